Source: an optimization exercise on an open RTL-to-GDS flow (aim: small area and a short achievable clock period). Production flows keep margins and buffers that such runs may drop. Only simulation tests tie the RTL to the original design; equivalence was not proved. Runs are listed by start time; runs that overlapped did not see each other's results, and the first one shown may already differ from the original design. Some runs may be left out. An edit can pass the tests and still lose a function that they never use.

$ cat design/flow/run.sh
#!/bin/bash
# synth_recipe.tcl (not shown) runs the flow's synth.tcl, then flattens the netlist and writes it again
# the make line also repeats each setting of config.mk as NAME=value (left out here)
make -C /OpenROAD-flow-scripts/flow DESIGN_CONFIG=/design/flow/config.mk WORK_HOME=/design/flow/orfs CLKGATE_MAP_FILE= SYNTH_SCRIPT=/design/flow/synth_recipe.tcl finish
$ cat design/flow/config.mk
export PLATFORM = sky130hd
export DESIGN_NAME = ka10_top
export DESIGN_NICKNAME = ka10_top
export VERILOG_FILES = /design/flow/design.v
export SDC_FILE = /design/flow/constraint.sdc
export NUM_CORES = 4
export LEC_CHECK = 0
export CAP_MARGIN = 20
export CORE_MARGIN = 2
export CORE_UTILIZATION = 40
export SLEW_MARGIN = 20
$ cat design/flow/constraint.sdc
create_clock -name core_clock -period 28.0 [get_ports {clk}]
set_input_delay 5.6000 -clock core_clock [delete_from_list [all_inputs] [get_ports {clk}]]
set_output_delay 5.6000 -clock core_clock [all_outputs]
set_load 0.01 [all_outputs]
$ cat design/flow/design.v
module dly45ns(input clk, input reset, input in, output p);
	reg [2-1:0] r;
	always @(posedge clk or posedge reset) begin
		if(reset)
			r <= 0;
		else begin
			if(r)
				r <= r + 2'b1;
			if(in)
				r <= 1;
		end
	end
	assign p = r == 2;
endmodule
module dly65ns(input clk, input reset, input in, output p);
	reg [2-1:0] r;
	always @(posedge clk or posedge reset) begin
		if(reset)
			r <= 0;
		else begin
			if(r)
				r <= r + 2'b1;
			if(in)
				r <= 1;
		end
	end
	assign p = r == 3;
endmodule
module dly90ns(input clk, input reset, input in, output p);
	reg [3-1:0] r;
	always @(posedge clk or posedge reset) begin
		if(reset)
			r <= 0;
		else begin
			if(r)
				r <= r + 3'b1;
			if(in)
				r <= 1;
		end
	end
	assign p = r == 4;
endmodule
module dly100ns(input clk, input reset, input in, output p);
	reg [3-1:0] r;
	always @(posedge clk or posedge reset) begin
		if(reset)
			r <= 0;
		else begin
			if(r)
				r <= r + 3'b1;
			if(in)
				r <= 1;
		end
	end
	assign p = r == 5;
endmodule
module dly115ns(input clk, input reset, input in, output p);
	reg [3-1:0] r;
	always @(posedge clk or posedge reset) begin
		if(reset)
			r <= 0;
		else begin
			if(r)
				r <= r + 3'b1;
			if(in)
				r <= 1;
		end
	end
	assign p = r == 5;
endmodule
module dly140ns(input clk, input reset, input in, output p);
	reg [3-1:0] r;
	always @(posedge clk or posedge reset) begin
		if(reset)
			r <= 0;
		else begin
			if(r)
				r <= r + 3'b1;
			if(in)
				r <= 1;
		end
	end
	assign p = r == 7;
endmodule
module dly150ns(input clk, input reset, input in, output p);
	reg [3-1:0] r;
	always @(posedge clk or posedge reset) begin
		if(reset)
			r <= 0;
		else begin
			if(r)
				r <= r + 3'b1;
			if(in)
				r <= 1;
		end
	end
	assign p = r == 7;
endmodule
module dly165ns(input clk, input reset, input in, output p);
	reg [4-1:0] r;
	always @(posedge clk or posedge reset) begin
		if(reset)
			r <= 0;
		else begin
			if(r)
				r <= r + 4'b1;
			if(in)
				r <= 1;
		end
	end
	assign p = r == 8;
endmodule
module dly170ns(input clk, input reset, input in, output p);
	reg [4-1:0] r;
	always @(posedge clk or posedge reset) begin
		if(reset)
			r <= 0;
		else begin
			if(r)
				r <= r + 4'b1;
			if(in)
				r <= 1;
		end
	end
	assign p = r == 8;
endmodule
module dly190ns(input clk, input reset, input in, output p);
	reg [4-1:0] r;
	always @(posedge clk or posedge reset) begin
		if(reset)
			r <= 0;
		else begin
			if(r)
				r <= r + 4'b1;
			if(in)
				r <= 1;
		end
	end
	assign p = r == 9;
endmodule
module dly215ns(input clk, input reset, input in, output p);
	reg [4-1:0] r;
	always @(posedge clk or posedge reset) begin
		if(reset)
			r <= 0;
		else begin
			if(r)
				r <= r + 4'b1;
			if(in)
				r <= 1;
		end
	end
	assign p = r == 10;
endmodule
module dly240ns(input clk, input reset, input in, output p);
	reg [4-1:0] r;
	always @(posedge clk or posedge reset) begin
		if(reset)
			r <= 0;
		else begin
			if(r)
				r <= r + 4'b1;
			if(in)
				r <= 1;
		end
	end
	assign p = r == 12;
endmodule
module dly265ns(input clk, input reset, input in, output p);
	reg [4-1:0] r;
	always @(posedge clk or posedge reset) begin
		if(reset)
			r <= 0;
		else begin
			if(r)
				r <= r + 4'b1;
			if(in)
				r <= 1;
		end
	end
	assign p = r == 13;
endmodule
module dly280ns(input clk, input reset, input in, output p);
	reg [4-1:0] r;
	always @(posedge clk or posedge reset) begin
		if(reset)
			r <= 0;
		else begin
			if(r)
				r <= r + 4'b1;
			if(in)
				r <= 1;
		end
	end
	assign p = r == 14;
endmodule
module gdly0_2us(input clk, input reset, input p, input l, output q, output ql);
	reg [4-1:0] r;
	wire t;
	dcd dcd(.clk(clk), .reset(reset), .p(p), .l(l), .q(t));
	always @(posedge clk or posedge reset) begin
		if(reset) begin
			r <= 0;
		end else begin
			if(ql)
				r <= r + 1;
			if(t)
				r <= -10;
		end
	end
	assign ql = r != 0 | t;
	assign q = (r != -4'b1) & (r != 0) | t;
endmodule
module gdly1us(input clk, input reset, input p, input l, output q, output ql);
	reg [6-1:0] r;
	wire t;
	dcd dcd(.clk(clk), .reset(reset), .p(p), .l(l), .q(t));
	always @(posedge clk or posedge reset) begin
		if(reset) begin
			r <= 0;
		end else begin
			if(ql)
				r <= r + 1;
			if(t)
				r <= -50;
		end
	end
	assign ql = r != 0 | t;
	assign q = (r != -6'b1) & (r != 0) | t;
endmodule
module gdly1_5us(input clk, input reset, input p, input l, output q, output ql);
	reg [7-1:0] r;
	wire t;
	dcd dcd(.clk(clk), .reset(reset), .p(p), .l(l), .q(t));
	always @(posedge clk or posedge reset) begin
		if(reset) begin
			r <= 0;
		end else begin
			if(ql)
				r <= r + 1;
			if(t)
				r <= -75;
		end
	end
	assign ql = r != 0 | t;
	assign q = (r != -7'b1) & (r != 0) | t;
endmodule
module gdly2us(input clk, input reset, input p, input l, output q, output ql);
	reg [7-1:0] r;
	wire t;
	dcd dcd(.clk(clk), .reset(reset), .p(p), .l(l), .q(t));
	always @(posedge clk or posedge reset) begin
		if(reset) begin
			r <= 0;
		end else begin
			if(ql)
				r <= r + 1;
			if(t)
				r <= -100;
		end
	end
	assign ql = r != 0 | t;
	assign q = (r != -7'b1) & (r != 0) | t;
endmodule
module gdly2_5us(input clk, input reset, input p, input l, output q, output ql);
	reg [7-1:0] r;
	wire t;
	dcd dcd(.clk(clk), .reset(reset), .p(p), .l(l), .q(t));
	always @(posedge clk or posedge reset) begin
		if(reset) begin
			r <= 0;
		end else begin
			if(ql)
				r <= r + 1;
			if(t)
				r <= -125;
		end
	end
	assign ql = r != 0 | t;
	assign q = (r != -7'b1) & (r != 0) | t;
endmodule
module gdly100us(input clk, input reset, input p, input l, output q, output ql);
	reg [13-1:0] r;
	wire t;
	dcd dcd(.clk(clk), .reset(reset), .p(p), .l(l), .q(t));
	always @(posedge clk or posedge reset) begin
		if(reset) begin
			r <= 0;
		end else begin
			if(ql)
				r <= r + 1;
			if(t)
				r <= -5000;
		end
	end
	assign ql = r != 0 | t;
	assign q = (r != -13'b1) & (r != 0) | t;
endmodule
module clk60hz(
	input wire clk,
	input wire reset,
	output wire outclk
);
	reg [19:0] cnt;
	assign outclk = cnt == 833333;
	always @(posedge clk or posedge reset)
		if(reset)
			cnt <= 0;
		else if(outclk)
			cnt <= 0;
		else
			cnt <= cnt + 20'b1;
endmodule
module adr(input a, input b, input cin, input cins, input ckill, output s, output cout);
	wire c = cin | cins;
	assign s = a ^ b ^ c;
	assign cout = (a & b | (a^b)&c) & ~ckill;
endmodule
module pg(
	input clk,
	input reset,
	input in,
	output p
);
	reg [1:0] x;
	always @(posedge clk or posedge reset)
		if(reset)
			x <= 0;
		else
			x <= { x[0], in };
	assign p = x[0] & !x[1];
endmodule
module pa(input wire clk, input wire reset, input wire in, output wire p);
	reg [1:0] x;
	reg [1:0] init;
	always @(posedge clk or posedge reset)
		if(reset)
			init <= 0;
		else begin
			x <= { x[0], in };
			init <= { init[0], 1'b1 };
		end
	assign p = (&init) & x[0] & !x[1];
endmodule
module dcd(input clk, input reset, input p, input l, output q);
	reg [1:0] x;
	reg [1:0] init;
	reg [1:0] ll;
	always @(posedge clk or posedge reset)
		if(reset)
			init <= 0;
		else begin
			x <= { x[0], p };
			ll <= { ll[0], l };
			init <= { init[0], 1'b1 };
		end
	assign q = ll[1] & (&init) & x[0] & !x[1];
endmodule
module pa_dcd(input clk, input reset, input p, input l, output q);
	dcd dcd(clk, reset, p, l, q);
endmodule
module pa_dcd2(input clk, input reset,
		input p1, input l1,
		input p2, input l2,
		output q);
	wire q1, q2;
	dcd dcd1(clk, reset, p1, l1, q1);
	dcd dcd2(clk, reset, p2, l2, q2);
	assign q = q1 | q2;
endmodule
module pa_dcd4(input clk, input reset,
		input p1, input l1,
		input p2, input l2,
		input p3, input l3,
		input p4, input l4,
		output q);
	wire q1, q2, q3, q4;
	dcd dcd1(clk, reset, p1, l1, q1);
	dcd dcd2(clk, reset, p2, l2, q2);
	dcd dcd3(clk, reset, p3, l3, q3);
	dcd dcd4(clk, reset, p4, l4, q4);
	assign q = q1 | q2 | q3 | q4;
endmodule
module ka10(
	input wire clk,
	input wire reset,
	input wire key_stop_sw,
	input wire key_exa_sw,
	input wire key_ex_nxt_sw,
	input wire key_dep_sw,
	input wire key_dep_nxt_sw,
	input wire key_reset_sw,
	input wire key_exe_sw,
	input wire key_sta_sw,
	input wire key_rdi_sw,
	input wire key_cont_sw,
	input wire key_sing_inst,
	input wire key_sing_cycle,
	input wire key_adr_inst,
	input wire key_adr_rd,
	input wire key_adr_wr,
	input wire key_adr_stop,
	input wire key_adr_brk,
	input wire key_par_stop,
	input wire key_nxm_stop,
	input wire key_repeat_sw,
	input wire [0:35] ds,
	input wire [18:35] as,
	output wire membus_rd_rq,
	output wire membus_wr_rq,
	output wire membus_rq_cyc,
	output wire membus_wr_rs,	 
	output wire [21:35] membus_ma,
	output wire [18:21] membus_sel,
	output wire membus_fmc_select,
	output wire [0:35] membus_mb_out,
	input  wire membus_addr_ack,	 
	input  wire membus_rd_rs,	 
	input  wire [0:35] membus_mb_in,
	output wire iobus_iob_poweron,	 
	output wire iobus_iob_reset,	 
	output wire iobus_datao_clear,	 
	output wire iobus_datao_set,	 
	output wire iobus_cono_clear,	 
	output wire iobus_cono_set,	 
	output wire iobus_iob_fm_datai,
	output wire iobus_iob_fm_status,
	output wire iobus_rdi_pulse,	 
	output wire [3:9]  iobus_ios,
	output wire [0:35] iobus_iob_out,
	input  wire [1:7]  iobus_pi_req,
	input  wire [0:35] iobus_iob_in,
	input  wire iobus_iob_dr_split,
	input  wire iobus_rdi_data,	 
	output wire ind_run,
	output wire ind_pi_on,
	output wire pwr_on_ind,
	output wire ind_prog_stop,
	output wire ind_user,
	output wire ind_mem_stop,
	output wire [1:7] ind_pih,
	output wire [1:7] ind_pir,
	output wire [1:7] ind_pio,
	output wire [1:7] ind_iob_req,
	output wire [18:35] ind_pc_reg,
	output wire [0:17] ind_ir_reg,
	output wire [18:35] ind_ma_reg,
	output wire [0:35] ind_mi_reg,
	output wire ind_mi_prog,
	output wire [6:0] ind_ar,
	output wire [0:35] ind_ar_reg,
	output wire [0:35] ind_br_reg,
	output wire [0:35] ind_mq_reg,
	output wire [10:0] ind_ad,
	output wire [0:35] ind_ad_reg,
	output wire ind_sc,
	output wire [0:8] ind_sc_reg,
	output wire [0:8] ind_fe_reg,
	output wire [7:0] ind_scad,
	output wire [0:8] ind_scad_reg,
	output wire [2:0] ind_ir,
	output wire [11:0] ind_key,
	output wire [11:0] ind_opr,
	output wire [5:0] ind_fetch,
	output wire [4:0] ind_store,
	output wire [32:35] ind_fma,
	output wire [15:0] ind_pr_reg,
	output wire [15:0] ind_rl_reg,
	output wire [15:0] ind_rla_reg,
	output wire [9:0] ind_mem,
	output wire [4:0] ind_ex,
	output wire [1:0] ind_pi,
	output wire [1:0] ind_byte,
	output wire [13:0] ind_cpa,
	output wire [15:0] ind_misc,
	output wire [2:0] ind_nr,
	output wire [1:0] ind_as,
	input wire sw_power,
	input wire sc_stop_sw,
	input wire fm_enable_sw,
	input wire key_repeat_bypass_sw,
	input wire mi_prog_dis_sw,
	input wire [3:9] rdi_sel,
	input wire [17:0] s_address,
	input wire s_write,
	input wire s_read,
	input wire [35:0] s_writedata,
	output wire [35:0] s_readdata,
	output wire s_waitrequest
);
	assign ind_run = run;
	assign ind_pi_on = pi_act;
	assign ind_prog_stop = key_prog_stop;
	assign ind_user = ex_user;
	assign ind_mem_stop = mc_stop;
	assign ind_pih = pih;
	assign ind_pir = pir;
	assign ind_pio = pio;
	assign ind_iob_req = iobus_pi_req;
	assign ind_pc_reg = pc;
	assign ind_ir_reg = ir;
	assign ind_ma_reg = ma;
	assign ind_mi_reg = mi;
	assign ind_mi_prog = mi_prog;
	assign ind_ar = {
		ar_ov_flag,
		ar_cry0_flag, ar_cry1_flag, ar_fov,
		ar_fxu, ar_dck, ar_ov_cond };
	assign ind_ar_reg = ar;
	assign ind_br_reg = br;
	assign ind_mq_reg = mq;
	assign ind_ad = {
		ad_ar_p_en, ad_ar_m_en,
		ad_br_p_en, ad_br_m_en, ad_cry_36,
		ad_cry_ins, ad_p1_lh, ad_m1_lh,
		ad_md_p, ad_md_m, ad_cond };
	assign ind_ad_reg = ad;
	assign ind_sc = sc_stop;
	assign ind_sc_reg = sc;
	assign ind_fe_reg = fe;
	assign ind_scad = {
		scad_data0, scad_data1,
		scad_sc_comp, scad_inc_en, scad_br_en,
		scad_ar6_11_en, scad_200_en, scad_33_en };
	assign ind_scad_reg = scad;
	assign ind_ir = { ir_uuo, ir_lt_en, ir_rt_en };
	assign ind_key = {
		key_f1, key_sync_rq, key_sync,
		key_reset, key_examine, key_ex_nxt,
		key_deposit, key_dep_nxt, key_rdi,
		key_start, key_execute, key_cont };
	assign ind_opr = {
		if0, af2, ff1,
		ff2, ff4, e_uuof,
		e_xctf, e_long, ef0_long,
		sf1, sf6, sf8 };
	assign ind_fetch = {
		fce, fce_pse, fac_inh,
		fac2, fcc_aclt, fcc_acrt };
	assign ind_store = {
		sce, st_inh,
		sac2, sac_inh, sac_eq_0 };	 
	assign ind_fma = fma;
	assign ind_pr_reg = { prb, pr };
	assign ind_rl_reg = { rlb, rl };
	assign ind_rla_reg = { rlc, rla };
	assign ind_mem = {
		mc_rq,
		mc_rd, mc_wr, mc_req_cyc,
		mc_split_cyc_sync, mc_fm_en, mai_fma_sel,
		fma_ac, fma_ac2, fma_xr };
	assign ind_ex = {
		ex_ill_op, ex_pi_sync,
		ex_mode_sync, ex_iot_user, ex_rel };
	assign ind_pi = { pi_ov, pi_cyc };
	assign ind_byte = { lb_byte_load, db_byte_dep };
	assign ind_cpa = {
		cpa_pwr_fail, cpa_adr_break,
		cpa_par_err, cpa_par_enb, cpa_pdl_ov,
		cpa_mem_prot_flag, cpa_non_ex_mem, cpa_clk_en,
		cpa_clk_flag, cpa_fov_en, cpa_ar_ov_en,
		cpa_pia };
	assign ind_misc = {
		bltf1, mpf1, mpf2,
		msf1, byf4, byf5,
		byf6, dsf1, dsf7,
		faf1, fdf1, fdf3,
		key_rim, iot_f1, iot_go };
	assign ind_nr = { nr_sh_rt_cond, nr_normal, nr_round };
	assign ind_as = { as_eq_rla, as_eq_fma };
	wire ma_trap_offset = 0;
	wire ir_fp_trap_sw = 0;
	wire pn_par_even = 0;
	assign membus_rd_rq = mc_rd;
	assign membus_wr_rq = mc_wr;
	assign membus_rq_cyc = mc_req_cyc;
	assign membus_wr_rs = mc_wr_rs;
	assign membus_sel = mai[18:21];
	assign membus_ma = mai[21:35];
	assign membus_fmc_select = 0;
	assign membus_mb_out =
		mc_membus_fm_ar1 ? ar :
		0;
	assign iobus_iob_poweron = sw_power;	 
	assign iobus_iob_reset = iot_reset;	 
	wire iob_dr_split = iobus_iob_dr_split;
	assign iobus_ios = ir[3:9];
	assign iobus_datao_clear = iot_datao_clr;	 
	assign iobus_datao_set = iot_datao_set;	 
	assign iobus_cono_clear = iot_cono_clr;	 
	assign iobus_cono_set = iot_cono_set;	 
	assign iobus_iob_fm_datai = iob_datai;
	assign iobus_iob_fm_status = iob_status;
	assign iobus_rdi_pulse = iot_rdi_pulse;	 
	assign iobus_iob_out = iob_fm_ar ? ar :
		cpa_status ? cpa_iob :
		pi_status ? pi_iob :
		0;
	wire [1:7] iob_pi = iobus_pi_req | {7{ cpa_req_enable}}&cpa_req;
	wire [0:35] iob = iobus_iob_in | iobus_iob_out;
	wire iob_status = iot_data_xfer & (iot_consx | iot_coni);
	wire iob_datai = iot_datai & iot_data_xfer;
	wire iob_fm_ar = iot_out_going & iot_data_xfer;
	wire iob_rdi_data_posedge;
	wire iob_rdi_data_negedge;
	wire iob_rdi_data;
	gdly1us iob_dly0(.clk(clk), .reset(reset),
		.p(iobus_rdi_data), .l(1'b1),
		.q(iob_rdi_data));
	pa iob_pa0(clk, reset, iob_rdi_data, iob_rdi_data_posedge);
	pa iob_pa1(clk, reset, ~iob_rdi_data, iob_rdi_data_negedge);
	wire bio_cpa_sel = ir[3:9] == 0;
	wire bio_pi_sel = ir[3:9] == 1;
	wire mr_pwr_clr_enb = 0;
	wire mr_pwr_clr;
	pg mr_pg1(.clk(clk), .reset(reset), .in(sw_power), .p(mr_pwr_clr));
	assign pwr_on_ind = sw_power;
	wire mr_start;
	wire mr_clr;
	pa mr_pa1(.clk(clk), .reset(reset),
		.in(mr_pwr_clr |
		    kt0a & key_rdi & ~run |
		    kst2),
		.p(mr_start));
	pa mr_pa2(.clk(clk), .reset(reset),
		.in(mr_start |
		    kt1 & ~key_cont |
		    it0),
		.p(mr_clr));
	reg key_examine, key_ex_nxt;
	reg key_deposit, key_dep_nxt;
	reg key_reset;
	reg key_execute;
	reg key_start;
	reg key_rdi;
	reg key_cont;
	reg key_rept_sync;
	reg key_pi_inh;
	reg key_sync;
	reg key_sync_rq;
	reg run;
	reg key_rim;
	reg key_f1;
	reg key_rdi_part2;
	wire key_manual = key_rdi_sw | key_sta_sw |
		key_cont_sw | key_reset_sw |
		key_exe_sw | key_exa_sw |
		key_dep_sw | key_ex_nxt_sw |
		key_dep_nxt_sw;
	wire key_next = key_dep_nxt | key_ex_nxt;
	wire key_mem_ref = key_dep_nxt | key_ex_nxt | key_examine | key_deposit;
	wire key_ex_OR_ex_nxt = key_examine | key_ex_nxt;
	wire key_dep_OR_dep_nxt = key_deposit | key_dep_nxt;
	wire key_dep_OR_dep_nxt_OR_exe = key_deposit | key_dep_nxt | key_execute;
	wire key_as_strobe_en = key_examine | key_deposit | key_start;
	wire kt1_en = ~run &
		(key_start | key_rdi | key_examine | key_deposit | key_execute);
	wire key_sync_ops = key_examine | key_deposit | key_execute;
	wire key_mid_inst_stop = mc_stop | sc_stop;
	wire key_prog_stop = ir_jrst & ir[10];
	wire key_fcn_strobe;
	wire key_fcn_clr;
	wire key_rept_dly;
	wire key_clr = mr_clr;
	wire key_run_clr = kst1 |
		et0 & (key_prog_stop | key_sing_inst);
	wire key_it0_en = run & ~pi_ov & (e_xctf | ~key_sync);
	wire key_at_inh;
	wire kt0;
	wire kt0a;
	wire kt1;
	wire kt2;
	wire kt3;
	wire kt3a;
	wire kt4;
	wire knt1;
	wire knt2;
	wire knt3;
	wire kct0;
	wire kst1;
	wire kst2;
	wire key_rdi_dly;
	wire key_rdi_done = st1 & key_rim & pi_ov;
	wire key_done;
	wire key_rept_in, key_at_inh_in;
	pa_dcd4 key_pa1(.clk(clk), .reset(reset),
		.p1(mr_pwr_clr), .l1(1'b1),
		.p2(kt0), .l2(run & (key_ex_nxt | key_dep_nxt | key_start | key_rdi)),
		.p3(key_done), .l3(~key_rept_sync),
		.p4(~key_rept_dly), .l4(~key_rept_sync),
		.q(key_fcn_clr));
	pa_dcd key_pa2(.clk(clk), .reset(reset),
		.p(~key_manual_D),
		.l(~key_rept_sync),
		.q(key_fcn_strobe));
	pa_dcd2 key_pa3(.clk(clk), .reset(reset),
		.p1(~key_fcn_strobe_D), .l1(1'b1),
		.p2(~key_rept_dly), .l2(key_rept_sync),
		.q(kt0));
	pa key_pa4(.clk(clk), .reset(reset), .in(kt0), .p(kt0a));
	pa key_pa5(.clk(clk), .reset(reset),
		.in(kt0a_D & kt1_en |
		    knt3_D |
		    st9 & key_sync & ~e_xctf |
		    iob_rdi_data_posedge & key_rim),
		.p(kt1));
	pa key_pa6(.clk(clk), .reset(reset), .in(kt1_D), .p(kt2));
	pa key_pa7(.clk(clk), .reset(reset), .in(kt2_D), .p(kt3));
	pa key_pa8(.clk(clk), .reset(reset), .in(kt3_D), .p(kt3a));
	pa key_pa9(.clk(clk), .reset(reset),
		.in(kt3_D & key_start |
		    mc_rst1 & key_f1 |
		    kct0_D),
		.p(kt4));
	pa key_pa10(.clk(clk), .reset(reset),
		.in(kt0a & (key_cont & key_mid_inst_stop |
		            run & key_cont & ~key_mid_inst_stop) |
		    kt3a & key_execute |
		    kt4 |
		    kst2 |
		    key_run_clr & key_cont |
		    key_rdi_done),
		.p(key_done));
	pa key_pa11(.clk(clk), .reset(reset),
		.in(kt0a & key_next & ~run),
		.p(knt1));
	pa key_pa12(.clk(clk), .reset(reset),
		.in(knt1_D),
		.p(knt2));
	pa key_pa13(.clk(clk), .reset(reset),
		.in(knt2_D),
		.p(knt3));
	pa_dcd2 key_pa14(.clk(clk), .reset(reset),
		.p1(key_done), .l1(key_rept_sync),
		.p2(kt0), .l2(key_repeat_bypass_sw),
		.q(key_rept_in));
	pa key_pa15(.clk(clk), .reset(reset),
		.in(kt0a & ~run & key_cont & ~key_mid_inst_stop),
		.p(kct0));
	pa_dcd2 key_pa16(.clk(clk), .reset(reset),
		.p1(key_stop_sw), .l1(1'b1),
		.p2(kt0), .l2(key_reset & run),
		.q(kst1));
	pa_dcd key_pa17(.clk(clk), .reset(reset),
		.p(~key_at_inh), .l(key_reset),
		.q(kst2));
	wire key_manual_D;
	wire key_fcn_strobe_D;
	wire kt0a_D, kt1_D, kt2_D, kt3_D;
	wire knt1_D, knt2_D, knt3_D;
	wire kct0_D;
	wire kst1_D;
	gdly0_2us key_dly1(.clk(clk), .reset(reset),
		.p(key_manual), .l(~mr_pwr_clr_enb),
		.q(key_manual_D));
	gdly1us key_dly2(.clk(clk), .reset(reset),
		.p(key_fcn_strobe), .l(1'b1),
		.q(key_fcn_strobe_D));
	dly165ns key_dly3(.clk(clk), .reset(reset), .in(kt0a), .p(kt0a_D));
	dly90ns key_dly4(.clk(clk), .reset(reset), .in(kt1), .p(kt1_D));
	dly90ns key_dly5(.clk(clk), .reset(reset), .in(kt2), .p(kt2_D));
	dly265ns key_dly6(.clk(clk), .reset(reset), .in(kt3), .p(kt3_D));
	dly90ns key_dly7(.clk(clk), .reset(reset), .in(knt1), .p(knt1_D));
	dly90ns key_dly8(.clk(clk), .reset(reset), .in(knt2), .p(knt2_D));
	dly90ns key_dly9(.clk(clk), .reset(reset), .in(knt3), .p(knt3_D));
	dly165ns key_dly10(.clk(clk), .reset(reset), .in(kct0), .p(kct0_D));
	gdly1us key_dly11(.clk(clk), .reset(reset),
		.p(key_rept_in), .l(1'b1),
		.q(key_rept_dly));
	gdly100us key_dly12(.clk(clk), .reset(reset),
		.p(kst1), .l(1'b1),
		.q(kst1_D));
	gdly100us key_dly13(.clk(clk), .reset(reset),
		.p(key_at_inh_in), .l(1'b1),
		.q(key_at_inh));
	gdly1_5us key_dly14(.clk(clk), .reset(reset),
		.p(kt0), .l(key_rdi & ~run),
		.q(key_rdi_dly));
	wire key_rept_sync_clr;
	wire key_rept_sync_set = 1'b0;
	pa_dcd2 key_dcd1(.clk(clk), .reset(reset),
		.p1(key_done), .l1(~key_repeat_sw),
		.p2(key_reset_sw), .l2(1'b1),
		.q(key_rept_sync_clr));
	pa_dcd2 key_dcd2(.clk(clk), .reset(reset),
		.p1(kt0), .l1(key_reset & ~run),
		.p2(~kst1_D), .l2(1'b1),
		.q(key_at_inh_in));
	always @(posedge clk) begin
		if(mr_pwr_clr)
			key_rept_sync <= 0;
		if(key_fcn_clr) begin
			key_examine <= 0;
			key_ex_nxt <= 0;
			key_deposit <= 0;
			key_dep_nxt <= 0;
			key_reset <= 0;
			key_execute <= 0;
			key_start <= 0;
			key_rdi <= 0;
			key_cont <= 0;
		end
		if(mr_start) begin
			key_sync <= 0;
			key_sync_rq <= 0;
			run <= 0;
			key_rim <= 0;
		end
		if(key_clr) begin
			key_f1 <= 0;
			key_pi_inh <= 0;
		end
		if(ex_clr)
			key_rdi_part2 <= 0;
		if(iob_rdi_data_negedge)
			key_rdi_part2 <= 1;
		if(key_run_clr)
			run <= 0;
		if(key_fcn_strobe) begin
			key_examine <= key_exa_sw;
			key_ex_nxt <= key_ex_nxt_sw;
			key_deposit <= key_dep_sw;
			key_dep_nxt <= key_dep_nxt_sw;
			key_reset <= key_reset_sw;
			key_execute <= key_exe_sw;
			key_start <= key_sta_sw;
			key_rdi <= key_rdi_sw;
			key_cont <= key_cont_sw;
		end
		if((key_fcn_strobe | kt0) & key_repeat_sw)
			key_rept_sync <= 1;
		if(key_rept_sync_clr)
			key_rept_sync <= 0;
		if(key_rept_sync_set)
			key_rept_sync <= 1;
		if(key_rdi_done) begin
			key_rim <= 0;
			if(~key_sing_inst)
				run <= 1;
		end
		if(kt0a & key_cont & ~key_mid_inst_stop)
			run <= 1;
		if(kt0a & run & key_sync_ops)
			key_sync_rq <= 1;
		if(kt2 & key_execute)
			key_pi_inh <= 1;
		if(kt3) begin
			if(key_start)
				run <= 1;
			if(key_mem_ref)
				key_f1 <= 1;
			key_sync <= 0;
			key_sync_rq <= 0;
		end
		if(kt3a & key_rdi)
			key_rim <= 1;
		if(kt4)
			key_f1 <= 0;
		if(ft9 & key_sync_rq)
			key_sync <= 1;
		if(reset) begin
			key_rept_sync <= 0;
			key_examine <= 0;
			key_ex_nxt <= 0;
			key_deposit <= 0;
			key_dep_nxt <= 0;
			key_reset <= 0;
			key_execute <= 0;
			key_start <= 0;
			key_rdi <= 0;
			key_cont <= 0;
			key_sync <= 0;
			key_sync_rq <= 0;
			run <= 0;
			key_rim <= 0;
			key_f1 <= 0;
			key_pi_inh <= 0;
			key_rdi_part2 <= 0;
		end
	end
	reg if0;
	wire it0;
	wire it1;
	pa i_pa1(.clk(clk), .reset(reset),
		.in(kt4 & run |
		    pi_t0_D |
		    st9 & key_it0_en),
		.p(it0));
	pa i_pa2(.clk(clk), .reset(reset),
		.in(kt3a & (key_execute | key_rim) |
		    mc_rst1 & if0 |
		    mc_illeg_adr_del & if0 |
		    byt7a_D),
		.p(it1));
	always @(posedge clk) begin
		if(mr_start | it1 | key_at_inh)
			if0 <= 0;
		if(it0 | at4)
			if0 <= 1;
		if(reset) begin
			if0 <= 0;
		end
	end
	reg af2;
	wire at1;
	wire at2;
	wire at3;
	wire at4;
	wire at6;
	pa a_pa1(.clk(clk), .reset(reset),
		.in(it1 & ~pi_rq & ir[14:17] != 0),
		.p(at1));
	pa a_pa2(.clk(clk), .reset(reset),
		.in(at1_D & mc_fm_en |
		    mc_rst1 & af2),
		.p(at2));
	pa a_pa3(.clk(clk), .reset(reset),
		.in(at2_D |
		    it1 & ~pi_rq & ir[14:17] == 0 |
		    iot_t1),
		.p(at3));
	pa a_pa4(.clk(clk), .reset(reset),
		.in(at3_D & ir[13]),
		.p(at4));
	pa a_pa6(.clk(clk), .reset(reset),
		.in(at3_D & ~ir[13]),
		.p(at6));
	wire at1_D, at2_D, at3_D, at6_D;
	dly90ns a_dly1(.clk(clk), .reset(reset),
		.in(at1), .p(at1_D));
	dly90ns a_dly2(.clk(clk), .reset(reset),
		.in(at2), .p(at2_D));
	dly90ns a_dly3(.clk(clk), .reset(reset),
		.in(at3), .p(at3_D));
	dly90ns a_dly4(.clk(clk), .reset(reset),
		.in(at6), .p(at6_D));
	always @(posedge clk) begin
		if(mr_clr | at3)
			af2 <= 0;
		if(at1)
			af2 <= 1;
		if(reset) begin
			af2 <= 0;
		end
	end
	reg ff1;
	reg ff2;
	reg ff4;
	wire ft0;
	wire ft1;
	wire ft1a;
	wire ft2;
	wire ft3;
	wire ft4;
	wire ft4a;
	wire ft5;
	wire ft6;
	wire ft7;
	wire ft8;
	wire ft9;
	wire fce = ir_as_dir | ir_fwt_dir | hwt_dir |
		ir_skipx | ir_camx | ir_test_fce |
		ir_push | ir_fp_NOT_imm | ir_md_fce |
		byte_ptr_not_inc | lb_byte_load | iot_datao |
		ir_boole_dir & ~ir_boole_0 & ~ir_boole_5 & ~ir_boole_12 & ~ir_boole_17 |
		ir_ufa | db_byte_dep;
	wire fce_pse = ir_as_mem | ir_as_both | ir_fwt_self | hwt_self |
		ir_dfn | ir_exch | ir_xosx |
		byte_ptr_inc | iot_blk |
		ir_boole & ir[7] & ~ir_boole_0 & ~ir_boole_5 & ~ir_boole_12 & ~ir_boole_17 |
		hwt_3_let & hwt_mem;
	wire fac_inh = ir_fwt_dir | ir_fwt_imm | ir_fwt_self | hwt_self |
		ir_boole_0 | ir_boole_3 | ir_boole_14 | ir_boole_17 |
		ir_skips | byte_ptr_inc | byte_ptr_not_inc | lb_byte_load |
		ir_xct | ir_uuo | ir_iot | ir_254_7 | ir_jsr | ir_jsp |
		ir_hwt & ~hwt_3_let & ~hwt_mem;
	wire fac2 = ir_ashc | ir_rotc | ir_lshc | ir_div | ir_fdvl;
	wire fcc_aclt = ir_jra | ir_blt;
	wire fcc_acrt = ir_pop | ir_popj;
	pa f_pa1(.clk(clk), .reset(reset),
		.in(at6 & fce),
		.p(ft0));
	pa f_pa2(.clk(clk), .reset(reset),
		.in(at6_D & fce_pse),
		.p(ft1));
	pa f_pa3(.clk(clk), .reset(reset),
		.in(at6 & ~ir_fp_imm & ~fce_pse & ~fce |
		    mc_rst1 & ff1 |
		    ft8_D),
		.p(ft1a));
	pa f_pa4(.clk(clk), .reset(reset),
		.in(ft1a & ~fac_inh),
		.p(ft2));
	pa f_pa5(.clk(clk), .reset(reset),
		.in(ft2_D & mc_fm_en |
		    mc_rst1 & ff2),
		.p(ft3));
	pa f_pa6(.clk(clk), .reset(reset),
		.in(ft3_D & fac2),
		.p(ft4));
	pa f_pa7(.clk(clk), .reset(reset),
		.in(ft4_D & mc_fm_en),
		.p(ft5));
	pa f_pa8(.clk(clk), .reset(reset),
		.in(ft5_D |
		    mc_rst1 & ff4),
		.p(ft4a));
	pa f_pa9(.clk(clk), .reset(reset),
		.in(ft3_D & fcc_aclt |
		    blt_t3_D & ~pi_rq),
		.p(ft6));
	pa f_pa10(.clk(clk), .reset(reset),
		.in(ft3_D & fcc_acrt |
		    ft6_D),
		.p(ft7));
	pa f_pa11(.clk(clk), .reset(reset),
		.in(at6 & ir_fp_imm),
		.p(ft8));
	pa f_pa12(.clk(clk), .reset(reset),
		.in(ft1a & fac_inh |
		    ft3 & ~fac2 & ~fcc_aclt & ~fcc_acrt |
		    ft4a),
		.p(ft9));
	wire ft2_D, ft3_D, ft4_D, ft5_D, ft6_D, ft8_D;
	wire ft9_D1, ft9_D2;
	dly100ns f_dly1(.clk(clk), .reset(reset), .in(ft2), .p(ft2_D));
	dly90ns f_dly2(.clk(clk), .reset(reset), .in(ft3), .p(ft3_D));
	dly90ns f_dly3(.clk(clk), .reset(reset), .in(ft4), .p(ft4_D));
	dly90ns f_dly4(.clk(clk), .reset(reset), .in(ft5), .p(ft5_D));
	dly115ns f_dly5(.clk(clk), .reset(reset), .in(ft6), .p(ft6_D));
	dly65ns f_dly6(.clk(clk), .reset(reset), .in(ft8), .p(ft8_D));
	dly90ns f_dly7(.clk(clk), .reset(reset), .in(ft9), .p(ft9_D1));
	dly265ns f_dly8(.clk(clk), .reset(reset), .in(ft9), .p(ft9_D2));
	always @(posedge clk) begin
		if(mr_clr) begin
			ff1 <= 0;
			ff2 <= 0;
			ff4 <= 0;
		end
		if(ft0 | ft1)
			ff1 <= 1;
		if(ft1a)
			ff1 <= 0;
		if(ft2)
			ff2 <= 1;
		if(ft3)
			ff2 <= 0;
		if(ft4 | ft7)
			ff4 <= 1;
		if(ft4a)
			ff4 <= 0;
		if(reset) begin
			ff1 <= 0;
			ff2 <= 0;
			ff4 <= 0;
		end
	end
	reg e_uuof;
	reg e_xctf;
	wire e_long = ir_boole_2 | ir_boole_10 | ir_boole_13 | ir_boole_16 |
		hwt_e_long | ir_test |
		ir_26x_e_long | key_prog_stop | ir_dfn | ir_idiv | ir_fsc | ir_blt |
		ir_div_OR_fdvl | ir_jffo;
	wire ef0_long = ir_as | ir_21x | ir_3xx |
		ir_aobjp | ir_aobjn | ir_260_3 |
		ir_idiv | ir_fsb | iot_blk |
		ir_dfn | ir_fdv_NOT_l | ir_jffo;
	wire e_long_OR_st_inh = e_long | st_inh;
	wire et0;
	wire et0_del, et0_dela;
	wire et1;
	wire et2;
	wire et2b_del;
	pa e_pa1(.clk(clk), .reset(reset),
		.in(ft9_D1 & ~ef0_long |
		    ft9_D2 & ef0_long),
		.p(et0));
	pa e_pa2(.clk(clk), .reset(reset),
		.in(et0_del & e_long),
		.p(et1));
	pa e_pa3(.clk(clk), .reset(reset),
		.in(et1_D),
		.p(et2));
	wire et1_D;
	dly140ns e_dly1(.clk(clk), .reset(reset), .in(et0), .p(et0_del));
	dly165ns e_dly2(.clk(clk), .reset(reset), .in(et0), .p(et0_dela));
	dly215ns e_dly3(.clk(clk), .reset(reset), .in(et1), .p(et1_D));
	dly90ns e_dly4(.clk(clk), .reset(reset), .in(et2), .p(et2b_del));
	always @(posedge clk) begin
		if(mr_start | it1) begin
			e_uuof <= 0;
			e_xctf <= 0;
		end
		if(et0 & ir_uuo)
			e_uuof <= 1;
		if(et0 & (ir_uuo | ir_xct) | key_rdi_done)
			e_xctf <= 1;
		if(reset) begin
			e_uuof <= 0;
			e_xctf <= 0;
		end
	end
	reg sf1;
	reg sf6;
	reg sf8;
	wire sce = ir_jsr | ir_uuo | ir_fwt_mem |
		ir_fp_mem | ir_fp_both | ir_md_sce |
		iot_datai | iot_coni | hwt_sce |
		ir_boole & ir[7] & ~fce_pse |
		db_byte_dep;
	wire sar_ne_br = ir_push | ir_pushj | ir_pop |
		ir_jsa | ir_exch | ir_dfn;
	wire sac2 = ir_ashc | ir_fp_long | ir_md_sac2 |
		ir_lshc | ir_rotc;
	wire sac_eq_0 = ir[9:12] == 0;
	wire sac_inh = ir_md_sac_inh | db_byte_dep |
		ir_fp_mem | ir_boole_mem | ir_fwt_mem | hwt_mem |
		ir_cax | ir_jumpx | ir_txnx | ir_jsr | ir_254_7 | ir_uuo |
		ir_iot | ir_as_mem | ir_ibp |
		(ir_fwt_self | hwt_self | ir_skips) & sac_eq_0;
	wire st_inh =
		sr_op | ir_md | ir_fp | ir_blt | ir_iot | ir_fsc |
		ir_ufa | byte_ptr_inc | byte_ptr_not_inc |
		lb_byte_load | db_byte_dep | ir_jffo;
	wire sar_ne_br_OR_sac2 = sar_ne_br | sac2;
	wire sac_inh_OR_fm_en = sac_inh | mc_fm_en;
	wire sce_OR_fce_pse = sce | fce_pse;
	wire st0;
	wire st1;
	wire st1a;
	wire st2;
	wire st5;
	wire st6;
	wire st6a;
	wire st7;
	wire st8;
	wire st9;
	pa s_pa1(.clk(clk), .reset(reset),
		.in(iot_t4 & ~iot_consx |
		    iot_t5 |
		    blt_t3 & pi_rq |
		    et2 & ir_jffo & ~jffo_cycle |
		    jffo_t1_del & ~jffo_cycle |
		    sct4 & sr_op |
		    lbt1 | dbt5 |
		    mpt2 & ir[6] | mpt4 |
		    div_t5 |
		    nrt99 |
		    fdt8_del & ir_fdv_NOT_l |
		    fdt14),
		.p(st0));
	pa s_pa2(.clk(clk), .reset(reset),
		.in(et2b_del & ~st_inh |
		    et0_del & ~e_long_OR_st_inh |
		    st0_D),
		.p(st1));
	pa s_pa3(.clk(clk), .reset(reset),
		.in(st1 & ex_pi_sync & sac_inh_OR_fm_en &
		          ~sce_OR_fce_pse & ~sar_ne_br_OR_sac2 |
		    blt_t2 |
		    mc_rst1 & byf4 & ir_ibp),
		.p(st1a));
	pa s_pa4(.clk(clk), .reset(reset),
		.in(mc_rst1 & sf1 |
		    st1 & sac_inh_OR_fm_en & sar_ne_br_OR_sac2),
		.p(st2));
	pa s_pa5(.clk(clk), .reset(reset),
		.in(st1 & sac_inh_OR_fm_en & fce_pse & ~sar_ne_br_OR_sac2 |
		    st2 & fce_pse),
		.p(st5));
	pa s_pa6(.clk(clk), .reset(reset),
		.in(st1 & sac_inh_OR_fm_en & sce & ~sar_ne_br_OR_sac2 |
		    st2 & ~fce_pse & sar_ne_br |
		    st2 & sce & ~sar_ne_br),	 
		.p(st6));
	pa s_pa7(.clk(clk), .reset(reset),
		.in(mc_rst1 & sf6),
		.p(st6a));
	pa s_pa8(.clk(clk), .reset(reset),
		.in(st6a & sac2 |
		    st2 & ~sce_OR_fce_pse & ~sar_ne_br & sac2),
		.p(st7));
	pa s_pa9(.clk(clk), .reset(reset), .in(st7_D), .p(st8));
	pa s_pa10(.clk(clk), .reset(reset),
		.in(st1 & ~ex_pi_sync & sac_inh_OR_fm_en &
		          ~sce_OR_fce_pse & ~sar_ne_br_OR_sac2 |
		    st1a |
		    st2 & ~sce_OR_fce_pse & ~sar_ne_br_OR_sac2 |
		    st6a & ~sac2 |
		    st8 & mc_fm_en |
		    mc_rst1 & sf8 |
		    mc_illeg_adr_del & ~if0 |
		    dst7),
		.p(st9));
	wire st0_D, st1_D, st7_D;
	dly90ns s_dly1(.clk(clk), .reset(reset), .in(st0), .p(st0_D));
	dly90ns s_dly2(.clk(clk), .reset(reset), .in(st1), .p(st1_D));
	dly115ns s_dly3(.clk(clk), .reset(reset), .in(st7), .p(st7_D));
	always @(posedge clk) begin
		if(mr_clr) begin
			sf1 <= 0;
			sf6 <= 0;
			sf8 <= 0;
		end
		if(st1 & ~sac_inh_OR_fm_en)
			sf1 <= 1;
		if(st2)
			sf1 <= 0;
		if(st5 | st6)
			sf6 <= 1;
		if(st6a)
			sf6 <= 0;
		if(st8 & ~mc_fm_en)
			sf8 <= 1;
		if(st9)
			sf8 <= 0;
		if(reset) begin
			sf1 <= 0;
			sf6 <= 0;
			sf8 <= 0;
		end
	end
	reg pi_act;
	reg pi_ov;
	reg pi_cyc;
	reg [1:7] pih;
	reg [1:7] pir;
	reg [1:7] pio;
	wire [1:7] pi_req = pir & ~pih & pi_ok;
	wire [1:7] pi_ok = { pi_act, ~pir[1:6] & ~pih[1:6] & pi_ok[1:6] };
	wire [32:34] pi_enc;
	wire pi_rq = (pi_req != 0) & ~pi_cyc & ~key_pi_inh;
	wire pi_data_io = iot_datao | iot_datai;
	wire pi_sel = bio_pi_sel;
	wire pi_status = pi_sel & iob_status;
	wire pi_hold = pi_cyc & (~ir_iot | ~pi_ov & pi_data_io);
	wire pi_restore = ir_jrst & ir[9] |
		 pi_cyc & ~pi_ov & pi_data_io;
	wire pi_ov_en = pi_cyc | key_rim;
	wire pi_reset =
		mr_start |
		iot_cono_clr & pi_sel & iob[23];
	wire pi_cono_set = iot_cono_set & pi_sel;
	wire pio_set = pi_cono_set & iob[25];
	wire pio_clr = pi_cono_set & iob[26];
	wire pir_fm_iob1 = pi_cono_set & iob[24];
	wire pir_stb = mc_rq_pulse & ~pi_cyc;
	wire pih_fm_pi_chrq = ft9 & pi_hold;
	wire pi_ok_clrs_pih = et0 & pi_restore;
	wire pi_t0;
	assign pi_enc[32] = pi_req[4] | pi_req[5] | pi_req[6] | pi_req[7];
	assign pi_enc[33] = pi_req[2] | pi_req[3] | pi_req[6] | pi_req[7];
	assign pi_enc[34] = pi_req[1] | pi_req[3] | pi_req[5] | pi_req[7];
	wire [18:35] pi_iob = {
		cpa_pwr_fail, cpa_par_err, cpa_par_enb,
		pih, pi_act, pio };
	pa pi_pa0(.clk(clk), .reset(reset),
		.in(it1 & pi_rq |
		    st9 & pi_ov),
		.p(pi_t0));
	wire pi_t0_D;
	dly90ns pi_dly0(.clk(clk), .reset(reset), .in(pi_t0), .p(pi_t0_D));
	always @(posedge clk) begin
		if(mr_start) begin
			pi_ov <= 0;
			pi_cyc <= 0;
		end
		if(st1 & pi_hold)
			pi_cyc <= 0;
		if(pi_t0)
			pi_cyc <= 1;
		if(st1 & pi_hold | key_rdi_done)
			pi_ov <= 0;
		if(et0 & iot_blk & pi_ov_en & ad_cry[0])
			pi_ov <= 1;
		if(pi_reset) begin
			pih <= 0;
			pir <= 0;
			pio <= 0;
			pi_act <= 0;
		end else if(pir_stb)
			pir <= pir | iob_pi & pio;
		else if(pir_fm_iob1)
			pir <= pir | iob[29:35];
		else
if(pih)
			pir <= pir & ~pih;
		if(pih_fm_pi_chrq)
			pih <= pih | pi_req;
		if(pi_ok_clrs_pih)
			pih <= pih & ~pi_ok;
		if(pi_cono_set) begin
			if(iob[27] &  pi_act) pi_act <= 0;
			if(iob[28] & ~pi_act) pi_act <= 1;
		end
		if(pio_clr & ~pio_set)
			pio <= pio & ~iob[29:35];
		if(~pio_clr & pio_set)
			pio <= pio | iob[29:35];
		if(pio_clr & pio_set)
			pio <= pio ^ iob[29:35];
		if(reset) begin
			pi_ov <= 0;
			pi_cyc <= 0;
			pih <= 0;
			pir <= 0;
			pio <= 0;
			pi_act <= 0;
		end
	end
	reg ex_user;
	reg ex_ill_op;
	reg ex_pi_sync;
	reg ex_mode_sync;
	reg ex_iot_user;
	wire ex_clr = mr_start | iot_datao_clr & bio_cpa_sel;
	wire ex_set = iot_datao_set & bio_cpa_sel;
	wire ex_allow_iots = ex_iot_user | ~ex_user;
	wire ex_trap_cond = ex_pi_sync | ex_ill_op;
	wire ex_rel = ex_user & ~ex_trap_cond &
		~ma18_31_eq_0 & ~mai_fma_sel &
		~key_f1;
	wire ex_non_rel_uuo = ir_uuo &
		(~ex_user | ir[2] | ir[3] | ir[4:8] == 0);
	always @(posedge clk) begin
		if(mr_start) begin
			ex_user <= 0;
			ex_ill_op <= 0;
			ex_iot_user <= 0;
		end
		if(mr_clr) begin
			if(~pi_cyc)	 
				ex_pi_sync <= 0;
			ex_mode_sync <= 0;
		end else if(pi_cyc)
			ex_pi_sync <= 1;
		if(et0_del & ex_trap_cond & ar_fm_pcJ_et0)
			ex_user <= 0;
		if(mr_clr & ex_mode_sync)
			ex_user <= 1;
		if(et0 & ex_non_rel_uuo)
			ex_ill_op <= 1;
		if(et0_del & ar_fm_pcJ_et0 |
		   et0 & iot_blk)
			ex_ill_op <= 0;
		if(arf_flags_fm_brJ) begin
			if(~br[6])
				ex_iot_user <= 0;
			else if(br[6] & ~ex_user)
				ex_iot_user <= 1;
		end
		if(arf_flags_fm_brJ & br[5] |
		   et0 & ir_jrst & ir[12])
			ex_mode_sync <= 1;
		if(reset) begin
			ex_user <= 0;
			ex_ill_op <= 0;
			ex_iot_user <= 0;
			ex_pi_sync <= 0;
			ex_mode_sync <= 0;
		end
	end
	reg [18:25] pr;
	reg [18:25] prb;
	reg [18:25] rl;
	reg [18:25] rlb;
	reg pr_wr_prot;
	wire [18:25] rla = rl + ma[18:25];
	wire [18:25] rlc = rlb + ma[18:25];
	wire pr1_ill_adr = ma[18:25] > pr;
	wire pr2_ill_adr = ma[18:25] > prb;
	wire pra_ill_adr =
		ex_rel &
		pr1_ill_adr &
		(pr2_ill_adr | ~ma[18] | pr_wr_prot) &
		(pr2_ill_adr | ~ma[18] | mc_wr);
	always @(posedge clk) begin
		if(ex_clr) begin
			pr <= 0;
			prb <= 0;
			pr_wr_prot <= 0;
			rl <= 0;
			rlb <= 0;
		end
		if(ex_set) begin
			pr <= iob[0:7];
			prb <= iob[9:16];
			pr_wr_prot <= iob[17];
			rl <= iob[18:25];
			rlb <= iob[27:34];
		end
		if(reset) begin
			pr <= 0;
			prb <= 0;
			pr_wr_prot <= 0;
			rl <= 0;
			rlb <= 0;
		end
	end
	reg cpa_pwr_fail;
	reg cpa_adr_break;
	reg cpa_par_err;
	reg cpa_par_enb;
	reg cpa_pdl_ov;
	reg cpa_mem_prot_flag;
	reg cpa_non_ex_mem;
	reg cpa_clk_en;
	reg cpa_clk_flag;
	reg cpa_fov_en;
	reg cpa_ar_ov_en;
	reg [33:35] cpa_pia;
	wire cpa_req_enable =	 
		cpa_pwr_fail |
		cpa_adr_break |
		cpa_par_enb & cpa_par_err |
		cpa_pdl_ov |
		cpa_mem_prot_flag |
		cpa_non_ex_mem |
		cpa_clk_en & cpa_clk_flag |
		cpa_fov_en & ar_fov |
		cpa_ar_ov_en & ar_ov_flag;
	wire [1:7] cpa_req = { cpa_req_enable, 7'b0 } >> cpa_pia;
	wire cpa_status = bio_cpa_sel & iob_status;
	wire cpa_pdl_ov_set =
		et0 & (ir_push | ir_pushj) & ad_cry[0] |
		et0 & ir_pops & ~ad_cry[0];
	wire cpa_cono_set = iot_cono_set & bio_cpa_sel;
	wire [18:35] cpa_iob = {
		1'b0, cpa_pdl_ov, ex_iot_user,
		cpa_adr_break, cpa_mem_prot_flag, cpa_non_ex_mem,
		1'b0, cpa_clk_en, cpa_clk_flag,
		1'b0, cpa_fov_en, ar_fov,
		ma_trap_offset, cpa_ar_ov_en, ar_ov_flag,
		cpa_pia };
	wire cpa_adr_break_set;
	dcd cpa_dcd(.clk(clk), .reset(reset),
		.p(mc_adr_break_set), .l(1'b1),
		.q(cpa_adr_break_set));
	wire cpa_pwr_clk;
	clk60hz cpa_clk(.clk(clk), .reset(reset), .outclk(cpa_pwr_clk));
	always @(posedge clk) begin
		if(mr_start) begin
			cpa_pwr_fail <= 0;
			cpa_adr_break <= 0;
			cpa_par_err <= 0;
			cpa_par_enb <= 0;
			cpa_pdl_ov <= 0;
			cpa_mem_prot_flag <= 0;
			cpa_non_ex_mem <= 0;
			cpa_clk_en <= 0;
			cpa_clk_flag <= 0;
			cpa_fov_en <= 0;
			cpa_ar_ov_en <= 0;
			cpa_pia <= 0;
		end
		if(cpa_pdl_ov_set)
			cpa_pdl_ov <= 1;
		if(mc_non_ex_mem)
			cpa_non_ex_mem <= 1;
		if(mc_illeg_adr)
			cpa_mem_prot_flag <= 1;
		if(cpa_adr_break_set)
			cpa_adr_break <= 1;
		if(cpa_cono_set) begin
			if(iob[18]) cpa_pdl_ov <= 0;
			if(iob[21]) cpa_adr_break <= 0;
			if(iob[22]) cpa_mem_prot_flag <= 0;
			if(iob[23]) cpa_non_ex_mem <= 0;
			if(iob[24] &  cpa_clk_en) cpa_clk_en <= 0;
			if(iob[25] & ~cpa_clk_en) cpa_clk_en <= 1;
			if(iob[26]) cpa_clk_flag <= 0;
			if(iob[27] &  cpa_fov_en) cpa_fov_en <= 0;
			if(iob[28] & ~cpa_fov_en) cpa_fov_en <= 1;
			if(iob[30] &  cpa_ar_ov_en) cpa_ar_ov_en <= 0;
			if(iob[31] & ~cpa_ar_ov_en) cpa_ar_ov_en <= 1;
			cpa_pia <= iob[33:35];
		end
		if(pi_cono_set) begin
			if(iob[18]) cpa_pwr_fail <= 0;
			if(iob[19]) cpa_par_err <= 0;
			if(iob[20] &  cpa_par_enb) cpa_par_enb <= 0;
			if(iob[21] & ~cpa_par_enb) cpa_par_enb <= 1;
		end
		if(~key_sing_inst & cpa_pwr_clk)
			cpa_clk_flag <= 1;
		if(reset) begin
			cpa_pwr_fail <= 0;
			cpa_adr_break <= 0;
			cpa_par_err <= 0;
			cpa_par_enb <= 0;
			cpa_pdl_ov <= 0;
			cpa_mem_prot_flag <= 0;
			cpa_non_ex_mem <= 0;
			cpa_clk_en <= 0;
			cpa_clk_flag <= 0;
			cpa_fov_en <= 0;
			cpa_ar_ov_en <= 0;
			cpa_pia <= 0;
		end
	end
	reg [0:35] mq;
	wire mq_clr = mr_clr | ft6 | nrt7;
	wire mq_fm_adJ =
		et0 & mq_fm_adJ_et0 |
		et1 & (ir_idiv | jffo_f1) |
		et2 & ir_blt |
		ft4 | ft7 | ft4a |
		dbt2 |
		mst0 |
		div_t0 & ar[0] |
		div_t1 |
		dst5 |
		nlt1 | nlt4 |
		fdt13;
	wire mq_sh_lt =
		et2 & ir_idiv |
		jffo_t1 |
		sct3 & (sr_go_left | db_byte_dep | dsf1 | byf4) |
		div_t4 |
		dst3 |
		nrt2 & ~ir_fdvx;
	wire mq_sh_rt =
		sct3 & (sr_go_right | msf1 | faf1) |
		mpt2 |
		nrt10 & ~ir_fdvx |
		fdt3;
	wire mq_fm_adJ_et0 = ir_pops | ir_pushj;
	always @(posedge clk) begin
		if(mq_clr)
			mq <= 0;
		if(mq_fm_adJ)
			mq <= ad;
		if(et0 & jffo_swap) begin
			mq[31] <= 1;
			mq[34] <= 1;
		end
		if(mq_sh_lt)
			mq <= { mq0_sh_lt_inp, mq[2:7],
				mq7_sh_lt_inp, mq[9:35],
				mq35_sh_lt_inp };
		if(mq_sh_rt)
			mq <= { mq0_sh_rt_inp,
				mq1_sh_rt_inp, mq[1:6],
				mq8_sh_rt_inp, mq[8:34] };
		if(fmt3)
			mq[35] <= 0;
		if(reset) begin
			mq <= 0;
		end
	end
	wire armq_fp_sh_en = ir_fp | ir_ufa | ir_fsc;
	wire armq_byte_mask = byte_ptr_inc | byte_ptr_not_inc;
	wire armq_preserve_sign = (ir_ash | ir_ashc | armq_fp_sh_en) & ~dsf1;
	wire armq_mul_OR_ashx_OR_fp = armq_preserve_sign | msf1;
	wire armq_ar35_fm_mq0_en = ir_lshc | ir_rotc | ir_xdiv;
	wire armq_fdv_norm = ir_fdvx & ~dsf1;
	wire armq_lrc_OR_mul = ir_lshc | ir_rotc | msf1;
	wire armq_ashc_OR_mul_last = ir_ashc | ir_xmul & ~msf1;
	wire ar0_sh_lt_inp = armq_preserve_sign & ad[0] | ~armq_preserve_sign & ad[1];
	wire ar35_sh_lt_inp =
		ir_rot & ad[0] |
		armq_ar35_fm_mq0_en & mq[0] |
		ir_ashc & mq[1] |
		armq_fp_sh_en & ~armq_fdv_norm & mq[8];
	wire ar0_sh_rt_inp =
		armq_mul_OR_ashx_OR_fp & ad[0] |
		ir_rot & ad[35] |
		ir_rotc & mq[35];
	wire mq0_sh_lt_inp = mq[1] & ~ir_ashc | ad[0] & ir_ashc;
	wire mq7_sh_lt_inp = mq[8] & ~armq_fp_sh_en;
	wire mq35_sh_lt_inp = armq_byte_mask | ad[0] & ir_rotc | ~ad[0] & dsf1;
	wire mq0_sh_rt_inp =
		armq_lrc_OR_mul & ~armq_fp_sh_en & ad[35] |
		armq_ashc_OR_mul_last & ~armq_fp_sh_en & ad[0];
	wire mq1_sh_rt_inp = ir_ashc & ad[35] | ~ir_ashc & mq[0];
	wire mq8_sh_rt_inp = armq_fp_sh_en & ad[35] | ~armq_fp_sh_en & mq[7];
	reg [0:35] ar;
	wire ar_clr =	 
		et0 & (iot_datai | iot_coni | iot_consx) |
		mc_rd_rq_pulse |
		mc_rdwr_rq_pulse |
		kt1 | at1 |
		ft2 | ft4 |
		mst1 |
		nlt1 & scad[0] |
		fat4 |
		fdt9 |
		fdt12 & ~ar0_eq_scad0;
	wire arlt_clr =
		ar_clr |
		et0 & hwt_arlt_clr_et0 |
		et1 & ir_idiv |
		at3 |
		blt_t1;
	wire arrt_clr =
		ar_clr |
		et1 & ir_idiv |
		et0 & hwt_arrt_clr_et0;
	wire ar_sh_lt =
		sct3 & (db_byte_dep | sr_go_left | dsf1) |
		nrt2 |
		et2 & ir_idiv;	 
	wire ar_sh_rt =
		sct3 & (lb_byte_load | sr_go_right | msf1 | faf1) |
		nrt10 | nlt2 |
		fdt3 |
		fdt6 & ir[6];
	wire ar_fm_ds1 =
		kt2 & key_dep_OR_dep_nxt_OR_exe |
		iot_t3 & bio_cpa_sel & iob_datai;
	wire ar_fm_pcJ =
		et0 & ar_fm_pcJ_et0 |
		et1 & ir_jsa |
		knt1 |
		knt3;
	wire arrt_fm_pcJ = ar_fm_pcJ;
	wire arlt_fm_ir1 = et0 & ir_uuo;
	wire arlt_fm_flagsJ = et0 & ar_fm_flags_et0;
	wire ar_fm_fm1 =
		at2 & mc_fm_en |
		ft3 & mc_fm_en |
		ft5 |
		fmat1 & mc_rd |
		fdt10;
	wire ar_fm_iob1 = iot_t3;
	wire ar_swap = ft6 | ft8;
	wire arlt_fm_arrtJ =
		ar_swap |
		et0 & arlt_fm_arrt_et0 |
		et1 & arlt_fm_arrt_et1 |
		et2 & ar_swap_et2;
	wire arrt_fm_arltJ =
		ar_swap |
		et0 & arrt_fm_arlt_et0 |
		et1 & arrt_fm_arlt_et1 |
		et2 & ar_swap_et2;
	wire ar_fm_adJ =
		st2 & sar_ne_br |
		byt2 |
		dbt3 |
		mpt2 |
		div_t3 |
		dst3 |
		dst4 & ~mq[35] |
		div_t5 & dsf7_XOR_br0 |
		nrt7 |
		fmt3 |
		fat3a | fat8 |
		fdt8 & (dsf7 ^ br[0]) |
		fdt14;
	wire arlt_fm_adJ =
		ar_fm_adJ |
		et0 & arlt_fm_adJ_et0 |
		et1 & arlt_fm_adJ_et1;
	wire arrt_fm_adJ =
		ar_fm_adJ |
		et0 & arrt_fm_adJ_et0 |
		et1 & arrt_fm_adJ_et1 |
		at3 & af2 |
		jffo_t1;
	wire ar_fm_ad0 =
		et0 & ar_fm_ad0_et0 |
		et1 & ar_fm_ad0_et1 |
		et2 & ar_fm_adJ_et2;
	wire ar_fm_ad1 =
		et0 & ar_fm_ad1_et0 |
		et1 & ar_fm_ad1_et1 |
		et2 & ar_fm_adJ_et2 |
		dbt5;
	wire arlt_fm_ad0 = arlt_fm_adJ | ar_fm_ad0;
	wire arlt_fm_ad1 = arlt_fm_adJ | ar_fm_ad1;
	wire arrt_fm_ad0 = arrt_fm_adJ | ar_fm_ad0;
	wire arrt_fm_ad1 = arrt_fm_adJ | ar_fm_ad1;
	wire ar_fm_mqJ =
		st7 |
		blt_t3 |
		ft4a |
		dbt2 |
		mpt4 |
		div_t0 & ar[0] |
		div_t1 |
		dst5 |
		nlt1 & ~scad[0] |
		nlt4 |
		fdt11;
	wire ar_fm_mq0 =
		ar_fm_mqJ |
		et0 & ir_pops |
		et1 & ar_fm_mqJ_et1 |
		et2 & ar_fm_mqJ_et2 |
		lbt1 |
		dbt4;
	wire ar_fm_mq1 =
		ar_fm_mqJ |
		et0 & ir_pops |
		et1 & ar_fm_mqJ_et1 |
		et2 & ar_fm_mqJ_et2;
	wire arlt_fm_mq0 = ar_fm_mq0;
	wire arlt_fm_mq1 = ar_fm_mq1;
	wire arrt_fm_mq0 = ar_fm_mq0 | blt_t1;
	wire arrt_fm_mq1 = ar_fm_mq1 | blt_t1;
	wire ar0_5_fm_scad3_8J = byt4;
	wire ar1_8_fm_scad1_8J =
		et1 & ir_dfn |
		nrt5 |
		nlt3 & ad[9:35] != 0 |
		fdt12 & ar0_eq_scad0 & ~ad_eq_0;
	wire ar1_8_fm_ar0J =
		et1 & ir_fsc |
		fpt3 |
		fat5;
	wire ari_dfn_clr = ir_dfn & ~scad[0];
	wire ari_dfn_set = ir_dfn & scad[0];
	wire ar_fm_adJ_et0 =
		ir_as | ir_exch | ir_3xx | ir_aobjp | ir_aobjn | ir_push |
		iot_blk | ir_jra | ir_movnx |
		ar[0] & (ir_movmx | ir_idiv | ir_fdv_NOT_l) |
		ir_dfn | ir_boole_0 | ir_boole_6 |
		ir_boole_11 | ir_boole_12 | ir_boole_14;
	wire ar_fm_ad0_et0 =
		ar_fm_adJ_et0 |
		ir_boole_1 | ir_boole_4 | ir_boole_13 | ir_boole_16;
	wire ar_fm_ad1_et0 =
		ar_fm_adJ_et0 |
		ir_boole_2 | ir_boole_7 | ir_boole_10 | ir_boole_15 | ir_boole_17;
	wire arlt_fm_arrt_et0 =
		ir_movsx | ir_test_swap |
		hwt_lt_fm_rt_et0 | iot_cono |
		ir_blt | jffo_swap;
	wire arrt_fm_arlt_et0 =
		ir_movsx | ir_test_swap |
		hwt_rt_fm_lt_et0 |
		ir_blt | jffo_swap;
	wire arlt_fm_adJ_et0 = hwt_arlt_fm_adJ_et0 | ir_fsb;
	wire arrt_fm_adJ_et0 = hwt_arrt_fm_adJ_et0 | ir_fsb;
	wire ar_fm_pcJ_et0 = ir_pushj | ir_jsa | ir_jsp | ir_jsr | ir_jrst;
	wire ar_fm_flags_et0 = ir_jsr | ir_jsp | ir_pushj;
	wire arlt_fm_arrt_et1 = hwt_lt_fm_rt_et1 | ir_jsa;
	wire arrt_fm_arlt_et1 = hwt_rt_fm_lt_et1;
	wire arlt_fm_adJ_et1 = hwt_e_long & ir[3];
	wire arrt_fm_adJ_et1 = hwt_e_long & ~ir[3];
	wire ar_fm_ad0_et1 = ir_pop | ir_txzx | ir_txcx;
	wire ar_fm_ad1_et1 = ir_pop | ir_txcx | ir_txox;
	wire ar_fm_mqJ_et1 = ir_popj | ir_jra | ir_pushj | jffo_f1;
	wire ar_fm_adJ_et2 = ir_boole | ir_dfn;
	wire ar_swap_et2 = ir_test_swap | ir_jsa;
	wire ar_fm_mqJ_et2 = ir_pop | ir_blt;
	wire ar0_eq_br0 = ar[0] == br[0];
	wire ar0_eq_scad0 = ar[0] == scad[0];
	always @(posedge clk) begin: arctl
		integer i;
		if(arlt_fm_ir1)
			ar[0:12] <= ar[0:12] | ir[0:12];
		if(ar_fm_iob1)
			ar <= ar | iob;
		if(ar_fm_ds1)
			ar <= ar | ds;
		if(arlt_clr)
			ar[0:17] <= 0;
		if(arrt_clr)
			ar[18:35] <= 0;
		if(arlt_fm_arrtJ)
			ar[0:17] <= ar[18:35];
		if(arrt_fm_arltJ)
			ar[18:35] <= ar[0:17];
		if(ar_sh_lt)
			ar <= { ar0_sh_lt_inp, ad[2:35], ar35_sh_lt_inp };
		if(ar_sh_rt)
			ar <= { ar0_sh_rt_inp, ad[0:34] };
		if(arlt_fm_flagsJ) begin
			ar[0:6] <= { ar_ov_flag, ar_cry0_flag, ar_cry1_flag, ar_fov,
				byf6, ex_user, ex_iot_user };
			ar[11:12] <= { ar_fxu, ar_dck };
		end
		if(arrt_fm_pcJ)
			ar[18:35] <= pc;
		for(i = 0; i < 18; i = i+1) begin
			if(arlt_fm_ad0 & ~ad[i])
				ar[i] <= 0;
			if(arlt_fm_ad1 & ad[i])
				ar[i] <= 1;
			if(arrt_fm_ad0 & ~ad[i+18])
				ar[i+18] <= 0;
			if(arrt_fm_ad1 & ad[i+18])
				ar[i+18] <= 1;
			if(arlt_fm_mq0 & ~mq[i])
				ar[i] <= 0;
			if(arlt_fm_mq1 & mq[i])
				ar[i] <= 1;
			if(arrt_fm_mq0 & ~mq[i+18])
				ar[i+18] <= 0;
			if(arrt_fm_mq1 & mq[i+18])
				ar[i+18] <= 1;
		end
		if(ar0_5_fm_scad3_8J)
			ar[0:5] <= scad[3:8];
		if(ar1_8_fm_scad1_8J) begin
			ar[1:8] <= scad[1:8];
			if(ari_dfn_clr)
				ar[0] <= 0;
			if(ari_dfn_set)
				ar[0] <= 1;
		end
		if(ar1_8_fm_ar0J)
			ar[1:8] <= {8{ar[0]}};
		if(mc_rd)
			ar <= ar | membus_mb_in;
		if(ar_fm_fm1)
			ar <= ar | fm;
		if(reset) begin
			ar <= 0;
		end
	end
	reg ar_ov_flag;
	reg ar_cry0_flag;
	reg ar_cry1_flag;
	reg ar_fov;
	reg ar_fxu;
	reg ar_dck;
	reg ar_fxu_hold;	 
	wire ar_ov_cond = ad_cry[0] ^ ad_cry[1];
	wire ar0_XOR_ar1 = ar[0] ^ ar[1];
	wire arf_flags_fm_brJ = et0 & ir_jrst & ir[11];
	wire ar_jfcl_clr = et0 & ir_jfcl;
	wire arf_cry_stb =
		et0 & (ir_as | ir_3xx & ir[3] | ar_fm_adJ_et0 & ir_21x);
	wire ar_ov_set =
		mpt2 & ad[0] & mpf2 |
		mpt4 & ~ad_eq_0 |
		sct3 & ar0_XOR_ar1 & sr_go_left & ir_24x & ir[7:8] == 0 |
		dst7 |
		nrt4 & ~sc[0];
	always @(posedge clk) begin
		if(mr_start) begin
			ar_ov_flag = 0;
			ar_cry0_flag = 0;
			ar_cry1_flag = 0;
			ar_fov = 0;
			ar_fxu = 0;
			ar_dck = 0;
		end
		if(arf_cry_stb & ar_ov_cond | ar_ov_set)
			ar_ov_flag <= 1;
		if(arf_cry_stb & ad_cry[0])
			ar_cry0_flag <= 1;
		if(arf_cry_stb & ad_cry[1])
			ar_cry1_flag <= 1;
		if(ar_jfcl_clr & ir[9])
			ar_ov_flag <= 0;
		if(ar_jfcl_clr & ir[10])
			ar_cry0_flag <= 0;
		if(ar_jfcl_clr & ir[11])
			ar_cry1_flag <= 0;
		if(ar_jfcl_clr & ir[12])
			ar_fov <= 0;
		if(ar_ov_set & (ir_fp | ir_13x))
			ar_fov <= 1;
		if(dst7)
			ar_dck <= 1;
		if(mr_clr)
			ar_fxu_hold <= 0;
		if(nrt1 & ~nrf1 & sc_sc0_XOR_sc1 |
		   fdt4 & sc_sc0_XOR_sc1)
			ar_fxu_hold <= 1;
		if(nrt4 & ~sc[0] & ~ar_fxu_hold)
			ar_fxu <= 1;
		if(arf_flags_fm_brJ) begin
			ar_ov_flag <= br[0];
			ar_cry0_flag <= br[1];
			ar_cry1_flag <= br[2];
			ar_fov <= br[3];
			ar_fxu <= br[11];
			ar_dck <= br[12];
		end
		if(cpa_cono_set) begin
			if(iob[29]) ar_fov <= 0;
			if(iob[32]) ar_ov_flag <= 0;
		end
		if(reset) begin
			ar_ov_flag <= 0;
			ar_cry0_flag <= 0;
			ar_cry1_flag <= 0;
			ar_fov <= 0;
			ar_dck <= 0;
			ar_fxu_hold <= 0;
			ar_fxu <= 0;
		end
	end
	reg [0:35] br;
	wire br_fm_ar0 =
		br_fm_arJ |
		et1 & ir_test |
		iot_t4 & iot_consx |
		dbt3;
	wire br_fm_ar1 = br_fm_arJ;
	wire br_fm_arJ =
		et0 & br_fm_arJ_et0 |
		et1 & br_fm_arJ_et1 |
		et2 & ir_dfn |
		at1 | at3 |
		ft1a & ~ir_jrst |
		dbt2 |
		mst0 |
		fat3a |
		fdt9;
	wire br1_8_clr = (fpt3 | fat7) & ~br[0];
	wire br1_8_set = (fpt3 | fat7) & br[0];
	wire br_fm_arJ_et0 = ir_jsa | ir_exch | ir_fsb |
		hwt_e_long | ir_dfn | ir_fsc;
	wire br_fm_arJ_et1 = ir_pushj | ir_pop;
	always @(posedge clk) begin: brctl
		integer i;
		for(i = 0; i < 36; i = i+1) begin
			if(br_fm_ar0 & ~ar[i])
				br[i] <= 0;
			if(br_fm_ar1 & ar[i])
				br[i] <= 1;
		end
		if(br1_8_clr)
			br[1:8] <= 0;
		if(br1_8_set)
			br[1:8] <= 8'o377;
		if(reset) begin
			br <= 0;
		end
	end
	reg ad_ar_p_en;
	reg ad_ar_m_en;
	reg ad_br_p_en;
	reg ad_br_m_en;
	reg ad_cry_ins;
	reg ad_p1_lh;
	reg ad_m1_lh;
	reg ad_cry_36;
	wire ad_cry_allow =
		ad_ar_p_en & ad_br_p_en |
		ad_ar_p_en & ad_br_m_en |
		ad_ar_m_en & ad_br_p_en |
		ad_ar_m_en & ad_br_m_en |
		ad_cry_36;
	wire ad_cond = ad[0] ^ (ad_cry[0] ^ ad_cry[1]);
	wire ad_md_p =
		msf1 & mq[35] & ~mq[34] |
		dsf1 & (ad[0] ^ br[0]);
	wire ad_md_m =
		msf1 & ~mq[35] & mq[34] |
		dsf1 & (ad[0] == br[0]);
	wire ad_ar_p_en_clr =
		ft9 & ~ad_ar_p_en_ft9 |
		et0 & ad_br_p_only_en_et0 |
		et1 & ir_test |
		et2 & ~st_inh |
		st0 |
		dbt1 |
		dst4 & dsf7 |
		dst5 & ir[1] |
		fdt7 | fdt13;
	wire ad_ar_p_en_set =
		mr_clr |
		et0 & ir_idiv |
		sct0 |
		div_t1 |
		dst1 |
		dst5 & ~ir[1] |
		nrt0 |
		fat4 |
		fdt1 | fdt8;
	wire ad_ar_m_en_clr =
		et0 & ad_br_p_only_en_et0 |
		et0 & ir_idiv |
		et2 & ~st_inh |
		st0 |
		sct0 |
		dbt3 |
		div_t1 |
		dst5 & ~ir[1] |
		fpt3 |
		fdt8;
	wire ad_ar_m_en_set =
		ft9 & ad_ar_m_en_ft9 |
		et1 & ir_boole |
		dbt2 |
		dst4 & dsf7 |
		dst5 & ir[1] |
		fdt7;
	wire ad_br_p_en_clr =
		at3 |
		et1 & ir_boole |
		sct3 & ~ad_md_p |
		dbt2 |
		mst1 |
		mpt3 |
		dst3 & ~ad_md_p |
		dst4 |
		nrt0 |
		fat5 |
		fdt2;
	wire ad_br_p_en_set =
		mr_clr | at4 |
		ft9 & ad_br_p_en_ft9 |
		et0 & ad_br_p_only_en_et0 |
		et1 & ir_test |
		et2 & ~st_inh |
		st0 |
		iot_t3 |
		sct3 & ad_md_p |
		byt7a |
		dbt1 | dbt3 |
		dst1 & br[0] |
		dst3 & ad_md_p |
		fmt1 |
		fat1 | fat6 |
		fdt1 & br[0] |
		fdt13;
	wire ad_br_m_en_clr =
		mr_clr |
		et0 & ad_br_p_only_en_et0 |
		et1 & (ir_boole | ir_test) |
		et2 & ~st_inh |
		st0 |
		blt_t3 |
		sct3 & ~ad_md_m |
		mst1 & ~mq[35] |
		mpt3 |
		dst3 & ~ad_md_m |
		dst4 |
		nrt0 |
		fat1 |
		fdt2;
	wire ad_br_m_en_set =
		ft9 & ad_br_m_en_ft9 |
		blt_t1 |
		sct3 & ad_md_m |
		mst1 & mq[35] |
		dst1 & ~br[0] |
		dst3 & ad_md_m |
		fdt1 & ~br[0];
	wire ad_clr = mr_clr | dst1;
	wire ad_cry_ins_clr = et1 | st0;
	wire ad_cry_ins_set =
		ft9 & ad_cry_ins_ft9 |
		mpt3 & ar[0];
	wire ad_cry36_clr =
		et0 & (ir_idiv | ad_br_p_only_en_et0) |
		et0 & ir_dfn & ad[9:35] != 0 |
		et2 & ~st_inh |
		st0 |
		blt_t1 |
		sct3 & ~ad_md_m |
		byt7a |
		mst1 & ~mq[35] |
		mpt3 |
		div_t1 & ~div_low_zero_cond |
		dst3 & ~ad_md_m |
		dst4 & ~dsf7 |
		nrt0 |
		fpt3 |
		fat1 |
		fdt2 | fdt8;
	wire ad_cry36_set =
		ft9 & ad_cry36_ft9 |
		et1 & jffo_f1 |
		sct3 & ad_md_m |
		mst1 & mq[35] |
		div_t0 & ar[0] |
		dst1 & ~br[0] |
		dst3 & ad_md_m |
		dst4 & dsf7 |
		dst5 |
		nrt6 |
		fdt1 & ~br[0] |
		fdt7;
	wire [0:35] ad_cry_kill = {
		5'b0, ~ad_cry_allow,
		8'b0, ~ad_cry_allow,
		8'b0, ~ad_cry_allow,
		8'b0, ~ad_cry_allow,
		3'b0 };
	wire [0:35] ad_ar_inp = {36{ad_ar_p_en}} & ar | {36{ad_ar_m_en}} & ~ar;
	wire [0:35] ad_br_inp =
		({36{ad_br_p_en}} & br | {36{ad_br_m_en}} & ~br) &
		 ~{ 17'b0, ad_m1_lh, 18'b0 } |
		{ 17'b0, ad_p1_lh, 18'b0 };
	wire [0:35] ad;
	wire [0:36] ad_cry;
	assign ad_cry[36] = ad_cry_36;
	wire [35:0] ad_p, ad_g;
	genvar i;
	generate
		for(i = 0; i < 36; i = i + 1) begin : adgen
			wire a = ad_ar_inp[35-i];
			wire b = ad_br_inp[35-i];
			wire k = ad_cry_kill[35-i];
			if(i == 0) begin : b0
				assign ad_p[0] = 1'b0;
				assign ad_g[0] = ((a & b) | ((a ^ b) & (ad_cry_ins | ad_cry_36))) & ~k;
			end else begin : bn
				assign ad_p[i] = (a ^ b) & ~k;
				assign ad_g[i] = ((a & b) | ((a ^ b) & ad_cry_ins)) & ~k;
			end
		end
	endgenerate
	wire [35:0] ad_gl [0:6];
	wire [35:0] ad_pl [0:6];
	assign ad_gl[0] = ad_g;
	assign ad_pl[0] = ad_p;
	genvar l, j;
	generate
		for(l = 0; l < 6; l = l + 1) begin : adlvl
			for(j = 0; j < 36; j = j + 1) begin : adbit
				if(((j >> l) & 1) == 1) begin : comb
					localparam integer s = ((j >> l) << l) - 1;
					assign ad_gl[l+1][j] = ad_gl[l][j] | ad_pl[l][j] & ad_gl[l][s];
					assign ad_pl[l+1][j] = ad_pl[l][j] & ad_pl[l][s];
				end else begin : pass
					assign ad_gl[l+1][j] = ad_gl[l][j];
					assign ad_pl[l+1][j] = ad_pl[l][j];
				end
			end
		end
		for(j = 0; j < 36; j = j + 1) begin : adsum
			assign ad_cry[35-j] = ad_gl[6][j];
			wire c = (j == 0) ? ad_cry_36 : ad_gl[6][j > 0 ? j-1 : 0];
			assign ad[35-j] = ad_ar_inp[35-j] ^ ad_br_inp[35-j] ^ (c | ad_cry_ins);
		end
	endgenerate
	wire ad_eq_0 = ad == 0;
	wire ad_inc_both_ft9 = ir_aobjp | ir_aobjn |
		ir_push | ir_pushj |
		iot_blk | ir_blt;
	wire ad_ar_negate_ft9 = ir_21x | ir_idiv | ir_fdv_NOT_l;
	wire ad_minus_br_ft9 = ir_sub | ir_fsb | ir_cax | ir_dfn;
	wire ad_br_pm_ft9 = ir_soxx | ir_pops | hwt_br_pm_en_ft9;
	wire ad_ar_p_en_ft9 = ad_inc_both_ft9 |
		ir_as | ir_3xx | ir_pops | ir_txcx |
		byte_ptr_inc | ir_jffo;
	wire ad_ar_m_en_ft9 = ad_ar_negate_ft9 |
		ir_boole_6 | ir_boole_11 | ir_boole_12 | ir_boole_17 |
		ir_div_OR_fdvl;
	wire ad_br_p_en_ft9 = ad_br_pm_ft9 |
		ir_add | ir_exch | ir_jsa | ir_jra | ir_txox | ir_hwt |
		ir_xmul | ir_boole_1 | ir_boole_6 | ir_boole_7 | ir_boole_10 | ir_boole_16;
	wire ad_br_m_en_ft9 = ad_br_pm_ft9 | ad_minus_br_ft9 |
		ir_txcx | ir_txzx | ir_boole_2 | ir_boole_4 |
		ir_boole_11 | ir_boole_13 | ir_boole_14 | ir_boole_15;
	wire ad_cry_ins_ft9 = ir_boole_6 | ir_boole_11 | ir_txcx;
	wire ad_cry36_ft9 = ad_inc_both_ft9 | ad_minus_br_ft9 |
		ad_ar_negate_ft9 | ir_aoxx | byte_ptr_inc;
	wire ad_br_p_only_en_et0 = hwt_e_long | ir_pops |
		~e_long_OR_st_inh;
	always @(posedge clk) begin
		if(ad_clr) begin
			ad_cry_ins <= 0;
			ad_p1_lh <= 0;
			ad_m1_lh <= 0;
			if(~ad_cry36_set)	 
				ad_cry_36 <= 0;
		end
		if(ad_cry_ins_clr)
			ad_cry_ins <= 0;
		if(ad_cry_ins_set)
			ad_cry_ins <= 1;
		if(ad_cry36_clr)
			ad_cry_36 <= 0;
		if(ad_cry36_set)
			ad_cry_36 <= 1;
		if(et0 & ~ir_blt | et2)
			ad_p1_lh <= 0;
		if(ft9 & ad_inc_both_ft9)
			ad_p1_lh <= 1;
		if(et0)
			ad_m1_lh <= 0;
		if(ft9 & ir_pops)
			ad_m1_lh <= 1;
		if(ad_ar_p_en_clr) ad_ar_p_en <= 0;
		if(ad_ar_m_en_clr | ad_clr) ad_ar_m_en <= 0;
		if(ad_ar_p_en_set) ad_ar_p_en <= 1;
		if(ad_ar_m_en_set) ad_ar_m_en <= 1;
		if(ad_br_p_en_clr) ad_br_p_en <= 0;
		if(ad_br_m_en_clr) ad_br_m_en <= 0;
		if(ad_br_p_en_set) ad_br_p_en <= 1;
		if(ad_br_m_en_set) ad_br_m_en <= 1;
		if(reset) begin
			ad_cry_ins <= 0;
			ad_p1_lh <= 0;
			ad_m1_lh <= 0;
			ad_cry_36 <= 0;
			ad_ar_p_en <= 0;
			ad_ar_m_en <= 0;
			ad_br_p_en <= 0;
			ad_br_m_en <= 0;
		end
	end
	reg [18:35] pc;
	wire pc_inc_inh =
		ir_xct | ir_uuo | iot_blk |
		ir_blt | pi_cyc | key_pi_inh |
		ir_134_7 & ~byf5;
	wire pc_cond_p =
		ir[6:8] == 4 |			 
		~ir[6] & ir[7] & ad_eq_0 |	 
		ir[6] & ~ir[8] & ~ad_eq_0;	 
	wire pc_cond_r =
		~ir[6] & ir[8] & ad[0] |	 
		ir[6] & ~ir[7] & ~ad[0] |	 
		ir[6] & ~ad_eq_0 & ~ad[0];	 
	wire pc_cond_q =
		~ir[6] & ir[8] & ad_cond |	 
		ir[6] & ~ir[7] & ~ad_cond |	 
		ir[6] & ~ad_eq_0 & ~ad_cond;	 
	wire pc_fm_ma =
		et0 & (pc_set_et0 | ir_jumps & (pc_cond_r | pc_cond_p)) |
		et2 & (ir_popj | ir_jra) |
		knt1 |
		knt3 |
		kt3 & key_start;
	wire pc_inc =
		et0 & ir_skips & (pc_cond_p | pc_cond_r) |
		et0 & ir_cax & (pc_cond_p | pc_cond_q) |
		et0 & iot_blk & ~pi_cyc & ~ad_cry[0] |
		et2 & pc_inc_et2 |
		ft9 & ~pc_inc_inh |
		knt2 |
		iot_t5 & (iot_conso & ~ad_eq_0 |
		          iot_consz & ad_eq_0) |
		blt_t2;
	wire pc_set_et0 =
		ir_aobjp & ~ad[0] |
		ir_aobjn & ad[0] |
		ir_jffo & ~ad_eq_0 |
		ar_fm_pcJ_et0 |
		ir_jfcl &
			(ir[9] & ar_ov_flag |
			 ir[10] & ar_cry0_flag |
			 ir[11] & ar_cry1_flag |
			 ir[12] & ar_fov);
	wire pc_inc_et2 =
		ir_test & (ir[6:7] == 1 & ad_eq_0 |
		           ir[6:7] == 2 |
		           ir[6:7] == 3 & ~ad_eq_0) |
		ir_jsr | ir_jsa;
	always @(posedge clk) begin
		if(pc_fm_ma)
			pc <= ma;
		if(pc_inc)
			pc <= pc + 1;
		if(reset) begin
			pc <= 0;
		end
	end
	reg [0:17] ir;
	reg ir_lt_en;
	reg ir_rt_en;
	wire ir_rdi_setup = kt3 & key_rdi;
	wire ir_lt_clr = mr_clr;
	wire ir_rt_clr = mr_clr | at4 | at6 & ir_134_7;
	wire ir_uuo = ir[0:1] == 0 &
			(ir_fp_trap_sw |
			 ir[2] == 0 |
			 ir[3] == 0 & (ir[4] == 0 | ir[5] == 0)) |
		ir_jrsta & ~ex_allow_iots & (ir[9] | ir[10]) |
		ir_iota & ~ex_allow_iots & ~ex_pi_sync;
	wire ir_0xx = ir[0:2] == 0;
	wire ir_1xx = ir[0:2] == 1;
	wire ir_2xx = ir[0:2] == 2;
	wire ir_3xx = ir[0:2] == 3;
	wire ir_boole = ir[0:2] == 4;
	wire ir_hwt = ir[0:2] == 5;
	wire ir_test = ir[0:2] == 6;
	wire ir_iota = ir[0:2] == 7;
	wire ir_iot = ir_iota & ~ir_uuo;
	wire ir_20x = ir_2xx & ir[3:5] == 0;
	wire ir_21x = ir_2xx & ir[3:5] == 1;
	wire ir_xmul = ir_2xx & ir[3:5] == 2;
	wire ir_xdiv = ir_2xx & ir[3:5] == 3;
	wire ir_24x = ir_2xx & ir[3:5] == 4;
	wire ir_25x = ir_2xx & ir[3:5] == 5;
	wire ir_26x = ir_2xx & ir[3:5] == 6;
	wire ir_as = ir_2xx & ir[3:5] == 7;
	wire ir_13x = ir[0:5] == 6'o13 & ~ir_uuo;
	wire ir_134_7 = ir_13x & ir[6];
	wire ir_ufa = ir_13x & ir[6:8] == 0;
	wire ir_dfn = ir_13x & ir[6:8] == 1;
	wire ir_fsc = ir_13x & ir[6:8] == 2;
	wire ir_ibp = ir_13x & ir[6:8] == 3;
	wire ir_ildb = ir_13x & ir[6:8] == 4;
	wire ir_ldb = ir_13x & ir[6:8] == 5;
	wire ir_idpb = ir_13x & ir[6:8] == 6;
	wire ir_dpb = ir_13x & ir[6:8] == 7;
	wire ir_fp = ir_1xx & ir[3] & ~ir_uuo;
	wire ir_fad = ir_fp & ir[4:5] == 0;
	wire ir_fsb = ir_fp & ir[4:5] == 1;
	wire ir_fmp = ir_fp & ir[4:5] == 2;
	wire ir_fdvx = ir_fp & ir[4:5] == 3;
	wire ir_fp_dir = ir_fp & ir[7:8] == 0;
	wire ir_fp_l_i = ir_fp & ir[7:8] == 1;
	wire ir_fp_mem = ir_fp & ir[7:8] == 2;
	wire ir_fp_both = ir_fp & ir[7:8] == 3;
	wire ir_fp_long = ir_fp_l_i & ~ir[6];
	wire ir_fp_imm = ir_fp_l_i & ir[6];
	wire ir_fp_NOT_imm = ir_fp & (~ir[6] | ir[7] | ~ir[8]);
	wire ir_fdvl = ir_fdvx & ir_fp_long;
	wire ir_fdv_NOT_l = ir_fdvx & ~ir_fp_long;
	wire ir_fwt = ir_20x | ir_21x;
	wire ir_movex = ir_fwt & ir[5:6] == 0;
	wire ir_movsx = ir_fwt & ir[5:6] == 1;
	wire ir_movnx = ir_fwt & ir[5:6] == 2;
	wire ir_movmx = ir_fwt & ir[5:6] == 3;
	wire ir_fwt_dir = ir_fwt & ir[7:8] == 0;
	wire ir_fwt_imm = ir_fwt & ir[7:8] == 1;
	wire ir_fwt_mem = ir_fwt & ir[7:8] == 2;
	wire ir_fwt_self = ir_fwt & ir[7:8] == 3;
	wire ir_idiv = ir_xdiv & ~ir[6];
	wire ir_div = ir_xdiv & ir[6];
	wire ir_md = ir_2xx & ~ir[3] & ir[4];
	wire ir_md_sce = ir_md & ir[7];
	wire ir_md_fce = ir_md & (ir[7] | ~ir[8]);
	wire ir_md_sac_inh = ir_md & ir[7] & ~ir[8];
	wire ir_md_sac2 = ~ir_md_sac_inh & (ir_xdiv | ir_xmul & ir[6]);
	wire ir_ash = ir_24x & ir[6:8] == 0;
	wire ir_rot = ir_24x & ir[6:8] == 1;
	wire ir_lsh = ir_24x & ir[6:8] == 2;
	wire ir_jffo = ir_24x & ir[6:8] == 3;
	wire ir_ashc = ir_24x & ir[6:8] == 4;
	wire ir_rotc = ir_24x & ir[6:8] == 5;
	wire ir_lshc = ir_24x & ir[6:8] == 6;
	wire ir_247 = ir_24x & ir[6:8] == 7;
	wire ir_254_7 = ir_25x & ir[6];
	wire ir_exch = ir_25x & ir[6:8] == 0;
	wire ir_blt = ir_25x & ir[6:8] == 1;
	wire ir_aobjp = ir_25x & ir[6:8] == 2;
	wire ir_aobjn = ir_25x & ir[6:8] == 3;
	wire ir_jrsta = ir_25x & ir[6:8] == 4;
	wire ir_jfcl = ir_25x & ir[6:8] == 5;
	wire ir_xct = ir_25x & ir[6:8] == 6;
	wire ir_257 = ir_25x & ir[6:8] == 7;
	wire ir_jrst = ir_jrsta & ~ir_uuo;
	wire ir_26x_e_long = ir_26x & ~ir_jsp;
	wire ir_260_3 = ir_26x & ~ir[6];
	wire ir_pushj = ir_26x & ir[6:8] == 0;
	wire ir_push = ir_26x & ir[6:8] == 1;
	wire ir_pop = ir_26x & ir[6:8] == 2;
	wire ir_popj = ir_26x & ir[6:8] == 3;
	wire ir_jsr = ir_26x & ir[6:8] == 4;
	wire ir_jsp = ir_26x & ir[6:8] == 5;
	wire ir_jsa = ir_26x & ir[6:8] == 6;
	wire ir_jra = ir_26x & ir[6:8] == 7;
	wire ir_pops = ir_pop | ir_popj;
	wire ir_add = ir_as & ~ir[6];
	wire ir_sub = ir_as & ir[6];
	wire ir_as_dir = ir_as & ir[7:8] == 0;
	wire ir_as_imm = ir_as & ir[7:8] == 1;
	wire ir_as_mem = ir_as & ir[7:8] == 2;
	wire ir_as_both = ir_as & ir[7:8] == 3;
	wire ir_caix = ir_3xx & ir[3:5] == 0;
	wire ir_camx = ir_3xx & ir[3:5] == 1;
	wire ir_jumpx = ir_3xx & ir[3:5] == 2;
	wire ir_skipx = ir_3xx & ir[3:5] == 3;
	wire ir_aojx = ir_3xx & ir[3:5] == 4;
	wire ir_aosx = ir_3xx & ir[3:5] == 5;
	wire ir_sojx = ir_3xx & ir[3:5] == 6;
	wire ir_sosx = ir_3xx & ir[3:5] == 7;
	wire ir_cax = ir_caix | ir_camx;
	wire ir_jumps = ir_jumpx | ir_aojx | ir_sojx;
	wire ir_aoxx = ir_aojx | ir_aosx;
	wire ir_soxx = ir_sojx | ir_sosx;
	wire ir_xosx = ir_3xx & ir[3] & ir[5];
	wire ir_skips = ir_3xx & ir[5] & ~ir_camx;
	wire ir_boole_0 = ir_boole & ir[3:6] == 0;
	wire ir_boole_1 = ir_boole & ir[3:6] == 1;
	wire ir_boole_2 = ir_boole & ir[3:6] == 2;
	wire ir_boole_3 = ir_boole & ir[3:6] == 3;
	wire ir_boole_4 = ir_boole & ir[3:6] == 4;
	wire ir_boole_5 = ir_boole & ir[3:6] == 5;
	wire ir_boole_6 = ir_boole & ir[3:6] == 6;
	wire ir_boole_7 = ir_boole & ir[3:6] == 7;
	wire ir_boole_10 = ir_boole & ir[3:6] == 8;
	wire ir_boole_11 = ir_boole & ir[3:6] == 9;
	wire ir_boole_12 = ir_boole & ir[3:6] == 10;
	wire ir_boole_13 = ir_boole & ir[3:6] == 11;
	wire ir_boole_14 = ir_boole & ir[3:6] == 12;
	wire ir_boole_15 = ir_boole & ir[3:6] == 13;
	wire ir_boole_16 = ir_boole & ir[3:6] == 14;
	wire ir_boole_17 = ir_boole & ir[3:6] == 15;
	wire ir_boole_dir = ir_boole & ir[7:8] == 0;
	wire ir_boole_mem = ir_boole & ir[7:8] == 2;
	wire ir_txnx = ir_test & ir[3:4] == 0;
	wire ir_txzx = ir_test & ir[3:4] == 1;
	wire ir_txcx = ir_test & ir[3:4] == 2;
	wire ir_txox = ir_test & ir[3:4] == 3;
	wire ir_test_fce = ir_test & ir[5];
	wire ir_test_swap = ir_test & ir[8];
	wire ir_div_OR_fdvl = ir_div | ir_fdvl;
	always @(posedge clk) begin
		if(ir_lt_en)
			ir[0:12] <= ir[0:12] | membus_mb_in[0:12];
		if(ir_rt_en)
			ir[13:17] <= ir[13:17] | membus_mb_in[13:17];
		if(ir_lt_clr)
			ir[0:12] <= 0;
		if(ir_rt_clr)
			ir[13:17] <= 0;
		if(it1) begin
			ir_lt_en <= 0;
			ir_rt_en <= 0;
		end
		if(ft1a)
			ir_rt_en <= 0;
		if(at4 | at6 & ir_134_7)
			ir_rt_en <= 1;
		if(kt2 & key_execute | it0) begin
			ir_lt_en <= 1;
			ir_rt_en <= 1;
		end
		if(st1 & key_rim)
			ir[12] <= 0;
		if(et0 & iot_blk)
			ir[12] <= 1;
		if(ir_rdi_setup) begin
			ir[0:2] <= 3'o7;
			ir[3:9] <= rdi_sel;
			ir[12] <= ~key_rdi_part2;
		end
		if(reset) begin
			ir <= 0;
			ir_lt_en <= 0;
			ir_rt_en <= 0;
		end
	end
	wire hwt_3_let = ir_hwt & ir[4:5] == 0;
	wire hwt_z = ir_hwt & ir[4:5] == 1;
	wire hwt_o = ir_hwt & ir[4:5] == 2;
	wire hwt_e = ir_hwt & ir[4:5] == 3;
	wire hwt_dir = ir_hwt & ir[7:8] == 0;
	wire hwt_imm = ir_hwt & ir[7:8] == 1;
	wire hwt_mem = ir_hwt & ir[7:8] == 2;
	wire hwt_self = ir_hwt & ir[7:8] == 3;
	wire hwt_e_long = hwt_3_let & ir[6] & ~ir[7];
	wire hwt_sce = hwt_mem & ~hwt_3_let;
	wire hwt_e_test =
		(ir[3]^ir[6]) & ar[18] |
		~(ir[3]^ir[6]) & ar[0];
	wire hwt_br_pm_en_ft9 = ir_hwt & ir[4];
	wire hwt_lt_fm_rt_et0 = ir_hwt & ir[6] & ~hwt_e_long & ~ir[3];
	wire hwt_rt_fm_lt_et0 = ir_hwt & ir[6] & ~hwt_e_long & ir[3];
	wire hwt_lt_fm_rt_et1 = ir_hwt & ir[6] & hwt_e_long & ~ir[3];
	wire hwt_rt_fm_lt_et1 = ir_hwt & ir[6] & hwt_e_long & ir[3];
	wire hwt_arrt_clr_et0 = hwt_e & ~hwt_e_test & ~ir[3] |
		hwt_z & ~ir[3];
	wire hwt_arlt_clr_et0 = hwt_e & ~hwt_e_test & ir[3] |
		hwt_z & ir[3];
	wire hwt_arrt_fm_adJ_et0 = hwt_e & hwt_e_test & ~ir[3] |
		hwt_e_long |
		hwt_3_let & hwt_mem & ~ir[3] |
		hwt_3_let & ~ir[7] & ir[3] |
		hwt_o & ~ir[3];
	wire hwt_arlt_fm_adJ_et0 = hwt_e & hwt_e_test & ir[3] |
		hwt_e_long |
		hwt_3_let & hwt_mem & ir[3] |
		hwt_3_let & ~ir[7] & ~ir[3] |
		hwt_o & ir[3];
	reg jffo_f1;
	wire jffo_swap = ir_jffo & ad[0:17] == 0;
	wire jffo_t1;
	wire jffo_t1_del;
	wire jffo_cycle = jffo_f1 & ~mq[0];
	pa jffo_pa1(.clk(clk), .reset(reset),
		.in((et2b_del | jffo_t1_del) & jffo_cycle),
		.p(jffo_t1));
	dly170ns jffo_dly1(.clk(clk), .reset(reset), .in(jffo_t1), .p(jffo_t1_del));
	always @(posedge clk) begin
		if(mr_clr)
			jffo_f1 <= 0;
		if(et0 & ir_jffo & ~ad_eq_0)
			jffo_f1 <= 1;
		if(reset) begin
			jffo_f1 <= 0;
		end
	end
	reg bltf1;
	wire blt_t1;
	wire blt_t2;
	wire blt_t3;
	pa blt_pa1(.clk(clk), .reset(reset),
		.in(mc_rst1 & bltf1),
		.p(blt_t1));
	pa blt_pa2(.clk(clk), .reset(reset),
		.in(blt_t1_D & ~ad[17]),
		.p(blt_t2));
	pa blt_pa3(.clk(clk), .reset(reset),
		.in(blt_t1_D & ad[17]),
		.p(blt_t3));
	wire blt_t1_D, blt_t3_D;
	dly265ns blt_dly1(.clk(clk), .reset(reset), .in(blt_t1), .p(blt_t1_D));
	dly90ns blt_dly3(.clk(clk), .reset(reset), .in(blt_t3), .p(blt_t3_D));
	always @(posedge clk) begin
		if(mr_clr | blt_t1)
			bltf1 <= 0;
		if(et2 & ir_blt)
			bltf1 <= 1;
		if(reset) begin
			bltf1 <= 0;
		end
	end
	reg byf4;
	reg byf5;
	reg byf6;
	wire byte_ptr_inc = (ir_ildb | ir_idpb | ir_ibp) & ~byf5 & ~byf6;
	wire byte_ptr_not_inc = (ir_ldb | ir_dpb | byf6) & ir_134_7 & ~byf5;
	wire lb_byte_load = (ir_ildb | ir_ldb) & byf5;
	wire db_byte_dep = (ir_idpb | ir_dpb) & byf5;
	wire byt1;
	wire byt2;
	wire byt3;
	wire byt4;
	wire byt6;
	wire byt7;
	wire byt7a;
	wire lbt1;
	wire dbt1;
	wire dbt2;
	wire dbt3;
	wire dbt4;
	wire dbt5;
	pa by_pa1(.clk(clk), .reset(reset),
		.in(et0 & byte_ptr_inc),
		.p(byt1));
	pa by_pa2(.clk(clk), .reset(reset),
		.in(byt1_D & scad[0]),
		.p(byt2));
	pa by_pa3(.clk(clk), .reset(reset), .in(byt2_D), .p(byt3));
	pa by_pa4(.clk(clk), .reset(reset),
		.in(byt1_D & ~scad[0] |
		    byt3_D),
		.p(byt4));
	pa by_pa5(.clk(clk), .reset(reset),
		.in(et0 & byte_ptr_not_inc),
		.p(byt6));
	pa by_pa6(.clk(clk), .reset(reset),
		.in(byt6_D | mc_rst1 & byf4 & ~ir_ibp),
		.p(byt7));
	pa by_pa7(.clk(clk), .reset(reset),
		.in(sct4 & byf4),
		.p(byt7a));
	pa by_pa8(.clk(clk), .reset(reset), .in(sct4 & lb_byte_load), .p(lbt1));
	pa by_pa9(.clk(clk), .reset(reset), .in(sct4 & db_byte_dep), .p(dbt1));
	pa by_pa10(.clk(clk), .reset(reset), .in(dbt1_D), .p(dbt2));
	pa by_pa11(.clk(clk), .reset(reset), .in(dbt2_D), .p(dbt3));
	pa by_pa12(.clk(clk), .reset(reset), .in(dbt3_D), .p(dbt4));
	pa by_pa13(.clk(clk), .reset(reset), .in(dbt4_D), .p(dbt5));
	wire byt1_D, byt2_D, byt3_D, byt6_D, byt7a_D;
	wire dbt1_D, dbt2_D, dbt3_D, dbt4_D;
	dly215ns by_dly1(.clk(clk), .reset(reset), .in(byt1), .p(byt1_D));
	dly90ns by_dly2(.clk(clk), .reset(reset), .in(byt2), .p(byt2_D));
	dly115ns by_dly3(.clk(clk), .reset(reset), .in(byt3), .p(byt3_D));
	dly190ns by_dly4(.clk(clk), .reset(reset), .in(byt6), .p(byt6_D));
	dly65ns by_dly5(.clk(clk), .reset(reset), .in(byt7a), .p(byt7a_D));
	dly115ns by_dly6(.clk(clk), .reset(reset), .in(dbt1), .p(dbt1_D));
	dly115ns by_dly7(.clk(clk), .reset(reset), .in(dbt2), .p(dbt2_D));
	dly90ns by_dly8(.clk(clk), .reset(reset), .in(dbt3), .p(dbt3_D));
	dly90ns by_dly9(.clk(clk), .reset(reset), .in(dbt4), .p(dbt4_D));
	always @(posedge clk) begin
		if(mr_clr | st1a | byt7a)
			byf4 <= 0;
		if(byt4 | byt6)
			byf4 <= 1;
		if(mr_clr)
			byf5 <= 0;
		if(byt7a)
			byf5 <= 1;
		if(mr_start |
		   arlt_fm_flagsJ |
		   arf_flags_fm_brJ & ~br[4] |
		   lbt1 | dbt1)
			byf6 <= 0;
		if(arf_flags_fm_brJ & br[4] | byt7a)
			byf6 <= 1;
		if(reset) begin
			byf4 <= 0;
			byf5 <= 0;
			byf6 <= 0;
		end
	end
	reg iot_f1;
	reg iot_go;
	wire iot_blki = ir_iot & ir[10:12] == 0;
	wire iot_datai = ir_iot & ir[10:12] == 1;
	wire iot_blko = ir_iot & ir[10:12] == 2;
	wire iot_datao = ir_iot & ir[10:12] == 3;
	wire iot_cono = ir_iot & ir[10:12] == 4;
	wire iot_coni = ir_iot & ir[10:12] == 5;
	wire iot_consz = ir_iot & ir[10:12] == 6;
	wire iot_conso = ir_iot & ir[10:12] == 7;
	wire iot_consx = iot_conso | iot_consz;
	wire iot_blk = iot_blki | iot_blko;
	wire iot_out_going = iot_cono | iot_datao;
	wire iot_t0;
	wire iot_t1;
	wire iot_t2;
	wire iot_t3;
	wire iot_t4;
	wire iot_t5;
	wire iot_rdi_pulse;
	wire iot_initial_setup_dly;
	wire iot_restart_dly;
	wire iot_data_dly;
	wire iot_reset_dly;
	wire iot_data_xfer = iot_restart_dly | iot_data_dly;
	wire iob_bus_reset = iot_reset_dly & ~iot_data_dly;
	wire iot_datao_clr;
	wire iot_datao_set;
	wire iot_cono_clr;
	wire iot_cono_set;
	wire iot_reset;
	dcd iot_dcd1(.clk(clk), .reset(reset),
		.p(iot_go & ~iot_reset_dly), .l(1'b1),
		.q(iot_t0));
	dcd iot_dcd2(.clk(clk), .reset(reset),
		.p(~iot_initial_setup_dly), .l(1'b1),
		.q(iot_t2));
	dcd iot_dcd3(.clk(clk), .reset(reset),
		.p(~iot_restart_dly), .l(1'b1),
		.q(iot_t3));
	dcd iot_dcd4(.clk(clk), .reset(reset),
		.p(~iot_data_dly), .l(1'b1),
		.q(iot_t4));
	dcd iot_dcd5(.clk(clk), .reset(reset),
		.p(~key_rdi_dly), .l(1'b1),
		.q(iot_rdi_pulse));
	pa iot_pa1(.clk(clk), .reset(reset),
		.in(iot_t4_D & iot_consx),
		.p(iot_t5));
	pa iot_pa2(.clk(clk), .reset(reset),
		.in(mc_rst1 & iot_f1),
		.p(iot_t1));
	pa iot_pa3(.clk(clk), .reset(reset),
		.in(iot_t2 & iot_datao),
		.p(iot_datao_clr));
	pa iot_pa4(.clk(clk), .reset(reset),
		.in(iot_t2 & iot_cono),
		.p(iot_cono_clr));
	pa iot_pa5(.clk(clk), .reset(reset),
		.in(iot_t3 & iot_datao),
		.p(iot_datao_set));
	pa iot_pa6(.clk(clk), .reset(reset),
		.in(iot_t3 & iot_cono),
		.p(iot_cono_set));
	pa iot_pa7(.clk(clk), .reset(reset),
		.in(mr_start |
		    cpa_cono_set & iob[19]),
		.p(iot_reset));
	wire iot_t4_D;
	gdly1us iot_dly1(.clk(clk), .reset(reset),
		.p(iot_t0), .l(1'b1),
		.q(iot_initial_setup_dly));
	gdly2us iot_dly2(.clk(clk), .reset(reset),
		.p(iot_t0), .l(1'b1),
		.q(iot_restart_dly));
	gdly1_5us iot_dly3(.clk(clk), .reset(reset),
		.p(iot_t2), .l(1'b1),
		.q(iot_data_dly));
	gdly2_5us iot_dly4(.clk(clk), .reset(reset),
		.p(iot_t3), .l(1'b1),
		.q(iot_reset_dly));
	dly190ns iot_dly5(.clk(clk), .reset(reset),
		.in(iot_t4),
		.p(iot_t4_D));
	always @(posedge clk) begin
		if(mr_clr | iot_t1)
			iot_f1 <= 0;
		if(et0 & iot_blk)
			iot_f1 <= 1;
		if(mr_start | iot_t2)
			iot_go <= 0;
		if(et0 & ir_iot & ~iot_blk)
			iot_go <= 1;
		if(reset) begin
			iot_f1 <= 0;
			iot_go <= 0;
		end
	end
	reg [0:8] sc;
	wire [0:8] scad = scad_inp_a + scad_inp_b + scad_inc_en;
	wire [0:8] scad_inp_a = scad_sc_comp ? ~sc : sc;
	wire [0:8] scad_inp_b = {9{scad_data1}} & sc_data | {9{scad_data0}} & ~sc_data;
	wire [0:8] sc_data =
		{9{scad_br_en}} & br[0:8] |
		{6{scad_ar6_11_en}} & ar[6:11] |
		{5{scad_33_en}} & (5'o33 & ~fdf3) |
		(scad_200_en << 7);
	always @(posedge clk) begin
		if(sc_clr)
			sc <= 0;
		if(sc_fm_scadJ)
			sc <= scad;
		if(sc_fm_ar0_5_1)
			sc[3:8] <= sc[3:8] | ar[0:5];
		if(sc_fm_ar0_8_1)
			sc <= sc | ar[0:8];
		if(sc_fm_br1)
			sc <= sc | { br[18], br[28:35] };
		if(sc_inc)
			sc <= sc + 1;
		if(sc_md_setup)
			sc <= sc | 9'o735;
		if(sc_fp_setup) begin
			sc[0:7] <= sc[0:7] | 9'o744>>1;
			if(~ir[5])
				sc[8] <= 1;
		end
		if(sc_fm_fe1)
			sc <= sc | fe;
		if(byt3)
			sc <= sc | 'o44;
		if(fdt5 & ~ir[6])
			sc[8] <= 1;
		if(reset) begin
			sc <= 0;
		end
	end
	reg scad_data0;
	reg scad_data1;
	reg scad_sc_comp;
	reg scad_inc_en;
	reg scad_br_en;
	reg scad_ar6_11_en;
	reg scad_200_en;
	reg scad_33_en;
	wire sc_sc0_XOR_sc1 = sc[0] ^ sc[1];
	wire sc0_eq_ar0 = sc[0] == ar[0];
	wire sc_clr =
		mr_clr |
		byt2 | byt4 |
		fpt3 & ~ir[5] |
		fat4 |
		fdt4 | fdt9;
	wire sc_inc = sct1;
	wire sc_fm_scadJ =
		srt1 |
		byt7 |
		et0 & (byf5 | ir_dfn) |
		et2 & ir_fsc |
		nrt2 | nrt3 | nrt4 | nrt6 | nrt10 | nlt1 |
		fpt1 | fpt2 |
		fpt3 & ir[5] |
		fat2 | fat3 | fat7 |
		fat8 & br[0];
	wire sc_fm_fe1 = fmt3 | fdt6;
	wire sc_fm_ar0_5_1 = byt1 | byt7a;
	wire sc_fm_br1 = et0 & (ir_fsc | sr_op);
	wire sc_fm_ar0_8_1 = fpt0 | fat1 | fdt11;
	wire sc_negate_setup =
		et0 & sr_go_left |
		byt7a |
		fat2 & ~scad[0] & ar0_eq_br0;
	wire scad_sc_inc_setup =
		sct0 |
		nrt0 | nrt2 |
		fpt3 |
		fat2 & scad[0] & ~ar0_eq_br0;
	wire scad_sc_comp_setup =
		nrt1 | nrt3 |
		fpt0 & ar[0] |
		fat2 & ~scad[0] & ~ar0_eq_br0 |
		fat7;
	wire scad_sc_p_br_setup =
		ft9 & ir_dfn |
		et0 & ir_fsc & ~ar[0] |
		fat1 & ~ar0_eq_br0 |
		fat6;
	wire scad_sc_m_br_setup =
		et0 & ir_fsc & ar[0] |
		fat1 & ar0_eq_br0;
	wire sc_md_setup = et0 & ir_md;
	wire sc_fp_setup = fmt1 | fdt5;
	wire scad_all_dis =
		mr_clr |
		et0 & ir_dfn |
		nrt4 & ~ar[0] |
		nlt2 |
		fat2 & scad[0] & ar0_eq_br0;
	wire scad_misc_clr =
		scad_all_dis |
		scad_sc_inc_setup |
		scad_sc_p_br_setup |
		scad_sc_m_br_setup;
	wire sc_p_en =
		scad_sc_p_br_setup |
		fpt2 & ir[5] |
		fdt11 & ar[0];
	wire sc_m_en =
		byt1 | byt6 |
		nlt0 |
		scad_sc_m_br_setup |
		fpt2 & ~ir[5] |
		fdt11 & ~ar[0];
	always @(posedge clk) begin
		if(scad_all_dis) begin
			scad_data0 <= 0;
			scad_data1 <= 0;
			scad_sc_comp <= 0;
			scad_inc_en <= 0;
			scad_br_en <= 0;
			scad_ar6_11_en <= 0;
		end
		if(scad_misc_clr) begin
			scad_200_en <= 0;
			scad_33_en <= 0;
		end
		if(scad_sc_comp_setup) begin
			scad_data0 <= 0;
			scad_data1 <= 0;
			scad_sc_comp <= 1;
			scad_inc_en <= 0;
		end
		if(sc_negate_setup) begin
			scad_data0 <= 0;
			scad_data1 <= 0;
			scad_sc_comp <= 1;
			scad_inc_en <= 1;
		end
		if(scad_sc_inc_setup) begin
			scad_data0 <= 0;
			scad_data1 <= 0;
			scad_sc_comp <= 0;
			scad_inc_en <= 1;
			scad_br_en <= 0;
		end
		if(sc_p_en) begin
			scad_data0 <= 0;
			scad_data1 <= 1;
			scad_sc_comp <= 0;
			scad_inc_en <= 0;
		end
		if(sc_m_en) begin
			scad_data0 <= 1;
			scad_data1 <= 0;
			scad_sc_comp <= 0;
			if(~ir_fsc)
				scad_inc_en <= 1;
		end
		if(fpt1) begin
			if(fp_exp_add)
				scad_data0 <= 1;
			else
				scad_data1 <= 1;
			scad_sc_comp <= 0;
			if(ir[5])
				scad_inc_en <= 1;
		end
		if(fpt2)
			scad_br_en <= 0;
		if(scad_sc_p_br_setup | scad_sc_m_br_setup | fpt1)
			scad_br_en <= 1;
		if(byt1 | byt6)
			scad_ar6_11_en <= 1;
		if(byt7a)
			scad_ar6_11_en <= 0;
		if(nlt0 | fdt11)
			scad_33_en <= 1;
		if(fpt2)
			scad_200_en <= 1;
		if(reset) begin
			scad_data0 <= 0;
			scad_data1 <= 0;
			scad_sc_comp <= 0;
			scad_inc_en <= 0;
			scad_br_en <= 0;
			scad_ar6_11_en <= 0;
			scad_200_en <= 0;
			scad_33_en <= 0;
		end
	end
	reg sc_stop;
	wire sr_op = ~ir_jffo & ~ir_247 & ir_24x;
	wire sr_go_left = sr_op & ~br[18];
	wire sr_go_right = sr_op & br[18];
	wire sc_sbr_et0 = db_byte_dep | lb_byte_load | sr_go_right;
	wire srt1;
	wire sct0;
	wire sct1;
	wire sct2;
	wire sct3;
	wire sct4;
	wire sct4_del;
	pa sr_pa1(.clk(clk), .reset(reset), .in(et0_D & sr_go_left), .p(srt1));
	pa sc_pa2(.clk(clk), .reset(reset),
		.in(et0_D & sc_sbr_et0 |
		    srt1 |
		    byt7 |
		    mst1 |
		    dst2 |
		    fat5),
		.p(sct0));
	pa sc_pa3(.clk(clk), .reset(reset),
		.in((sct0_D | sct3_D) & ~sc_stop & sc[0] |
		    kt0a & sc_stop),
		.p(sct1));
	pa sc_pa4(.clk(clk), .reset(reset),
		.in(sct1 & (ad_br_p_en | ad_br_m_en)),
		.p(sct2));
	pa sc_pa5(.clk(clk), .reset(reset),
		.in(sct1 & ~ad_br_p_en & ~ad_br_m_en |
		    sct2_D),
		.p(sct3));
	pa sc_pa6(.clk(clk), .reset(reset),
		.in((sct0_D | sct3_D) & ~sc[0]),
		.p(sct4));
	wire et0_D;
	wire sct0_D, sct2_D, sct3_D;
	dly140ns sr_dly1(.clk(clk), .reset(reset), .in(et0), .p(et0_D));
	dly165ns sc_dly1(.clk(clk), .reset(reset), .in(sct0), .p(sct0_D));
	dly280ns sc_dly2(.clk(clk), .reset(reset), .in(sct2), .p(sct2_D));
	dly150ns sc_dly3(.clk(clk), .reset(reset), .in(sct3), .p(sct3_D));
	dly165ns sc_dly4(.clk(clk), .reset(reset), .in(sct4), .p(sct4_del));
	always @(posedge clk) begin
		if(mr_clr | sct4)
			sc_stop <= 0;
		if(sct0 & sc_stop_sw)
			sc_stop <= 1;
		if(reset) begin
			sc_stop <= 0;
		end
	end
	reg mpf1;
	reg mpf2;
	reg msf1;
	wire mpt2;
	wire mpt3;
	wire mpt4;
	wire mst0;
	wire mst1;
	pa ms_pa1(.clk(clk), .reset(reset),
		.in(et0 & ir_xmul |
		    fmt1_D),
		.p(mst0));
	pa ms_pa2(.clk(clk), .reset(reset), .in(mst0_D), .p(mst1));
	pa ms_pa3(.clk(clk), .reset(reset),
		.in(sct4_del & mpf1),
		.p(mpt2));
	pa ms_pa4(.clk(clk), .reset(reset), .in(mpt2_D & ~ir[6]), .p(mpt3));
	pa ms_pa5(.clk(clk), .reset(reset), .in(mpt3_D), .p(mpt4));
	wire mst0_D, mpt2_D, mpt3_D;
	dly115ns ms_dly1(.clk(clk), .reset(reset), .in(mst0), .p(mst0_D));
	dly115ns ms_dly2(.clk(clk), .reset(reset), .in(mpt2), .p(mpt2_D));
	dly165ns ms_dly3(.clk(clk), .reset(reset), .in(mpt3), .p(mpt3_D));
	always @(posedge clk) begin
		if(mr_clr) begin
			mpf1 <= 0;
			mpf2 <= 0;
			msf1 <= 0;
		end
		if(mpt2)
			mpf1 <= 0;
		if(et0 & ir_xmul)
			mpf1 <= 1;
		if(mst0 & ar[0] & br[0])
			mpf2 <= 1;
		if(sct4)
			msf1 <= 0;
		if(mst1)
			msf1 <= 1;
		if(reset) begin
			mpf1 <= 0;
			mpf2 <= 0;
			msf1 <= 0;
		end
	end
	reg dsf1;
	reg dsf7;
	wire div_t0;
	wire div_t1;
	wire div_t3;
	wire div_t4;
	wire div_t4_del;
	wire div_t5;
	wire dst1;
	wire dst2;
	wire dst3;
	wire dst4;
	wire dst5;
	wire dst5_del;
	wire dst7;
	wire div_low_zero_cond = ir[1] & ad_cry[1] | ~ir[0] & ad[8:35] == 0;
	wire dsf7_XOR_br0 = dsf7 ^ br[0];
	pa div_pa1(.clk(clk), .reset(reset),
		.in(et0 & ir_div_OR_fdvl),
		.p(div_t0));
	pa div_pa2(.clk(clk), .reset(reset),
		.in(et2 & ir_idiv |
		    div_t4_del & ~ir_fdvl |
		    fdt5),
		.p(dst1));
	pa div_pa3(.clk(clk), .reset(reset),
		.in(et2 & ir_div_OR_fdvl & dsf7),
		.p(div_t1));
	pa div_pa4(.clk(clk), .reset(reset),
		.in(div_t1_D),
		.p(div_t3));
	pa div_pa5(.clk(clk), .reset(reset),
		.in(div_t3 | et2 & ir_div_OR_fdvl & ~dsf7),
		.p(div_t4));
	pa div_pa6(.clk(clk), .reset(reset),
		.in(dst1_D & ad[0]),
		.p(dst2));
	pa div_pa7(.clk(clk), .reset(reset),
		.in(dst1_D & ~ad[0]),
		.p(dst7));
	pa div_pa8(.clk(clk), .reset(reset),
		.in(sct4_del & dsf1),
		.p(dst3));
	pa div_pa9(.clk(clk), .reset(reset),
		.in(dst3_D),
		.p(dst4));
	pa div_pa10(.clk(clk), .reset(reset),
		.in(dst4_D),
		.p(dst5));
	pa div_pa11(.clk(clk), .reset(reset),
		.in(dst5_del & ir[1]),
		.p(div_t5));
	wire div_t1_D, dst1_D, dst3_D, dst4_D;
	dly240ns div_dly1(.clk(clk), .reset(reset), .in(div_t1), .p(div_t1_D));
	dly115ns div_dly2(.clk(clk), .reset(reset), .in(div_t4), .p(div_t4_del));
	dly280ns div_dly3(.clk(clk), .reset(reset), .in(dst1), .p(dst1_D));
	dly240ns div_dly4(.clk(clk), .reset(reset), .in(dst3), .p(dst3_D));
	dly240ns div_dly5(.clk(clk), .reset(reset), .in(dst4), .p(dst4_D));
	dly240ns div_dly6(.clk(clk), .reset(reset), .in(dst5), .p(dst5_del));
	always @(posedge clk) begin
		if(mr_clr) begin
			dsf1 <= 0;
			dsf7 <= 0;
		end
		if(dst4)
			dsf1 <= 0;
		if(dst1)
			dsf1 <= 1;
		if(div_t0 & ar[0] |
		   et0 & ar[0] & (ir_idiv | ir_fdv_NOT_l))
			dsf7 <= 1;
		if(reset) begin
			dsf1 <= 0;
			dsf7 <= 0;
		end
	end
	reg nrf1;
	wire nr_all_zero = ad_eq_0 & (mq[8:35] == 0 | ir_fdvx);
	wire nr_normal = (ar[0] ^ ar[9]) | ad[9] & ad[10:35] == 0 | ir_ufa;
	wire nr_sh_rt_cond = (ar[0] ^ ar[8]) | ad[9:35] == 0;
	wire nr_round = ~nrf1 & ir[6] & mq[8] & (mq[9:35] != 0 & ~ar[0]);
	wire nrt0;
	wire nrt0_del;
	wire nrt10;
	wire nrt1;
	wire nrt2;
	wire nrt3;
	wire nrt4;
	wire nrt5;
	wire nrt6;
	wire nrt7;
	wire nrt99;
	wire nlt0;
	wire nlt1;
	wire nlt2;
	wire nlt3;
	wire nlt4;
	pa pa_nrt1(.clk(clk), .reset(reset),
		.in(et2 & ir_fsc |
		    nrt7 |
		    fmt3 |
		    fat8 |
		    fdt6),
		.p(nrt0));
	pa pa_nrt2(.clk(clk), .reset(reset),
		.in(nrt0_del & nr_sh_rt_cond),
		.p(nrt10));
	pa pa_nrt3(.clk(clk), .reset(reset),
		.in(nrt0_del & ~nr_all_zero),
		.p(nrt1));
	pa pa_nrt4(.clk(clk), .reset(reset),
		.in((nrt1_D | nrt2_D) & ~nr_normal),
		.p(nrt2));
	pa pa_nrt5(.clk(clk), .reset(reset),
		.in((nrt1_D | nrt2_D) & nr_normal),
		.p(nrt3));
	pa pa_nrt6(.clk(clk), .reset(reset),
		.in(nrt3_D & ~nr_round),
		.p(nrt4));
	pa pa_nrt7(.clk(clk), .reset(reset), .in(nrt4_D), .p(nrt5));
	pa pa_nrt8(.clk(clk), .reset(reset),
		.in(nrt3_D & nr_round),
		.p(nrt6));
	pa pa_nrt9(.clk(clk), .reset(reset), .in(nrt6_D), .p(nrt7));
	pa pa_nrt10(.clk(clk), .reset(reset),
		.in(nrt5 & ~ir_fdvx & ir_fp_long),
		.p(nlt0));
	pa pa_nrt11(.clk(clk), .reset(reset), .in(nlt0_D), .p(nlt1));
	pa pa_nrt12(.clk(clk), .reset(reset), .in(nlt1_D), .p(nlt2));
	pa pa_nrt13(.clk(clk), .reset(reset), .in(nlt2_D), .p(nlt3));
	pa pa_nrt14(.clk(clk), .reset(reset), .in(nlt3_D), .p(nlt4));
	pa pa_nrt15(.clk(clk), .reset(reset),
		.in(nlt4 |
		    nrt0_del & nr_all_zero |
		    nrt5 & ~ir_fdvx & ~ir_fp_long),
		.p(nrt99));
	wire nrt1_D, nrt2_D, nrt3_D, nrt4_D, nrt6_D;
	wire nlt0_D, nlt1_D, nlt2_D, nlt3_D;
	dly215ns pa_dly1(.clk(clk), .reset(reset), .in(nrt0), .p(nrt0_del));
	dly215ns pa_dly2(.clk(clk), .reset(reset), .in(nrt1), .p(nrt1_D));
	dly215ns pa_dly3(.clk(clk), .reset(reset), .in(nrt2), .p(nrt2_D));
	dly165ns pa_dly4(.clk(clk), .reset(reset), .in(nrt3), .p(nrt3_D));
	dly140ns pa_dly5(.clk(clk), .reset(reset), .in(nrt4), .p(nrt4_D));
	dly240ns pa_dly6(.clk(clk), .reset(reset), .in(nrt6), .p(nrt6_D));
	dly190ns pa_dly7(.clk(clk), .reset(reset), .in(nlt0), .p(nlt0_D));
	dly115ns pa_dly8(.clk(clk), .reset(reset), .in(nlt1), .p(nlt1_D));
	dly190ns pa_dly9(.clk(clk), .reset(reset), .in(nlt2), .p(nlt2_D));
	dly65ns pa_dly10(.clk(clk), .reset(reset), .in(nlt3), .p(nlt3_D));
	always @(posedge clk) begin
		if(mr_clr)
			nrf1 <= 0;
		if(nrt6 | fdt6)
			nrf1 <= 1;
		if(reset) begin
			nrf1 <= 0;
		end
	end
	reg [0:8] fe;
	wire fe_clr = mr_clr | fdt2;
	wire fe_fm_scad1 = fpt3 | fdt3;
	always @(posedge clk) begin
		if(fe_clr)
			fe <= 0;
		if(fe_fm_scad1)
			fe <= fe | scad;
		if(reset) begin
			fe <= 0;
		end
	end
	wire fp_exp_add = ir[5] ^ br[0];
	wire fpt0;
	wire fpt1;
	wire fpt2;
	wire fpt3;
	wire fpt3_del;
	wire fmt1;
	wire fmt3;
	pa fp_pa1(.clk(clk), .reset(reset),
		.in(et0_del & ir_fdv_NOT_l |
		    et0 & ir_fmp |
		    div_t4_del & ir_fdvl),
		.p(fpt0));
	pa fp_pa2(.clk(clk), .reset(reset), .in(fpt0_D), .p(fpt1));
	pa fp_pa3(.clk(clk), .reset(reset), .in(fpt1_D), .p(fpt2));
	pa fp_pa4(.clk(clk), .reset(reset), .in(fpt2_D), .p(fpt3));
	pa fm_pa1(.clk(clk), .reset(reset), .in(fpt3_del & ~ir[5]), .p(fmt1));
	pa fm_pa2(.clk(clk), .reset(reset), .in(sct4_del & ir_fmp), .p(fmt3));
	wire fpt0_D, fpt1_D, fpt2_D;
	wire fmt1_D;
	dly140ns fp_dly1(.clk(clk), .reset(reset), .in(fpt0), .p(fpt0_D));
	dly140ns fp_dly2(.clk(clk), .reset(reset), .in(fpt1), .p(fpt1_D));
	dly140ns fp_dly3(.clk(clk), .reset(reset), .in(fpt2), .p(fpt2_D));
	dly65ns fp_dly4(.clk(clk), .reset(reset), .in(fpt3), .p(fpt3_del));
	dly90ns fm_dly1(.clk(clk), .reset(reset), .in(fmt1), .p(fmt1_D));
	reg faf1;
	wire fat1;
	wire fat2;
	wire fat3;
	wire fat3a;
	wire fat4;
	wire fat5;
	wire fat6;
	wire fat7;
	wire fat8;
	pa fa_pa1(.clk(clk), .reset(reset),
		.in(et0_del & (ir_fad | ir_fsb | ir_ufa)),
		.p(fat1));
	pa fa_pa2(.clk(clk), .reset(reset), .in(fat1_D), .p(fat2));
	pa fa_pa3(.clk(clk), .reset(reset), .in(fat2_D), .p(fat3));
	pa fa_pa4(.clk(clk), .reset(reset), .in(fat3 & sc0_eq_ar0), .p(fat3a));
	pa fa_pa5(.clk(clk), .reset(reset),
		.in(fat3_D & sc[0] & (~sc[1] | ~sc[2])),	 
		.p(fat4));
	pa fa_pa6(.clk(clk), .reset(reset),
		.in(fat3_D & (~sc[0] | sc[1] & sc[2])),		 
		.p(fat5));
	pa fa_pa7(.clk(clk), .reset(reset),
		.in(sct4 & faf1 | fat4),
		.p(fat6));
	pa fa_pa8(.clk(clk), .reset(reset), .in(fat6_D), .p(fat7));
	pa fa_pa9(.clk(clk), .reset(reset), .in(fat7_D), .p(fat8));
	wire fat1_D, fat2_D, fat3_D, fat6_D, fat7_D;
	dly190ns fa_dly1(.clk(clk), .reset(reset), .in(fat1), .p(fat1_D));
	dly165ns fa_dly2(.clk(clk), .reset(reset), .in(fat2), .p(fat2_D));
	dly140ns fa_dly3(.clk(clk), .reset(reset), .in(fat3), .p(fat3_D));
	dly165ns fa_dly4(.clk(clk), .reset(reset), .in(fat6), .p(fat6_D));
	dly140ns fa_dly5(.clk(clk), .reset(reset), .in(fat7), .p(fat7_D));
	always @(posedge clk) begin
		if(mr_clr | fat6)
			faf1 <= 0;
		if(fat5)
			faf1 <= 1;
		if(reset) begin
			faf1 <= 0;
		end
	end
	reg fdf1;
	reg fdf3;
	wire fdt1;
	wire fdt2;
	wire fdt3;
	wire fdt4;
	wire fdt5;
	wire fdt6;
	wire fdt7;
	wire fdt8;
	wire fdt8_del;
	wire fdt9;
	wire fdt10;
	wire fdt11;
	wire fdt12;
	wire fdt13;
	wire fdt14;
	pa fd_pa1(.clk(clk), .reset(reset),
		.in(fpt3_del & ir[5]),
		.p(fdt1));
	pa fd_pa2(.clk(clk), .reset(reset),
		.in(fdt1_D & ~ar[0]),
		.p(fdt2));
	pa fd_pa3(.clk(clk), .reset(reset), .in(fdt2_D), .p(fdt3));
	pa fd_pa4(.clk(clk), .reset(reset),
		.in(fdt1_D & ar[0] |
		    fdt3),
		.p(fdt4));
	pa fd_pa5(.clk(clk), .reset(reset), .in(fdt4_D), .p(fdt5));
	pa fd_pa6(.clk(clk), .reset(reset), .in(dst5_del & ~ir[1]), .p(fdt6));
	pa fd_pa7(.clk(clk), .reset(reset), .in(nrt5 & ir_fdvx), .p(fdt7));
	pa fd_pa8(.clk(clk), .reset(reset), .in(fdt7_D), .p(fdt8));
	pa fd_pa9(.clk(clk), .reset(reset), .in(fdt8_del & ir_fdvl), .p(fdt9));
	pa fd_pa10(.clk(clk), .reset(reset), .in(fdt9_D & mc_fm_en), .p(fdt10));
	pa fd_pa11(.clk(clk), .reset(reset),
		.in(fdt10_D |
		    mc_rst1 & fdf1),
		.p(fdt11));
	pa fd_pa12(.clk(clk), .reset(reset), .in(fdt11_D), .p(fdt12));
	pa fd_pa13(.clk(clk), .reset(reset), .in(fdt12_D), .p(fdt13));
	pa fd_pa14(.clk(clk), .reset(reset), .in(fdt13_D), .p(fdt14));
	wire fdt1_D, fdt2_D, fdt4_D, fdt7_D, fdt9_D;
	wire fdt10_D, fdt11_D, fdt12_D, fdt13_D;
	dly280ns fd_dly1(.clk(clk), .reset(reset), .in(fdt1), .p(fdt1_D));
	dly115ns fd_dly2(.clk(clk), .reset(reset), .in(fdt2), .p(fdt2_D));
	dly90ns fd_dly3(.clk(clk), .reset(reset), .in(fdt4), .p(fdt4_D));
	dly190ns fd_dly4(.clk(clk), .reset(reset), .in(fdt7), .p(fdt7_D));
	dly90ns fd_dly5(.clk(clk), .reset(reset), .in(fdt8), .p(fdt8_del));
	dly115ns fd_dly6(.clk(clk), .reset(reset), .in(fdt9), .p(fdt9_D));
	dly65ns fd_dly7(.clk(clk), .reset(reset), .in(fdt10), .p(fdt10_D));
	dly215ns fd_dly8(.clk(clk), .reset(reset), .in(fdt11), .p(fdt11_D));
	dly140ns fd_dly9(.clk(clk), .reset(reset), .in(fdt12), .p(fdt12_D));
	dly90ns fd_dly10(.clk(clk), .reset(reset), .in(fdt13), .p(fdt13_D));
	always @(posedge clk) begin
		if(mr_clr | fdt11)
			fdf1 <= 0;
		if(fdt9)
			fdf1 <= 1;
		if(mr_clr)
			fdf3 <= 0;
		if(fdt3)
			fdf3 <= 1;
		if(reset) begin
			fdf1 <= 0;
			fdf3 <= 0;
		end
	end
	reg [0:35] mi;
	reg mi_prog;
	wire mi_prog_en = bio_pi_sel & ~mi_prog_dis_sw;
	wire mi_load;
	wire mit0;
	wire mit1;
	pa mi_pa1(.clk(clk), .reset(reset),
		.in(mc_rst1 & key_f1 |
		    iot_datao_set & mi_prog_en |
		    mit1 & ~mi_prog),
		.p(mi_load));
	pa mi_pa2(.clk(clk), .reset(reset),
		.in(mc_rst0 & as_cond & mc_rd |
		    ar_fm_fm1 & as_eq_fma),
		.p(mit0));
	pa mi_pa3(.clk(clk), .reset(reset),
		.in(mit0_D |
		    st1 & as_eq_fma & ~sac_inh |
		    st8 & as_eq_fma |
		    mc_rst0 & as_cond & ~mc_rd),
		.p(mit1));
	wire mit0_D;
	pa mi_dly1(.clk(clk), .reset(reset), .in(mit0), .p(mit0_D));
	always @(posedge clk) begin
		if(mr_pwr_clr)
			mi <= 0;
		if(mi_load)
			mi <= ar;
		if(mr_start | key_f1 | mi_prog_dis_sw)
			mi_prog <= 0;
		if(iot_datao_set & mi_prog_en)
			mi_prog <= 1;
		if(reset) begin
			mi <= 0;
			mi_prog <= 0;
		end
	end
	wire as_eq_fma = as == { 14'b0, fma };
	wire as_eq_rla = as[18:25] == mai[18:25] & as[26:35] == ma[26:35];
	wire as_cond = as_eq_rla & ~mai_fma_sel | as_eq_fma & mai_fma_sel;
	reg [18:35] ma;
	wire ma18_31_eq_0 = ma[18:31] == 0;
	wire ma_fm_arJ =
		ft7 |
		et1 & (ir_blt | ir_jra | ir_push | ir_popj | ir_jrst) |
		et2 & br_fm_arJ_et1 |
		knt2 |
		kt1 & key_next |
		at4 |
		at6 & ~ir_uuo;
	wire ma_fm_asJ = kt2 & key_as_strobe_en;
	wire ma_fm_pcJ = it0 & ~pi_cyc & ~e_xctf;
	wire ma_fm_pich1 = it0 & pi_cyc;
	wire ma_clr = it1 | pi_t0 & pi_ov;
	always @(posedge clk) begin
		if(ma_clr)
			ma <= 0;
		if(ma_fm_arJ)
			ma <= ar[18:35];
		if(ma_fm_asJ)
			ma <= as;
		if(ma_fm_pcJ)
			ma <= pc;
		if(ma_fm_pich1) begin
			ma[30] <= 1;
			ma[32:34] <= ma[32:34] | pi_enc;
		end
		if(ma_fm_pich1 & ma_trap_offset |
		   et0 & ma_trap_offset & ex_non_rel_uuo)
			ma[29] <= 1;
		if(it0 & (pi_ov | e_uuof))
			ma[35] <= 1;
		if(et0) begin
			if(ir_uuo)
				ma[30] <= 1;
			if(ir_uuo & ir_1xx)
				ma[31] <= 1;
		end
		if(reset) begin
			ma <= 0;
		end
	end
	reg mai_fma_sel;
	wire [18:35] mai;
	assign mai[32:35] = mai_fma_sel ? fma : ma[32:35];
	assign mai[26:31] = mai_fma_sel ? 0 : ma[26:31];
	assign mai[18:25] =
		{8{ex_rel & ~pr1_ill_adr}} & rla |
		{8{ex_rel & pr1_ill_adr}} & rlc |
		{8{~ex_rel & ~mai_fma_sel}} & ma[18:25];
	wire mai_cmc_adr_ack = membus_addr_ack;
	wire mai_cmc_rd_rs = membus_rd_rs;
	always @(posedge clk) begin
		if(mr_start | mc_rst0)
			mai_fma_sel <= 0;
		if(mc_fm_rd_rq | mc_fm_wr_rq)
			mai_fma_sel <= 1;
		if(reset) begin
			mai_fma_sel <= 0;
		end
	end
	reg mc_rd;
	reg mc_wr;
	reg mc_rq;
	reg mc_stop;
	reg mc_split_cyc_sync;
	reg mc_par_stop;
	reg mc_ignore_parity;
	wire mc_req_cyc = (mc_rd | mc_wr) & mc_rq &
		(~ma18_31_eq_0 | ~mc_fm_en);
	wire mc_sw_cond =
		key_adr_inst & if0 |
		key_adr_rd & ~if0 & mc_rd |
		key_adr_wr & ~mc_rd & mc_wr;
	wire mc_stop_en =
		key_sing_cycle |
		as_cond & key_adr_stop & mc_sw_cond;
	wire mc_adr_break_set = mc_rq & mc_sw_cond & as_cond & key_adr_brk;
	wire mc_split_cyc_en =
		key_adr_stop | key_sing_cycle |
		~mc_fm_en | iob_dr_split;
	wire mc_fm_en = fm_enable_sw;
	wire mc_fm_rd_rq;
	wire mc_fm_wr_rq;
	wire mc_rdwr_rs;
	wire mc_rd_rq_pulse;
	wire mc_wr_rq_pulse;
	wire mc_rdwr_rq_pulse;
	wire mc_rq_pulse;
	wire mc_rq_set;
	wire mc_illeg_adr;
	wire mc_illeg_adr_del;
	wire mc_adr_ack;
	wire mc_rd_rs;
	wire mc_wr_rs;
	wire mc_membus_fm_ar1;
	wire mc_bus_wr_rs;
	wire mc_rst0;
	wire mc_rst1;
	wire mc_non_ex_mem;
	wire mc_nxm_rst;
	wire mc_nxm_rd;
	wire mc_stop_set;
	pa mc_pa1(.clk(clk), .reset(reset),
		.in(mc_fm_rd_rq |
		    kt3 & key_ex_OR_ex_nxt |
		    it0 |
		    at4 |
		    ft0 |
		    ft1 & (mc_split_cyc_sync | ma18_31_eq_0) |
		    ft7),
		.p(mc_rd_rq_pulse));
	pa mc_pa2(.clk(clk), .reset(reset),
		.in(mc_fm_wr_rq |
		    mc_rdwr_rs & mc_split_cyc_sync |
		    kt3 & key_dep_OR_dep_nxt |
		    et2 & ir_blt |
		    st6),
		.p(mc_wr_rq_pulse));
	pa mc_pa3(.clk(clk), .reset(reset),
		.in(ft1 & ~mc_split_cyc_sync & ~ma18_31_eq_0),
		.p(mc_rdwr_rq_pulse));
	pa mc_pa4(.clk(clk), .reset(reset),
		.in(et0 & iot_blk |
		    st5 |
		    byt4),
		.p(mc_rdwr_rs));
	pa mc_pa5(.clk(clk), .reset(reset),
		.in((at1 | ft2 | ft4 | fdt9) & ~mc_fm_en),
		.p(mc_fm_rd_rq));
	pa mc_pa6(.clk(clk), .reset(reset),
		.in(st1 & ~sac_inh_OR_fm_en |
		    st8 & ~mc_fm_en),
		.p(mc_fm_wr_rq));
	pa mc_pa7(.clk(clk), .reset(reset),
		.in(mc_rd_rq_pulse | mc_wr_rq_pulse | mc_rdwr_rq_pulse),
		.p(mc_rq_pulse));
	pa mc_pa8(.clk(clk), .reset(reset),
		.in(mc_rq_pulse_D2 & ex_user & pra_ill_adr),
		.p(mc_illeg_adr));
	pa mc_pa9(.clk(clk), .reset(reset),
		.in(mc_rq_pulse_D2 & ex_user & ~pra_ill_adr & ~ma18_31_eq_0 |
		    mc_rq_pulse_D1 & (~ex_user | ma18_31_eq_0)),
		.p(mc_rq_set));
	pa mc_pa10(.clk(clk), .reset(reset),
		.in(fmat2 | mai_cmc_adr_ack | mc_nxm_rst),
		.p(mc_adr_ack));
	pa mc_pa11(.clk(clk), .reset(reset),
		.in(mai_cmc_rd_rs),
		.p(mc_rd_rs));
	pa mc_pa12(.clk(clk), .reset(reset),
		.in(kt3 & key_execute |
		    mc_rdwr_rs_D & ~mc_split_cyc_sync |
		    mc_adr_ack & (fma_ma_en | mc_wr & ~mc_rd)),
		.p(mc_wr_rs));
	pa mc_pa13(.clk(clk), .reset(reset),
		.in(mc_wr_rs),
		.p(mc_membus_fm_ar1));
	pa mc_pa14(.clk(clk), .reset(reset),
		.in(mc_wr_rs_D),
		.p(mc_bus_wr_rs));
	pa mc_pa15(.clk(clk), .reset(reset),
		.in(mc_rd_rs_D & (~pn_par_even | mc_ignore_parity) & ~mc_stop & mc_par_stop |
		    mai_cmc_rd_rs & ~mc_stop & ~mc_par_stop |
		    mc_wr_rs & ~mc_stop |
		    mc_nxm_rd & ~mc_stop |
		    kt0a & mc_stop & key_cont
		),
		.p(mc_rst0));
	pa mc_pa16(.clk(clk), .reset(reset),
		.in(mc_rst0_D),
		.p(mc_rst1));
	pa_dcd mc_pa17(.clk(clk), .reset(reset),
		.p(~mc_rq_pulse_D3), .l(mc_rq & ~mc_stop),
		.q(mc_non_ex_mem));
	pa mc_pa18(.clk(clk), .reset(reset),
		.in(mc_non_ex_mem & ~key_nxm_stop),
		.p(mc_nxm_rst));
	pa mc_pa19(.clk(clk), .reset(reset),
		.in(mc_nxm_rst & mc_rd),
		.p(mc_nxm_rd));
	wire mc_rq_pulse_D1, mc_rq_pulse_D2, mc_rq_pulse_D3;
	wire mc_wr_rs_D, mc_rd_rs_D, mc_rdwr_rs_D;
	wire mc_rst0_D;
	dly45ns mc_dly1(.clk(clk), .reset(reset), .in(mc_rq_pulse), .p(mc_rq_pulse_D1));
	dly140ns mc_dly2(.clk(clk), .reset(reset), .in(mc_rq_pulse), .p(mc_rq_pulse_D2));
	dly215ns mc_dly3(.clk(clk), .reset(reset), .in(mc_rq_pulse), .p(mc_stop_set));
	dly190ns mc_dly4(.clk(clk), .reset(reset), .in(mc_wr_rs), .p(mc_wr_rs_D));
	dly140ns mc_dly5(.clk(clk), .reset(reset), .in(mc_rd_rs), .p(mc_rd_rs_D));
	dly65ns mc_dly6(.clk(clk), .reset(reset), .in(mc_rdwr_rs), .p(mc_rdwr_rs_D));
	dly65ns mc_dly7(.clk(clk), .reset(reset), .in(mc_rst0), .p(mc_rst0_D));
	dly265ns mc_dly8(.clk(clk), .reset(reset), .in(mc_illeg_adr), .p(mc_illeg_adr_del));
	gdly100us mc_dly9(.clk(clk), .reset(reset),
		.p(mc_rq_pulse), .l(1'b1),
		.q(mc_rq_pulse_D3));
	always @(posedge clk) begin
		if(mr_start) begin
			mc_rd <= 0;
			mc_wr <= 0;
			mc_rq <= 0;
			mc_stop <= 0;
			mc_ignore_parity <= 0;
		end
		if(mr_clr) begin
			mc_split_cyc_sync <= 0;
			mc_par_stop <= 0;
		end
		if(mc_stop_set) begin
			if(key_par_stop)
				mc_par_stop <= 1;
			if(mc_stop_en |
			   mc_non_ex_mem & key_nxm_stop)
				mc_stop <= 1;
		end
		if(mc_wr_rq_pulse | mc_rst1)
			mc_rd <= 0;
		if(mc_rd_rq_pulse | mc_rdwr_rq_pulse)
			mc_rd <= 1;
		if(mc_rd_rq_pulse)
			mc_wr <= 0;
		if(mc_wr_rq_pulse | mc_rdwr_rq_pulse)
			mc_wr <= 1;
		if(mc_rq_pulse) begin
			mc_stop <= 0;
			mc_par_stop <= 0;
			mc_ignore_parity <= 0;
		end
		if(mc_rq_set)
			mc_rq <= 1;
		if(mc_adr_ack)
			mc_rq <= 0;
		if(kt0a & ~key_cont | mc_rst1)
			mc_stop <= 0;
		if(it1 & mc_split_cyc_en |
		   ft1 & ma18_31_eq_0)
			mc_split_cyc_sync <= 1;
		if(reset) begin
			mc_rd <= 0;
			mc_wr <= 0;
			mc_rq <= 0;
			mc_stop <= 0;
			mc_ignore_parity <= 0;
			mc_split_cyc_sync <= 0;
			mc_par_stop <= 0;
		end
	end
	reg [0:35] fmem[0:15];
	reg fma_xr;
	reg fma_ac;
	reg fma_ac2;
	wire fma_ma_en = mc_rq & ma18_31_eq_0 & mc_fm_en;
	wire fma_xr_en = fma_xr & ~fma_ma_en;
	wire fma_ac_en = fma_ac & ~fma_ma_en;
	wire fma_ac2_en = fma_ac2 & ~fma_ma_en;
	wire [32:35] fma =
		{4{fma_ma_en}} & ma[32:35] |
		{4{fma_xr_en}} & ir[14:17] |
		{4{fma_ac_en}} & ir[9:12] |
		{4{fma_ac2_en}} & (ir[9:12]+1);
	wire [0:35] fm = fmem[fma];
	wire fmat1;
	wire fmat2;
	wire fma_fm_arJ =
		fmat1 & mc_wr |
		st1 & mc_fm_en & ~sac_inh |
		st8 & mc_fm_en;
	pa fma_pa1(.clk(clk), .reset(reset),
		.in(mc_rq_set_D & fma_ma_en),
		.p(fmat1));
	pa fma_pa2(.clk(clk), .reset(reset),
		.in(fmat1_D),
		.p(fmat2));
	wire mc_rq_set_D, fmat1_D;
	dly115ns fma_dly1(.clk(clk), .reset(reset), .in(mc_rq_set), .p(mc_rq_set_D));
	dly65ns fma_dly2(.clk(clk), .reset(reset), .in(fmat1), .p(fmat1_D));
	always @(posedge clk) begin
		if(mr_clr | at4 | byt7a) begin
			fma_xr <= 1;
			fma_ac <= 0;
			fma_ac2 <= 0;
		end
		if(at3) begin
			fma_xr <= 0;
			fma_ac <= 1;
		end
		if(ft3 & fac2) begin
			fma_ac <= 0;
			fma_ac2 <= 1;
		end
		if(ft4a) begin
			fma_ac <= 1;
			fma_ac2 <= 0;
		end
		if(fma_fm_arJ)
			fmem[fma] <= ar;
		if(et0 & (ir_ufa | ir_jffo) |
		   st2) begin
			fma_ac <= 0;
			fma_ac2 <= 1;
		end
		if(s_write)
			fmem[s_address[3:0]] <= s_writedata;
		if(reset) begin
			fma_xr <= 0;
			fma_ac <= 0;
			fma_ac2 <= 0;
		end
	end
	assign s_readdata = fmem[s_address[3:0]];
	assign s_waitrequest = 0;
endmodule
module ka10_top(
	input wire clk,
	input wire reset,
	input wire sw_power,
	input wire key_stop_sw,
	input wire key_exa_sw,
	input wire key_ex_nxt_sw,
	input wire key_dep_sw,
	input wire key_dep_nxt_sw,
	input wire key_reset_sw,
	input wire key_exe_sw,
	input wire key_sta_sw,
	input wire key_rdi_sw,
	input wire key_cont_sw,
	input wire key_sing_inst,
	input wire key_sing_cycle,
	input wire key_adr_inst,
	input wire key_adr_rd,
	input wire key_adr_wr,
	input wire key_adr_stop,
	input wire key_adr_brk,
	input wire key_par_stop,
	input wire key_nxm_stop,
	input wire key_repeat_sw,
	input wire [0:35] ds,
	input wire [18:35] as,
	input wire sc_stop_sw,
	input wire fm_enable_sw,
	input wire key_repeat_bypass_sw,
	input wire mi_prog_dis_sw,
	input wire [3:9] rdi_sel,
	output wire membus_rd_rq,
	output wire membus_wr_rq,
	output wire membus_rq_cyc,
	output wire membus_wr_rs,
	output wire [21:35] membus_ma,
	output wire [18:21] membus_sel,
	output wire [0:35] membus_mb_out,
	input  wire membus_addr_ack,
	input  wire membus_rd_rs,
	input  wire [0:35] membus_mb_in,
	output wire iobus_iob_reset,
	output wire iobus_datao_clear,
	output wire iobus_datao_set,
	output wire iobus_cono_clear,
	output wire iobus_cono_set,
	output wire iobus_iob_fm_datai,
	output wire iobus_iob_fm_status,
	output wire iobus_rdi_pulse,
	output wire [3:9] iobus_ios,
	output wire [0:35] iobus_iob_out,
	input  wire [1:7] iobus_pi_req,
	input  wire [0:35] iobus_iob_in,
	input  wire iobus_iob_dr_split,
	input  wire iobus_rdi_data,
	output wire ind_run,
	output wire ind_pi_on,
	output wire ind_prog_stop,
	output wire ind_user,
	output wire ind_mem_stop,
	output wire [1:7] ind_pih,
	output wire [1:7] ind_pir,
	output wire [1:7] ind_pio,
	output wire [18:35] ind_pc_reg,
	output wire [0:17] ind_ir_reg,
	output wire [18:35] ind_ma_reg,
	output wire [0:35] ind_mi_reg,
	output wire ind_mi_prog
);
	wire [35:0] s_readdata;
	wire s_waitrequest;
	ka10 ka10(
		.clk(clk),
		.reset(reset),
		.key_stop_sw(key_stop_sw),
		.key_exa_sw(key_exa_sw),
		.key_ex_nxt_sw(key_ex_nxt_sw),
		.key_dep_sw(key_dep_sw),
		.key_dep_nxt_sw(key_dep_nxt_sw),
		.key_reset_sw(key_reset_sw),
		.key_exe_sw(key_exe_sw),
		.key_sta_sw(key_sta_sw),
		.key_rdi_sw(key_rdi_sw),
		.key_cont_sw(key_cont_sw),
		.key_sing_inst(key_sing_inst),
		.key_sing_cycle(key_sing_cycle),
		.key_adr_inst(key_adr_inst),
		.key_adr_rd(key_adr_rd),
		.key_adr_wr(key_adr_wr),
		.key_adr_stop(key_adr_stop),
		.key_adr_brk(key_adr_brk),
		.key_par_stop(key_par_stop),
		.key_nxm_stop(key_nxm_stop),
		.key_repeat_sw(key_repeat_sw),
		.ds(ds),
		.as(as),
		.membus_rd_rq(membus_rd_rq),
		.membus_wr_rq(membus_wr_rq),
		.membus_rq_cyc(membus_rq_cyc),
		.membus_wr_rs(membus_wr_rs),
		.membus_ma(membus_ma),
		.membus_sel(membus_sel),
		.membus_fmc_select(),
		.membus_mb_out(membus_mb_out),
		.membus_addr_ack(membus_addr_ack),
		.membus_rd_rs(membus_rd_rs),
		.membus_mb_in(membus_mb_in),
		.iobus_iob_poweron(),
		.iobus_iob_reset(iobus_iob_reset),
		.iobus_datao_clear(iobus_datao_clear),
		.iobus_datao_set(iobus_datao_set),
		.iobus_cono_clear(iobus_cono_clear),
		.iobus_cono_set(iobus_cono_set),
		.iobus_iob_fm_datai(iobus_iob_fm_datai),
		.iobus_iob_fm_status(iobus_iob_fm_status),
		.iobus_rdi_pulse(iobus_rdi_pulse),
		.iobus_ios(iobus_ios),
		.iobus_iob_out(iobus_iob_out),
		.iobus_pi_req(iobus_pi_req),
		.iobus_iob_in(iobus_iob_in),
		.iobus_iob_dr_split(iobus_iob_dr_split),
		.iobus_rdi_data(iobus_rdi_data),
		.ind_run(ind_run),
		.ind_pi_on(ind_pi_on),
		.pwr_on_ind(),
		.ind_prog_stop(ind_prog_stop),
		.ind_user(ind_user),
		.ind_mem_stop(ind_mem_stop),
		.ind_pih(ind_pih),
		.ind_pir(ind_pir),
		.ind_pio(ind_pio),
		.ind_iob_req(),
		.ind_pc_reg(ind_pc_reg),
		.ind_ir_reg(ind_ir_reg),
		.ind_ma_reg(ind_ma_reg),
		.ind_mi_reg(ind_mi_reg),
		.ind_mi_prog(ind_mi_prog),
		.ind_ar(), .ind_ar_reg(), .ind_br_reg(), .ind_mq_reg(),
		.ind_ad(), .ind_ad_reg(), .ind_sc(), .ind_sc_reg(),
		.ind_fe_reg(), .ind_scad(), .ind_scad_reg(), .ind_ir(),
		.ind_key(), .ind_opr(), .ind_fetch(), .ind_store(),
		.ind_fma(), .ind_pr_reg(), .ind_rl_reg(), .ind_rla_reg(),
		.ind_mem(), .ind_ex(), .ind_pi(), .ind_byte(), .ind_cpa(),
		.ind_misc(), .ind_nr(), .ind_as(),
		.sw_power(sw_power),
		.sc_stop_sw(sc_stop_sw),
		.fm_enable_sw(fm_enable_sw),
		.key_repeat_bypass_sw(key_repeat_bypass_sw),
		.mi_prog_dis_sw(mi_prog_dis_sw),
		.rdi_sel(rdi_sel),
		.s_address(18'd0),
		.s_write(1'b0),
		.s_read(1'b0),
		.s_writedata(36'd0),
		.s_readdata(s_readdata),
		.s_waitrequest(s_waitrequest)
	);
endmodule
==> results.toml, run 1 <==
[detailed_routing]
ant_nets = 0
vias_per_cell = 6.23
wl_per_cell_um = 30.9
drtIter0Drc = 10270
first_pass_iters = 9
vias = 79865
drc_errors = 0
wl_um = 396000

[logic_synthesis]
synth-simple-area-share = 0.203
yosysSeqAreaShare = 0.514
synth.most_common_cell = "nand2_1"
synth_area_um2 = 91700
yosys_register_bits = 1762
synth_commonest_cells = "nand2_1 (1136), edfxtp_1 (970), nor2_1 (871)"
netlist-cell-type-count = 116
syn_inst = 9245
synth_edf_count = 970
ys_warn_count = 25
synth_adder_area_share = 0.0489
synth_top_family_by_area = "simple AND/OR/NAND/NOR gates"
ys_top_cells_by_area = "edfxtp_1 (32%), dfrtp_1 (11%), dfxtp_1 (8.1%), ha_1 (4.8%), nand2_1 (4.7%)"
syn_nets = 9771
synth_top_cell_area_share = 0.318
syn_area_per_cell_um2 = 9.91
yosysTopAreaCell = "edfxtp_1"
ys_async_sr_fraction = 0.238
synth_compound_area_frac = 0.141
synthFlopType = "edfxtp_1"
synthXorXnorAreaFrac = 0.0300
muxShareOfSynthArea = 0.0259

[place]
gp_congestion = 1.02
dpl_cell_area_um2 = 100000
dpl.cell_count = 12426
place_hpwl_um = 282000
portBuffers = 397

[timing]
skew_ns = 0.0534
worstMarginPinSlew_ns = 1.25
rsz0062_at_grt = "false"
max_freq_ghz = 0.0682
relSlewSlack = 0.167
finalSetupTns_ns = 0
finalHoldViolations = 0
fin_crit_sh = 0.524
fin_crit_ns = 14.66
setup_violations = 0
finalMaxSlewViolations = 0

[critical_path]
path_class = "primary input to output port"
end_kind = "output port"
ff2ff_setup_slack_ns = 20.06
crit_fanout = 33
r2r_start = "ka10.ad_br_m_en"
worst_r2r_endpoint = "ka10.pc[33]"
cp.required_ns = 22.40
critPathLaunch = "fm_enable_sw"
reg2reg_depth = 19
arrival_ns = 9.06
crit_end = "membus_ma[32]"
startpoint_type = "primary input"

[clock_tree]
post-cts-setup-buffers = 0
cts_tree = "yes"
htreeDepth = 4
cts_max_path_buffers = 3
clk_pin_slew_ns = 0.06
cts_resized = 0
cts.sink_count = 1762
clk_latency_ns = 0.90
cts-root-buf = "clkbuf_16"
ctsHoldBuffers = 0
numCtsBuffers = 191

[cells_and_area]
finish.instance_area_um2 = 107000
syn2layout_area_growth_pct = 16.4
nNetsFinal = 10139
postLayoutCoreUtil = 0.469
fin_cells = 12816
drive_above_1_share = 0.0898

[die]
start_util = 0.403
rows = 175
die_area_um2 = 233000
die_height_um = 483
io_pins = 398
coreArea_um2 = 227000
die_width_um = 483

[worst_hold_path]
min-delay-path-class = "flip-flop to flip-flop"

[run_status]
status = "timing/DRC/antenna clean"

[global_routing]
grt_start_max_net_pins = 183
overflow = 0
grt_pass1_wl_um = 556000
grt_pass1_vias = 75538
antenna_found_initial = 56
grt_use_total = 0.332

[job]
drv_cap = 0
[placed cells by master, fill, tap and decap left out, drive strengths merged, types with 268 or more instances in the layout]
master,count
o21ai,322
a21oi,536
dfxtp,372
edfxtp,970
dfrtp,420
buf,301
ha,350
nand3,520
inv,371
clkbuf,268
clkdlybuf4s50,396
nor2,872
nand2,1137
[state kept, by name (all words and copies together) (netlist names), 9 cells and up]
register          cells
ka10.ir              18
ka10.mi              36
ka10.cpa_clk.cnt     20
ka10.ma              18
ka10.mq              36
ka10.sc               9
ka10.mc_dly9.r       13
ka10.ar              36
ka10.fe               9
ka10.br              36
ka10.key_dly12.r     13
ka10.fmem           576
ka10.key_dly13.r     13
ka10.pc              18
[worst min path at each step]
| stage | start | end | slack, ns | depth (start not counted) |
|---|---|---|---|---|
| 2_1_floorplan | ka10.mr_pg1.x[0] | ka10.mr_pg1.x[1] | 0.35 | 0 |
| 3_3_place_gp | ka10.mr_pg1.x[0] | ka10.mr_pg1.x[1] | 0.38 | 0 |
| 3_5_place_dp | ka10.mr_pg1.x[0] | ka10.mr_pg1.x[1] | 0.39 | 0 |
| 4_1_cts | ka10.mr_pg1.x[0] | ka10.mr_pg1.x[1] | 0.40 | 0 |
| 5_1_grt | ka10.mr_pg1.x[0] | ka10.mr_pg1.x[1] | 0.42 | 0 |
| 6_report | ka10.mr_pg1.x[0] | ka10.mr_pg1.x[1] | 0.40 | 0 |
[layout make-up]
cell class / instances / area (um^2)
clock buffers: 267 / 5280
repair buffers: 698 / 6290
flip-flops and latches: 1762 / 47100
diodes: 30 / 75.1
well taps: 3009 / 3760
multi-input cells: 6596 / 41700
inverters: 364 / 1370
fillers: 21151 / 121000
clock inverters: 90 / 1110
[per-stage QoR]
stage / worst slack, ns / hold slack (ns)
4_1_cts: 13.39 / 0.404
3_5_place_dp: 13.40 / 0.392
2_1_floorplan: 7.54 / 0.355
3_3_place_gp: 13.45 / 0.384
5_1_grt: 13.27 / 0.421
6_report: 13.34 / 0.401
[layer usage]
layer  wire length (um)  GRT usage
met3              39100     0.0830
met5                457    0.00327
met1             151000      0.415
met2             171000      0.493
met4              34700      0.253
[kinds of logic (layout without fill, tap and decap cells)]
logic type,after synthesis,count (layout)
flops,1762,1762
mux,220,220
simple gates,3817,3817
compound gates,1892,1892
buf+inv,887,1419
other cells,1,31
xor+xnor,311,311
fa+ha+maj,355,355
[worst max-delay path, stage by stage]
cell and delay (ns):
clkdlybuf4s50_1 0.46, buf_4 0.33, nand3_1 0.78, nor2_1 0.55, a31oi_4 0.04, buf_4 0.38, mux2_2 0.39, clkdlybuf4s50_1 0.50
Power of run 1 is not shown: the default activity estimate is doubtful for this run.
==> run 2, diff against run 1 <==
--- a/design/flow/design.v
+++ b/design/flow/design.v
@@ -334,25 +334,38 @@
 	reg [1:0] x;
 	reg [1:0] init;
+	always @(posedge clk)
+		x <= { x[0], in };
 	always @(posedge clk or posedge reset)
 		if(reset)
 			init <= 0;
-		else begin
-			x <= { x[0], in };
+		else
 			init <= { init[0], 1'b1 };
-		end
 	assign p = (&init) & x[0] & !x[1];
 endmodule
+module pa1(input wire clk, input wire reset, input wire in, output wire p);
+	reg x;
+	reg [1:0] init;
+	always @(posedge clk)
+		x <= in;
+	always @(posedge clk or posedge reset)
+		if(reset)
+			init <= 0;
+		else
+			init <= { init[0], 1'b1 };
+	assign p = (&init) & x;
+endmodule
 module dcd(input clk, input reset, input p, input l, output q);
 	reg [1:0] x;
 	reg [1:0] init;
 	reg [1:0] ll;
+	always @(posedge clk) begin
+		x <= { x[0], p };
+		ll <= { ll[0], l };
+	end
 	always @(posedge clk or posedge reset)
 		if(reset)
 			init <= 0;
-		else begin
-			x <= { x[0], p };
-			ll <= { ll[0], l };
+		else
 			init <= { init[0], 1'b1 };
-		end
 	assign q = ll[1] & (&init) & x[0] & !x[1];
 endmodule
@@ -574,8 +587,15 @@
 	assign membus_rd_rq = mc_rd;
 	assign membus_wr_rq = mc_wr;
-	assign membus_rq_cyc = mc_req_cyc;
+	wire mc_req_cyc_v = (mc_rd | mc_wr) & mc_rq;
+	assign membus_rq_cyc = fm_enable_sw ? mc_req_cyc_v & ~ma18_31_eq_0 : mc_req_cyc_v;
 	assign membus_wr_rs = mc_wr_rs;
 	assign membus_sel = mai[18:21];
-	assign membus_ma = mai[21:35];
+	wire [32:35] mai_fma_nomem =
+		{4{fma_xr}} & ir[14:17] |
+		{4{fma_ac}} & ir[9:12] |
+		{4{fma_ac2}} & (ir[9:12]+1);
+	wire [32:35] mai_v0 = mai_fma_sel ? mai_fma_nomem : ma[32:35];
+	wire [32:35] mai_v1 = (~mai_fma_sel | mc_rq & ma18_31_eq_0) ? ma[32:35] : mai_v0;
+	assign membus_ma = { mai[21:31], fm_enable_sw ? mai_v1 : mai_v0 };
 	assign membus_fmc_select = 0;
 	assign membus_mb_out =
@@ -705,7 +725,7 @@
 		    iob_rdi_data_posedge & key_rim),
 		.p(kt1));
-	pa key_pa6(.clk(clk), .reset(reset), .in(kt1_D), .p(kt2));
-	pa key_pa7(.clk(clk), .reset(reset), .in(kt2_D), .p(kt3));
-	pa key_pa8(.clk(clk), .reset(reset), .in(kt3_D), .p(kt3a));
+	pa1 key_pa6(.clk(clk), .reset(reset), .in(kt1_D), .p(kt2));
+	pa1 key_pa7(.clk(clk), .reset(reset), .in(kt2_D), .p(kt3));
+	pa1 key_pa8(.clk(clk), .reset(reset), .in(kt3_D), .p(kt3a));
 	pa key_pa9(.clk(clk), .reset(reset),
 		.in(kt3_D & key_start |
@@ -722,11 +742,11 @@
 		    key_rdi_done),
 		.p(key_done));
-	pa key_pa11(.clk(clk), .reset(reset),
+	pa1 key_pa11(.clk(clk), .reset(reset),
 		.in(kt0a & key_next & ~run),
 		.p(knt1));
-	pa key_pa12(.clk(clk), .reset(reset),
+	pa1 key_pa12(.clk(clk), .reset(reset),
 		.in(knt1_D),
 		.p(knt2));
-	pa key_pa13(.clk(clk), .reset(reset),
+	pa1 key_pa13(.clk(clk), .reset(reset),
 		.in(knt2_D),
 		.p(knt3));
@@ -735,5 +755,5 @@
 		.p2(kt0), .l2(key_repeat_bypass_sw),
 		.q(key_rept_in));
-	pa key_pa15(.clk(clk), .reset(reset),
+	pa1 key_pa15(.clk(clk), .reset(reset),
 		.in(kt0a & ~run & key_cont & ~key_mid_inst_stop),
 		.p(kct0));
@@ -908,5 +928,5 @@
 	wire at4;
 	wire at6;
-	pa a_pa1(.clk(clk), .reset(reset),
+	pa1 a_pa1(.clk(clk), .reset(reset),
 		.in(it1 & ~pi_rq & ir[14:17] != 0),
 		.p(at1));
@@ -920,8 +940,8 @@
 		    iot_t1),
 		.p(at3));
-	pa a_pa4(.clk(clk), .reset(reset),
+	pa1 a_pa4(.clk(clk), .reset(reset),
 		.in(at3_D & ir[13]),
 		.p(at4));
-	pa a_pa6(.clk(clk), .reset(reset),
+	pa1 a_pa6(.clk(clk), .reset(reset),
 		.in(at3_D & ~ir[13]),
 		.p(at6));
@@ -978,8 +998,8 @@
 	wire fcc_aclt = ir_jra | ir_blt;
 	wire fcc_acrt = ir_pop | ir_popj;
-	pa f_pa1(.clk(clk), .reset(reset),
+	pa1 f_pa1(.clk(clk), .reset(reset),
 		.in(at6 & fce),
 		.p(ft0));
-	pa f_pa2(.clk(clk), .reset(reset),
+	pa1 f_pa2(.clk(clk), .reset(reset),
 		.in(at6_D & fce_pse),
 		.p(ft1));
@@ -989,5 +1009,5 @@
 		    ft8_D),
 		.p(ft1a));
-	pa f_pa4(.clk(clk), .reset(reset),
+	pa1 f_pa4(.clk(clk), .reset(reset),
 		.in(ft1a & ~fac_inh),
 		.p(ft2));
@@ -996,8 +1016,8 @@
 		    mc_rst1 & ff2),
 		.p(ft3));
-	pa f_pa6(.clk(clk), .reset(reset),
+	pa1 f_pa6(.clk(clk), .reset(reset),
 		.in(ft3_D & fac2),
 		.p(ft4));
-	pa f_pa7(.clk(clk), .reset(reset),
+	pa1 f_pa7(.clk(clk), .reset(reset),
 		.in(ft4_D & mc_fm_en),
 		.p(ft5));
@@ -1014,5 +1034,5 @@
 		    ft6_D),
 		.p(ft7));
-	pa f_pa11(.clk(clk), .reset(reset),
+	pa1 f_pa11(.clk(clk), .reset(reset),
 		.in(at6 & ir_fp_imm),
 		.p(ft8));
@@ -1076,8 +1096,8 @@
 		    ft9_D2 & ef0_long),
 		.p(et0));
-	pa e_pa2(.clk(clk), .reset(reset),
+	pa1 e_pa2(.clk(clk), .reset(reset),
 		.in(et0_del & e_long),
 		.p(et1));
-	pa e_pa3(.clk(clk), .reset(reset),
+	pa1 e_pa3(.clk(clk), .reset(reset),
 		.in(et1_D),
 		.p(et2));
@@ -1174,5 +1194,5 @@
 		    st2 & sce & ~sar_ne_br),	 
 		.p(st6));
-	pa s_pa7(.clk(clk), .reset(reset),
+	pa1 s_pa7(.clk(clk), .reset(reset),
 		.in(mc_rst1 & sf6),
 		.p(st6a));
@@ -1181,5 +1201,5 @@
 		    st2 & ~sce_OR_fce_pse & ~sar_ne_br & sac2),
 		.p(st7));
-	pa s_pa9(.clk(clk), .reset(reset), .in(st7_D), .p(st8));
+	pa1 s_pa9(.clk(clk), .reset(reset), .in(st7_D), .p(st8));
 	pa s_pa10(.clk(clk), .reset(reset),
 		.in(st1 & ~ex_pi_sync & sac_inh_OR_fm_en &
@@ -2482,11 +2502,11 @@
 	wire blt_t2;
 	wire blt_t3;
-	pa blt_pa1(.clk(clk), .reset(reset),
+	pa1 blt_pa1(.clk(clk), .reset(reset),
 		.in(mc_rst1 & bltf1),
 		.p(blt_t1));
-	pa blt_pa2(.clk(clk), .reset(reset),
+	pa1 blt_pa2(.clk(clk), .reset(reset),
 		.in(blt_t1_D & ~ad[17]),
 		.p(blt_t2));
-	pa blt_pa3(.clk(clk), .reset(reset),
+	pa1 blt_pa3(.clk(clk), .reset(reset),
 		.in(blt_t1_D & ad[17]),
 		.p(blt_t3));
@@ -2523,16 +2543,16 @@
 	wire dbt4;
 	wire dbt5;
-	pa by_pa1(.clk(clk), .reset(reset),
+	pa1 by_pa1(.clk(clk), .reset(reset),
 		.in(et0 & byte_ptr_inc),
 		.p(byt1));
-	pa by_pa2(.clk(clk), .reset(reset),
+	pa1 by_pa2(.clk(clk), .reset(reset),
 		.in(byt1_D & scad[0]),
 		.p(byt2));
-	pa by_pa3(.clk(clk), .reset(reset), .in(byt2_D), .p(byt3));
+	pa1 by_pa3(.clk(clk), .reset(reset), .in(byt2_D), .p(byt3));
 	pa by_pa4(.clk(clk), .reset(reset),
 		.in(byt1_D & ~scad[0] |
 		    byt3_D),
 		.p(byt4));
-	pa by_pa5(.clk(clk), .reset(reset),
+	pa1 by_pa5(.clk(clk), .reset(reset),
 		.in(et0 & byte_ptr_not_inc),
 		.p(byt6));
@@ -2540,13 +2560,13 @@
 		.in(byt6_D | mc_rst1 & byf4 & ~ir_ibp),
 		.p(byt7));
-	pa by_pa7(.clk(clk), .reset(reset),
+	pa1 by_pa7(.clk(clk), .reset(reset),
 		.in(sct4 & byf4),
 		.p(byt7a));
-	pa by_pa8(.clk(clk), .reset(reset), .in(sct4 & lb_byte_load), .p(lbt1));
-	pa by_pa9(.clk(clk), .reset(reset), .in(sct4 & db_byte_dep), .p(dbt1));
-	pa by_pa10(.clk(clk), .reset(reset), .in(dbt1_D), .p(dbt2));
-	pa by_pa11(.clk(clk), .reset(reset), .in(dbt2_D), .p(dbt3));
-	pa by_pa12(.clk(clk), .reset(reset), .in(dbt3_D), .p(dbt4));
-	pa by_pa13(.clk(clk), .reset(reset), .in(dbt4_D), .p(dbt5));
+	pa1 by_pa8(.clk(clk), .reset(reset), .in(sct4 & lb_byte_load), .p(lbt1));
+	pa1 by_pa9(.clk(clk), .reset(reset), .in(sct4 & db_byte_dep), .p(dbt1));
+	pa1 by_pa10(.clk(clk), .reset(reset), .in(dbt1_D), .p(dbt2));
+	pa1 by_pa11(.clk(clk), .reset(reset), .in(dbt2_D), .p(dbt3));
+	pa1 by_pa12(.clk(clk), .reset(reset), .in(dbt3_D), .p(dbt4));
+	pa1 by_pa13(.clk(clk), .reset(reset), .in(dbt4_D), .p(dbt5));
 	wire byt1_D, byt2_D, byt3_D, byt6_D, byt7a_D;
 	wire dbt1_D, dbt2_D, dbt3_D, dbt4_D;
@@ -2628,20 +2648,20 @@
 		.p(~key_rdi_dly), .l(1'b1),
 		.q(iot_rdi_pulse));
-	pa iot_pa1(.clk(clk), .reset(reset),
+	pa1 iot_pa1(.clk(clk), .reset(reset),
 		.in(iot_t4_D & iot_consx),
 		.p(iot_t5));
-	pa iot_pa2(.clk(clk), .reset(reset),
+	pa1 iot_pa2(.clk(clk), .reset(reset),
 		.in(mc_rst1 & iot_f1),
 		.p(iot_t1));
-	pa iot_pa3(.clk(clk), .reset(reset),
+	pa1 iot_pa3(.clk(clk), .reset(reset),
 		.in(iot_t2 & iot_datao),
 		.p(iot_datao_clr));
-	pa iot_pa4(.clk(clk), .reset(reset),
+	pa1 iot_pa4(.clk(clk), .reset(reset),
 		.in(iot_t2 & iot_cono),
 		.p(iot_cono_clr));
-	pa iot_pa5(.clk(clk), .reset(reset),
+	pa1 iot_pa5(.clk(clk), .reset(reset),
 		.in(iot_t3 & iot_datao),
 		.p(iot_datao_set));
-	pa iot_pa6(.clk(clk), .reset(reset),
+	pa1 iot_pa6(.clk(clk), .reset(reset),
 		.in(iot_t3 & iot_cono),
 		.p(iot_cono_set));
@@ -2884,5 +2904,5 @@
 	wire sct4;
 	wire sct4_del;
-	pa sr_pa1(.clk(clk), .reset(reset), .in(et0_D & sr_go_left), .p(srt1));
+	pa1 sr_pa1(.clk(clk), .reset(reset), .in(et0_D & sr_go_left), .p(srt1));
 	pa sc_pa2(.clk(clk), .reset(reset),
 		.in(et0_D & sc_sbr_et0 |
@@ -2897,5 +2917,5 @@
 		    kt0a & sc_stop),
 		.p(sct1));
-	pa sc_pa4(.clk(clk), .reset(reset),
+	pa1 sc_pa4(.clk(clk), .reset(reset),
 		.in(sct1 & (ad_br_p_en | ad_br_m_en)),
 		.p(sct2));
@@ -2935,10 +2955,10 @@
 		    fmt1_D),
 		.p(mst0));
-	pa ms_pa2(.clk(clk), .reset(reset), .in(mst0_D), .p(mst1));
-	pa ms_pa3(.clk(clk), .reset(reset),
+	pa1 ms_pa2(.clk(clk), .reset(reset), .in(mst0_D), .p(mst1));
+	pa1 ms_pa3(.clk(clk), .reset(reset),
 		.in(sct4_del & mpf1),
 		.p(mpt2));
-	pa ms_pa4(.clk(clk), .reset(reset), .in(mpt2_D & ~ir[6]), .p(mpt3));
-	pa ms_pa5(.clk(clk), .reset(reset), .in(mpt3_D), .p(mpt4));
+	pa1 ms_pa4(.clk(clk), .reset(reset), .in(mpt2_D & ~ir[6]), .p(mpt3));
+	pa1 ms_pa5(.clk(clk), .reset(reset), .in(mpt3_D), .p(mpt4));
 	wire mst0_D, mpt2_D, mpt3_D;
 	dly115ns ms_dly1(.clk(clk), .reset(reset), .in(mst0), .p(mst0_D));
@@ -2984,5 +3004,5 @@
 	wire div_low_zero_cond = ir[1] & ad_cry[1] | ~ir[0] & ad[8:35] == 0;
 	wire dsf7_XOR_br0 = dsf7 ^ br[0];
-	pa div_pa1(.clk(clk), .reset(reset),
+	pa1 div_pa1(.clk(clk), .reset(reset),
 		.in(et0 & ir_div_OR_fdvl),
 		.p(div_t0));
@@ -2992,8 +3012,8 @@
 		    fdt5),
 		.p(dst1));
-	pa div_pa3(.clk(clk), .reset(reset),
+	pa1 div_pa3(.clk(clk), .reset(reset),
 		.in(et2 & ir_div_OR_fdvl & dsf7),
 		.p(div_t1));
-	pa div_pa4(.clk(clk), .reset(reset),
+	pa1 div_pa4(.clk(clk), .reset(reset),
 		.in(div_t1_D),
 		.p(div_t3));
@@ -3001,20 +3021,20 @@
 		.in(div_t3 | et2 & ir_div_OR_fdvl & ~dsf7),
 		.p(div_t4));
-	pa div_pa6(.clk(clk), .reset(reset),
+	pa1 div_pa6(.clk(clk), .reset(reset),
 		.in(dst1_D & ad[0]),
 		.p(dst2));
-	pa div_pa7(.clk(clk), .reset(reset),
+	pa1 div_pa7(.clk(clk), .reset(reset),
 		.in(dst1_D & ~ad[0]),
 		.p(dst7));
-	pa div_pa8(.clk(clk), .reset(reset),
+	pa1 div_pa8(.clk(clk), .reset(reset),
 		.in(sct4_del & dsf1),
 		.p(dst3));
-	pa div_pa9(.clk(clk), .reset(reset),
+	pa1 div_pa9(.clk(clk), .reset(reset),
 		.in(dst3_D),
 		.p(dst4));
-	pa div_pa10(.clk(clk), .reset(reset),
+	pa1 div_pa10(.clk(clk), .reset(reset),
 		.in(dst4_D),
 		.p(dst5));
-	pa div_pa11(.clk(clk), .reset(reset),
+	pa1 div_pa11(.clk(clk), .reset(reset),
 		.in(dst5_del & ir[1]),
 		.p(div_t5));
@@ -3071,8 +3091,8 @@
 		    fdt6),
 		.p(nrt0));
-	pa pa_nrt2(.clk(clk), .reset(reset),
+	pa1 pa_nrt2(.clk(clk), .reset(reset),
 		.in(nrt0_del & nr_sh_rt_cond),
 		.p(nrt10));
-	pa pa_nrt3(.clk(clk), .reset(reset),
+	pa1 pa_nrt3(.clk(clk), .reset(reset),
 		.in(nrt0_del & ~nr_all_zero),
 		.p(nrt1));
@@ -3083,19 +3103,19 @@
 		.in((nrt1_D | nrt2_D) & nr_normal),
 		.p(nrt3));
-	pa pa_nrt6(.clk(clk), .reset(reset),
+	pa1 pa_nrt6(.clk(clk), .reset(reset),
 		.in(nrt3_D & ~nr_round),
 		.p(nrt4));
-	pa pa_nrt7(.clk(clk), .reset(reset), .in(nrt4_D), .p(nrt5));
-	pa pa_nrt8(.clk(clk), .reset(reset),
+	pa1 pa_nrt7(.clk(clk), .reset(reset), .in(nrt4_D), .p(nrt5));
+	pa1 pa_nrt8(.clk(clk), .reset(reset),
 		.in(nrt3_D & nr_round),
 		.p(nrt6));
-	pa pa_nrt9(.clk(clk), .reset(reset), .in(nrt6_D), .p(nrt7));
-	pa pa_nrt10(.clk(clk), .reset(reset),
+	pa1 pa_nrt9(.clk(clk), .reset(reset), .in(nrt6_D), .p(nrt7));
+	pa1 pa_nrt10(.clk(clk), .reset(reset),
 		.in(nrt5 & ~ir_fdvx & ir_fp_long),
 		.p(nlt0));
-	pa pa_nrt11(.clk(clk), .reset(reset), .in(nlt0_D), .p(nlt1));
-	pa pa_nrt12(.clk(clk), .reset(reset), .in(nlt1_D), .p(nlt2));
-	pa pa_nrt13(.clk(clk), .reset(reset), .in(nlt2_D), .p(nlt3));
-	pa pa_nrt14(.clk(clk), .reset(reset), .in(nlt3_D), .p(nlt4));
+	pa1 pa_nrt11(.clk(clk), .reset(reset), .in(nlt0_D), .p(nlt1));
+	pa1 pa_nrt12(.clk(clk), .reset(reset), .in(nlt1_D), .p(nlt2));
+	pa1 pa_nrt13(.clk(clk), .reset(reset), .in(nlt2_D), .p(nlt3));
+	pa1 pa_nrt14(.clk(clk), .reset(reset), .in(nlt3_D), .p(nlt4));
 	pa pa_nrt15(.clk(clk), .reset(reset),
 		.in(nlt4 |
@@ -3149,9 +3169,9 @@
 		    div_t4_del & ir_fdvl),
 		.p(fpt0));
-	pa fp_pa2(.clk(clk), .reset(reset), .in(fpt0_D), .p(fpt1));
-	pa fp_pa3(.clk(clk), .reset(reset), .in(fpt1_D), .p(fpt2));
-	pa fp_pa4(.clk(clk), .reset(reset), .in(fpt2_D), .p(fpt3));
-	pa fm_pa1(.clk(clk), .reset(reset), .in(fpt3_del & ~ir[5]), .p(fmt1));
-	pa fm_pa2(.clk(clk), .reset(reset), .in(sct4_del & ir_fmp), .p(fmt3));
+	pa1 fp_pa2(.clk(clk), .reset(reset), .in(fpt0_D), .p(fpt1));
+	pa1 fp_pa3(.clk(clk), .reset(reset), .in(fpt1_D), .p(fpt2));
+	pa1 fp_pa4(.clk(clk), .reset(reset), .in(fpt2_D), .p(fpt3));
+	pa1 fm_pa1(.clk(clk), .reset(reset), .in(fpt3_del & ~ir[5]), .p(fmt1));
+	pa1 fm_pa2(.clk(clk), .reset(reset), .in(sct4_del & ir_fmp), .p(fmt3));
 	wire fpt0_D, fpt1_D, fpt2_D;
 	wire fmt1_D;
@@ -3171,14 +3191,14 @@
 	wire fat7;
 	wire fat8;
-	pa fa_pa1(.clk(clk), .reset(reset),
+	pa1 fa_pa1(.clk(clk), .reset(reset),
 		.in(et0_del & (ir_fad | ir_fsb | ir_ufa)),
 		.p(fat1));
-	pa fa_pa2(.clk(clk), .reset(reset), .in(fat1_D), .p(fat2));
-	pa fa_pa3(.clk(clk), .reset(reset), .in(fat2_D), .p(fat3));
-	pa fa_pa4(.clk(clk), .reset(reset), .in(fat3 & sc0_eq_ar0), .p(fat3a));
-	pa fa_pa5(.clk(clk), .reset(reset),
+	pa1 fa_pa2(.clk(clk), .reset(reset), .in(fat1_D), .p(fat2));
+	pa1 fa_pa3(.clk(clk), .reset(reset), .in(fat2_D), .p(fat3));
+	pa1 fa_pa4(.clk(clk), .reset(reset), .in(fat3 & sc0_eq_ar0), .p(fat3a));
+	pa1 fa_pa5(.clk(clk), .reset(reset),
 		.in(fat3_D & sc[0] & (~sc[1] | ~sc[2])),	 
 		.p(fat4));
-	pa fa_pa6(.clk(clk), .reset(reset),
+	pa1 fa_pa6(.clk(clk), .reset(reset),
 		.in(fat3_D & (~sc[0] | sc[1] & sc[2])),		 
 		.p(fat5));
@@ -3186,6 +3206,6 @@
 		.in(sct4 & faf1 | fat4),
 		.p(fat6));
-	pa fa_pa8(.clk(clk), .reset(reset), .in(fat6_D), .p(fat7));
-	pa fa_pa9(.clk(clk), .reset(reset), .in(fat7_D), .p(fat8));
+	pa1 fa_pa8(.clk(clk), .reset(reset), .in(fat6_D), .p(fat7));
+	pa1 fa_pa9(.clk(clk), .reset(reset), .in(fat7_D), .p(fat8));
 	wire fat1_D, fat2_D, fat3_D, fat6_D, fat7_D;
 	dly190ns fa_dly1(.clk(clk), .reset(reset), .in(fat1), .p(fat1_D));
@@ -3220,28 +3240,28 @@
 	wire fdt13;
 	wire fdt14;
-	pa fd_pa1(.clk(clk), .reset(reset),
+	pa1 fd_pa1(.clk(clk), .reset(reset),
 		.in(fpt3_del & ir[5]),
 		.p(fdt1));
-	pa fd_pa2(.clk(clk), .reset(reset),
+	pa1 fd_pa2(.clk(clk), .reset(reset),
 		.in(fdt1_D & ~ar[0]),
 		.p(fdt2));
-	pa fd_pa3(.clk(clk), .reset(reset), .in(fdt2_D), .p(fdt3));
+	pa1 fd_pa3(.clk(clk), .reset(reset), .in(fdt2_D), .p(fdt3));
 	pa fd_pa4(.clk(clk), .reset(reset),
 		.in(fdt1_D & ar[0] |
 		    fdt3),
 		.p(fdt4));
-	pa fd_pa5(.clk(clk), .reset(reset), .in(fdt4_D), .p(fdt5));
-	pa fd_pa6(.clk(clk), .reset(reset), .in(dst5_del & ~ir[1]), .p(fdt6));
-	pa fd_pa7(.clk(clk), .reset(reset), .in(nrt5 & ir_fdvx), .p(fdt7));
-	pa fd_pa8(.clk(clk), .reset(reset), .in(fdt7_D), .p(fdt8));
-	pa fd_pa9(.clk(clk), .reset(reset), .in(fdt8_del & ir_fdvl), .p(fdt9));
-	pa fd_pa10(.clk(clk), .reset(reset), .in(fdt9_D & mc_fm_en), .p(fdt10));
+	pa1 fd_pa5(.clk(clk), .reset(reset), .in(fdt4_D), .p(fdt5));
+	pa1 fd_pa6(.clk(clk), .reset(reset), .in(dst5_del & ~ir[1]), .p(fdt6));
+	pa1 fd_pa7(.clk(clk), .reset(reset), .in(nrt5 & ir_fdvx), .p(fdt7));
+	pa1 fd_pa8(.clk(clk), .reset(reset), .in(fdt7_D), .p(fdt8));
+	pa1 fd_pa9(.clk(clk), .reset(reset), .in(fdt8_del & ir_fdvl), .p(fdt9));
+	pa1 fd_pa10(.clk(clk), .reset(reset), .in(fdt9_D & mc_fm_en), .p(fdt10));
 	pa fd_pa11(.clk(clk), .reset(reset),
 		.in(fdt10_D |
 		    mc_rst1 & fdf1),
 		.p(fdt11));
-	pa fd_pa12(.clk(clk), .reset(reset), .in(fdt11_D), .p(fdt12));
-	pa fd_pa13(.clk(clk), .reset(reset), .in(fdt12_D), .p(fdt13));
-	pa fd_pa14(.clk(clk), .reset(reset), .in(fdt13_D), .p(fdt14));
+	pa1 fd_pa12(.clk(clk), .reset(reset), .in(fdt11_D), .p(fdt12));
+	pa1 fd_pa13(.clk(clk), .reset(reset), .in(fdt12_D), .p(fdt13));
+	pa1 fd_pa14(.clk(clk), .reset(reset), .in(fdt13_D), .p(fdt14));
 	wire fdt1_D, fdt2_D, fdt4_D, fdt7_D, fdt9_D;
 	wire fdt10_D, fdt11_D, fdt12_D, fdt13_D;
@@ -3292,5 +3312,5 @@
 		.p(mit1));
 	wire mit0_D;
-	pa mi_dly1(.clk(clk), .reset(reset), .in(mit0), .p(mit0_D));
+	pa1 mi_dly1(.clk(clk), .reset(reset), .in(mit0), .p(mit0_D));
 	always @(posedge clk) begin
 		if(mr_pwr_clr)
@@ -3429,5 +3449,5 @@
 		    st6),
 		.p(mc_wr_rq_pulse));
-	pa mc_pa3(.clk(clk), .reset(reset),
+	pa1 mc_pa3(.clk(clk), .reset(reset),
 		.in(ft1 & ~mc_split_cyc_sync & ~ma18_31_eq_0),
 		.p(mc_rdwr_rq_pulse));
@@ -3447,5 +3467,5 @@
 		.in(mc_rd_rq_pulse | mc_wr_rq_pulse | mc_rdwr_rq_pulse),
 		.p(mc_rq_pulse));
-	pa mc_pa8(.clk(clk), .reset(reset),
+	pa1 mc_pa8(.clk(clk), .reset(reset),
 		.in(mc_rq_pulse_D2 & ex_user & pra_ill_adr),
 		.p(mc_illeg_adr));
@@ -3465,8 +3485,8 @@
 		    mc_adr_ack & (fma_ma_en | mc_wr & ~mc_rd)),
 		.p(mc_wr_rs));
-	pa mc_pa13(.clk(clk), .reset(reset),
+	pa1 mc_pa13(.clk(clk), .reset(reset),
 		.in(mc_wr_rs),
 		.p(mc_membus_fm_ar1));
-	pa mc_pa14(.clk(clk), .reset(reset),
+	pa1 mc_pa14(.clk(clk), .reset(reset),
 		.in(mc_wr_rs_D),
 		.p(mc_bus_wr_rs));
@@ -3479,5 +3499,5 @@
 		),
 		.p(mc_rst0));
-	pa mc_pa16(.clk(clk), .reset(reset),
+	pa1 mc_pa16(.clk(clk), .reset(reset),
 		.in(mc_rst0_D),
 		.p(mc_rst1));
@@ -3485,8 +3505,8 @@
 		.p(~mc_rq_pulse_D3), .l(mc_rq & ~mc_stop),
 		.q(mc_non_ex_mem));
-	pa mc_pa18(.clk(clk), .reset(reset),
+	pa1 mc_pa18(.clk(clk), .reset(reset),
 		.in(mc_non_ex_mem & ~key_nxm_stop),
 		.p(mc_nxm_rst));
-	pa mc_pa19(.clk(clk), .reset(reset),
+	pa1 mc_pa19(.clk(clk), .reset(reset),
 		.in(mc_nxm_rst & mc_rd),
 		.p(mc_nxm_rd));
@@ -3576,8 +3596,8 @@
 		st1 & mc_fm_en & ~sac_inh |
 		st8 & mc_fm_en;
-	pa fma_pa1(.clk(clk), .reset(reset),
+	pa1 fma_pa1(.clk(clk), .reset(reset),
 		.in(mc_rq_set_D & fma_ma_en),
 		.p(fmat1));
-	pa fma_pa2(.clk(clk), .reset(reset),
+	pa1 fma_pa2(.clk(clk), .reset(reset),
 		.in(fmat1_D),
 		.p(fmat2));
==> run 2 against run 1 <==
- non-clock buffer count is 39 lower
- via count fell by 3.4%
- cell area is 7.0% lower
- sequential cell count fell by 100
- clock-buffer cell count is the same
- first-iteration DRC count rose by 2.5%
- sequential share of layout area fell by 2.6 points
- global-route usage rose by 0.21 points
- synthesized area fell by 7.4%
- worst hold slack got worse by 0.096 ns
==> results.toml, run 2 <==
[global_routing]
grt_pass1_wl_um = 526000
overflow = 0
grt_use_total = 0.334
grt_pass1_vias = 72423
antenna_found_initial = 53
grt_start_max_net_pins = 144

[clock_tree]
cts_resized = 0
clk_pin_slew_ns = 0.06
numCtsBuffers = 184
ctsHoldBuffers = 0
htreeDepth = 4
cts_max_path_buffers = 3
clk_latency_ns = 0.91
cts-root-buf = "clkbuf_16"
post-cts-setup-buffers = 0
cts.sink_count = 1662
cts_tree = "yes"

[detailed_routing]
wl_per_cell_um = 30.0
first_pass_iters = 9
wl_um = 372000
ant_nets = 0
drtIter0Drc = 10529
vias = 77164
vias_per_cell = 6.21
drc_errors = 0

[timing]
finalMaxSlewViolations = 0
setup_violations = 0
rsz0062_at_grt = "false"
worstMarginPinSlew_ns = 1.25
skew_ns = 0.0988
whs_ns = 0.305
relSlewSlack = 0.162
finalSetupTns_ns = 0
fin_crit_ns = 13.78
max_freq_ghz = 0.0726
fin_crit_sh = 0.492
finalHoldViolations = 0

[logic_synthesis]
synth_compound_area_frac = 0.155
synthXorXnorAreaFrac = 0.0326
synthFlopType = "dfxtp_1"
synth_commonest_cells = "nand2_1 (1280), nor2_1 (829), dfxtp_1 (666)"
ys_warn_count = 26
synth_area_um2 = 84900
ys_async_sr_fraction = 0.253
synth_top_family_by_area = "simple AND/OR/NAND/NOR gates"
syn_inst = 9119
ys_top_cells_by_area = "edfxtp_1 (20%), dfxtp_1 (16%), dfrtp_1 (12%), nand2_1 (5.7%), ha_1 (5.2%)"
netlist-cell-type-count = 118
yosysSeqAreaShare = 0.485
syn_area_per_cell_um2 = 9.31
muxShareOfSynthArea = 0.0307
synth.most_common_cell = "nand2_1"
synth_adder_area_share = 0.0528
synth-simple-area-share = 0.204
yosysTopAreaCell = "edfxtp_1"
yosys_register_bits = 1662
synth_edf_count = 576
synth_top_cell_area_share = 0.204
syn_nets = 9645

[die]
start_util = 0.401
die_area_um2 = 216000
coreArea_um2 = 211000
rows = 169
die_height_um = 465
io_pins = 398
die_width_um = 465

[worst_hold_path]
min-delay-path-class = "flip-flop to flip-flop"
hold_end = "ka10.s_pa3.x[1]"
min_path_cells = 0
hp-start = "ka10.s_pa3.x[0]"

[cells_and_area]
regArea_um2 = 41200
largest_reg_flops = 576
fin_cells = 12422
drive_above_1_share = 0.0871
largest_register = "ka10.fmem"
mostFrequentLayoutCells = "nand2_1 (1279), nor2_1 (827), dfxtp_1 (651), a21oi_1 (625), edfxtp_1 (576)"
multi_input_area_um2 = 40800
nNetsFinal = 9940
nFillCells = 20003
postLayoutCoreUtil = 0.469
syn2layout_area_growth_pct = 16.8
final_common_cell = "nand2_1"

[place]
portBuffers = 397
gp_congestion = 1.01
place_hpwl_um = 264000
dpl.cell_count = 12045

[job]
drv_cap = 0

[critical_path]
r2r_start = "ka10.ar[33]"
cp.required_ns = 22.40
crit_fanout = 13
arrival_ns = 8.18
ff2ff_setup_slack_ns = 19.90
worst_r2r_endpoint = "ka10.pc[20]"
startpoint_type = "primary input"
reg2reg_depth = 17
end_kind = "output port"
path_class = "primary input to output port"

[run_status]
status = "timing/DRC/antenna clean"
==> run 2: how the worst max path moves through the flow <==
stage / slack [ns] / end / startpoint
6_report: 14.22 / membus_ma[35] / fm_enable_sw
5_1_grt: 14.19 / membus_ma[35] / fm_enable_sw
4_1_cts: 14.27 / membus_ma[35] / fm_enable_sw
3_5_place_dp: 14.29 / membus_ma[35] / fm_enable_sw
3_3_place_gp: 14.29 / membus_ma[35] / fm_enable_sw
2_1_floorplan: 4.91 / ka10.a_dly1.r[0] / reset
==> run 2: kinds of logic (layout without fill, tap and decap cells) <==
logic type               after synthesis  in the layout
buffers and inverters                896           1349
multiplexers                         247            247
AND/OR/NAND/NOR                     3684           3684
other                                  1             30
flip-flops                          1662           1662
adder cells (fa/ha/maj)              355            355
AO/OA/AOI/OAI                       1960           1960
XOR/XNOR                             314            314
==> run 2: area by class of cell <==
class	instances	share of cell area
inverters	346	0.0132
diodes	29	0.000732
clock inverters	77	0.0103
clock buffers	267	0.0537
well taps	2821	0.0356
repair buffers	659	0.0605
flip-flops and latches	1662	0.415
multi-input cells	6561	0.411
==> run 2: metrics by stage <==
| stage | cell area [um^2] | setup WS, ns |
|---|---|---|
| 5_1_grt | 99100 | 14.19 |
| 3_3_place_gp | 92700 | 14.29 |
| 4_1_cts | 99000 | 14.27 |
| 2_1_floorplan | 84900 | 4.91 |
| 3_5_place_dp | 92700 | 14.29 |
| 6_report | 99200 | 14.22 |
==> run 2: critical path, cell delays in order <==
cell             delay (ns)
clkdlybuf4s50_1        0.40
buf_4                  0.21
and2_1                 0.17
nand2_1                0.09
buf_4                  0.40
and2_0                 0.41
mux2_2                 0.39
clkdlybuf4s50_1        0.48
==> run 2: routing by layer <==
metal / vias up / global-route usage / wire length, um / part of all wire
met5: - / 0 / 234 / 0.00063
met3: 1149 / 0.0837 / 39800 / 0.11
met2: 4616 / 0.496 / 160000 / 0.43
met4: 28 / 0.213 / 27100 / 0.073
li1: 33406 / - / - / -
met1: 37965 / 0.433 / 145000 / 0.39
Power of run 2 is not shown: the default activity estimate is doubtful for this run.
==> run 3, diff against run 2 <==
--- a/design/flow/design.v
+++ b/design/flow/design.v
@@ -4,12 +4,12 @@
 		if(reset)
 			r <= 0;
-		else begin
-			if(r)
-				r <= r + 2'b1;
-			if(in)
-				r <= 1;
-		end
+		else if(in)
+			r <= 2'd1;
+		else if(p)
+			r <= 0;
+		else
+			r <= { r[0:0], r[1] ^ r[0] };
 	end
-	assign p = r == 2;
+	assign p = r == 2'd3;
 endmodule
 module dly65ns(input clk, input reset, input in, output p);
@@ -18,12 +18,12 @@
 		if(reset)
 			r <= 0;
-		else begin
-			if(r)
-				r <= r + 2'b1;
-			if(in)
-				r <= 1;
-		end
+		else if(in)
+			r <= 2'd1;
+		else if(p)
+			r <= 0;
+		else
+			r <= { r[0:0], r[1] ^ r[0] };
 	end
-	assign p = r == 3;
+	assign p = r == 2'd2;
 endmodule
 module dly90ns(input clk, input reset, input in, output p);
@@ -32,12 +32,12 @@
 		if(reset)
 			r <= 0;
-		else begin
-			if(r)
-				r <= r + 3'b1;
-			if(in)
-				r <= 1;
-		end
+		else if(in)
+			r <= 3'd1;
+		else if(p)
+			r <= 0;
+		else
+			r <= { r[1:0], r[2] ^ r[1] };
 	end
-	assign p = r == 4;
+	assign p = r == 3'd3;
 endmodule
 module dly100ns(input clk, input reset, input in, output p);
@@ -46,12 +46,12 @@
 		if(reset)
 			r <= 0;
-		else begin
-			if(r)
-				r <= r + 3'b1;
-			if(in)
-				r <= 1;
-		end
+		else if(in)
+			r <= 3'd1;
+		else if(p)
+			r <= 0;
+		else
+			r <= { r[1:0], r[2] ^ r[1] };
 	end
-	assign p = r == 5;
+	assign p = r == 3'd7;
 endmodule
 module dly115ns(input clk, input reset, input in, output p);
@@ -60,12 +60,12 @@
 		if(reset)
 			r <= 0;
-		else begin
-			if(r)
-				r <= r + 3'b1;
-			if(in)
-				r <= 1;
-		end
+		else if(in)
+			r <= 3'd1;
+		else if(p)
+			r <= 0;
+		else
+			r <= { r[1:0], r[2] ^ r[1] };
 	end
-	assign p = r == 5;
+	assign p = r == 3'd7;
 endmodule
 module dly140ns(input clk, input reset, input in, output p);
@@ -74,12 +74,12 @@
 		if(reset)
 			r <= 0;
-		else begin
-			if(r)
-				r <= r + 3'b1;
-			if(in)
-				r <= 1;
-		end
+		else if(in)
+			r <= 3'd1;
+		else if(p)
+			r <= 0;
+		else
+			r <= { r[1:0], r[2] ^ r[1] };
 	end
-	assign p = r == 7;
+	assign p = r == 3'd4;
 endmodule
 module dly150ns(input clk, input reset, input in, output p);
@@ -88,12 +88,12 @@
 		if(reset)
 			r <= 0;
-		else begin
-			if(r)
-				r <= r + 3'b1;
-			if(in)
-				r <= 1;
-		end
+		else if(in)
+			r <= 3'd1;
+		else if(p)
+			r <= 0;
+		else
+			r <= { r[1:0], r[2] ^ r[1] };
 	end
-	assign p = r == 7;
+	assign p = r == 3'd4;
 endmodule
 module dly165ns(input clk, input reset, input in, output p);
@@ -102,12 +102,12 @@
 		if(reset)
 			r <= 0;
-		else begin
-			if(r)
-				r <= r + 4'b1;
-			if(in)
-				r <= 1;
-		end
+		else if(in)
+			r <= 4'd1;
+		else if(p)
+			r <= 0;
+		else
+			r <= { r[2:0], r[3] ^ r[2] };
 	end
-	assign p = r == 8;
+	assign p = r == 4'd10;
 endmodule
 module dly170ns(input clk, input reset, input in, output p);
@@ -116,12 +116,12 @@
 		if(reset)
 			r <= 0;
-		else begin
-			if(r)
-				r <= r + 4'b1;
-			if(in)
-				r <= 1;
-		end
+		else if(in)
+			r <= 4'd1;
+		else if(p)
+			r <= 0;
+		else
+			r <= { r[2:0], r[3] ^ r[2] };
 	end
-	assign p = r == 8;
+	assign p = r == 4'd10;
 endmodule
 module dly190ns(input clk, input reset, input in, output p);
@@ -130,12 +130,12 @@
 		if(reset)
 			r <= 0;
-		else begin
-			if(r)
-				r <= r + 4'b1;
-			if(in)
-				r <= 1;
-		end
+		else if(in)
+			r <= 4'd1;
+		else if(p)
+			r <= 0;
+		else
+			r <= { r[2:0], r[3] ^ r[2] };
 	end
-	assign p = r == 9;
+	assign p = r == 4'd5;
 endmodule
 module dly215ns(input clk, input reset, input in, output p);
@@ -144,12 +144,12 @@
 		if(reset)
 			r <= 0;
-		else begin
-			if(r)
-				r <= r + 4'b1;
-			if(in)
-				r <= 1;
-		end
+		else if(in)
+			r <= 4'd1;
+		else if(p)
+			r <= 0;
+		else
+			r <= { r[2:0], r[3] ^ r[2] };
 	end
-	assign p = r == 10;
+	assign p = r == 4'd11;
 endmodule
 module dly240ns(input clk, input reset, input in, output p);
@@ -158,12 +158,12 @@
 		if(reset)
 			r <= 0;
-		else begin
-			if(r)
-				r <= r + 4'b1;
-			if(in)
-				r <= 1;
-		end
+		else if(in)
+			r <= 4'd1;
+		else if(p)
+			r <= 0;
+		else
+			r <= { r[2:0], r[3] ^ r[2] };
 	end
-	assign p = r == 12;
+	assign p = r == 4'd15;
 endmodule
 module dly265ns(input clk, input reset, input in, output p);
@@ -172,12 +172,12 @@
 		if(reset)
 			r <= 0;
-		else begin
-			if(r)
-				r <= r + 4'b1;
-			if(in)
-				r <= 1;
-		end
+		else if(in)
+			r <= 4'd1;
+		else if(p)
+			r <= 0;
+		else
+			r <= { r[2:0], r[3] ^ r[2] };
 	end
-	assign p = r == 13;
+	assign p = r == 4'd14;
 endmodule
 module dly280ns(input clk, input reset, input in, output p);
@@ -186,114 +186,120 @@
 		if(reset)
 			r <= 0;
-		else begin
-			if(r)
-				r <= r + 4'b1;
-			if(in)
-				r <= 1;
-		end
+		else if(in)
+			r <= 4'd1;
+		else if(p)
+			r <= 0;
+		else
+			r <= { r[2:0], r[3] ^ r[2] };
 	end
-	assign p = r == 14;
+	assign p = r == 4'd12;
 endmodule
 module gdly0_2us(input clk, input reset, input p, input l, output q, output ql);
 	reg [4-1:0] r;
 	wire t;
+	wire last = r == 4'd11;
 	dcd dcd(.clk(clk), .reset(reset), .p(p), .l(l), .q(t));
 	always @(posedge clk or posedge reset) begin
-		if(reset) begin
+		if(reset)
 			r <= 0;
-		end else begin
-			if(ql)
-				r <= r + 1;
-			if(t)
-				r <= -10;
-		end
+		else if(t)
+			r <= 4'd1;
+		else if(last)
+			r <= 0;
+		else
+			r <= { r[2:0], r[3] ^ r[2] };
 	end
 	assign ql = r != 0 | t;
-	assign q = (r != -4'b1) & (r != 0) | t;
+	assign q = (r != 0) & ~last | t;
 endmodule
 module gdly1us(input clk, input reset, input p, input l, output q, output ql);
 	reg [6-1:0] r;
 	wire t;
+	wire last = r == 6'd26;
 	dcd dcd(.clk(clk), .reset(reset), .p(p), .l(l), .q(t));
 	always @(posedge clk or posedge reset) begin
-		if(reset) begin
+		if(reset)
 			r <= 0;
-		end else begin
-			if(ql)
-				r <= r + 1;
-			if(t)
-				r <= -50;
-		end
+		else if(t)
+			r <= 6'd1;
+		else if(last)
+			r <= 0;
+		else
+			r <= { r[4:0], r[5] ^ r[4] };
 	end
 	assign ql = r != 0 | t;
-	assign q = (r != -6'b1) & (r != 0) | t;
+	assign q = (r != 0) & ~last | t;
 endmodule
 module gdly1_5us(input clk, input reset, input p, input l, output q, output ql);
 	reg [7-1:0] r;
 	wire t;
+	wire last = r == 7'd53;
 	dcd dcd(.clk(clk), .reset(reset), .p(p), .l(l), .q(t));
 	always @(posedge clk or posedge reset) begin
-		if(reset) begin
+		if(reset)
 			r <= 0;
-		end else begin
-			if(ql)
-				r <= r + 1;
-			if(t)
-				r <= -75;
-		end
+		else if(t)
+			r <= 7'd1;
+		else if(last)
+			r <= 0;
+		else
+			r <= { r[5:0], r[6] ^ r[5] };
 	end
 	assign ql = r != 0 | t;
-	assign q = (r != -7'b1) & (r != 0) | t;
+	assign q = (r != 0) & ~last | t;
 endmodule
 module gdly2us(input clk, input reset, input p, input l, output q, output ql);
 	reg [7-1:0] r;
 	wire t;
+	wire last = r == 7'd93;
 	dcd dcd(.clk(clk), .reset(reset), .p(p), .l(l), .q(t));
 	always @(posedge clk or posedge reset) begin
-		if(reset) begin
+		if(reset)
 			r <= 0;
-		end else begin
-			if(ql)
-				r <= r + 1;
-			if(t)
-				r <= -100;
-		end
+		else if(t)
+			r <= 7'd1;
+		else if(last)
+			r <= 0;
+		else
+			r <= { r[5:0], r[6] ^ r[5] };
 	end
 	assign ql = r != 0 | t;
-	assign q = (r != -7'b1) & (r != 0) | t;
+	assign q = (r != 0) & ~last | t;
 endmodule
 module gdly2_5us(input clk, input reset, input p, input l, output q, output ql);
 	reg [7-1:0] r;
 	wire t;
+	wire last = r == 7'd112;
 	dcd dcd(.clk(clk), .reset(reset), .p(p), .l(l), .q(t));
 	always @(posedge clk or posedge reset) begin
-		if(reset) begin
+		if(reset)
 			r <= 0;
-		end else begin
-			if(ql)
-				r <= r + 1;
-			if(t)
-				r <= -125;
-		end
+		else if(t)
+			r <= 7'd1;
+		else if(last)
+			r <= 0;
+		else
+			r <= { r[5:0], r[6] ^ r[5] };
 	end
 	assign ql = r != 0 | t;
-	assign q = (r != -7'b1) & (r != 0) | t;
+	assign q = (r != 0) & ~last | t;
 endmodule
 module gdly100us(input clk, input reset, input p, input l, output q, output ql);
 	reg [13-1:0] r;
 	wire t;
+	wire last = r == 13'd6578;
 	dcd dcd(.clk(clk), .reset(reset), .p(p), .l(l), .q(t));
 	always @(posedge clk or posedge reset) begin
-		if(reset) begin
+		if(reset)
 			r <= 0;
-		end else begin
-			if(ql)
-				r <= r + 1;
-			if(t)
-				r <= -5000;
-		end
+		else if(t)
+			r <= 13'd1;
+		else if(last)
+			r <= 0;
+		else
+			r <= { r[11:0], r[12] ^ r[11] };
 	end
 	assign ql = r != 0 | t;
-	assign q = (r != -13'b1) & (r != 0) | t;
+	assign q = (r != 0) & ~last | t;
 endmodule
 module clk60hz(
@@ -303,5 +309,6 @@
 );
 	reg [19:0] cnt;
-	assign outclk = cnt == 833333;
+	wire [19:0] r = cnt;
+	assign outclk = cnt == 20'd468554;
 	always @(posedge clk or posedge reset)
 		if(reset)
@@ -310,5 +317,5 @@
 			cnt <= 0;
 		else
-			cnt <= cnt + 20'b1;
+			cnt <= { r[18:0], r[19] ~^ r[16] };
 endmodule
 module adr(input a, input b, input cin, input cins, input ckill, output s, output cout);
==> run 3 against run 2 <==
- first-iteration DRC count shrank 3.3%
- cell area shrank 6.9%
- critical path type unchanged
- cell count shrank 8.2%
- critical endpoint unchanged
==> results.toml, run 3 <==
[detailed_routing]
wl_um = 353000
first_pass_iters = 8
drtIter0Drc = 10178
vias = 71680
vias_per_cell = 6.28
drc_errors = 0
wl_per_cell_um = 30.9
ant_nets = 0

[logic_synthesis]
synth_area_um2 = 78600
synth_edf_count = 576
synth_top_cell_area_share = 0.220
synth_commonest_cells = "nand2_1 (1179), dfxtp_1 (666), nor2_1 (647)"
netlist-cell-type-count = 110
ys_warn_count = 26
ys_top_cells_by_area = "edfxtp_1 (22%), dfxtp_1 (17%), dfrtp_1 (13%), nand2_1 (5.6%), a21oi_1 (3.1%)"
syn_nets = 8582
ys_async_sr_fraction = 0.253
yosysSeqAreaShare = 0.523
syn_inst = 8288
yosys_register_bits = 1662
synth.most_common_cell = "nand2_1"
yosysTopAreaCell = "edfxtp_1"
synthFlopType = "dfxtp_1"
syn_area_per_cell_um2 = 9.49

[clock_tree]
cts_resized = 0
htreeDepth = 4
clk_pin_slew_ns = 0.06
cts.sink_count = 1662
numCtsBuffers = 177
cts_tree = "yes"
clk_latency_ns = 0.88
cts_max_path_buffers = 3
post-cts-setup-buffers = 0
ctsHoldBuffers = 0
cts-root-buf = "clkbuf_16"

[critical_path]
r2r_start = "ka10.ar[34]"
crit_end = "membus_ma[35]"
ff2ff_setup_slack_ns = 19.39
crit_fanout = 14
crit_chain = "clkdlybuf4s50_1 > buf_4 > nand3_1 > buf_4 > and2_0 > mux2_2 > clkdlybuf4s50_1"
path_class = "primary input to output port"
startpoint_type = "primary input"
worst_r2r_endpoint = "ka10.pc[27]"
cp.required_ns = 22.40
critPathLaunch = "fm_enable_sw"
end_kind = "output port"
reg2reg_depth = 18
cp_slowest_cell = "clkdlybuf4s50_1"
arrival_ns = 7.99
slowest_delay_ns = 0.48

[timing]
fin_crit_ns = 13.59
setup_slack_ns = 14.41
finalHoldViolations = 0
finalSetupTns_ns = 0
relSlewSlack = 0.131
worstMarginPinSlew_ns = 1.29
fin_crit_sh = 0.485
skew_ns = 0.0756
rsz0062_at_grt = "false"
finalMaxSlewViolations = 0
max_freq_ghz = 0.0736
setup_violations = 0
whs_ns = 0.326

[global_routing]
grt_pass1_wl_um = 495000
grt_use_total = 0.343
grt_pass1_vias = 67083
overflow = 0
antenna_found_initial = 36
grt_start_max_net_pins = 153

[die]
start_util = 0.403
rows = 162
die_height_um = 447
die_area_um2 = 200000
io_pins = 398
die_width_um = 447
coreArea_um2 = 195000

[job]
drv_cap = 0

[place]
place_ws_ns = 14.43
gp_congestion = 1.02
place_hpwl_um = 247000
portBuffers = 397

[cells_and_area]
mostFrequentLayoutCells = "nand2_1 (1178), dfxtp_1 (659), nor2_1 (645), edfxtp_1 (576), a21oi_1 (490)"
largest_reg_flops = 576
multi_input_area_um2 = 35000
syn2layout_area_growth_pct = 17.4
largest_register = "ka10.fmem"
nFillCells = 18327
regArea_um2 = 41100
drive_above_1_share = 0.0903
final_common_cell = "nand2_1"
nNetsFinal = 8880

[run_status]
status = "timing/DRC/antenna clean"

[worst_hold_path]
hp-start = "ka10.key_dcd2.dcd1.ll[0]"
min-delay-path-class = "flip-flop to flip-flop"
run 3: layout make-up:
type	count	area share
Clock inverter	85	0.00995
Tap cell	2624	0.0356
Multi-Input combinational cell	5880	0.380
Timing Repair Buffer	672	0.0658
Sequential cell	1662	0.446
Clock buffer	249	0.0540
Antenna cell	41	0.00111
Inverter	193	0.00793
run 3: through the flow:
stage,util,cells,cell area (um^2)
after global placement,0.442,11028,86200
final,0.473,11406,92300
after detailed placement,0.442,11029,86200
after CTS,0.472,11363,92100
after floorplan,-,8288,78600
after global routing,0.472,11377,92200
run 3: worst min path at each step:
stage          cells after the start  slack, ns                       end
2_1_floorplan                      0       0.31  ka10.key_dcd1.dcd1.ll[1]
3_3_place_gp                       0       0.31  ka10.key_pa16.dcd2.ll[1]
3_5_place_dp                       0       0.31   ka10.key_pa17.dcd.ll[1]
4_1_cts                            0       0.32  ka10.key_dcd2.dcd1.ll[1]
5_1_grt                            0       0.33   ka10.key_pa17.dcd.ll[1]
6_report                           0       0.33  ka10.key_dcd2.dcd1.ll[1]
run 3: critical path, delay by kind of cell:
family / cells / cell delay, ns
buffers and inverters: 4 / 1.41
muxes: 1 / 0.38
and+or+nand+nor: 2 / 0.53
run 3: cells by family after synthesis:
logic type	share of synthesized area
buffers and inverters	0.0367
xor gates and xnor gates	0.0139
AOI/OAI and AO/OA	0.167
and+or+nand+nor	0.222
muxes	0.0172
adders and majority gates	0.0200
other	0.0000477
DFF	0.523
run 3: metal layers:
metal / part of all wire / vias up / GRT usage
li1: - / 30926 / -
met1: 0.39 / 35231 / 0.443
met2: 0.43 / 4420 / 0.506
met3: 0.11 / 1093 / 0.0898
met4: 0.075 / 10 / 0.224
met5: 0.00020 / - / 0
Power of run 3 is not shown: the default activity estimate is doubtful for this run.
==> run 4, diff against run 3 <==
==> design/flow/flow/run.sh (new file) <==
#!/bin/bash
# The standard layout (standard.sh, the standard flow's own ORFS run with the standard
# synthesis), with two changes to how it is made:
#  - the port buffers that buffer_ports inserts are sky130_fd_sc_hd__buf_2
#    instead of the resizer's default pick (clkdlybuf4s50_1, a delay cell);
#  - repair_timing is asked for 16 ns of setup margin, so it also works on
#    the paths from inputs to outputs, which otherwise never violate.
# The clock period and constraints are the design's (constraint.sdc).
# Each tool's full output stays in orfs/logs/; standard.sh's own output goes
# to standard_sh.log in this folder.
set -euo pipefail
cd "$(dirname "$0")/.."
bash standard.sh \
  "SETUP_SLACK_MARGIN=16" \
  "BUFFER_PORTS_ARGS=-buffer_cell sky130_fd_sc_hd__buf_2" \
  finish > standard_sh.log 2>&1
==> design/flow/standard.sh (new file) <==
#!/bin/bash
# synth_recipe.tcl (not shown) runs the flow's synth.tcl, then flattens the netlist and writes it again
# the make line also repeats each setting of config.mk as NAME=value (left out here)
make -C /OpenROAD-flow-scripts/flow DESIGN_CONFIG=/design/flow/config.mk WORK_HOME=/design/flow/orfs CLKGATE_MAP_FILE= SYNTH_SCRIPT=/design/flow/synth_recipe.tcl "${@:-finish}"
--- a/design/flow/config.mk
+++ b/design/flow/config.mk
@@ -8,4 +8,8 @@
 export CAP_MARGIN = 20
 export CORE_MARGIN = 2
-export CORE_UTILIZATION = 40
+export CORE_UTILIZATION = 55
+export CTS_BUF_LIST = sky130_fd_sc_hd__clkbuf_8
+export CTS_CLUSTER_DIAMETER = 50
+export CTS_CLUSTER_SIZE = 15
+export PLACE_DENSITY = 0.65
 export SLEW_MARGIN = 20
removed: design/flow/run.sh
==> run 4 against run 3 <==
- worst hold slack improved by 0.0090 ns
- largest cell class unchanged
- critical endpoint unchanged
- cell count decreased by 7.0%
- critical path type unchanged
- register-to-register slack improved by 0.20 ns
- sequential share of layout area rose by 2.8 points
- highest routed layer unchanged
- routed wire length shrank 5.4%
==> results.toml, run 4 <==
[global_routing]
grt_use_total = 0.445
grt_start_max_net_pins = 169
grt_pass1_wl_um = 474000
overflow = 0
antenna_found_initial = 49
grt_pass1_vias = 66965

[place]
dpl.cell_count = 10269
place_hpwl_um = 235000
portBuffers = 397
gp_congestion = 1.08

[detailed_routing]
wl_um = 334000
vias = 72547
vias_per_cell = 6.84
first_pass_iters = 7
wl_per_cell_um = 31.5
drtIter0Drc = 10580
dr_wl_met2_um = 138000
m1WireLength_um = 124000
drc_errors = 0
wl_met3_um = 46000
ant_nets = 0
routed.top_layer = "met5"

[logic_synthesis]
synth_area_um2 = 78600
synth_compound_area_frac = 0.167
netlist-cell-type-count = 110
syn_inst = 8288
syn_nets = 8582
synth.most_common_cell = "nand2_1"
synth_commonest_cells = "nand2_1 (1179), dfxtp_1 (666), nor2_1 (647)"
synth_edf_count = 576
synthXorXnorAreaFrac = 0.0139
yosysSeqAreaShare = 0.523
ys_async_sr_fraction = 0.253
muxShareOfSynthArea = 0.0172
synth_adder_area_share = 0.0200
synth_top_cell_area_share = 0.220
synth-simple-area-share = 0.222
syn_area_per_cell_um2 = 9.49
ys_warn_count = 26
yosysTopAreaCell = "edfxtp_1"
ys_top_cells_by_area = "edfxtp_1 (22%), dfxtp_1 (17%), dfrtp_1 (13%), nand2_1 (5.6%), a21oi_1 (3.1%)"
yosys_register_bits = 1662
synth_top_family_by_area = "simple AND/OR/NAND/NOR gates"
synthFlopType = "dfxtp_1"

[timing]
finalMaxSlewViolations = 0
whs_ns = 0.335
max_freq_ghz = 0.0825
setup_violations = 0
rsz0062_at_grt = "true"
fin_crit_ns = 12.12
worstMarginPinSlew_ns = 1.33
skew_ns = 0.105
finalSetupTns_ns = 0
fin_crit_sh = 0.433
relSlewSlack = 0.105
finalHoldViolations = 0

[die]
io_pins = 398
die_width_um = 382
die_height_um = 382
start_util = 0.555
die_area_um2 = 146000
rows = 138
coreArea_um2 = 142000

[clock_tree]
ctsHoldBuffers = 0
cts-root-buf = "clkbuf_8"
clk_latency_ns = 0.96
clk_pin_slew_ns = 0.09
htreeDepth = 4
cts_max_path_buffers = 3
cts_tree = "yes"
cts.sink_count = 1662
numCtsBuffers = 164

[critical_path]
startpoint_type = "primary input"
path_class = "primary input to output port"
crit_fanout = 2
end_kind = "output port"
cp_slowest_cell = "mux2_4"
cp.required_ns = 22.40
arrival_ns = 6.52
slowest_delay_ns = 0.30
crit_chain = "buf_12 > nand3_4 > and2_4 > mux2_4 > buf_6"

[cells_and_area]
drive_above_1_share = 0.132
nNetsFinal = 8846
largest_reg_flops = 576
largest_register = "ka10.fmem"
fin_cells = 10604
mostFrequentLayoutCells = "nand2_1 (1178), dfxtp_1 (660), nor2_1 (642), edfxtp_1 (576), a21oi_1 (490)"
final_common_cell = "nand2_1"
syn2layout_area_growth_pct = 10.4

[worst_hold_path]
min-delay-path-class = "flip-flop to flip-flop"

[run_status]
status = "timing/DRC/antenna clean"

[job]
drv_cap = 0
==> run 4: final timing paths <==
check / from / endpoint / slack (ns) / depth (start not counted)
min reg2reg: ka10.key_dcd2.dcd1.ll[0] / ka10.key_dcd2.dcd1.ll[1] / 0.34 / 0
min: ka10.key_dcd2.dcd1.ll[0] / ka10.key_dcd2.dcd1.ll[1] / 0.34 / 0
max reg2reg: ka10.ar[35] / ka10.ar[18] / 19.59 / 18
max: fm_enable_sw / membus_ma[35] / 15.88 / 5
max in group asynchronous: reset / ka10.f_dly2.r[1] / 20.89 / 4
min in group asynchronous: reset / ka10.mr_pg1.x[0] / 4.95 / 2
==> run 4: worst max-delay path, delay by kind of cell <==
family	cells	cell delay (ns)
buf+inv	2	0.22
mux	1	0.30
simple gates	2	0.39
==> run 4: per-layer routing <==
metal | vias to the layer above | global-route usage
met2 | 5292 | 0.637
met5 | - | 0.00761
met4 | 32 | 0.282
met1 | 35083 | 0.582
li1 | 30804 | -
met3 | 1336 | 0.142
==> run 4: area by class of cell <==
class                      instances  area (um^2)
antenna                           19         47.5
clock buffer                     181         2490
clock inverter                   128         1020
fill                           12049        54900
inverter                         193          732
multi-input combinational       5880        35000
sequential                      1662        41100
tap                             1890         2360
timing repair buffer             651         3980
==> run 4: metrics by stage <==
stage,util,setup slack [ns],instance area (um^2)
floorplan,-,15.83,78700
global placement,0.586,15.37,83100
detailed placement,0.586,15.35,83100
CTS,0.612,15.93,86700
global route,0.612,15.89,86800
finish,0.612,15.88,86800
==> run 4: kinds of logic after synthesis <==
| logic type | count (synthesis) |
|---|---|
| flops | 1662 |
| fa+ha+maj | 123 |
| other cells | 1 |
| buf+inv | 746 |
| xor+xnor | 120 |
| mux | 125 |
| compound gates | 1936 |
| simple gates | 3575 |
==> run 4: what timing repair did <==
action	in CTS	in global routing
setup buffers	4	1
endpoints found under the setup margin	4	4
resized for setup	5	2
pin swaps	1	0
Power of run 4 is not shown: the default activity estimate is doubtful for this run.
==> run 5, diff against run 4 <==
--- a/design/flow/design.v
+++ b/design/flow/design.v
@@ -1,5 +1,5 @@
 module dly45ns(input clk, input reset, input in, output p);
 	reg [2-1:0] r;
-	always @(posedge clk or posedge reset) begin
+	always @(posedge clk) begin
 		if(reset)
 			r <= 0;
@@ -15,5 +15,5 @@
 module dly65ns(input clk, input reset, input in, output p);
 	reg [2-1:0] r;
-	always @(posedge clk or posedge reset) begin
+	always @(posedge clk) begin
 		if(reset)
 			r <= 0;
@@ -29,5 +29,5 @@
 module dly90ns(input clk, input reset, input in, output p);
 	reg [3-1:0] r;
-	always @(posedge clk or posedge reset) begin
+	always @(posedge clk) begin
 		if(reset)
 			r <= 0;
@@ -43,5 +43,5 @@
 module dly100ns(input clk, input reset, input in, output p);
 	reg [3-1:0] r;
-	always @(posedge clk or posedge reset) begin
+	always @(posedge clk) begin
 		if(reset)
 			r <= 0;
@@ -57,5 +57,5 @@
 module dly115ns(input clk, input reset, input in, output p);
 	reg [3-1:0] r;
-	always @(posedge clk or posedge reset) begin
+	always @(posedge clk) begin
 		if(reset)
 			r <= 0;
@@ -71,5 +71,5 @@
 module dly140ns(input clk, input reset, input in, output p);
 	reg [3-1:0] r;
-	always @(posedge clk or posedge reset) begin
+	always @(posedge clk) begin
 		if(reset)
 			r <= 0;
@@ -85,5 +85,5 @@
 module dly150ns(input clk, input reset, input in, output p);
 	reg [3-1:0] r;
-	always @(posedge clk or posedge reset) begin
+	always @(posedge clk) begin
 		if(reset)
 			r <= 0;
@@ -99,5 +99,5 @@
 module dly165ns(input clk, input reset, input in, output p);
 	reg [4-1:0] r;
-	always @(posedge clk or posedge reset) begin
+	always @(posedge clk) begin
 		if(reset)
 			r <= 0;
@@ -113,5 +113,5 @@
 module dly170ns(input clk, input reset, input in, output p);
 	reg [4-1:0] r;
-	always @(posedge clk or posedge reset) begin
+	always @(posedge clk) begin
 		if(reset)
 			r <= 0;
@@ -127,5 +127,5 @@
 module dly190ns(input clk, input reset, input in, output p);
 	reg [4-1:0] r;
-	always @(posedge clk or posedge reset) begin
+	always @(posedge clk) begin
 		if(reset)
 			r <= 0;
@@ -141,5 +141,5 @@
 module dly215ns(input clk, input reset, input in, output p);
 	reg [4-1:0] r;
-	always @(posedge clk or posedge reset) begin
+	always @(posedge clk) begin
 		if(reset)
 			r <= 0;
@@ -155,5 +155,5 @@
 module dly240ns(input clk, input reset, input in, output p);
 	reg [4-1:0] r;
-	always @(posedge clk or posedge reset) begin
+	always @(posedge clk) begin
 		if(reset)
 			r <= 0;
@@ -169,5 +169,5 @@
 module dly265ns(input clk, input reset, input in, output p);
 	reg [4-1:0] r;
-	always @(posedge clk or posedge reset) begin
+	always @(posedge clk) begin
 		if(reset)
 			r <= 0;
@@ -183,5 +183,5 @@
 module dly280ns(input clk, input reset, input in, output p);
 	reg [4-1:0] r;
-	always @(posedge clk or posedge reset) begin
+	always @(posedge clk) begin
 		if(reset)
 			r <= 0;
@@ -200,5 +200,5 @@
 	wire last = r == 4'd11;
 	dcd dcd(.clk(clk), .reset(reset), .p(p), .l(l), .q(t));
-	always @(posedge clk or posedge reset) begin
+	always @(posedge clk) begin
 		if(reset)
 			r <= 0;
@@ -218,5 +218,5 @@
 	wire last = r == 6'd26;
 	dcd dcd(.clk(clk), .reset(reset), .p(p), .l(l), .q(t));
-	always @(posedge clk or posedge reset) begin
+	always @(posedge clk) begin
 		if(reset)
 			r <= 0;
@@ -236,5 +236,5 @@
 	wire last = r == 7'd53;
 	dcd dcd(.clk(clk), .reset(reset), .p(p), .l(l), .q(t));
-	always @(posedge clk or posedge reset) begin
+	always @(posedge clk) begin
 		if(reset)
 			r <= 0;
@@ -254,5 +254,5 @@
 	wire last = r == 7'd93;
 	dcd dcd(.clk(clk), .reset(reset), .p(p), .l(l), .q(t));
-	always @(posedge clk or posedge reset) begin
+	always @(posedge clk) begin
 		if(reset)
 			r <= 0;
@@ -272,5 +272,5 @@
 	wire last = r == 7'd112;
 	dcd dcd(.clk(clk), .reset(reset), .p(p), .l(l), .q(t));
-	always @(posedge clk or posedge reset) begin
+	always @(posedge clk) begin
 		if(reset)
 			r <= 0;
@@ -290,5 +290,5 @@
 	wire last = r == 13'd6578;
 	dcd dcd(.clk(clk), .reset(reset), .p(p), .l(l), .q(t));
-	always @(posedge clk or posedge reset) begin
+	always @(posedge clk) begin
 		if(reset)
 			r <= 0;
@@ -311,5 +311,5 @@
 	wire [19:0] r = cnt;
 	assign outclk = cnt == 20'd468554;
-	always @(posedge clk or posedge reset)
+	always @(posedge clk)
 		if(reset)
 			cnt <= 0;
@@ -3596,5 +3596,11 @@
 		{4{fma_ac_en}} & ir[9:12] |
 		{4{fma_ac2_en}} & (ir[9:12]+1);
-	wire [0:35] fm = fmem[fma];
+	reg [0:35] fm;
+	always @(*) begin: fmrd
+		integer k;
+		fm = 0;
+		for(k = 0; k < 16; k = k + 1)
+			fm = fm | ({36{fma == k}} & fmem[k]);
+	end
 	wire fmat1;
 	wire fmat2;
==> run 5 against run 4 <==
- fmax is 0.33% higher
- critical path depth grew 2
- clock skew down 0.055 ns
- cell area down 3.9%
- worst hold slack lost 0.0018 ns
- via count shrank 2.2%
- die area decreased by 4.0%
- sequential share of layout area shrank 0.58 points
- register-to-register slack improved by 0.28 ns
- highest routed layer unchanged
- synthesized area shrank 4.0%
- clock-buffer cell count fell by 16
- largest cell class unchanged
==> results.toml, run 5 <==
[place]
place_ws_ns = 15.16
dpl_cell_area_um2 = 80000
portBuffers = 397
place_hpwl_um = 240000
gp_congestion = 1.07

[timing]
whs_ns = 0.333
fin_crit_ns = 12.08
fin_crit_sh = 0.431
finalHoldViolations = 0
skew_ns = 0.0499
finalSetupTns_ns = 0
setup_slack_ns = 15.92
finalMaxSlewViolations = 0
rsz0062_at_grt = "true"
relSlewSlack = 0.0822
max_freq_ghz = 0.0828
worstMarginPinSlew_ns = 1.36
setup_violations = 0

[logic_synthesis]
synth.most_common_cell = "dfxtp_1"
netlist-cell-type-count = 114
synthFlopType = "dfxtp_1"
syn_inst = 7827
ys_warn_count = 26
yosysTopAreaCell = "dfxtp_1"
synth_top_cell_area_share = 0.287
syn_area_per_cell_um2 = 9.64
synth_edf_count = 576
synth_commonest_cells = "dfxtp_1 (1082), nor2_1 (801), edfxtp_1 (576)"
ys_async_sr_fraction = 0.00241
yosys_register_bits = 1662
yosysSeqAreaShare = 0.517
syn_nets = 8112
ys_top_cells_by_area = "dfxtp_1 (29%), edfxtp_1 (23%), nor2_1 (4.0%), a21oi_1 (3.8%), nand2_1 (2.7%)"
synth_area_um2 = 75500

[global_routing]
overflow = 0
grt_pass1_vias = 64269
grt_pass1_wl_um = 472000
grt_start_max_net_pins = 135
grt_use_total = 0.467
antenna_found_initial = 37

[job]
drv_cap = 0

[clock_tree]
ctsHoldBuffers = 0
htreeDepth = 4
cts.sink_count = 1662
cts_max_path_buffers = 3
cts_tree = "yes"
cts-root-buf = "clkbuf_8"
clk_pin_slew_ns = 0.09
clk_latency_ns = 0.97
numCtsBuffers = 156

[worst_hold_path]
min-delay-path-class = "flip-flop to flip-flop"

[die]
io_pins = 398
die_area_um2 = 140000
start_util = 0.556
rows = 135
die_height_um = 374
coreArea_um2 = 136000
die_width_um = 374

[detailed_routing]
drc_errors = 0
drtIter0Drc = 11899
wl_um = 339000
vias = 70965
first_pass_iters = 10
ant_nets = 0
wl_per_cell_um = 33.8
vias_per_cell = 7.07

[critical_path]
end_kind = "output port"
startpoint_type = "primary input"
path_class = "primary input to output port"
cp_slowest_cell = "nand2_4"
slowest_delay_ns = 0.17
crit_chain = "buf_16 > nand3_4 > nand2_4 > buf_6 > nand2_2 > o21ai_1 > buf_2"
crit_fanout = 6
cp.required_ns = 22.40
arrival_ns = 6.48

[cells_and_area]
largest_register = "ka10.fmem"
finish.instance_area_um2 = 83500
drive_above_1_share = 0.140
syn2layout_area_growth_pct = 10.6
largest_reg_flops = 576
mostFrequentLayoutCells = "dfxtp_1 (1076), nor2_1 (782), edfxtp_1 (576), a21oi_1 (566), nand2_1 (544)"
nNetsFinal = 8398
final_common_cell = "dfxtp_1"

[run_status]
status = "timing/DRC/antenna clean"
==> run 5: what timing repair did <==
item,CTS,global route
pin swaps,1,1
setup endpoints to repair,4,4
setup buffers,4,1
cloned,1,0
gates resized for setup,8,9
==> run 5: worst paths after layout <==
check                                         start                       end  slack [ns]  cells after the start
min                        ka10.key_dcd1.dcd1.ll[0]  ka10.key_dcd1.dcd1.ll[1]        0.33                      0
max in group asynchronous                     reset        ka10.a_pa1.init[1]       21.82                      3
min reg2reg                ka10.key_dcd1.dcd1.ll[0]  ka10.key_dcd1.dcd1.ll[1]        0.33                      0
max                                    fm_enable_sw             membus_ma[34]       15.92                      7
min in group asynchronous                     reset          ka10.mr_pg1.x[1]        4.97                      2
max reg2reg                             ka10.ar[35]               ka10.pc[32]       19.87                     18
==> run 5: layout make-up <==
type                       instances  area [um^2]
antenna                           32         80.1
multi-input combinational       5493        34400
sequential                      1662        39100
inverter                         164          618
clock buffer                     165         2270
timing repair buffer             636         3840
clock inverter                   101          990
tap                             1781         2230
fill                           11553        52400
==> run 5: worst max-delay path, delay by kind of cell <==
kind | cells | cell delay [ns]
buffers and inverters | 3 | 0.38
AND/OR/NAND/NOR | 3 | 0.38
AO/OA/AOI/OAI | 1 | 0.10
==> run 5: cell families (layout without fill, tap and decap cells) <==
family | after synthesis | after routing | synth area share
flops | 1662 | 1662 | 0.517
mux | 159 | 159 | 0.0227
simple gates | 2972 | 2973 | 0.200
fa+ha+maj | 114 | 114 | 0.0194
xor+xnor | 111 | 111 | 0.0131
compound gates | 2135 | 2135 | 0.193
other cells | 1 | 33 | 0.0000497
buf+inv | 673 | 1066 | 0.0347
==> run 5: metrics by stage <==
step           utilization  cells
2_1_floorplan            -   7827
3_3_place_gp         0.589   9730
3_5_place_dp         0.589   9730
4_1_cts              0.613  10001
5_1_grt              0.614  10007
6_report             0.614  10034
==> run 5: metal layers <==
layer	track usage	vias up	part of all wire	routed length, um
met3	0.170	1367	0.15	51600
met4	0.301	24	0.079	26900
met1	0.604	34110	0.36	123000
met5	0.00412	-	0.00078	264
met2	0.656	5667	0.40	137000
li1	-	29797	-	-
Power of run 5 is not shown: the default activity estimate is doubtful for this run.
==> run 6, diff against run 5 <==
--- a/design/flow/design.v
+++ b/design/flow/design.v
@@ -5,11 +5,9 @@
 			r <= 0;
 		else if(in)
-			r <= 2'd1;
-		else if(p)
-			r <= 0;
+			r <= 2'd3;
 		else
-			r <= { r[0:0], r[1] ^ r[0] };
+			r <= { r[0:0], (r[1] ^ r[0]) & ~p };
 	end
-	assign p = r == 2'd3;
+	assign p = r == 2'd2;
 endmodule
 module dly65ns(input clk, input reset, input in, output p);
@@ -20,8 +18,6 @@
 		else if(in)
 			r <= 2'd1;
-		else if(p)
-			r <= 0;
 		else
-			r <= { r[0:0], r[1] ^ r[0] };
+			r <= { r[0:0], (r[1] ^ r[0]) & ~p };
 	end
 	assign p = r == 2'd2;
@@ -33,11 +29,9 @@
 			r <= 0;
 		else if(in)
-			r <= 3'd1;
-		else if(p)
-			r <= 0;
+			r <= 3'd3;
 		else
-			r <= { r[1:0], r[2] ^ r[1] };
+			r <= { r[1:0], (r[2] ^ r[1]) & ~p };
 	end
-	assign p = r == 3'd3;
+	assign p = r == 3'd4;
 endmodule
 module dly100ns(input clk, input reset, input in, output p);
@@ -47,11 +41,9 @@
 			r <= 0;
 		else if(in)
-			r <= 3'd1;
-		else if(p)
-			r <= 0;
+			r <= 3'd5;
 		else
-			r <= { r[1:0], r[2] ^ r[1] };
+			r <= { r[1:0], (r[2] ^ r[1]) & ~p };
 	end
-	assign p = r == 3'd7;
+	assign p = r == 3'd4;
 endmodule
 module dly115ns(input clk, input reset, input in, output p);
@@ -61,11 +53,9 @@
 			r <= 0;
 		else if(in)
-			r <= 3'd1;
-		else if(p)
-			r <= 0;
+			r <= 3'd5;
 		else
-			r <= { r[1:0], r[2] ^ r[1] };
+			r <= { r[1:0], (r[2] ^ r[1]) & ~p };
 	end
-	assign p = r == 3'd7;
+	assign p = r == 3'd4;
 endmodule
 module dly140ns(input clk, input reset, input in, output p);
@@ -76,8 +66,6 @@
 		else if(in)
 			r <= 3'd1;
-		else if(p)
-			r <= 0;
 		else
-			r <= { r[1:0], r[2] ^ r[1] };
+			r <= { r[1:0], (r[2] ^ r[1]) & ~p };
 	end
 	assign p = r == 3'd4;
@@ -90,8 +78,6 @@
 		else if(in)
 			r <= 3'd1;
-		else if(p)
-			r <= 0;
 		else
-			r <= { r[1:0], r[2] ^ r[1] };
+			r <= { r[1:0], (r[2] ^ r[1]) & ~p };
 	end
 	assign p = r == 3'd4;
@@ -103,11 +89,9 @@
 			r <= 0;
 		else if(in)
-			r <= 4'd1;
-		else if(p)
-			r <= 0;
+			r <= 4'd10;
 		else
-			r <= { r[2:0], r[3] ^ r[2] };
+			r <= { r[2:0], (r[3] ^ r[2]) & ~p };
 	end
-	assign p = r == 4'd10;
+	assign p = r == 4'd8;
 endmodule
 module dly170ns(input clk, input reset, input in, output p);
@@ -117,11 +101,9 @@
 			r <= 0;
 		else if(in)
-			r <= 4'd1;
-		else if(p)
-			r <= 0;
+			r <= 4'd10;
 		else
-			r <= { r[2:0], r[3] ^ r[2] };
+			r <= { r[2:0], (r[3] ^ r[2]) & ~p };
 	end
-	assign p = r == 4'd10;
+	assign p = r == 4'd8;
 endmodule
 module dly190ns(input clk, input reset, input in, output p);
@@ -131,11 +113,9 @@
 			r <= 0;
 		else if(in)
-			r <= 4'd1;
-		else if(p)
-			r <= 0;
+			r <= 4'd13;
 		else
-			r <= { r[2:0], r[3] ^ r[2] };
+			r <= { r[2:0], (r[3] ^ r[2]) & ~p };
 	end
-	assign p = r == 4'd5;
+	assign p = r == 4'd8;
 endmodule
 module dly215ns(input clk, input reset, input in, output p);
@@ -145,11 +125,9 @@
 			r <= 0;
 		else if(in)
-			r <= 4'd1;
-		else if(p)
-			r <= 0;
+			r <= 4'd6;
 		else
-			r <= { r[2:0], r[3] ^ r[2] };
+			r <= { r[2:0], (r[3] ^ r[2]) & ~p };
 	end
-	assign p = r == 4'd11;
+	assign p = r == 4'd8;
 endmodule
 module dly240ns(input clk, input reset, input in, output p);
@@ -159,11 +137,9 @@
 			r <= 0;
 		else if(in)
-			r <= 4'd1;
-		else if(p)
-			r <= 0;
+			r <= 4'd9;
 		else
-			r <= { r[2:0], r[3] ^ r[2] };
+			r <= { r[2:0], (r[3] ^ r[2]) & ~p };
 	end
-	assign p = r == 4'd15;
+	assign p = r == 4'd8;
 endmodule
 module dly265ns(input clk, input reset, input in, output p);
@@ -173,11 +149,9 @@
 			r <= 0;
 		else if(in)
-			r <= 4'd1;
-		else if(p)
-			r <= 0;
+			r <= 4'd4;
 		else
-			r <= { r[2:0], r[3] ^ r[2] };
+			r <= { r[2:0], (r[3] ^ r[2]) & ~p };
 	end
-	assign p = r == 4'd14;
+	assign p = r == 4'd8;
 endmodule
 module dly280ns(input clk, input reset, input in, output p);
@@ -187,16 +161,14 @@
 			r <= 0;
 		else if(in)
-			r <= 4'd1;
-		else if(p)
-			r <= 0;
+			r <= 4'd2;
 		else
-			r <= { r[2:0], r[3] ^ r[2] };
+			r <= { r[2:0], (r[3] ^ r[2]) & ~p };
 	end
-	assign p = r == 4'd12;
+	assign p = r == 4'd8;
 endmodule
 module gdly0_2us(input clk, input reset, input p, input l, output q, output ql);
 	reg [4-1:0] r;
 	wire t;
-	wire last = r == 4'd11;
+	wire last = r == 4'd8;
 	dcd dcd(.clk(clk), .reset(reset), .p(p), .l(l), .q(t));
 	always @(posedge clk) begin
@@ -204,9 +176,7 @@
 			r <= 0;
 		else if(t)
-			r <= 4'd1;
-		else if(last)
-			r <= 0;
+			r <= 4'd6;
 		else
-			r <= { r[2:0], r[3] ^ r[2] };
+			r <= { r[2:0], (r[3] ^ r[2]) & ~last };
 	end
 	assign ql = r != 0 | t;
@@ -216,5 +186,5 @@
 	reg [6-1:0] r;
 	wire t;
-	wire last = r == 6'd26;
+	wire last = r == 6'd32;
 	dcd dcd(.clk(clk), .reset(reset), .p(p), .l(l), .q(t));
 	always @(posedge clk) begin
@@ -222,9 +192,7 @@
 			r <= 0;
 		else if(t)
-			r <= 6'd1;
-		else if(last)
-			r <= 0;
+			r <= 6'd10;
 		else
-			r <= { r[4:0], r[5] ^ r[4] };
+			r <= { r[4:0], (r[5] ^ r[4]) & ~last };
 	end
 	assign ql = r != 0 | t;
@@ -234,5 +202,5 @@
 	reg [7-1:0] r;
 	wire t;
-	wire last = r == 7'd53;
+	wire last = r == 7'd64;
 	dcd dcd(.clk(clk), .reset(reset), .p(p), .l(l), .q(t));
 	always @(posedge clk) begin
@@ -240,9 +208,7 @@
 			r <= 0;
 		else if(t)
-			r <= 7'd1;
-		else if(last)
-			r <= 0;
+			r <= 7'd104;
 		else
-			r <= { r[5:0], r[6] ^ r[5] };
+			r <= { r[5:0], (r[6] ^ r[5]) & ~last };
 	end
 	assign ql = r != 0 | t;
@@ -252,5 +218,5 @@
 	reg [7-1:0] r;
 	wire t;
-	wire last = r == 7'd93;
+	wire last = r == 7'd64;
 	dcd dcd(.clk(clk), .reset(reset), .p(p), .l(l), .q(t));
 	always @(posedge clk) begin
@@ -258,9 +224,7 @@
 			r <= 0;
 		else if(t)
-			r <= 7'd1;
-		else if(last)
-			r <= 0;
+			r <= 7'd72;
 		else
-			r <= { r[5:0], r[6] ^ r[5] };
+			r <= { r[5:0], (r[6] ^ r[5]) & ~last };
 	end
 	assign ql = r != 0 | t;
@@ -270,5 +234,5 @@
 	reg [7-1:0] r;
 	wire t;
-	wire last = r == 7'd112;
+	wire last = r == 7'd64;
 	dcd dcd(.clk(clk), .reset(reset), .p(p), .l(l), .q(t));
 	always @(posedge clk) begin
@@ -276,9 +240,7 @@
 			r <= 0;
 		else if(t)
-			r <= 7'd1;
-		else if(last)
-			r <= 0;
+			r <= 7'd4;
 		else
-			r <= { r[5:0], r[6] ^ r[5] };
+			r <= { r[5:0], (r[6] ^ r[5]) & ~last };
 	end
 	assign ql = r != 0 | t;
@@ -288,5 +250,5 @@
 	reg [13-1:0] r;
 	wire t;
-	wire last = r == 13'd6578;
+	wire last = r == 13'd4096;
 	dcd dcd(.clk(clk), .reset(reset), .p(p), .l(l), .q(t));
 	always @(posedge clk) begin
@@ -294,9 +256,7 @@
 			r <= 0;
 		else if(t)
-			r <= 13'd1;
-		else if(last)
-			r <= 0;
+			r <= 13'd4952;
 		else
-			r <= { r[11:0], r[12] ^ r[11] };
+			r <= { r[11:0], (r[12] ^ r[11]) & ~last };
 	end
 	assign ql = r != 0 | t;
--- a/design/flow/config.mk
+++ b/design/flow/config.mk
@@ -6,5 +6,5 @@
 export NUM_CORES = 4
 export LEC_CHECK = 0
-export CAP_MARGIN = 20
+export CAP_MARGIN = 10
 export CORE_MARGIN = 2
 export CORE_UTILIZATION = 55
@@ -13,3 +13,3 @@
 export CTS_CLUSTER_SIZE = 15
 export PLACE_DENSITY = 0.65
-export SLEW_MARGIN = 20
+export SLEW_MARGIN = 10
==> run 6 against run 5 <==
- global-route usage shrank 0.70 points
- non-clock buffer count rose by 20
- critical endpoint is now membus_ma[33]
- critical path depth fell by 2
- first-iteration DRC count down 5.1%
- via count down 1.3%
- clock skew fell by 0.0049 ns
- critical path type unchanged
- die area down 0.52%
- cell area down 0.24%
==> results.toml, run 6 <==
[timing]
finalHoldViolations = 0
relSlewSlack = 0.0796
setup_violations = 0
finalMaxSlewViolations = 0
finalSetupTns_ns = 0
fin_crit_sh = 0.433
fin_crit_ns = 12.11
rsz0062_at_grt = "true"
whs_ns = 0.323
skew_ns = 0.0450
max_freq_ghz = 0.0826
worstMarginPinSlew_ns = 1.38

[clock_tree]
cts-root-buf = "clkbuf_8"
htreeDepth = 4
cts_max_path_buffers = 3
cts_tree = "yes"
ctsHoldBuffers = 0
numCtsBuffers = 168
clk_latency_ns = 0.97
cts.sink_count = 1662
clk_pin_slew_ns = 0.09

[global_routing]
use_met1 = 0.615
use_met3 = 0.173
antenna_found_initial = 29
grt_most_used_layer = "met2"
grt_pass1_vias = 63410
grt_pass1_wl_um = 465000
overflow = 0
grt_use_total = 0.460
grt_start_max_net_pins = 178
grtUsageMet2 = 0.631

[logic_synthesis]
synth_edf_count = 576
yosys_register_bits = 1662
ys_top_cells_by_area = "dfxtp_1 (29%), edfxtp_1 (23%), nor2_1 (4.6%), a21oi_1 (4.0%), nand2_1 (2.9%)"
netlist-cell-type-count = 120
synth_area_um2 = 75100
synthFlopType = "dfxtp_1"
syn_area_per_cell_um2 = 9.59
yosysSeqAreaShare = 0.520
syn_nets = 8104
syn_inst = 7833
ys_async_sr_fraction = 0.00241
synth_top_cell_area_share = 0.288
yosysTopAreaCell = "dfxtp_1"
ys_warn_count = 26
synth.most_common_cell = "dfxtp_1"
synth_commonest_cells = "dfxtp_1 (1082), nor2_1 (912), a21oi_1 (604)"

[cells_and_area]
mostFrequentLayoutCells = "dfxtp_1 (1075), nor2_1 (904), a21oi_1 (602), nand2_1 (579), edfxtp_1 (576)"
final_common_cell = "dfxtp_1"
syn2layout_area_growth_pct = 10.9
drive_above_1_share = 0.146
nNetsFinal = 8400
largest_reg_flops = 576
largest_register = "ka10.fmem"

[die]
io_pins = 398
rows = 135
die_area_um2 = 139000
die_width_um = 373
die_height_um = 373
coreArea_um2 = 135000
start_util = 0.554

[worst_hold_path]
hp-start = "ka10.key_dcd1.dcd1.ll[0]"
hold_end = "ka10.key_dcd1.dcd1.ll[1]"
min-delay-path-class = "flip-flop to flip-flop"
min_path_cells = 0

[critical_path]
startpoint_type = "primary input"
path_class = "primary input to output port"
crit_fanout = 5
reg2reg_depth = 16
ff2ff_setup_slack_ns = 20.20
r2r_start = "ka10.ar[24]"
cp_slowest_cell = "mux2_4"
cp.required_ns = 22.40
slowest_delay_ns = 0.33
worst_r2r_endpoint = "ka10.ar[5]"
arrival_ns = 6.51
end_kind = "output port"
crit_chain = "buf_12 > nand3_4 > nand2_4 > mux2_4 > buf_6"

[detailed_routing]
wl_per_cell_um = 33.1
drc_errors = 0
vias = 70060
drtIter0Drc = 11288
first_pass_iters = 9
vias_per_cell = 6.98
ant_nets = 0
wl_um = 332000

[place]
gp_congestion = 1.05
portBuffers = 397
place_hpwl_um = 233000

[job]
drv_cap = 0

[run_status]
status = "timing/DRC/antenna clean"
run 6: cell types whose count changed after synthesis, sizes merged, moves of 23 or more:
cell / change
and2: -111
nor3b: +40
nor2: +113
a21oi: +40
o21ai: +41
nand3: -50
nand2: +34
nor2b: +27
nor3: -36
nand3b: +23
a22oi: -44
nand2b: +35
run 6: how the worst max path moves through the flow:
stage | depth (start not counted) | startpoint | slack (ns) | end
final | 5 | fm_enable_sw | 15.89 | membus_ma[33]
after global routing | 5 | fm_enable_sw | 15.91 | membus_ma[33]
after CTS | 5 | fm_enable_sw | 15.91 | membus_ma[35]
after detailed placement | 5 | fm_enable_sw | 15.07 | membus_ma[35]
after global placement | 5 | fm_enable_sw | 15.17 | membus_ma[35]
after floorplan | 4 | fm_enable_sw | 16.04 | membus_ma[33]
run 6: cell families after synthesis:
logic type               after synthesis  share of synthesized area
AND/OR/NAND/NOR                     3002                      0.201
multiplexers                         161                     0.0232
flip-flops                          1662                      0.520
other                                  1                  0.0000499
adder cells (fa/ha/maj)              100                     0.0172
XOR/XNOR                             108                     0.0130
buffers and inverters                670                     0.0345
AO/OA/AOI/OAI                       2129                      0.191
run 6: worst max-delay path, delay by kind of cell:
| kind | cells | cell delay, ns |
|---|---|---|
| and+or+nand+nor | 2 | 0.36 |
| muxes | 1 | 0.33 |
| buffers and inverters | 2 | 0.21 |
run 6: stage by stage:
stage	worst slack (ns)	cells	instance area, um^2	util
finish	15.89	10032	83200	0.615
global route	15.91	10021	83200	0.614
CTS	15.91	10015	83200	0.614
detailed placement	15.07	9737	79600	0.588
global placement	15.17	9737	79600	0.588
floorplan	16.04	7833	75100	-
run 6: what timing repair did:
| item | CTS | global route |
|---|---|---|
| resized for setup | 12 | 0 |
| setup buffers | 2 | 0 |
| setup endpoints to repair | 4 | 4 |
| pin swaps | 2 | 0 |
run 6: layer usage:
metal  up-vias  wire, um
met5         -       272
met4        24     23400
met3      1100     50900
met2      5616    132000
met1     33647    125000
li1      29673         -
run 6: area by class of cell:
type | count | area, um^2
clock buffers | 177 | 2440
repair buffers | 656 | 4000
multi-input cells | 5501 | 33900
well taps | 1781 | 2230
fillers | 11489 | 52200
clock inverters | 99 | 1070
inverters | 140 | 531
flip-flops and latches | 1662 | 39100
diodes | 16 | 40.0
Power of run 6 is not shown: the default activity estimate is doubtful for this run.
==> run 7, diff against run 6 <==
--- a/design/flow/flow/run.sh
+++ b/design/flow/flow/run.sh
@@ -2,5 +2,5 @@
 # The standard layout (standard.sh, the standard flow's own ORFS run with the standard
 # synthesis), with two changes to how it is made:
-#  - the port buffers that buffer_ports inserts are sky130_fd_sc_hd__buf_2
+#  - the port buffers that buffer_ports inserts are sky130_fd_sc_hd__buf_1
 #    instead of the resizer's default pick (clkdlybuf4s50_1, a delay cell);
 #  - repair_timing is asked for 16 ns of setup margin, so it also works on
@@ -13,4 +13,4 @@
 bash standard.sh \
   "SETUP_SLACK_MARGIN=16" \
-  "BUFFER_PORTS_ARGS=-buffer_cell sky130_fd_sc_hd__buf_2" \
+  "BUFFER_PORTS_ARGS=-buffer_cell sky130_fd_sc_hd__buf_1" \
   finish > standard_sh.log 2>&1
==> design/flow/config.mk (replaced) <==
export PLATFORM = sky130hd
export DESIGN_NAME = ka10_top
export DESIGN_NICKNAME = ka10_top
export VERILOG_FILES = /design/flow/design.v
export SDC_FILE = /design/flow/constraint.sdc
export NUM_CORES = 4
export LEC_CHECK = 0
export CAP_MARGIN = 25
export CORE_MARGIN = 2
export CORE_UTILIZATION = 62
export CTS_BUF_LIST = sky130_fd_sc_hd__clkbuf_8
export CTS_CLUSTER_DIAMETER = 50
export CTS_CLUSTER_SIZE = 15
export PLACE_DENSITY = 0.7
export SLEW_MARGIN = 20
==> run 7 against run 6 <==
- utilization increased by 7.2 points
- critical endpoint is now membus_ma[34]
- sequential cell count unchanged
- critical path depth increased by 1
- clock skew increased by 0.0032 ns
- synthesized area unchanged
- cell area decreased by 1.1%
- register-to-register slack got worse by 0.16 ns
- via count increased by 2.0%
- synthesized cell count unchanged
- sequential share of layout area increased by 0.53 points
- worst setup slack got worse by 0.15 ns
- die area decreased by 11%
- largest cell class unchanged
- highest routed layer unchanged
==> results.toml, run 7 <==
[job]
drv_cap = 0

[clock_tree]
cts_tree = "yes"
clk_pin_slew_ns = 0.09
htreeDepth = 4
clk_latency_ns = 0.97
cts-root-buf = "clkbuf_8"
ctsHoldBuffers = 0
numCtsBuffers = 160
cts_max_path_buffers = 3
cts.sink_count = 1662

[die]
start_util = 0.626
io_pins = 398
rows = 127
die_width_um = 352
die_height_um = 352
coreArea_um2 = 120000
die_area_um2 = 124000

[timing]
finalSetupTns_ns = 0
finalHoldViolations = 0
max_freq_ghz = 0.0816
worstMarginPinSlew_ns = 1.38
relSlewSlack = 0.0782
rsz0062_at_grt = "true"
skew_ns = 0.0482
setup_violations = 0
fin_crit_sh = 0.438
finalMaxSlewViolations = 0
setup_slack_ns = 15.74
fin_crit_ns = 12.26

[logic_synthesis]
yosysTopAreaCell = "dfxtp_1"
ys_warn_count = 26
synth.most_common_cell = "dfxtp_1"
netlist-cell-type-count = 120
synth_commonest_cells = "dfxtp_1 (1082), nor2_1 (912), a21oi_1 (604)"
yosysSeqAreaShare = 0.520
yosys_register_bits = 1662
synth_top_cell_area_share = 0.288
ys_top_cells_by_area = "dfxtp_1 (29%), edfxtp_1 (23%), nor2_1 (4.6%), a21oi_1 (4.0%), nand2_1 (2.9%)"
synth_edf_count = 576
synthFlopType = "dfxtp_1"
syn_nets = 8104
synth_area_um2 = 75100
syn_inst = 7833
ys_async_sr_fraction = 0.00241
syn_area_per_cell_um2 = 9.59

[detailed_routing]
vias_per_cell = 7.24
drtIter0Drc = 12942
wl_per_cell_um = 33.0
drc_errors = 0
vias = 71472
wl_um = 325000
first_pass_iters = 15
ant_nets = 0

[worst_hold_path]
min-delay-path-class = "flip-flop to flip-flop"

[place]
place_ws_ns = 15.13
dpl_cell_area_um2 = 78900
portBuffers = 397
place_hpwl_um = 228000
gp_congestion = 1.08

[cells_and_area]
postLayoutCoreUtil = 0.686
largest_register = "ka10.fmem"
final_common_cell = "dfxtp_1"
mostFrequentLayoutCells = "dfxtp_1 (1077), nor2_1 (904), a21oi_1 (602), nand2_1 (579), edfxtp_1 (576)"
syn2layout_area_growth_pct = 9.63
finish.instance_area_um2 = 82300
nNetsFinal = 8400
drive_above_1_share = 0.0959
largest_reg_flops = 576

[global_routing]
grt_pass1_wl_um = 460000
antenna_found_initial = 33
grt_pass1_vias = 65273
grt_use_total = 0.507
grt_start_max_net_pins = 132
overflow = 0

[run_status]
status = "timing/DRC/antenna clean"

[critical_path]
startpoint_type = "primary input"
cp.required_ns = 22.40
path_class = "primary input to output port"
crit_fanout = 5
arrival_ns = 6.66
end_kind = "output port"
==> run 7: cell families after synthesis <==
group,Yosys count,share of synthesized area
DFF,1662,0.520
adders and majority gates,100,0.0172
and+or+nand+nor,3002,0.201
AOI/OAI and AO/OA,2129,0.191
buffers and inverters,670,0.0345
xor gates and xnor gates,108,0.0130
muxes,161,0.0232
other,1,0.0000499
==> run 7: area by class of cell <==
class / count / area [um^2]
well taps: 1612 / 2020
inverters: 140 / 531
multi-input cells: 5501 / 33900
repair buffers: 664 / 3560
fillers: 9303 / 37700
clock inverters: 90 / 875
diodes: 33 / 82.6
clock buffers: 164 / 2260
flip-flops and latches: 1662 / 39100
==> run 7: final timing paths <==
path                       depth (start not counted)                   endpoint                      from  slack, ns
min                                                0   ka10.key_dly14.dcd.ll[1]  ka10.key_dly14.dcd.ll[0]       0.33
max in group asynchronous                          4           ka10.mr_pg1.x[0]                     reset      21.39
max reg2reg                                       18                ka10.pc[30]               ka10.ar[34]      20.04
max                                                6              membus_ma[34]              fm_enable_sw      15.74
min reg2reg                                        0   ka10.key_dly14.dcd.ll[1]  ka10.key_dly14.dcd.ll[0]       0.33
min in group asynchronous                          3  ka10.iob_dly0.dcd.init[0]                     reset       5.48
==> run 7: critical path, stage by stage <==
cell and delay (ns):
buf_1 0.09, buf_6 0.12, nand3_4 0.20, nand2_4 0.19
mux2_4 0.32, buf_6 0.13
==> run 7: what timing repair did <==
item	4_1_cts	5_1_grt
setup buffers	2	1
setup endpoints to repair	4	4
resized for setup	13	0
pin swaps	1	0
==> run 7: per-stage QoR <==
step	hold slack, ns	instances
2_1_floorplan	0.310	7833
3_3_place_gp	0.310	9568
3_5_place_dp	0.312	9570
4_1_cts	0.333	9826
5_1_grt	0.343	9838
6_report	0.333	9866
==> run 7: per-layer routing <==
layer	wire length, um	up-vias	global-route usage
met5	294	-	0.00577
met4	27000	24	0.345
met3	57200	1473	0.234
met2	128000	6636	0.687
met1	113000	33626	0.639
li1	-	29713	-
Power of run 7 is not shown: the default activity estimate is doubtful for this run.
==> run 8, diff against run 7 <==
--- a/design/flow/design.v
+++ b/design/flow/design.v
@@ -307,5 +307,5 @@
 			init <= 0;
 		else
-			init <= { init[0], 1'b1 };
+			init <= { init[0], ~reset };
 	assign p = (&init) & x[0] & !x[1];
 endmodule
@@ -319,5 +319,5 @@
 			init <= 0;
 		else
-			init <= { init[0], 1'b1 };
+			init <= { init[0], ~reset };
 	assign p = (&init) & x;
 endmodule
@@ -334,5 +334,5 @@
 			init <= 0;
 		else
-			init <= { init[0], 1'b1 };
+			init <= { init[0], ~reset };
 	assign q = ll[1] & (&init) & x[0] & !x[1];
 endmodule
==> design/flow/flow/run.sh (replaced) <==
#!/bin/bash
# The standard layout (standard.sh, the standard flow's own ORFS run with the standard
# synthesis), with these changes to how it is made:
#  - after the standard synthesis (run unchanged), OpenROAD's restructure
#    remaps the combinational logic for area (restructure.tcl), with a copy of the
#    platform's Liberty file that leaves out the platform's don't-use cells;
#  - the port buffers that buffer_ports inserts are sky130_fd_sc_hd__buf_1
#    instead of the resizer's default pick (clkdlybuf4s50_1, a delay cell);
#  - repair_timing is asked for 16 ns of setup margin, so it also works on
#    the paths from inputs to outputs, which otherwise never violate.
# The clock period and constraints are the design's (constraint.sdc).
# Each tool's full output is in orfs/logs/ or in a .log file in this folder.
set -euo pipefail
cd "$(dirname "$0")/.."
knobs=("SETUP_SLACK_MARGIN=16" "BUFFER_PORTS_ARGS=-buffer_cell sky130_fd_sc_hd__buf_1")
bash standard.sh "${knobs[@]}" synth > standard_synth.log 2>&1
python3 flow/libfilter.py "$FLOW_HOME/platforms/sky130hd/lib/sky130_fd_sc_hd__tt_025C_1v80.lib" \
  rmp.lib '*probe*' '*lpflow*' > libfilter.log 2>&1
mkdir -p rmp_work
RES=orfs/results/sky130hd/ka10_top/base openroad -exit flow/restructure.tcl > restructure.log 2>&1
bash standard.sh "${knobs[@]}" finish > standard_finish.log 2>&1
==> design/flow/flow/libfilter.py (new file) <==
#!/usr/bin/env python3
# Copy a Liberty file without the cells whose names match the given patterns.
import re, sys, fnmatch
src, dst = sys.argv[1], sys.argv[2]
pats = sys.argv[3:]
text = open(src).read()
out = []
i = 0
cell = re.compile(r'cell\s*\(\s*"?([A-Za-z0-9_]+)"?\s*\)\s*\{')
while True:
    m = cell.search(text, i)
    if not m:
        out.append(text[i:]); break
    name = m.group(1)
    # find the matching brace
    depth = 0; j = m.end() - 1
    while True:
        c = text[j]
        if c == '{': depth += 1
        elif c == '}':
            depth -= 1
            if depth == 0: break
        j += 1
    if any(fnmatch.fnmatch(name, p) for p in pats):
        out.append(text[i:m.start()])
    else:
        out.append(text[i:j+1])
    i = j + 1
open(dst, 'w').write(''.join(out))
==> design/flow/flow/restructure.tcl (new file) <==
# Area recovery on the synthesized netlist before floorplanning: OpenROAD's
# restructure remaps the combinational logic between the registers with ABC
# (registers and ports are left as they are). The result replaces
# 1_synth.odb, from which ORFS continues with the floorplan.
set res $::env(RES)
read_liberty $::env(FLOW_HOME)/platforms/sky130hd/lib/sky130_fd_sc_hd__tt_025C_1v80.lib
read_db $res/1_synth.odb
read_sdc $res/1_synth.sdc
source $::env(FLOW_HOME)/platforms/sky130hd/setRC.tcl
set_dont_use [get_lib_cells {*probe* *lpflow*}]
report_design_area
restructure -target area -liberty_file rmp.lib \
  -tielo_port sky130_fd_sc_hd__conb_1/LO -tiehi_port sky130_fd_sc_hd__conb_1/HI \
  -work_dir rmp_work -abc_logfile rmp_abc.log
report_design_area
write_db $res/1_synth.odb
--- a/design/flow/config.mk
+++ b/design/flow/config.mk
@@ -8,8 +8,8 @@
 export CAP_MARGIN = 25
 export CORE_MARGIN = 2
-export CORE_UTILIZATION = 62
+export CORE_UTILIZATION = 55
 export CTS_BUF_LIST = sky130_fd_sc_hd__clkbuf_8
 export CTS_CLUSTER_DIAMETER = 50
 export CTS_CLUSTER_SIZE = 15
-export PLACE_DENSITY = 0.7
+export PLACE_DENSITY = 0.65
 export SLEW_MARGIN = 20
==> run 8 against run 7 <==
- via count fell by 3.1%
- synthesized cell count fell by 10%
- critical path depth rose by 1
- cell count fell by 2.4%
- worst setup slack improved by 0.17 ns
- first-iteration DRC count rose by 0.80%
==> results.toml, run 8 <==
[place]
gp_congestion = 1.08
portBuffers = 397
place_hpwl_um = 234000

[logic_synthesis]
syn_inst = 7052
syn_nets = 7223
ys_warn_count = 26
synth_area_um2 = 70100
syn_area_per_cell_um2 = 9.94

[cells_and_area]
regArea_um2 = 39100
syn2layout_area_growth_pct = 12.8
largest_register = "ka10.fmem"
multi_input_area_um2 = 28300
largest_reg_flops = 576
nNetsFinal = 8023
final_common_cell = "dfxtp_1"
mostFrequentLayoutCells = "dfxtp_1 (1081), nor2_1 (900), clkinv_1 (828), edfxtp_1 (576), buf_1 (391)"
drive_above_1_share = 0.0700
nFillCells = 10603

[timing]
rsz0062_at_grt = "true"
skew_ns = 0.0590
finalSetupTns_ns = 0
fin_crit_ns = 12.09
whs_ns = 0.325
max_freq_ghz = 0.0827
setup_violations = 0
worstMarginPinSlew_ns = 1.26
finalMaxSlewViolations = 0
fin_crit_sh = 0.432
finalHoldViolations = 0
relSlewSlack = 0.152

[clock_tree]
cts_tree = "yes"
cts.sink_count = 1662
ctsHoldBuffers = 0
cts_max_path_buffers = 3
htreeDepth = 4
clk_pin_slew_ns = 0.09
clk_latency_ns = 1.00
cts-root-buf = "clkbuf_8"
numCtsBuffers = 155

[critical_path]
slowest_delay_ns = 0.21
cp.required_ns = 22.40
crit_family = "buffers and inverters"
startpoint_type = "primary input"
crit_fanout = 4
arrival_ns = 6.49
path_buf_inv = 4
cp_slowest_cell = "a22o_1"
path_class = "primary input to output port"
crit_chain = "buf_12 > nand3_4 > clkinv_4 > nor2_4 > inv_4 > a22o_1 > buf_2"
end_kind = "output port"

[die]
die_width_um = 361
die_height_um = 361
coreArea_um2 = 126000
rows = 130
io_pins = 398
die_area_um2 = 130000
start_util = 0.556

[detailed_routing]
wl_per_cell_um = 34.0
vias = 69278
drtIter0Drc = 13046
wl_um = 328000
vias_per_cell = 7.19
first_pass_iters = 14
ant_nets = 0
drc_errors = 0

[run_status]
status = "timing/DRC/antenna clean"

[global_routing]
grt_use_total = 0.486
grt_pass1_wl_um = 456000
antenna_found_initial = 39
overflow = 0
grt_start_max_net_pins = 90
grt_pass1_vias = 63194

[worst_hold_path]
min-delay-path-class = "flip-flop to flip-flop"

[job]
drv_cap = 0
-- run 8: repair_timing --
action | in CTS | in global routing
hold endpoints to repair | 0 | 0
endpoints found under the setup margin | 4 | 5
resized for setup | 12 | 2
buffers inserted | 5 | 1
pin swaps | 3 | 1
-- run 8: metrics by stage --
step	std cells	util	worst slack, ns	area, um^2
after floorplan	7052	-	16.00	70100
after global placement	9328	0.601	15.40	75800
after detailed placement	9329	0.601	15.38	75800
after CTS	9597	0.626	15.90	78900
after global routing	9615	0.627	15.91	79000
final	9632	0.627	15.91	79100
-- run 8: layout make-up --
cell class / instances / share of cell area
diodes: 24 / 0.000760
clock buffers: 163 / 0.0284
clock inverters: 100 / 0.00975
inverters: 831 / 0.0396
multi-input cells: 4551 / 0.358
flip-flops and latches: 1662 / 0.494
well taps: 1650 / 0.0261
repair buffers: 651 / 0.0434
-- run 8: final timing paths --
| check | startpoint | endpoint | slack (ns) | cells after the start |
|---|---|---|---|---|
| min in group asynchronous | reset | ka10.iob_dly0.dcd.init[0] | 5.93 | 3 |
| worst max register to register | ka10.ad_br_p_en | ka10.ar[2] | 16.10 | 28 |
| worst max-delay path | fm_enable_sw | membus_ma[32] | 15.91 | 7 |
| worst min register to register | ka10.key_pa17.dcd.ll[0] | ka10.key_pa17.dcd.ll[1] | 0.33 | 0 |
| max in group asynchronous | reset | ka10.a_pa1.init[1] | 21.48 | 3 |
| worst min-delay path | ka10.key_pa17.dcd.ll[0] | ka10.key_pa17.dcd.ll[1] | 0.33 | 0 |
-- run 8: metal layers --
metal / vias to the layer above / global-route usage / wire [um]
li1: 28722 / - / -
met1: 33053 / 0.599 / 116000
met2: 5886 / 0.690 / 133000
met3: 1565 / 0.199 / 50700
met4: 52 / 0.340 / 28400
met5: - / 0 / 340
Power of run 8 is not shown: the default activity estimate is doubtful for this run.
==> run 9, diff against run 8 <==
--- a/design/flow/config.mk
+++ b/design/flow/config.mk
@@ -9,7 +9,7 @@
 export CORE_MARGIN = 2
 export CORE_UTILIZATION = 55
-export CTS_BUF_LIST = sky130_fd_sc_hd__clkbuf_8
-export CTS_CLUSTER_DIAMETER = 50
-export CTS_CLUSTER_SIZE = 15
+export CTS_BUF_LIST = sky130_fd_sc_hd__clkbuf_16
+export CTS_CLUSTER_DIAMETER = 80
+export CTS_CLUSTER_SIZE = 30
 export PLACE_DENSITY = 0.65
 export SLEW_MARGIN = 20
==> run 9 against run 8 <==
- routed wire length fell by 0.50%
- largest cell class unchanged
- fmax hardly changed
- die area unchanged
- cell count down 1.3%
- worst hold slack better by 0.0093 ns
- via count decreased by 0.41%
- non-clock buffer count down 3
- still clean
- synthesized cell count unchanged
- first-iteration DRC count rose by 0.16%
- global-route usage down 0.42 points
- register-to-register slack improved by 0.03 ns
==> results.toml, run 9 <==
[detailed_routing]
wl_per_cell_um = 34.3
vias_per_cell = 7.26
ant_nets = 0
vias = 68994
first_pass_iters = 11
drc_errors = 0
drtIter0Drc = 13067
wl_um = 326000

[timing]
setup_violations = 0
fin_crit_sh = 0.432
worstMarginPinSlew_ns = 1.31
finalHoldViolations = 0
relSlewSlack = 0.124
max_freq_ghz = 0.0827
finalSetupTns_ns = 0
rsz0062_at_grt = "true"
fin_crit_ns = 12.09
skew_ns = 0.0516
finalMaxSlewViolations = 0

[critical_path]
cp.required_ns = 22.40
crit_family = "buffers and inverters"
end_kind = "output port"
arrival_ns = 6.49
path_class = "primary input to output port"
slowest_delay_ns = 0.21
path_buf_inv = 4
crit_chain = "buf_12 > nand3_4 > clkinv_4 > nor2_4 > inv_4 > a22o_1 > buf_2"
cp_slowest_cell = "a22o_1"
startpoint_type = "primary input"
crit_fanout = 4

[place]
gp_congestion = 1.08
portBuffers = 397
place_hpwl_um = 234000

[global_routing]
grt_pass1_wl_um = 452000
overflow = 0
grt_pass1_vias = 62337
antenna_found_initial = 38
grt_start_max_net_pins = 90
grt_use_total = 0.482

[clock_tree]
cts.sink_count = 1662
cts-root-buf = "clkbuf_16"
ctsHoldBuffers = 0
clk_latency_ns = 0.74
cts_max_path_buffers = 3
htreeDepth = 3
numCtsBuffers = 79
clk_pin_slew_ns = 0.11
cts_tree = "yes"

[cells_and_area]
syn2layout_area_growth_pct = 12.4
largest_reg_flops = 576
largest_register = "ka10.fmem"
postLayoutCoreUtil = 0.625
final_common_cell = "dfxtp_1"
mostFrequentLayoutCells = "dfxtp_1 (1081), nor2_1 (900), clkinv_1 (828), edfxtp_1 (576), buf_1 (391)"
nFillCells = 10607
drive_above_1_share = 0.0571
nNetsFinal = 7944

[die]
rows = 130
die_height_um = 361
die_area_um2 = 130000
coreArea_um2 = 126000
start_util = 0.556
die_width_um = 361
io_pins = 398

[logic_synthesis]
syn_inst = 7052
ys_warn_count = 26
synth_area_um2 = 70100
syn_area_per_cell_um2 = 9.94
syn_nets = 7223

[worst_hold_path]
min-delay-path-class = "flip-flop to flip-flop"

[job]
drv_cap = 0

[run_status]
status = "timing/DRC/antenna clean"
-- run 9: worst reg2reg max path: cells and delay by family (launching register included) --
kind / cells / cell delay (ns)
AO/OA/AOI/OAI: 8 / 2.79
flip-flops: 1 / 0.80
AND/OR/NAND/NOR: 13 / 5.36
buffers and inverters: 7 / 2.85
-- run 9: final timing paths --
| path | start | endpoint | cells after the start | slack (ns) |
|---|---|---|---|---|
| max | fm_enable_sw | membus_ma[32] | 7 | 15.91 |
| min | ka10.key_pa16.dcd2.ll[0] | ka10.key_pa16.dcd2.ll[1] | 0 | 0.33 |
| max reg2reg | ka10.ad_br_p_en | ka10.ar[2] | 28 | 16.13 |
| min reg2reg | ka10.key_pa16.dcd2.ll[0] | ka10.key_pa16.dcd2.ll[1] | 0 | 0.33 |
| max in group asynchronous | reset | ka10.a_pa1.init[1] | 3 | 21.19 |
| min in group asynchronous | reset | ka10.iob_dly0.dcd.init[0] | 3 | 6.21 |
-- run 9: what timing repair did --
item                       4_1_cts  5_1_grt
buffers inserted                 5        1
setup endpoints to repair        4        5
pin swaps                        3        1
resized for setup               12        2
-- run 9: final cells by class --
| type | instances | area, um^2 | share of cell area |
|---|---|---|---|
| sequential | 1662 | 39100 | 0.496 |
| tap | 1650 | 2060 | 0.0262 |
| inverter | 831 | 3130 | 0.0398 |
| clock inverter | 56 | 676 | 0.00858 |
| multi-input combinational | 4551 | 28300 | 0.359 |
| clock buffer | 82 | 2050 | 0.0261 |
| antenna | 22 | 55.1 | 0.000699 |
| timing repair buffer | 648 | 3410 | 0.0433 |
-- run 9: routing by layer --
metal	part of all wire	wire, um	global-route usage
met3	0.15	49600	0.179
met1	0.35	116000	0.605
met2	0.41	132000	0.686
met5	0.0010	329	0.00777
met4	0.086	28100	0.334
-- run 9: through the flow --
step           area [um^2]  std cells  hold slack [ns]  worst slack [ns]
4_1_cts              78600       9472            0.333             15.90
5_1_grt              78700       9484            0.342             15.91
3_3_place_gp         75800       9328            0.312             15.40
3_5_place_dp         75800       9329            0.312             15.38
6_report             78700       9502            0.335             15.91
2_1_floorplan        70100       7052            0.310             16.00
Power of run 9 is not shown: the default activity estimate is doubtful for this run.
==> run 10, diff against run 9 <==
--- a/design/flow/flow/run.sh
+++ b/design/flow/flow/run.sh
@@ -7,5 +7,5 @@
 #  - the port buffers that buffer_ports inserts are sky130_fd_sc_hd__buf_1
 #    instead of the resizer's default pick (clkdlybuf4s50_1, a delay cell);
-#  - repair_timing is asked for 16 ns of setup margin, so it also works on
+#  - repair_timing is asked for 16.5 ns of setup margin, so it also works on
 #    the paths from inputs to outputs, which otherwise never violate.
 # The clock period and constraints are the design's (constraint.sdc).
@@ -13,5 +13,5 @@
 set -euo pipefail
 cd "$(dirname "$0")/.."
-knobs=("SETUP_SLACK_MARGIN=16" "BUFFER_PORTS_ARGS=-buffer_cell sky130_fd_sc_hd__buf_1")
+knobs=("SETUP_SLACK_MARGIN=16.5" "BUFFER_PORTS_ARGS=-buffer_cell sky130_fd_sc_hd__buf_1")
 bash standard.sh "${knobs[@]}" synth > standard_synth.log 2>&1
 python3 flow/libfilter.py "$FLOW_HOME/platforms/sky130hd/lib/sky130_fd_sc_hd__tt_025C_1v80.lib" \
==> run 10 against run 9 <==
- still clean
- sequential share of layout area is essentially flat
- synthesized cell count is the same
- worst hold slack lost 0.0037 ns
- synthesized area is the same
- sequential cell count is the same
- non-clock buffer count grew 3
- routed wire length grew 0.83%
- global-route usage grew 0.48 points
- cell area is essentially flat
- fmax shrank 0.42%
- first-iteration DRC count shrank 4.2%
- critical endpoint unchanged
==> results.toml, run 10 <==
[run_status]
status = "timing/DRC/antenna clean"

[critical_path]
startpoint_type = "primary input"
path_class = "primary input to output port"
crit_fanout = 4
arrival_ns = 6.54
end_kind = "output port"
cp.required_ns = 22.40

[detailed_routing]
first_pass_iters = 8
wl_per_cell_um = 34.6
routed.top_layer = "met5"
wl_met3_um = 50300
drc_errors = 0
dr_wl_met2_um = 133000
m1WireLength_um = 116000
drtIter0Drc = 12522
wl_um = 329000
vias = 68546
ant_nets = 0
vias_per_cell = 7.22

[die]
rows = 130
die_height_um = 361
coreArea_um2 = 126000
io_pins = 398
die_area_um2 = 130000
start_util = 0.556
die_width_um = 361

[logic_synthesis]
syn_inst = 7052
synth_area_um2 = 70100
ys_warn_count = 26
syn_nets = 7223
syn_area_per_cell_um2 = 9.94

[global_routing]
grt_start_max_net_pins = 125
grt_pass1_wl_um = 457000
antenna_found_initial = 29
overflow = 0
grt_use_total = 0.486
grt_pass1_vias = 62999

[cells_and_area]
syn2layout_area_growth_pct = 12.3
postLayoutCoreUtil = 0.624
mostFrequentLayoutCells = "dfxtp_1 (1079), nor2_1 (900), clkinv_1 (830), edfxtp_1 (576), buf_1 (392)"
finish.instance_area_um2 = 78700
drive_above_1_share = 0.0588
largest_register = "ka10.fmem"
largest_reg_flops = 576
final_common_cell = "dfxtp_1"
nNetsFinal = 7946

[timing]
finalHoldViolations = 0
relSlewSlack = 0.162
finalSetupTns_ns = 0
finalMaxSlewViolations = 0
max_freq_ghz = 0.0824
rsz0062_at_grt = "true"
setup_violations = 0
worstMarginPinSlew_ns = 1.25
skew_ns = 0.0531
fin_crit_sh = 0.434
fin_crit_ns = 12.14

[clock_tree]
cts-root-buf = "clkbuf_16"
htreeDepth = 3
clk_pin_slew_ns = 0.10
cts_max_path_buffers = 3
clk_latency_ns = 0.75
cts_tree = "yes"
numCtsBuffers = 78
ctsHoldBuffers = 0
cts.sink_count = 1662

[job]
drv_cap = 0

[place]
dpl_cell_area_um2 = 75900
gp_congestion = 1.09
place_hpwl_um = 234000
portBuffers = 397

[worst_hold_path]
min-delay-path-class = "flip-flop to flip-flop"
run 10: final cells by class:
class	count	area, um^2
Inverter	831	3140
Antenna cell	14	35.0
Fill cell	10485	47300
Sequential cell	1662	39100
Tap cell	1650	2060
Multi-Input combinational cell	4551	28400
Clock inverter	54	604
Timing Repair Buffer	651	3450
Clock buffer	80	2000
run 10: critical path, cell delays in order:
cell and delay (ns):
buf_12 0.10, nand3_4 0.14, clkinv_4 0.08, nor2_4 0.17
inv_4 0.08, a22o_1 0.22, buf_2 0.15
run 10: timing repair:
action                                  4_1_cts  5_1_grt
pin swaps                                     3        3
resized for setup                            10        6
endpoints found under the setup margin        5        5
buffers inserted                              5        5
hold endpoints to repair                      0        0
run 10: path summary, 6_finish.rpt:
check                                          from                  endpoint  slack (ns)  cells past startpoint
max                                    fm_enable_sw             membus_ma[32]       15.86                      7
min                        ka10.key_dcd1.dcd1.ll[0]  ka10.key_dcd1.dcd1.ll[1]        0.33                      0
max reg2reg                         ka10.ad_br_p_en                ka10.ar[3]       17.54                     25
min reg2reg                ka10.key_dcd1.dcd1.ll[0]  ka10.key_dcd1.dcd1.ll[1]        0.33                      0
max in group asynchronous                     reset        ka10.a_pa1.init[1]       21.77                      3
min in group asynchronous                     reset          ka10.mr_pg1.x[1]        5.25                      2
run 10: through the flow:
step / hold WS [ns] / setup WS (ns) / instances
after floorplan: 0.310 / 16.18 / 7052
after global placement: 0.311 / 15.38 / 9323
after detailed placement: 0.314 / 15.34 / 9328
after CTS: 0.337 / 15.81 / 9467
after global routing: 0.341 / 15.86 / 9484
final: 0.331 / 15.86 / 9493
run 10: per-layer routing:
layer | vias up | track usage
met3 | 1441 | 0.189
met2 | 5803 | 0.689
met1 | 32747 | 0.603
met5 | - | 0.00518
li1 | 28523 | -
met4 | 32 | 0.351
Power of run 10 is not shown: the default activity estimate is doubtful for this run.
==> run 11, diff against run 10 <==
--- a/design/flow/config.mk
+++ b/design/flow/config.mk
@@ -9,7 +9,7 @@
 export CORE_MARGIN = 2
 export CORE_UTILIZATION = 55
-export CTS_BUF_LIST = sky130_fd_sc_hd__clkbuf_16
-export CTS_CLUSTER_DIAMETER = 80
-export CTS_CLUSTER_SIZE = 30
+export CTS_BUF_LIST = sky130_fd_sc_hd__clkbuf_8
+export CTS_CLUSTER_DIAMETER = 50
+export CTS_CLUSTER_SIZE = 15
 export PLACE_DENSITY = 0.65
 export SLEW_MARGIN = 20
==> run 11 against run 10 <==
- still clean
- non-clock buffer count fell by 1
- sequential share of layout area decreased by 0.32 points
- cell area up 0.66%
- global-route usage is 0.29 points higher
- synthesized cell count unchanged
- first-iteration DRC count is 5.0% higher
- cell count grew 1.2%
- utilization up 0.41 points
- critical endpoint unchanged
==> results.toml, run 11 <==
[global_routing]
use_met1 = 0.612
grt_start_max_net_pins = 125
grt_pass1_vias = 63680
overflow = 0
grt_pass1_wl_um = 459000
grtUsageMet2 = 0.688
grt_most_used_layer = "met2"
grt_use_total = 0.489
use_met3 = 0.184
antenna_found_initial = 22

[clock_tree]
clk_pin_slew_ns = 0.09
cts_tree = "yes"
htreeDepth = 4
clk_latency_ns = 0.99
ctsHoldBuffers = 0
cts.sink_count = 1662
cts-root-buf = "clkbuf_8"
numCtsBuffers = 151
cts_max_path_buffers = 3

[logic_synthesis]
syn_nets = 7223
ys_warn_count = 26
synth_area_um2 = 70100
syn_inst = 7052
syn_area_per_cell_um2 = 9.94

[detailed_routing]
wl_per_cell_um = 34.4
vias_per_cell = 7.22
first_pass_iters = 12
ant_nets = 0
drc_errors = 0
wl_um = 330000
drtIter0Drc = 13151
vias = 69347

[cells_and_area]
largest_register = "ka10.fmem"
mostFrequentLayoutCells = "dfxtp_1 (1079), nor2_1 (900), clkinv_1 (827), edfxtp_1 (576), buf_1 (392)"
final_common_cell = "dfxtp_1"
drive_above_1_share = 0.0702
largest_reg_flops = 576
syn2layout_area_growth_pct = 13.1
nNetsFinal = 8018

[critical_path]
startpoint_type = "primary input"
crit_fanout = 4
path_buf_inv = 4
cp_slowest_cell = "a22o_1"
cp.required_ns = 22.40
crit_chain = "buf_12 > nand3_4 > clkinv_4 > nor2_4 > inv_4 > a22o_1 > buf_2"
arrival_ns = 6.54
ff2ff_setup_slack_ns = 17.44
crit_family = "buffers and inverters"
end_kind = "output port"
path_class = "primary input to output port"
slowest_delay_ns = 0.22

[timing]
fin_crit_ns = 12.14
setup_slack_ns = 15.86
rsz0062_at_grt = "true"
max_freq_ghz = 0.0824
fin_crit_sh = 0.434
relSlewSlack = 0.129
skew_ns = 0.0655
worstMarginPinSlew_ns = 1.30
finalSetupTns_ns = 0
whs_ns = 0.332
finalMaxSlewViolations = 0
finalHoldViolations = 0
setup_violations = 0

[job]
drv_cap = 0

[worst_hold_path]
min-delay-path-class = "flip-flop to flip-flop"

[die]
coreArea_um2 = 126000
rows = 130
start_util = 0.556
die_area_um2 = 130000
die_width_um = 361
die_height_um = 361
io_pins = 398

[place]
portBuffers = 397
place_hpwl_um = 234000
place_ws_ns = 15.34
gp_congestion = 1.09

[run_status]
status = "timing/DRC/antenna clean"
## run 11: changes by cell type in the layout (fill, tap and decap cells not counted), sizes merged
| cell | delta |
|---|---|
| buf | -1 |
| diode | -2 |
| inv | +24 |
| bufinv | +5 |
| clkbuf | +83 |
| clkinv | +4 |
| clkinvlp | +3 |
## run 11: final cells by class
| type | instances | area [um^2] |
|---|---|---|
| fillers | 10404 | 46800 |
| clock inverters | 90 | 893 |
| clock buffers | 163 | 2240 |
| well taps | 1650 | 2060 |
| repair buffers | 650 | 3430 |
| multi-input cells | 4551 | 28400 |
| flip-flops and latches | 1662 | 39100 |
| inverters | 831 | 3140 |
| diodes | 12 | 30.0 |
## run 11: final timing paths
kind                       cells after the start                      from                  endpoint
max in group asynchronous                      3                     reset        ka10.a_pa1.init[1]
setup reg to reg                              29               ka10.ar[27]                ka10.ar[3]
min in group asynchronous                      2                     reset          ka10.mr_pg1.x[1]
hold / removal                                 0  ka10.key_dcd1.dcd1.ll[0]  ka10.key_dcd1.dcd1.ll[1]
setup / recovery                               7              fm_enable_sw             membus_ma[32]
hold reg to reg                                0  ka10.key_dcd1.dcd1.ll[0]  ka10.key_dcd1.dcd1.ll[1]
## run 11: timing repair
item                                    in CTS  in global routing
endpoints found under the setup margin       5                  7
buffers inserted                             5                  5
resized for setup                           10                  7
pin swaps                                    3                  3
## run 11: per-stage QoR
stage | std cells | utilization | instance area [um^2]
after global placement | 9323 | 0.602 | 75800
after CTS | 9586 | 0.627 | 79100
after detailed placement | 9328 | 0.602 | 75900
final | 9609 | 0.629 | 79200
after floorplan | 7052 | - | 70100
after global routing | 9600 | 0.628 | 79200
## run 11: worst reg2reg max path, delay by kind of cell (launching register included)
family,cells,cell delay (ns)
DFF,1,0.32
AOI/OAI and AO/OA,12,4.07
and+or+nand+nor,8,3.28
buffers and inverters,9,2.76
## run 11: per-layer routing
metal | up-vias | wire length (um)
met5 | - | 139
met2 | 5996 | 133000
met3 | 1536 | 50900
met1 | 33099 | 117000
li1 | 28704 | -
met4 | 12 | 29700
Power of run 11 is not shown: the default activity estimate is doubtful for this run.

[afterwards: timing with drivers on the ports]
How much do the figures lean on ideal ports? The routed layouts below were timed once more, with nothing changed but the port constraints.
Step 1, drivers: a clkbuf_16 drives clk and a buf_2 each remaining input, both assumed.
Step 2 times the ports against the registers' clock, not the clock port: input delays grow and output delays shrink by t, the midpoint of the rising clock arrivals with the driver on.
Slacks: no drivers / after step 1 / after step 2; pairs: no drivers / after step 1.
| run | t, ns | slack for setup (ns) | latest minus earliest clock arrival (ns) | worst register clock-pin slew, ns | worst data-port slew with drivers (ns) |
|---|---|---|---|---|---|
| run 1 | 0.955 | 13.338 / 13.310 / 13.310 | 0.054 / 0.054 | 0.07 / 0.07 | 0.17 |
| run 2 | 0.948 | 14.224 / 14.198 / 14.198 | 0.103 / 0.103 | 0.07 / 0.07 | 0.14 |
| run 3 | 0.942 | 14.407 / 14.385 / 14.385 | 0.083 / 0.083 | 0.08 / 0.08 | 0.14 |
| run 4 | 1.002 | 15.885 / 15.817 / 15.817 | 0.105 / 0.105 | 0.10 / 0.10 | 0.17 |
| run 5 | 1.032 | 15.925 / 15.827 / 15.827 | 0.051 / 0.050 | 0.11 / 0.11 | 0.15 |
| run 6 | 1.028 | 15.889 / 15.825 / 15.825 | 0.046 / 0.046 | 0.11 / 0.11 | 0.13 |
| run 7 | 1.029 | 15.743 / 15.713 / 15.713 | 0.052 / 0.052 | 0.10 / 0.10 | 0.14 |
| run 8 | 1.053 | 15.911 / 15.860 / 15.860 | 0.060 / 0.060 | 0.10 / 0.10 | 0.13 |
| run 9 | 0.800 | 15.911 / 15.865 / 15.865 | 0.051 / 0.051 | 0.12 / 0.12 | 0.12 |
| run 10 | 0.803 | 15.859 / 15.806 / 15.806 | 0.054 / 0.054 | 0.12 / 0.12 | 0.16 |
| run 11 | 1.044 | 15.860 / 15.807 / 15.807 | 0.066 / 0.066 | 0.11 / 0.11 | 0.15 |
After both steps setup and hold are still met in every run listed. The setup slack of run 5, which loses most, moves by -0.098 ns with the drivers and by -0.098 ns with both steps.
